This design comes from an exercise in tuning for small area on the open sky130 flow, not from production work.
At most, simulation tests tie the RTL to the original design; equivalence was not proved.
Order is by start time. A run may have started before the one above it ended, and the first run may already hold edits.
The series may have gaps, and a smaller design here may also do less where the tests do not look.
No functional check of the RTL was part of runs 1, 2, 4 to 7, 12 and 13.
The clock cells of runs 14 and 16 to 20 come from the design's own scripts or RTL, not from TritonCTS.
The flow treats the clock pin as an ideal source. Dropping or thinning the clock tree relies on that and would not hold on a real chip.
Power and IR drop assume default switching activity.

===== config.mk =====
export PLATFORM = sky130hd
export DESIGN_NAME = overall_top
export DESIGN_NICKNAME = overall_top
export VERILOG_FILES = /design/flow/design.v
export SDC_FILE = /design/flow/constraint.sdc
export NUM_CORES = 4
export LEC_CHECK = 0
export CAP_MARGIN = 20
export CORE_MARGIN = 2
export CORE_UTILIZATION = 40
export SLEW_MARGIN = 20
export SYNTH_MEMORY_MAX_BITS = 16384

===== constraint.sdc =====
create_clock -name core_clock -period 10.0 [get_ports {clk_100MHz}]
set_input_delay 2.0000 -clock core_clock [delete_from_list [all_inputs] [get_ports {clk_100MHz}]]
set_output_delay 2.0000 -clock core_clock [all_outputs]
set_load 0.01 [all_outputs]

===== design.v =====
`timescale 1ns / 1ps
module dff(
    input D,
    input clk,
    input rst,
    output reg Q,
    output notQ
    );
    assign notQ = ~Q;
    always @(posedge clk or posedge rst) begin
        if(rst)
            Q <= 1'b0;
        else
            Q <= D;
    end
endmodule
`timescale 1ns / 1ps
module jkff(
    input J,
    input K,
    input clk,
    input rst,
    output Q,
    output notQ
    );
    wire D;
    assign D = (J & ~Q)|(~K & Q);
    dff dff_inst(.clk(clk), .rst(rst), .D(D), .Q(Q), .notQ(notQ));
endmodule
`timescale 1ns / 1ps
module vga_controller(
    input clk_100MHz,
    input reset,
    output display_true,
    output h_sync,
    output v_sync,
    output pixel_clk, 
    output [9:0] x, y
    );
    parameter h_display = 640;
    parameter h_front = 16;
    parameter h_pulse = 96;
    parameter h_back = 48;
    parameter h_max = 799;
    parameter v_display = 480;
    parameter v_front = 10;
    parameter v_pulse = 2;
    parameter v_back = 33;
    parameter v_max = 524;
	reg  [1:0] counter;
	wire result;
	always @(posedge clk_100MHz or posedge reset)begin
		if(reset)
		  counter <= 0;
		else
		  counter <= counter + 1;
	end
	assign result = (counter == 0) ? 1 : 0;
    reg [9:0] h_position, h_position_next, v_position, v_position_next;
    reg v_sync_reg, h_sync_reg;
    wire v_sync_next, h_sync_next;
    always @(posedge clk_100MHz or posedge reset)
        if(reset) begin
            h_position <= 0;
            v_position <= 0;
            v_sync_reg  <= 1'b0;
            h_sync_reg  <= 1'b0;
        end
        else begin
            h_position <= h_position_next;
            v_position <= v_position_next;
            h_sync_reg  <= h_sync_next;
            v_sync_reg  <= v_sync_next;
        end
    wire pixel_rise = (counter == 2'd3);
    always @(posedge clk_100MHz or posedge reset)
        if(reset)
            h_position_next <= 0;
        else if(pixel_rise)
            if(h_position_next == h_max)
                h_position_next <= 0;
            else
                h_position_next <= h_position_next + 1;         
    always @(posedge clk_100MHz or posedge reset)
        if(reset)
            v_position_next <= 0;
        else if(pixel_rise)
            if(h_position_next == h_max)
                if((v_position_next == v_max))
                    v_position_next <= 0;
                else
                    v_position_next <= v_position_next + 1;
    assign h_sync_next = (h_position >= (h_display + h_front) && h_position <= (h_display + h_front + h_pulse - 1));
    assign v_sync_next = (v_position >= (v_display + v_front) && v_position <= (v_display + v_front + v_pulse - 1));
    assign display_true = (h_position < h_display) && (v_position < v_display); 
    assign h_sync = h_sync_reg;
    assign v_sync = v_sync_reg;
    assign x = h_position;
    assign y = v_position;
    assign pixel_clk = result;
endmodule
`timescale 1ns /1ps
module clock_digit_rom(
	input clk, 
	input wire [10:0] addr,
	output reg [7:0] data
	);
	reg [10:0] addr_reg;
	always @(posedge clk)
		addr_reg <= addr;
	always @*
		case(addr_reg)
			11'h300: data = 8'b00000000;	
			11'h301: data = 8'b00000000;	
			11'h302: data = 8'b11111110;	 
			11'h303: data = 8'b11111110;	 
			11'h304: data = 8'b11000110;	 
			11'h305: data = 8'b11000110;	 
			11'h306: data = 8'b11000110;	 
			11'h307: data = 8'b11000110;	 
			11'h308: data = 8'b11000110;	 
			11'h309: data = 8'b11000110;	 
			11'h30a: data = 8'b11111110;	 
			11'h30b: data = 8'b11111110;	 
			11'h30c: data = 8'b00000000;	
			11'h30d: data = 8'b00000000;	
			11'h30e: data = 8'b00000000;	
			11'h30f: data = 8'b00000000;	
			11'h310: data = 8'b00000000;	
			11'h311: data = 8'b00000000;	
			11'h312: data = 8'b00000110;	 
			11'h313: data = 8'b00000110;	 
			11'h314: data = 8'b00000110;	 
			11'h315: data = 8'b00000110;	 
			11'h316: data = 8'b00000110;	 
			11'h317: data = 8'b00000110;	 
			11'h318: data = 8'b00000110;	 
			11'h319: data = 8'b00000110;	 
			11'h31a: data = 8'b00000110;	 
			11'h31b: data = 8'b00000110;	 
			11'h31c: data = 8'b00000000;	
			11'h31d: data = 8'b00000000;	
			11'h31e: data = 8'b00000000;	
			11'h31f: data = 8'b00000000;	
			11'h320: data = 8'b00000000;	
			11'h321: data = 8'b00000000;	
			11'h322: data = 8'b11111110;	 
			11'h323: data = 8'b11111110;	 
			11'h324: data = 8'b00000110;	 
			11'h325: data = 8'b00000110;	 
			11'h326: data = 8'b11111110;	 
			11'h327: data = 8'b11111110;	 
			11'h328: data = 8'b11000000;	 
			11'h329: data = 8'b11000000;	 
			11'h32a: data = 8'b11111110;	 
			11'h32b: data = 8'b11111110;	 
			11'h32c: data = 8'b00000000;	
			11'h32d: data = 8'b00000000;	
			11'h32e: data = 8'b00000000;	
			11'h32f: data = 8'b00000000;	
			11'h330: data = 8'b00000000;	
			11'h331: data = 8'b00000000;	
			11'h332: data = 8'b11111110;	 
			11'h333: data = 8'b11111110;	 
			11'h334: data = 8'b00000110;	 
			11'h335: data = 8'b00000110;	 
			11'h336: data = 8'b11111110;	 
			11'h337: data = 8'b11111110;	 
			11'h338: data = 8'b00000110;	 
			11'h339: data = 8'b00000110;	 
			11'h33a: data = 8'b11111110;	 
			11'h33b: data = 8'b11111110;	 
			11'h33c: data = 8'b00000000;	
			11'h33d: data = 8'b00000000;	
			11'h33e: data = 8'b00000000;	
			11'h33f: data = 8'b00000000;	
			11'h340: data = 8'b00000000;	
			11'h341: data = 8'b00000000;	
			11'h342: data = 8'b11000110;	 
			11'h343: data = 8'b11000110;	 
			11'h344: data = 8'b11000110;	 
			11'h345: data = 8'b11000110;	 
			11'h346: data = 8'b11111110;	 
			11'h347: data = 8'b11111110;	 
			11'h348: data = 8'b00000110;	 
			11'h349: data = 8'b00000110;	 
			11'h34a: data = 8'b00000110;	 
			11'h34b: data = 8'b00000110;	 
			11'h34c: data = 8'b00000000;	
			11'h34d: data = 8'b00000000;	
			11'h34e: data = 8'b00000000;	
			11'h34f: data = 8'b00000000;	
			11'h350: data = 8'b00000000;	
			11'h351: data = 8'b00000000;	
			11'h352: data = 8'b11111110;	 
			11'h353: data = 8'b11111110;	 
			11'h354: data = 8'b11000000;	 
			11'h355: data = 8'b11000000;	 
			11'h356: data = 8'b11111110;	 
			11'h357: data = 8'b11111110;	 
			11'h358: data = 8'b00000110;	 
			11'h359: data = 8'b00000110;	 
			11'h35a: data = 8'b11111110;	 
			11'h35b: data = 8'b11111110;	 
			11'h35c: data = 8'b00000000;	
			11'h35d: data = 8'b00000000;	
			11'h35e: data = 8'b00000000;	
			11'h35f: data = 8'b00000000;	
			11'h360: data = 8'b00000000;	
			11'h361: data = 8'b00000000;	
			11'h362: data = 8'b11111110;	 
			11'h363: data = 8'b11111110;	 
			11'h364: data = 8'b11000000;	 
			11'h365: data = 8'b11000000;	 
			11'h366: data = 8'b11111110;	 
			11'h367: data = 8'b11111110;	 
			11'h368: data = 8'b11000110;	 
			11'h369: data = 8'b11000110;	 
			11'h36a: data = 8'b11111110;	 
			11'h36b: data = 8'b11111110;	 
			11'h36c: data = 8'b00000000;	
			11'h36d: data = 8'b00000000;	
			11'h36e: data = 8'b00000000;	
			11'h36f: data = 8'b00000000;	
			11'h370: data = 8'b00000000;	
			11'h371: data = 8'b00000000;	
			11'h372: data = 8'b11111110;	 
			11'h373: data = 8'b11111110;	 
			11'h374: data = 8'b00000110;	 
			11'h375: data = 8'b00000110;	 
			11'h376: data = 8'b00000110;	 
			11'h377: data = 8'b00000110;	 
			11'h378: data = 8'b00000110;	 
			11'h379: data = 8'b00000110;	 
			11'h37a: data = 8'b00000110;	 
			11'h37b: data = 8'b00000110;	 
			11'h37c: data = 8'b00000000;	
			11'h37d: data = 8'b00000000;	
			11'h37e: data = 8'b00000000;	
			11'h37f: data = 8'b00000000;	
			11'h380: data = 8'b00000000;	
			11'h381: data = 8'b00000000;	
			11'h382: data = 8'b11111110;	 
			11'h383: data = 8'b11111110;	 
			11'h384: data = 8'b11000110;	 
			11'h385: data = 8'b11000110;	 
			11'h386: data = 8'b11111110;	 
			11'h387: data = 8'b11111110;	 
			11'h388: data = 8'b11000110;	 
			11'h389: data = 8'b11000110;	 
			11'h38a: data = 8'b11111110;	 
			11'h38b: data = 8'b11111110;	 
			11'h38c: data = 8'b00000000;	
			11'h38d: data = 8'b00000000;	
			11'h38e: data = 8'b00000000;	
			11'h38f: data = 8'b00000000;	
			11'h390: data = 8'b00000000;	
			11'h391: data = 8'b00000000;	
			11'h392: data = 8'b11111110;	 
			11'h393: data = 8'b11111110;	 
			11'h394: data = 8'b11000110;	 
			11'h395: data = 8'b11000110;	 
			11'h396: data = 8'b11111110;	 
			11'h397: data = 8'b11111110;	 
			11'h398: data = 8'b00000110;	 
			11'h399: data = 8'b00000110;	 
			11'h39a: data = 8'b11111110;	 
			11'h39b: data = 8'b11111110;	 
			11'h39c: data = 8'b00000000;	
			11'h39d: data = 8'b00000000;	
			11'h39e: data = 8'b00000000;	
			11'h39f: data = 8'b00000000;	
			11'h3a0: data = 8'b00000000;	
			11'h3a1: data = 8'b00000000;	
			11'h3a2: data = 8'b00000000;	
			11'h3a3: data = 8'b00000000;	
			11'h3a4: data = 8'b00011000;	 
			11'h3a5: data = 8'b00011000;	 
			11'h3a6: data = 8'b00000000;	
			11'h3a7: data = 8'b00000000;	
			11'h3a8: data = 8'b00011000;	 
			11'h3a9: data = 8'b00011000;	 
			11'h3aa: data = 8'b00000000;	
			11'h3ab: data = 8'b00000000;	
			11'h3ac: data = 8'b00000000;	
			11'h3ad: data = 8'b00000000;	
			11'h3ae: data = 8'b00000000;	
			11'h3af: data = 8'b00000000;	
			11'h3b0: data = 8'b00000000;	
			11'h3b1: data = 8'b00000000;	
			11'h3b2: data = 8'b00000000;	
			11'h3b3: data = 8'b00000000;	
			11'h3b4: data = 8'b00000000;	
			11'h3b5: data = 8'b00000000;	
			11'h3b6: data = 8'b00000000;	
			11'h3b7: data = 8'b01110000;	 
			11'h3b8: data = 8'b10001000;	 
			11'h3b9: data = 8'b11111000;	 
			11'h3ba: data = 8'b10001000;	 
			11'h3bb: data = 8'b10001000;	 
			11'h3bc: data = 8'b00000000;	
			11'h3bd: data = 8'b00000000;	
			11'h3be: data = 8'b00000000;	
			11'h3bf: data = 8'b00000000;	
			11'h3c0: data = 8'b00000000;	
			11'h3c1: data = 8'b00000000;	
			11'h3c2: data = 8'b00000000;	
			11'h3c3: data = 8'b00000000;	
			11'h3c4: data = 8'b00000000;	
			11'h3c5: data = 8'b00000000;	
			11'h3c6: data = 8'b00000000;	
			11'h3c7: data = 8'b11111000;	 
			11'h3c8: data = 8'b00100000;	 
			11'h3c9: data = 8'b00100000;	 
			11'h3ca: data = 8'b00100000;	 
			11'h3cb: data = 8'b00100000;	 
			11'h3cc: data = 8'b00000000;	
			11'h3cd: data = 8'b00000000;	
			11'h3ce: data = 8'b00000000;	
			11'h3cf: data = 8'b00000000;	
			default: data = 8'b00000000;
		endcase
endmodule
`timescale 1ns / 1ps
module pixel_clk_gen(
    input clk,
    input display_true,
    input [9:0] x, y,
    input [3:0] sec_first, sec_second, min_first, min_second, hour_first, hour_second, mode_at,
    output reg [11:0] rgb
    );
    reg [6:0] number_addr;
    wire [6:0] number_addr_sec_first, number_addr_sec_second, number_addr_colon_first, number_addr_min_first, number_addr_min_second, number_addr_colon_second, number_addr_hour_first, number_addr_hour_second, number_addr_at;
    assign number_addr_hour_first = {3'b011, hour_first};
    assign number_addr_hour_second = {3'b011, hour_second};
    assign number_addr_colon_first = 7'h3a;
    assign number_addr_min_first = {3'b011, min_first};
    assign number_addr_min_second = {3'b011, min_second};
    assign number_addr_colon_second = 7'h3a;
    assign number_addr_sec_first = {3'b011, sec_first};
    assign number_addr_sec_second = {3'b011, sec_second};
    assign number_addr_at = {3'b011, mode_at};
    reg [3:0] x_addr;
    wire [3:0] x_addr_sec_first, x_addr_sec_second, x_addr_colon_first, x_addr_min_first, x_addr_min_second, x_addr_colon_second, x_addr_hour_first, x_addr_hour_second, x_addr_at;
    reg [2:0] y_addr;
    wire [2:0] y_addr_sec_first, y_addr_sec_second, y_addr_colon_first, y_addr_min_first, y_addr_min_second, y_addr_colon_second, y_addr_hour_first, y_addr_hour_second, y_addr_at;
    assign x_addr_hour_first = y[5:2];
    assign y_addr_hour_first = x[4:2];
    assign x_addr_hour_second = y[5:2];
    assign y_addr_hour_second = x[4:2];
    assign x_addr_colon_first = y[5:2];
    assign y_addr_colon_first = x[4:2];
    assign x_addr_min_first = y[5:2];
    assign y_addr_min_first = x[4:2];
    assign x_addr_min_second = y[5:2];
    assign y_addr_min_second = x[4:2];
    assign x_addr_colon_second = y[5:2];
    assign y_addr_colon_second = x[4:2];
    assign x_addr_sec_first = y[5:2];
    assign y_addr_sec_first = x[4:2];
    assign x_addr_sec_second = y[5:2];
    assign y_addr_sec_second = x[4:2];
    assign x_addr_at = y[5:2];
    assign y_addr_at = x[4:2];
    wire sec_first_on, sec_second_on, colon_first_on, min_first_on, min_second_on, colon_second_on, hour_first_on, hour_second_on, at_on;
    localparam hour_first_x_l = 192;
    localparam hour_first_x_r = 223;
    localparam hour_first_y_t = 192;
    localparam hour_first_y_b = 256;
    localparam hour_second_x_l = 224;
    localparam hour_second_x_r = 255;
    localparam hour_second_y_t = 192;
    localparam hour_second_y_b = 256;
    localparam colon_first_x_l = 256;
    localparam colon_first_x_r = 287;
    localparam colon_first_y_t = 192;
    localparam colon_first_y_b = 256;
    localparam min_first_x_l = 288;
    localparam min_first_x_r = 319;
    localparam min_first_y_t = 192;
    localparam min_first_y_b = 256;
    localparam min_second_x_l = 320;
    localparam min_second_x_r = 351;
    localparam min_second_y_t = 192;
    localparam min_second_y_b = 256;
    localparam colon_second_x_l = 352;
    localparam colon_second_x_r = 383;
    localparam colon_second_y_t = 192;
    localparam colon_second_y_b = 256;
    localparam sec_first_x_l = 384;
    localparam sec_first_x_r = 415;
    localparam sec_first_y_t = 192;
    localparam sec_first_y_b = 256;  
    localparam sec_second_x_l = 416;
    localparam sec_second_x_r = 447;
    localparam sec_second_y_t = 192;
    localparam sec_second_y_b = 256;
    localparam at_x_l = 448;
    localparam at_x_r = 479;
    localparam at_y_t = 192;
    localparam at_y_b = 256;
    assign hour_first_on = (hour_first_x_l <= x) && (x <= hour_first_x_r) &&
                    (hour_first_y_t <= y) && (y <= hour_first_y_b) && (hour_first != 0);  
    assign hour_second_on =  (hour_second_x_l <= x) && (x <= hour_second_x_r) &&
                    (hour_second_y_t <= y) && (y <= hour_second_y_b);
    assign colon_first_on = (colon_first_x_l <= x) && (x <= colon_first_x_r) &&
                   (colon_first_y_t <= y) && (y <= colon_first_y_b);
    assign min_first_on = (min_first_x_l <= x) && (x <= min_first_x_r) &&
                    (min_first_y_t <= y) && (y <= min_first_y_b);
    assign min_second_on =  (min_second_x_l <= x) && (x <= min_second_x_r) &&
                    (min_second_y_t <= y) && (y <= min_second_y_b);                             
    assign colon_second_on = (colon_second_x_l <= x) && (x <= colon_second_x_r) &&
                   (colon_second_y_t <= y) && (y <= colon_second_y_b);
    assign sec_first_on = (sec_first_x_l <= x) && (x <= sec_first_x_r) &&
                    (sec_first_y_t <= y) && (y <= sec_first_y_b);
    assign sec_second_on =  (sec_second_x_l <= x) && (x <= sec_second_x_r) &&
                    (sec_second_y_t <= y) && (y <= sec_second_y_b);
    assign at_on = (at_x_l <= x) && (x <= at_x_r) &&
                   (at_y_t <= y) && (y <= at_y_b);
    wire [10:0] rom_addr;
    wire [7:0] digit_word; 
    wire digit_bit;
    clock_digit_rom cdr(.clk(clk), .addr(rom_addr), .data(digit_word));
    always @* begin
        rgb = 12'h000;
        number_addr = number_addr_at;
        x_addr = x_addr_at;
        y_addr = y_addr_at;
        if(hour_first_on) begin
            number_addr = number_addr_hour_first;
            x_addr = x_addr_hour_first;
            y_addr = y_addr_hour_first;
            if(digit_bit)
                rgb = 12'hFFF;
        end
        else if(hour_second_on) begin
            number_addr = number_addr_hour_second;
            x_addr = x_addr_hour_second;
            y_addr = y_addr_hour_second;
            if(digit_bit)
                rgb = 12'hFFF;
        end
        else if(colon_first_on) begin
            number_addr = number_addr_colon_first;
            x_addr = x_addr_colon_first;
            y_addr = y_addr_colon_first;
            if(digit_bit)
                rgb = 12'hFFF;
        end
        else if(min_first_on) begin
            number_addr = number_addr_min_first;
            x_addr = x_addr_min_first;
            y_addr = y_addr_min_first;
            if(digit_bit)
                rgb = 12'hFFF;
        end
        else if(min_second_on) begin
            number_addr = number_addr_min_second;
            x_addr = x_addr_min_second;
            y_addr = y_addr_min_second;
            if(digit_bit)
                rgb = 12'hFFF;
        end
        else if(colon_second_on) begin
            number_addr = number_addr_colon_second;
            x_addr = x_addr_colon_second;
            y_addr = y_addr_colon_second;
            if(digit_bit)
                rgb = 12'hFFF;
        end
        else if(sec_first_on) begin
            number_addr = number_addr_sec_first;
            x_addr = x_addr_sec_first;
            y_addr = y_addr_sec_first;
            if(digit_bit)
                rgb = 12'hFFF;
        end
        else if(sec_second_on) begin
            number_addr = number_addr_sec_second;
            x_addr = x_addr_sec_second;
            y_addr = y_addr_sec_second;
            if(digit_bit)
                rgb = 12'hFFF;
        end  
        else if(at_on) begin
            number_addr = number_addr_at;
            x_addr = x_addr_at;
            y_addr = y_addr_at;
            if(digit_bit)
                rgb = 12'hFFF;
        end 
    end    
    assign rom_addr = {number_addr, x_addr};
    assign digit_bit = digit_word[~y_addr];    
endmodule
`timescale 1ns / 1ps
module timer(
    input start,
    input pause,
    input mode,
    input clk_100MHz,
    input reset,
    output one_sec,
    output [3:0] sec_first, sec_second, min_first, min_second, hour_first, hour_second,
    output reg [3:0] mode_at
    );
    parameter HALF_SEC = 50;
    wire Q;
    wire clk_1;
    wire reset_2;
    assign reset_2 = mode & reset;
    jkff jkff_inst(.J(start), .K(pause), .clk(clk_100MHz), .rst(reset_2), .Q(Q), .notQ());
    assign clk_1 = Q & mode;
    reg [31:0] counter;
    reg result;
    wire sec_tick = clk_1 && (counter == HALF_SEC - 1) && !result;
    always @(posedge clk_100MHz or posedge reset_2)
        if(reset_2) begin
            counter <= 32'h0;
            result <= 1'b0;
        end
        else if(clk_1)
            if(counter == HALF_SEC - 1) begin
                counter <= 32'h0;
                result <= ~result;
            end
            else
                counter <= counter + 1;
    reg [5:0] sec_counter;
    reg [5:0] min_counter;
    reg [3:0] hour_counter;
    always @(posedge clk_100MHz or posedge reset_2)
        if(reset_2)
            sec_counter <= 6'b0;
        else if(sec_tick)
            if(sec_counter == 59)
                sec_counter <= 6'b0;
            else
                sec_counter <= sec_counter + 1;
    always @(posedge clk_100MHz or posedge reset_2)
        if(reset_2)
            min_counter <= 6'b0;
        else if(sec_tick)
            if(sec_counter == 59)
                if(min_counter == 59)
                    min_counter <= 6'b0;
                else
                    min_counter <= min_counter + 1;
    always @(posedge clk_100MHz or posedge reset_2)
        if(reset_2)
            hour_counter <= 5'h0;
        else if(sec_tick)
            if(min_counter == 59 && sec_counter == 59)
                if(hour_counter == 23)
                    hour_counter <= 5'h0;
                else
                    hour_counter <= hour_counter + 1;
    assign sec_first = sec_counter / 10;
    assign sec_second = sec_counter % 10;
    assign min_first = min_counter / 10;
    assign min_second = min_counter % 10;
    assign hour_first = hour_counter / 10;
    assign hour_second = hour_counter % 10;
    always @(*) begin
        mode_at = (mode == 1'b0) ? 4'hb : 4'hc;
    end
    assign one_sec = result; 
endmodule
`timescale 1ns / 1ps
module binary_clock(
    input clk_100MHz,
    input reset,
    input mode,
    input sec_button,
    input min_button,
    input hour_button,
    output one_sec,
    output [3:0] sec_first, sec_second, min_first, min_second, hour_first, hour_second,
    output reg [3:0] mode_at
    );
    wire reset_1;
    assign reset_1 = ~mode & reset;
	reg sec_1, sec_2, sec_3, min_1, min_2, min_3, hour_1, hour_2, hour_3;
	wire sec_button_debounce, min_button_debounce, hour_button_debounce;
	always @(posedge clk_100MHz) begin
		sec_1 <= sec_button;
		sec_2 <= sec_1;
		sec_3 <= sec_2;
	end
	assign sec_button_debounce = sec_3;
	always @(posedge clk_100MHz) begin
		min_1 <= min_button;
		min_2 <= min_1;
		min_3 <= min_2;
	end
	assign min_button_debounce = min_3;
	always @(posedge clk_100MHz) begin
		hour_1 <= hour_button;
		hour_2 <= hour_1;
		hour_3 <= hour_2;
	end
	assign hour_button_debounce = hour_3;
    parameter HALF_SEC = 50;
    reg [31:0] counter;
    reg result;
    wire sec_tick = (counter == HALF_SEC - 1) && !result;
    always @(posedge clk_100MHz or posedge reset_1)
        if(reset_1) begin
            counter <= 32'h0;
            result <= 1'b0;
        end
        else
            if(counter == HALF_SEC - 1) begin
                counter <= 32'h0;
                result <= ~result;
            end
            else
                counter <= counter + 1;
    reg [5:0] sec_counter;
    reg [5:0] min_counter;
    reg [4:0] hour_counter;
    always @(posedge clk_100MHz or posedge reset_1)
        if(reset_1)
            sec_counter <= 6'b0;
        else if(sec_tick)
            if(sec_button_debounce)
                if(sec_counter == 59)
                    sec_counter <= 6'b1;
                else if (sec_counter == 58)
                    sec_counter <= 6'b0;
                else
                    sec_counter <= sec_counter + 2;
            else
                if(sec_counter == 59)
                    sec_counter <= 6'b0;
                else
                    sec_counter <= sec_counter + 1;
    always @(posedge clk_100MHz or posedge reset_1)
        if(reset_1)
            min_counter <= 6'b0;
        else if(sec_tick)
            if(min_button_debounce | (sec_counter == 59))
                if(min_counter == 59)
                    min_counter <= 6'b0;
                else
                    min_counter <= min_counter + 1;
    always @(posedge clk_100MHz or posedge reset_1)
        if(reset_1)
            hour_counter <= 5'h0;
        else if(sec_tick)
            if(hour_button_debounce | (min_counter == 59 && sec_counter == 59))
                if(hour_counter == 23)
                    hour_counter <= 5'h0;
                else
                    hour_counter <= hour_counter + 1;
    assign sec_first = sec_counter / 10;
    assign sec_second = sec_counter % 10;
    assign min_first = min_counter / 10;
    assign min_second = min_counter % 10;
    assign hour_first = hour_counter / 10;
    assign hour_second = hour_counter % 10;
    always @(*) begin
        mode_at = (mode == 1'b0) ? 4'hb : 4'hc;
    end
    assign one_sec = result; 
endmodule
`timescale 1ns / 1ps
module timer_top(
    input start,
    input pause,
    input mode,
    input clk_100MHz,
    input reset,
    output h_sync,
    output v_sync, 
    output [11:0] rgb
    );
    wire [9:0] x, y;
    wire display_true, pixel_clk;
    wire [3:0] hour_first, hour_second, min_first, min_second, sec_first, sec_second, mode_at;
    reg [11:0] rgb_reg;
    wire [11:0] rgb_next;
    vga_controller vga(
        .clk_100MHz(clk_100MHz),
        .reset(reset),
        .display_true(display_true),
        .h_sync(h_sync),
        .v_sync(v_sync),
        .pixel_clk(pixel_clk),
        .x(x),
        .y(y)
        );
    timer timer(
        .clk_100MHz(clk_100MHz),
        .reset(reset),
        .mode(mode),
        .start(start),
        .pause(pause),
        .one_sec(),
        .sec_first(sec_first),
        .sec_second(sec_second),
        .min_first(min_first),
        .min_second(min_second),
        .hour_first(hour_first),
        .hour_second(hour_second),
        .mode_at(mode_at)
        );
    pixel_clk_gen pclk(
        .clk(clk_100MHz),
        .display_true(display_true),
        .x(x),
        .y(y),
        .sec_first(sec_first),
        .sec_second(sec_second),
        .min_first(min_first),
        .min_second(min_second),
        .hour_first(hour_first),
        .hour_second(hour_second),
        .mode_at(mode_at),
        .rgb(rgb_next)
        );
    always @(posedge clk_100MHz)
        if(pixel_clk)
            rgb_reg <= rgb_next;
    assign rgb = rgb_reg; 
endmodule
`timescale 1ns / 1ps
module alarm_top(
    input clk_100MHz, 
    input reset,
    input sec_button,
    input mode,
    input min_button,
    input hour_button,
    output h_sync,
    output v_sync, 
    output [11:0] rgb
    );
    wire [9:0] x, y;
    wire display_true, pixel_clk;
    wire [3:0] hour_first, hour_second, min_first, min_second, sec_first, sec_second, mode_at;
    reg [11:0] rgb_reg;
    wire [11:0] rgb_next;
    vga_controller vga(
        .clk_100MHz(clk_100MHz),
        .reset(reset),
        .display_true(display_true),
        .h_sync(h_sync),
        .v_sync(v_sync),
        .pixel_clk(pixel_clk),
        .x(x),
        .y(y)
        );
    binary_clock digital_clock(
        .clk_100MHz(clk_100MHz),
        .reset(reset),
        .mode(mode),
        .sec_button(sec_button),
        .min_button(min_button),
        .hour_button(hour_button),
        .one_sec(),
        .sec_first(sec_first),
        .sec_second(sec_second),
        .min_first(min_first),
        .min_second(min_second),
        .hour_first(hour_first),
        .hour_second(hour_second),
        .mode_at(mode_at)
        );
    pixel_clk_gen pclk(
        .clk(clk_100MHz),
        .display_true(display_true),
        .x(x),
        .y(y),
        .sec_first(sec_first),
        .sec_second(sec_second),
        .min_first(min_first),
        .min_second(min_second),
        .hour_first(hour_first),
        .hour_second(hour_second),
        .mode_at(mode_at),
        .rgb(rgb_next)
        );
    always @(posedge clk_100MHz)
        if(pixel_clk)
            rgb_reg <= rgb_next;
    assign rgb = rgb_reg; 
endmodule
`timescale 1ns / 1ps
module overall_top(
    input clk_100MHz, 
    input reset,
    input sec_button,
    input min_button,
    input hour_button,
    input start,
    input pause,
    input mode,
    output reg h_sync,
    output reg v_sync, 
    output reg [11:0] rgb
    );
    wire [11:0] rgb_a, rgb_t;
    wire h_sync_t, v_sync_t, h_sync_a, v_sync_a;
    timer_top inst1(
        .clk_100MHz(clk_100MHz),
        .reset(reset),
        .start(start),
        .pause(pause),
        .mode(mode),
        .h_sync(h_sync_t),
        .v_sync(v_sync_t),
        .rgb(rgb_t)
        );
    alarm_top inst2(
        .clk_100MHz(clk_100MHz),
        .reset(reset),
        .sec_button(sec_button),
        .min_button(min_button),
        .hour_button(hour_button),
        .mode(mode),
        .h_sync(h_sync_a),
        .v_sync(v_sync_a),
        .rgb(rgb_a)
        );
    always @* begin
        if(mode) begin
            h_sync <= h_sync_t;
            v_sync <= v_sync_t;
            rgb <= rgb_t;
        end
        else begin
            h_sync <= h_sync_a;
            v_sync <= v_sync_a;
            rgb <= rgb_a;
        end
    end    
endmodule

===== run.sh =====
#!/bin/bash
# synth_recipe.tcl (not shown) runs the flow's synth.tcl, then flattens the netlist and writes it again
# the make line also repeats each setting of config.mk as NAME=value (left out here)
make -C /OpenROAD-flow-scripts/flow DESIGN_CONFIG=/design/flow/config.mk WORK_HOME=/design/flow/orfs CLKGATE_MAP_FILE= SYNTH_SCRIPT=/design/flow/synth_recipe.tcl finish

==> summary.md, run 1 <==
| Metric | Value |
|---|---|
| Setup repair after global routing missed its margin | `no` |
| Detailed placer's ending HPWL | `17400 um` |
| Post-synthesis share of cell area spent on xor and xnor gates | `7.71%` |
| Fraction of the yosys area taken by sequential cells | `41.1%` |
| Post-cts resize count | `0` |
| Peak ir drop on the vdd network | `0.000106 V` |
| Adder-cell share of the synthesized area | `5.49%` |
| Largest regs | `inst1.timer.counter: 32 flops, inst2.digital_clock.counter: 32 flops` |
| Initial Util | `40.6%` |
| Syn_area_per_cell | `9.32 um^2` |
| Final worst path period share | `56.7%` |
| Static power due to leakage | `5.64 nW` |
| Met1 Track Usage GR | `22.3%` |
| Post-detailed-routing wire length | `25000 um` |
| TritonCTS Sinks | `207` |
| Final global-route overflow total | `0` |
| Arrival @ worst endpoint | `3.67 ns` |
| Synth unique cells | `105` |
| Register bit count reported by yosys | `207` |
| Number of inserted diodes | `0` |
| 1st-pass router iterations | `5` |
| Die span in y | `180 um` |
| Total negative setup slack | `0 ns` |
| Compound-gate portion of the synthesized area | `16.5%` |
| Post-CTS Repair Setup Buffers | `0` |
| Number of nets at the end of the flow | `1382` |
| Rel. slew slack | `41.6%` |
| Actual transition at the worst max-transition pin | `0.867 ns` |
| Crit path time final | `5.67 ns` |
| Basic-gate share of the synthesized area counting and, or, nand and nor cells | `22.9%` |
| Portion of netlist area occupied by mux cells | `1.90%` |
| IO buf count | `21` |
| Synth top area cells | `sky130_fd_sc_hd__dfrtp_1 37%, sky130_fd_sc_hd__xnor2_1 5.6%, sky130_fd_sc_hd__ha_1 5.3%` |
| Row count | `64` |
| Worst setup SP type | `primary input` |
| Combined area of all synthesized cells | `0.0124 mm^2` |
| Number of buffers between clock root and the deepest sink | `3` |
| Core area | `0.0305 mm^2` |
| Number of standard cells in the layout, taps in and fillers out | `1736` |
| Gr busiest metal | `met2` |
| Power density over the cells | `130 mW/mm^2` |
| Layout Skew | `0.0196 ns` |
| Instance count after placement with tap cells included | `1692` |
| Required time worst endpoint | `8.00 ns` |
| Global-route total usage across every layer | `15.3%` |
| Status | `complete, no violations` |
| Reg2reg setup slack | `5.34 ns` |
| Synth-to-Final Area Change | `9.73%` |
| Die outline area | `0.0324 mm^2` |
| Flip-flop and latch area | `0.00508 mm^2` |
| CTS Hold Bufs | `0` |
| Post-synthesis cell type with the largest combined area | `sky130_fd_sc_hd__dfrtp_1` |
| Critical-path maximum fanout | `15` |
| Layout cell share with drive strength beyond 1 | `8.43%` |
| Async set-reset flop share out of synthesis | `88.9%` |
| Total setup violations reported at the end of the flow | `0` |
| Multi-input combinational cell area | `0.00677 mm^2` |
| Number of global-route vias before repair | `8875` |
| Main combinational cell family by area after synthesis | `simple AND/OR/NAND/NOR gates` |
| Source-to-sink clock delay at the later pin of the worst-skew pair | `0.52 ns` |
| WL/cell | `14.4 um` |
| Final number of hold-violating endpoints | `0` |
| DRC violation count after routing | `0` |
| Clock transition at path regs | `0.05 ns` |
| Antenna violations before repair | `0` |
| EDFF count, synth | `2` |
| Wire length of the first global-routing pass | `43100 um` |
| Post-synth top flop | `sky130_fd_sc_hd__dfrtp_1` |
| Worst Setup End Kind | `output port` |
| Worst setup path category | `primary input to output port` |
| Hold Path Class | `register to register` |
| Syn Inst Count | `1329` |
| Number of max-slew violations in the final report | `0` |
| Fmax | `176 MHz` |
| Number of levels the H-tree was split into | `1` |
| Maximum Capacitance Violations | `0` |
| Met3 usage in global routing | `2.23%` |
| Final estimated routing congestion in global placement | `0.815` |
| Total I/O pin count | `22` |
| Syn Nets | `1389` |
| Die width | `180 um` |
| Met2 usage in global routing | `24.1%` |
| Number of DRC violations after detailed-routing iteration 0 | `544` |
| Post-synth top area share | `37.2%` |
| CTS buffer count | `24` |
| Root buf cell | `sky130_fd_sc_hd__clkbuf_16` |
| Count of antenna-violating nets left after detailed routing | `0` |
| Clock tree from TritonCTS | `yes` |
| Pin count of the biggest net entering global routing | `85` |
| Number of fillers in the final layout | `2908` |
| Mean number of vias per cell | `5.46` |
| Total via count in the routed design | `9482` |
| Synth warn | `9` |
[report_power, final]
group	switching, mW	leakage, nW	total [mW]	internal, mW
clock network	0.343	0.383	0.843	0.499
registers	0.0125	2.66	0.862	0.849
logic	0.0401	2.59	0.0626	0.0225
[critical path, stage by stage]
cell                              delay [ns]
sky130_fd_sc_hd__clkdlybuf4s50_1        0.45
sky130_fd_sc_hd__buf_4                  0.24
sky130_fd_sc_hd__mux2_2                 0.45
sky130_fd_sc_hd__clkdlybuf4s50_1        0.52
[synth_stat cells (14+ instances only)]
cell type,n
sky130_fd_sc_hd__nor4_1,16
sky130_fd_sc_hd__nor3_1,34
sky130_fd_sc_hd__inv_1,59
sky130_fd_sc_hd__dfxtp_1,21
sky130_fd_sc_hd__nor2_1,107
sky130_fd_sc_hd__nand4_1,42
sky130_fd_sc_hd__nand2_1,122
sky130_fd_sc_hd__clkbuf_1,31
sky130_fd_sc_hd__ha_1,52
sky130_fd_sc_hd__xnor2_1,79
sky130_fd_sc_hd__dfrtp_1,184
sky130_fd_sc_hd__a21oi_1,54
sky130_fd_sc_hd__o21ai_0,71
sky130_fd_sc_hd__xor2_1,30
sky130_fd_sc_hd__and3_1,19
sky130_fd_sc_hd__nand3_1,59
sky130_fd_sc_hd__buf_4,14
sky130_fd_sc_hd__o211ai_1,16
sky130_fd_sc_hd__nand2b_1,21
sky130_fd_sc_hd__a21o_1,16
[logic make-up after synthesis]
family,count (synthesis)
buffers and inverters,119
AOI/OAI and AO/OA,289
xor gates and xnor gates,109
muxes,20
and+or+nand+nor,530
adders and majority gates,55
DFF,207
[placed cells by master, fill, tap and decap left out, drive strengths merged, types with 30 or more instances in the layout]
| master | Yosys | routed |
|---|---|---|
| nor3 | 36 | 36 |
| ha | 52 | 52 |
| inv | 61 | 61 |
| xor2 | 30 | 30 |
| nand2 | 123 | 123 |
| a21oi | 57 | 57 |
| clkbuf | 32 | 33 |
| nor2 | 110 | 110 |
| xnor2 | 79 | 79 |
| dfrtp | 184 | 184 |
| o21ai | 80 | 80 |
| nand4 | 42 | 42 |
| nand3 | 59 | 59 |
[final timing paths]
path,startpoint,to,cells past startpoint
setup reg to reg,inst2.digital_clock.sec_counter[2],inst2.pclk.digit_word[6],17
hold reg to reg,inst2.digital_clock.hour_2,inst2.digital_clock.hour_3,0
min in group asynchronous,reset,inst2.digital_clock.hour_counter[1],3
max in group asynchronous,mode,inst2.digital_clock.counter[9],4
hold / removal,inst2.digital_clock.hour_2,inst2.digital_clock.hour_3,0
setup / recovery,mode,rgb[7],4
[final cells by class]
| cell class | instances | share of cell area (%) |
|---|---|---|
| inverters | 61 | 1.69 |
| well taps | 396 | 3.65 |
| repair buffers | 25 | 1.80 |
| clock inverters | 11 | 0.718 |
| multi-input cells | 1003 | 49.8 |
| flip-flops and latches | 207 | 37.4 |
| clock buffers | 33 | 4.96 |
[per-stage QoR]
stage	power, mW	cell area, um^2	setup slack, ns	utilization [%]	hold slack [ns]
3_3_place_gp	0.940	12800	4.35	42.0	0.311
6_report	1.77	13600	4.33	44.5	0.327
2_1_floorplan	0.920	12400	5.11	-	0.310
5_1_grt	1.84	13600	4.29	44.5	0.338
3_5_place_dp	0.941	12800	4.32	42.0	0.314
4_1_cts	1.80	13600	4.32	44.5	0.328
[per-layer routing]
metal	vias up	wire length, um
met5	-	0
met3	28	862
met1	4556	12600
li1	4777	-
met2	121	11100
met4	0	367
==> run 2: changes to the inputs <==
==> design.v (replaced) <==
`timescale 1ns / 1ps
module overall_top(
    input clk_100MHz,
    input reset,
    input sec_button,
    input min_button,
    input hour_button,
    input start,
    input pause,
    input mode,
    output h_sync,
    output v_sync,
    output [11:0] rgb
    );
    reg [1:0] phase;
    reg [9:0] h_pos, v_pos;
    reg h_sync_reg, v_sync_reg;
    wire pix_en = (phase == 2'd3);
    wire h_end = (h_pos == 10'd799);
    always @(posedge clk_100MHz or posedge reset)
        if (reset) begin
            phase <= 2'd3;
            h_pos <= 10'd799;
            v_pos <= 10'd524;
            h_sync_reg <= 1'b0;
            v_sync_reg <= 1'b0;
        end
        else begin
            phase <= phase + 2'd1;
            if (pix_en) begin
                h_pos <= h_end ? 10'd0 : h_pos + 10'd1;
                if (h_end)
                    v_pos <= (v_pos == 10'd524) ? 10'd0 : v_pos + 10'd1;
            end
            h_sync_reg <= (h_pos >= 10'd656) && (h_pos <= 10'd751);
            v_sync_reg <= (v_pos >= 10'd490) && (v_pos <= 10'd491);
        end
    assign h_sync = h_sync_reg;
    assign v_sync = v_sync_reg;
    wire reset_a = reset & ~mode;
    reg [6:0] base_a;           
    wire tick_a = (base_a == 7'd49);
    always @(posedge clk_100MHz or posedge reset_a)
        if (reset_a)
            base_a <= 7'd0;
        else
            base_a <= (base_a == 7'd99) ? 7'd0 : base_a + 7'd1;
    reg sb, mb, hb;
    always @(posedge clk_100MHz)
        if (base_a == 7'd46) begin
            sb <= sec_button;
            mb <= min_button;
            hb <= hour_button;
        end
    reg [3:0] as1, am1, ah1;
    reg [2:0] as10, am10;
    reg [1:0] ah10;
    wire as59 = (as10 == 3'd5) && (as1 == 4'd9);
    wire am59 = (am10 == 3'd5) && (am1 == 4'd9);
    wire as_carry = sb ? as1[3] : (as1 == 4'd9);
    wire am_inc = mb | as59;
    wire ah_inc = hb | (am59 & as59);
    always @(posedge clk_100MHz or posedge reset_a)
        if (reset_a) begin
            as1 <= 4'd0; as10 <= 3'd0;
            am1 <= 4'd0; am10 <= 3'd0;
            ah1 <= 4'd0; ah10 <= 2'd0;
        end
        else if (tick_a) begin
            if (sb)
                as1 <= as1[3] ? {3'b000, as1[0]} : as1 + 4'd2;
            else
                as1 <= (as1 == 4'd9) ? 4'd0 : as1 + 4'd1;
            if (as_carry)
                as10 <= (as10 == 3'd5) ? 3'd0 : as10 + 3'd1;
            if (am_inc) begin
                am1 <= (am1 == 4'd9) ? 4'd0 : am1 + 4'd1;
                if (am1 == 4'd9)
                    am10 <= (am10 == 3'd5) ? 3'd0 : am10 + 3'd1;
            end
            if (ah_inc) begin
                if (ah10 == 2'd2 && ah1 == 4'd3) begin
                    ah1 <= 4'd0; ah10 <= 2'd0;
                end
                else if (ah1 == 4'd9) begin
                    ah1 <= 4'd0; ah10 <= ah10 + 2'd1;
                end
                else
                    ah1 <= ah1 + 4'd1;
            end
        end
    wire reset_t = reset & mode;
    reg run;                    
    always @(posedge clk_100MHz or posedge reset_t)
        if (reset_t)
            run <= 1'b0;
        else
            run <= (start & ~run) | (~pause & run);
    wire en_t = run & mode;
    reg [6:0] base_t;
    wire tick_t = en_t && (base_t == 7'd49);
    always @(posedge clk_100MHz or posedge reset_t)
        if (reset_t)
            base_t <= 7'd0;
        else if (en_t)
            base_t <= (base_t == 7'd99) ? 7'd0 : base_t + 7'd1;
    reg [3:0] ts1, tm1, th1;
    reg [2:0] ts10, tm10;
    reg th10;
    wire ts59 = (ts10 == 3'd5) && (ts1 == 4'd9);
    wire tm59 = (tm10 == 3'd5) && (tm1 == 4'd9);
    always @(posedge clk_100MHz or posedge reset_t)
        if (reset_t) begin
            ts1 <= 4'd0; ts10 <= 3'd0;
            tm1 <= 4'd0; tm10 <= 3'd0;
            th1 <= 4'd0; th10 <= 1'b0;
        end
        else if (tick_t) begin
            ts1 <= (ts1 == 4'd9) ? 4'd0 : ts1 + 4'd1;
            if (ts1 == 4'd9)
                ts10 <= (ts10 == 3'd5) ? 3'd0 : ts10 + 3'd1;
            if (ts59) begin
                tm1 <= (tm1 == 4'd9) ? 4'd0 : tm1 + 4'd1;
                if (tm1 == 4'd9)
                    tm10 <= (tm10 == 3'd5) ? 3'd0 : tm10 + 3'd1;
                if (tm59) begin
                    if (th10 && th1 == 4'd5) begin
                        th1 <= 4'd0; th10 <= 1'b0;
                    end
                    else if (th1 == 4'd9) begin
                        th1 <= 4'd0; th10 <= 1'b1;
                    end
                    else
                        th1 <= th1 + 4'd1;
                end
            end
        end
    wire [4:0] slot = h_pos[9:5];
    wire [3:0] row = v_pos[5:2];
    wire [2:0] col = h_pos[4:2];
    wire in_area = (v_pos[9:6] == 4'd3) && (slot >= 5'd6) && (slot <= 5'd14);
    function glyph_pixel;
        input [3:0] g;
        input [3:0] r;
        input [2:0] c;
        reg [7:0] bits;
        begin
            bits = 8'h00;
            case (g)
                4'd0: case (r)
                    4'd2, 4'd3, 4'd10, 4'd11: bits = 8'b11111110;
                    4'd4, 4'd5, 4'd6, 4'd7, 4'd8, 4'd9: bits = 8'b11000110;
                    default: bits = 8'h00;
                endcase
                4'd1: case (r)
                    4'd2, 4'd3, 4'd4, 4'd5, 4'd6, 4'd7, 4'd8, 4'd9, 4'd10, 4'd11: bits = 8'b00000110;
                    default: bits = 8'h00;
                endcase
                4'd2: case (r)
                    4'd2, 4'd3, 4'd6, 4'd7, 4'd10, 4'd11: bits = 8'b11111110;
                    4'd4, 4'd5: bits = 8'b00000110;
                    4'd8, 4'd9: bits = 8'b11000000;
                    default: bits = 8'h00;
                endcase
                4'd3: case (r)
                    4'd2, 4'd3, 4'd6, 4'd7, 4'd10, 4'd11: bits = 8'b11111110;
                    4'd4, 4'd5, 4'd8, 4'd9: bits = 8'b00000110;
                    default: bits = 8'h00;
                endcase
                4'd4: case (r)
                    4'd2, 4'd3, 4'd4, 4'd5: bits = 8'b11000110;
                    4'd6, 4'd7: bits = 8'b11111110;
                    4'd8, 4'd9, 4'd10, 4'd11: bits = 8'b00000110;
                    default: bits = 8'h00;
                endcase
                4'd5: case (r)
                    4'd2, 4'd3, 4'd6, 4'd7, 4'd10, 4'd11: bits = 8'b11111110;
                    4'd4, 4'd5: bits = 8'b11000000;
                    4'd8, 4'd9: bits = 8'b00000110;
                    default: bits = 8'h00;
                endcase
                4'd6: case (r)
                    4'd2, 4'd3, 4'd6, 4'd7, 4'd10, 4'd11: bits = 8'b11111110;
                    4'd4, 4'd5: bits = 8'b11000000;
                    4'd8, 4'd9: bits = 8'b11000110;
                    default: bits = 8'h00;
                endcase
                4'd7: case (r)
                    4'd2, 4'd3: bits = 8'b11111110;
                    4'd4, 4'd5, 4'd6, 4'd7, 4'd8, 4'd9, 4'd10, 4'd11: bits = 8'b00000110;
                    default: bits = 8'h00;
                endcase
                4'd8: case (r)
                    4'd2, 4'd3, 4'd6, 4'd7, 4'd10, 4'd11: bits = 8'b11111110;
                    4'd4, 4'd5, 4'd8, 4'd9: bits = 8'b11000110;
                    default: bits = 8'h00;
                endcase
                4'd9: case (r)
                    4'd2, 4'd3, 4'd6, 4'd7, 4'd10, 4'd11: bits = 8'b11111110;
                    4'd4, 4'd5: bits = 8'b11000110;
                    4'd8, 4'd9: bits = 8'b00000110;
                    default: bits = 8'h00;
                endcase
                4'd10: case (r)
                    4'd4, 4'd5, 4'd8, 4'd9: bits = 8'b00011000;
                    default: bits = 8'h00;
                endcase
                4'd11: case (r)
                    4'd7: bits = 8'b01110000;
                    4'd8, 4'd10, 4'd11: bits = 8'b10001000;
                    4'd9: bits = 8'b11111000;
                    default: bits = 8'h00;
                endcase
                4'd12: case (r)
                    4'd7: bits = 8'b11111000;
                    4'd8, 4'd9, 4'd10, 4'd11: bits = 8'b00100000;
                    default: bits = 8'h00;
                endcase
                default: bits = 8'h00;
            endcase
            glyph_pixel = bits[~c];
        end
    endfunction
    wire [3:0] letter = mode ? 4'd12 : 4'd11;
    reg [3:0] ga, gt;
    always @* begin
        case (slot)
            5'd6:  ga = (ah10 != 2'd0) ? {2'b00, ah10} : letter;
            5'd7:  ga = ah1;
            5'd9:  ga = {1'b0, am10};
            5'd10: ga = am1;
            5'd12: ga = {1'b0, as10};
            5'd13: ga = as1;
            5'd8, 5'd11: ga = 4'd10;
            default: ga = letter;
        endcase
        case (slot)
            5'd6:  gt = th10 ? 4'd1 : letter;
            5'd7:  gt = th1;
            5'd9:  gt = {1'b0, tm10};
            5'd10: gt = tm1;
            5'd12: gt = {1'b0, ts10};
            5'd13: gt = ts1;
            5'd8, 5'd11: gt = 4'd10;
            default: gt = letter;
        endcase
    end
    reg bit_a, bit_t;
    always @(posedge clk_100MHz) begin
        bit_a <= in_area & glyph_pixel(ga, row, col);
        bit_t <= in_area & glyph_pixel(gt, row, col);
    end
    wire blank_a = (slot == 5'd6) && (ah10 == 2'd0);
    wire blank_t = (slot == 5'd6) && !th10;
    reg pix_a, pix_t;
    always @(posedge clk_100MHz)
        if (pix_en) begin
            pix_a <= bit_a & in_area & ~blank_a;
            pix_t <= bit_t & in_area & ~blank_t;
        end
    assign rgb = {12{mode ? pix_t : pix_a}};
endmodule
==> summary.md, run 2 <==
| Metric | Value |
|---|---|
| Highest routed layer | `met4 (unchanged)` |
| Combined area of all synthesized cells | `0.00577 mm^2 (was 0.0124 mm^2)` |
| Crit path time final | `5.75 ns (was 5.67 ns)` |
| Cell family contributing the most delay on the critical path | `buffers and inverters (unchanged)` |
| Post-CTS Repair Setup Buffers | `0 (unchanged)` |
| Synth top area cells | `sky130_fd_sc_hd__dfrtp_1 29%, sky130_fd_sc_hd__dfstp_2 5.5%, sky130_fd_sc_hd__nand2_1 4.1% (was sky130_fd_sc_hd__dfrtp_1 37%, sky130_fd_sc_hd__xnor2_1 5.6%, sky130_fd_sc_hd__ha_1 5.3%)` |
| Antenna violations before repair | `0 (unchanged)` |
| Synth-to-Final Area Change | `9.65% (was 9.73%)` |
| Setup repair after global routing missed its margin | `no (unchanged)` |
| Total via count in the routed design | `4932 (was 9482)` |
| Die span in y | `124 um (was 180 um)` |
| Power density over the cells | `122 mW/mm^2 (was 130 mW/mm^2)` |
| Met2 routed WL | `6110 um (was 11100 um)` |
| EDFF count, synth | `5 (was 2)` |
| Worst setup path category | `primary input to output port (unchanged)` |
| Detailed placer's ending HPWL | `9820 um (was 17400 um)` |
| Final estimated routing congestion in global placement | `0.920 (was 0.815)` |
| Critical-path maximum fanout | `12 (was 15)` |
| Routed length on met1 | `7030 um (was 12600 um)` |
| Initial Util | `41.2% (was 40.6%)` |
| WL/cell | `16.4 um (was 14.4 um)` |
| Arrival @ worst endpoint | `3.75 ns (was 3.67 ns)` |
| Wire length of the first global-routing pass | `23200 um (was 43100 um)` |
| Mean number of vias per cell | `5.80 (was 5.46)` |
| Status | `complete, no violations (unchanged)` |
| Minimum hold slack | `0.442 ns (was 0.327 ns)` |
| Required time worst endpoint | `8.00 ns (about the same)` |
| Core area | `0.0140 mm^2 (was 0.0305 mm^2)` |
| Number of global-route vias before repair | `4575 (was 8875)` |
| Synth warn | `1 (was 9)` |
| Worst setup SP type | `primary input (unchanged)` |
| Most frequent cells in the layout | `66 x sky130_fd_sc_hd__dfrtp_1, 62 x sky130_fd_sc_hd__nand2_1, 58 x sky130_fd_sc_hd__nor2_1, 39 x sky130_fd_sc_hd__o21ai_0, 33 x sky130_fd_sc_hd__inv_1 (was 184 x sky130_fd_sc_hd__dfrtp_1, 121 x sky130_fd_sc_hd__nand2_1, 107 x sky130_fd_sc_hd__nor2_1, 79 x sky130_fd_sc_hd__xnor2_1, 71 x sky130_fd_sc_hd__o21ai_0)` |
| Async set-reset flop share out of synthesis | `91.8% (was 88.9%)` |
| Layout Skew | `0.00841 ns (was 0.0196 ns)` |
| Row count | `43 (was 64)` |
| Global-route total usage across every layer | `19.4% (was 15.3%)` |
| Post-layout util | `45.2% (was 44.5%)` |
| Most used cell along the critical path | `sky130_fd_sc_hd__clkdlybuf4s50_1 (unchanged)` |
| Largest regs | `h_pos: 10 flops, v_pos: 10 flops (was inst1.timer.counter: 32 flops, inst2.digital_clock.counter: 32 flops)` |
| Fmax | `174 MHz (was 176 MHz)` |
| Cell Chain, Critical Path | `clkdlybuf4s50_1 -> mux2_2 -> clkdlybuf4s50_1 (was clkdlybuf4s50_1 -> buf_4 -> mux2_2 -> clkdlybuf4s50_1)` |
| Register bit count reported by yosys | `85 (was 207)` |
| Source-to-sink clock delay at the later pin of the worst-skew pair | `0.36 ns (was 0.52 ns)` |
| Layout cell share with drive strength beyond 1 | `7.15% (was 8.43%)` |
| 1st-pass router iterations | `4 (was 5)` |
| Number of inserted diodes | `0 (unchanged)` |
| Peak per-stage delay on the critical path | `0.76 ns (was 0.52 ns)` |
| Synth unique cells | `78 (was 105)` |
| Most numerous cell in the Yosys netlist | `sky130_fd_sc_hd__dfrtp_1 (unchanged)` |
| IO buf count | `21 (unchanged)` |
| Final worst path period share | `57.5% (was 56.7%)` |
| Hold Path Class | `register to register (unchanged)` |
| Number of nets at the end of the flow | `690 (was 1382)` |
| Syn Nets | `701 (was 1389)` |
| Critical-path cell with the highest stage delay | `sky130_fd_sc_hd__clkdlybuf4s50_1 (unchanged)` |
| TritonCTS Sinks | `85 (was 207)` |
| Final number of hold-violating endpoints | `0 (unchanged)` |
| Leading cell types by count after synthesis | `66 x sky130_fd_sc_hd__dfrtp_1, 63 x sky130_fd_sc_hd__nand2_1, 58 x sky130_fd_sc_hd__nor2_1 (was 184 x sky130_fd_sc_hd__dfrtp_1, 122 x sky130_fd_sc_hd__nand2_1, 107 x sky130_fd_sc_hd__nor2_1)` |
| Number of buffers between clock root and the deepest sink | `2 (was 3)` |
| Fraction of the yosys area taken by sequential cells | `37.4% (was 41.1%)` |
| Worst Path Buf+Inv | `2 (was 3)` |
| Actual transition at the worst max-transition pin | `0.926 ns (was 0.867 ns)` |
| Total setup violations reported at the end of the flow | `0 (unchanged)` |
| Post-synth top area share | `28.6% (was 37.2%)` |
| CTS buffer count | `9 (was 24)` |
| Total negative setup slack | `0 ns (unchanged)` |
| Post-detailed-routing wire length | `13900 um (was 25000 um)` |
| Maximum Capacitance Violations | `0 (unchanged)` |
| Pin count of the biggest net entering global routing | `31 (was 85)` |
| Leading cell type in the layout, fill and taps excluded | `sky130_fd_sc_hd__dfrtp_1 (unchanged)` |
| Syn Inst Count | `677 (was 1329)` |
| Die width | `124 um (was 180 um)` |
| Post-cts resize count | `0 (unchanged)` |
| Number of DRC violations after detailed-routing iteration 0 | `353 (was 544)` |
| Clock tree from TritonCTS | `yes (unchanged)` |
| Total I/O pin count | `22 (unchanged)` |
| Peak ir drop on the vdd network | `0.0000774 V (was 0.000106 V)` |
| Worst Setup End Kind | `output port (unchanged)` |
| Final global-route overflow total | `0 (unchanged)` |
| Number of levels the H-tree was split into | `3 (was 1)` |
| Clock transition at path regs | `0.06 ns (was 0.05 ns)` |
| Count of antenna-violating nets left after detailed routing | `0 (unchanged)` |
| Met3 wire length | `558 um (was 862 um)` |
| Static power due to leakage | `2.68 nW (was 5.64 nW)` |
| CTS Hold Bufs | `0 (unchanged)` |
| Number of max-slew violations in the final report | `0 (unchanged)` |
| Syn_area_per_cell | `8.52 um^2 (was 9.32 um^2)` |
| Post-synth top flop | `sky130_fd_sc_hd__dfrtp_1 (unchanged)` |
| Post-synthesis cell type with the largest combined area | `sky130_fd_sc_hd__dfrtp_1 (unchanged)` |
| Rel. slew slack | `38.2% (was 41.6%)` |
| Root buf cell | `sky130_fd_sc_hd__clkbuf_16 (unchanged)` |
| DRC violation count after routing | `0 (unchanged)` |
| Die outline area | `0.0154 mm^2 (was 0.0324 mm^2)` |
-- run 2: path summary, 6_finish.rpt --
check	from	end	slack [ns]	cells past startpoint
worst max register to register	h_pos[5]	bit_t	6.13	9
worst max-delay path	mode	rgb[5]	4.25	3
worst min-delay path	phase[0]	phase[0]	0.44	1
worst min register to register	phase[0]	phase[0]	0.44	1
min in group asynchronous	reset	ah10[1]	2.18	3
max in group asynchronous	reset	v_pos[4]	7.11	2
-- run 2: cell type report --
class	instances	area [um^2]
Timing Repair Buffer	24	233
Sequential cell	85	2160
Tap cell	180	225
Clock inverter	6	68.8
Fill cell	1338	7660
Multi-Input combinational cell	512	3270
Clock buffer	10	239
Inverter	34	128
-- run 2: through the flow --
stage / power (mW) / cells / area [um^2] / setup slack, ns
final: 0.772 / 851 / 6320 / 4.25
after global routing: 0.804 / 851 / 6320 / 4.16
after CTS: 0.782 / 851 / 6320 / 4.23
after detailed placement: 0.422 / 835 / 6010 / 4.24
after global placement: 0.420 / 835 / 6010 / 4.26
after floorplan: 0.409 / 677 / 5770 / 5.11
-- run 2: worst register-to-register path: stages (launching register included) --
cell	delay, ns
sky130_fd_sc_hd__dfrtp_1	0.94
sky130_fd_sc_hd__clkinv_1	0.59
sky130_fd_sc_hd__nand3_1	0.32
sky130_fd_sc_hd__o21ai_1	0.14
sky130_fd_sc_hd__or3_1	0.46
sky130_fd_sc_hd__nor3_1	0.47
sky130_fd_sc_hd__nand3_1	0.14
sky130_fd_sc_hd__a21oi_1	0.17
sky130_fd_sc_hd__o21ai_1	0.08
sky130_fd_sc_hd__a2111oi_0	0.42
-- run 2: logic make-up (layout without fill, tap and decap cells) --
logic type / after synthesis / after routing / share of synthesized area [%]
xor gates and xnor gates: 34 / 34 / 5.16
and+or+nand+nor: 289 / 289 / 27.2
DFF: 85 / 85 / 37.4
muxes: 12 / 12 / 2.17
AOI/OAI and AO/OA: 160 / 160 / 18.3
buffers and inverters: 80 / 74 / 6.10
adders and majority gates: 17 / 17 / 3.64
-- run 2: per-layer routing --
metal / GRT usage (%) / vias up
met5: 0 / -
met4: 8.08 / 0
met3: 3.66 / 20
met2: 28.7 / 106
met1: 27.6 / 2392
li1: - / 2414
-- run 2: power breakdown --
group | switching, mW | internal (mW)
registers | 0.0169 | 0.357
clock network | 0.155 | 0.203
logic | 0.0235 | 0.0170
total | 0.195 | 0.577
==> run 3: changes to the inputs <==
==> design.v (replaced) <==
`timescale 1ns / 1ps
module vga_timing(
    input clk,
    input reset,
    output pix_en,
    output reg [9:0] h_pos,
    output reg [9:0] v_pos,
    output reg h_sync,
    output reg v_sync
    );
    reg [1:0] phase;
    assign pix_en = phase[1] & phase[0];
    wire [11:0] hc_inc = {h_pos, phase} + 12'd1;
    wire h_wrap = pix_en & h_pos[9] & h_pos[8] & (&h_pos[4:0]);
    wire [9:0] h_next = hc_inc[11:2] & ~{h_wrap, h_wrap, 2'b00, h_wrap, 5'b00000};
    wire v_last = v_pos[9] & v_pos[3] & v_pos[2];
    wire [9:0] v_inc = v_pos + {9'd0, h_wrap};
    wire vc = h_wrap & v_last;
    wire [9:0] v_next = v_inc & ~{vc, 5'b00000, vc, vc, 1'b0, vc};
    always @(posedge clk or posedge reset)
        if (reset) begin
            phase <= 2'd3;
            h_pos <= 10'd799;
            v_pos <= 10'd524;
            h_sync <= 1'b0;
            v_sync <= 1'b0;
        end
        else begin
            phase <= hc_inc[1:0];
            h_pos <= h_next;
            v_pos <= v_next;
            h_sync <= h_pos[9] & ~h_pos[8] & h_pos[7] & (|h_pos[6:4]) & ~(&h_pos[6:4]);
            v_sync <= (v_pos[8:1] == 8'b11110101);
        end
endmodule
`timescale 1ns / 1ps
module digit_pixel(
    input [3:0] d,
    input rt, ru, rm, rl, rb,
    input cl, cc, cr,
    output p
    );
    wire is1 = d[0] & ~d[1] & ~d[2] & ~d[3];
    wire is4 = d[2] & ~d[1] & ~d[0];
    wire is7 = d[2] & d[1] & d[0];
    wire s_f = d[3] | (d[2] & ~(d[1] & d[0])) | ~(d[2] | d[1] | d[0]);
    wire s_b = ~(d[2] & (d[1] ^ d[0]));
    wire s_e = ~d[0] & (~d[2] | d[1]);
    wire s_c = ~(d[1] & ~d[0] & ~d[2]);
    wire s_g = ~((~d[3] & ~d[2] & ~d[1]) | is7);
    wire s_d = ~(is1 | is4 | is7);
    wire s_a = ~(is1 | is4);
    wire ml = ~(is1 | is7);
    assign p = (cr & (rt | rm | rb | (ru & s_b) | (rl & s_c)))
             | (cl & ((rt & ~is1) | (ru & s_f) | (rm & ml) | (rl & s_e) | (rb & s_d)))
             | (cc & ((rt & s_a) | (rm & s_g) | (rb & s_d)));
endmodule
module glyph_bit(
    input sel_h10, sel_h1, sel_m10, sel_m1, sel_s10, sel_s1, sel_colon, sel_letter,
    input rt, ru, rm, rl, rb,
    input cl, cc, cr,
    input colon_px, letter_px,
    input [3:0] h10, h1, m1, s1,
    input [2:0] m10, s10,
    output bit_o
    );
    wire h10_nz = |h10;
    wire [3:0] d = ({4{sel_h10}} & h10) | ({4{sel_h1}} & h1)
                 | ({4{sel_m10}} & {1'b0, m10}) | ({4{sel_m1}} & m1)
                 | ({4{sel_s10}} & {1'b0, s10}) | ({4{sel_s1}} & s1);
    wire is_digit = (sel_h10 & h10_nz) | sel_h1 | sel_m10 | sel_m1 | sel_s10 | sel_s1;
    wire is_letter = sel_letter | (sel_h10 & ~h10_nz);
    wire dp;
    digit_pixel dpx(.d(d), .rt(rt), .ru(ru), .rm(rm), .rl(rl), .rb(rb),
        .cl(cl), .cc(cc), .cr(cr), .p(dp));
    assign bit_o = (is_digit & dp) | (sel_colon & colon_px) | (is_letter & letter_px);
endmodule
`timescale 1ns / 1ps
module timer_keeper(
    input clk,
    input rst,
    input mode,
    input start,
    input pause,
    output reg [3:0] s1,
    output reg [2:0] s10,
    output reg [3:0] m1,
    output reg [2:0] m10,
    output reg [3:0] h1,
    output reg h10
    );
    reg run;                    
    always @(posedge clk or posedge rst)
        if (rst)
            run <= 1'b0;
        else
            run <= (start & ~run) | (~pause & run);
    wire en = run & mode;
    reg [6:0] base;
    wire tick = en && (base == 7'd49);
    always @(posedge clk or posedge rst)
        if (rst)
            base <= 7'd0;
        else if (en)
            base <= (base == 7'd99) ? 7'd0 : base + 7'd1;
    wire s59 = (s10 == 3'd5) && (s1 == 4'd9);
    wire m59 = (m10 == 3'd5) && (m1 == 4'd9);
    always @(posedge clk or posedge rst)
        if (rst) begin
            s1 <= 4'd0; s10 <= 3'd0;
            m1 <= 4'd0; m10 <= 3'd0;
            h1 <= 4'd0; h10 <= 1'b0;
        end
        else if (tick) begin
            s1 <= (s1 == 4'd9) ? 4'd0 : s1 + 4'd1;
            if (s1 == 4'd9)
                s10 <= (s10 == 3'd5) ? 3'd0 : s10 + 3'd1;
            if (s59) begin
                m1 <= (m1 == 4'd9) ? 4'd0 : m1 + 4'd1;
                if (m1 == 4'd9)
                    m10 <= (m10 == 3'd5) ? 3'd0 : m10 + 3'd1;
                if (m59) begin
                    if (h10 && h1 == 4'd5) begin
                        h1 <= 4'd0; h10 <= 1'b0;
                    end
                    else if (h1 == 4'd9) begin
                        h1 <= 4'd0; h10 <= 1'b1;
                    end
                    else
                        h1 <= h1 + 4'd1;
                end
            end
        end
endmodule
`timescale 1ns / 1ps
module clock_keeper(
    input clk,
    input rst,
    input sec_button,
    input min_button,
    input hour_button,
    output reg [3:0] s1,
    output reg [2:0] s10,
    output reg [3:0] m1,
    output reg [2:0] m10,
    output reg [3:0] h1,
    output reg [1:0] h10
    );
    reg [6:0] base;             
    wire tick = (base == 7'd49);
    always @(posedge clk or posedge rst)
        if (rst)
            base <= 7'd0;
        else
            base <= (base == 7'd99) ? 7'd0 : base + 7'd1;
    reg sb, mb, hb;
    always @(posedge clk)
        if (base == 7'd46) begin
            sb <= sec_button;
            mb <= min_button;
            hb <= hour_button;
        end
    wire s59 = (s10 == 3'd5) && (s1 == 4'd9);
    wire m59 = (m10 == 3'd5) && (m1 == 4'd9);
    wire s_carry = sb ? s1[3] : (s1 == 4'd9);
    wire m_inc = mb | s59;
    wire h_inc = hb | (m59 & s59);
    always @(posedge clk or posedge rst)
        if (rst) begin
            s1 <= 4'd0; s10 <= 3'd0;
            m1 <= 4'd0; m10 <= 3'd0;
            h1 <= 4'd0; h10 <= 2'd0;
        end
        else if (tick) begin
            if (sb)
                s1 <= s1[3] ? {3'b000, s1[0]} : s1 + 4'd2;
            else
                s1 <= (s1 == 4'd9) ? 4'd0 : s1 + 4'd1;
            if (s_carry)
                s10 <= (s10 == 3'd5) ? 3'd0 : s10 + 3'd1;
            if (m_inc) begin
                m1 <= (m1 == 4'd9) ? 4'd0 : m1 + 4'd1;
                if (m1 == 4'd9)
                    m10 <= (m10 == 3'd5) ? 3'd0 : m10 + 3'd1;
            end
            if (h_inc) begin
                if (h10 == 2'd2 && h1 == 4'd3) begin
                    h1 <= 4'd0; h10 <= 2'd0;
                end
                else if (h1 == 4'd9) begin
                    h1 <= 4'd0; h10 <= h10 + 2'd1;
                end
                else
                    h1 <= h1 + 4'd1;
            end
        end
endmodule
`timescale 1ns / 1ps
module overall_top(
    input clk_100MHz,
    input reset,
    input sec_button,
    input min_button,
    input hour_button,
    input start,
    input pause,
    input mode,
    output h_sync,
    output v_sync,
    output [11:0] rgb
    );
    wire pix_en;
    wire [9:0] h_pos, v_pos;
    vga_timing vga(.clk(clk_100MHz), .reset(reset), .pix_en(pix_en),
        .h_pos(h_pos), .v_pos(v_pos), .h_sync(h_sync), .v_sync(v_sync));
    wire [3:0] as1, am1, ah1;
    wire [2:0] as10, am10;
    wire [1:0] ah10;
    clock_keeper ck(.clk(clk_100MHz), .rst(reset & ~mode),
        .sec_button(sec_button), .min_button(min_button), .hour_button(hour_button),
        .s1(as1), .s10(as10), .m1(am1), .m10(am10), .h1(ah1), .h10(ah10));
    wire [3:0] ts1, tm1, th1;
    wire [2:0] ts10, tm10;
    wire th10;
    timer_keeper tk(.clk(clk_100MHz), .rst(reset & mode), .mode(mode),
        .start(start), .pause(pause),
        .s1(ts1), .s10(ts10), .m1(tm1), .m10(tm10), .h1(th1), .h10(th10));
    wire [4:0] slot = h_pos[9:5];
    wire [3:0] row = v_pos[5:2];
    wire [2:0] col = h_pos[4:2];
    wire vband = (v_pos[9:6] == 4'd3);
    wire sel_h10 = (slot == 5'd6), sel_h1 = (slot == 5'd7);
    wire sel_m10 = (slot == 5'd9), sel_m1 = (slot == 5'd10);
    wire sel_s10 = (slot == 5'd12), sel_s1 = (slot == 5'd13);
    wire sel_colon = (slot == 5'd8) | (slot == 5'd11);
    wire sel_letter = (slot == 5'd14);
    wire rt = (row[3:1] == 3'd1), ru = (row[3:1] == 3'd2), rm = (row[3:1] == 3'd3);
    wire rl = (row[3:1] == 3'd4), rb = (row[3:1] == 3'd5);
    wire cl = (col[2:1] == 2'd0), cc = (col >= 3'd2) & (col <= 3'd4), cr = (col == 3'd5) | (col == 3'd6);
    wire colon_px = (ru | rl) & ((col == 3'd3) | (col == 3'd4));
    wire c04 = (col == 3'd0) | (col == 3'd4);
    wire c0to4 = (col <= 3'd4);
    wire a_px = ((row == 4'd7) & (col >= 3'd1) & (col <= 3'd3))
              | (((row == 4'd8) | (row == 4'd10) | (row == 4'd11)) & c04)
              | ((row == 4'd9) & c0to4);
    wire t_px = ((row == 4'd7) & c0to4)
              | ((row >= 4'd8) & (row <= 4'd11) & (col == 3'd2));
    wire letter_px = mode ? t_px : a_px;
    wire nbit_a, nbit_t;
    glyph_bit ga(.sel_h10(sel_h10), .sel_h1(sel_h1), .sel_m10(sel_m10), .sel_m1(sel_m1),
        .sel_s10(sel_s10), .sel_s1(sel_s1), .sel_colon(sel_colon), .sel_letter(sel_letter),
        .rt(rt), .ru(ru), .rm(rm), .rl(rl), .rb(rb), .cl(cl), .cc(cc), .cr(cr),
        .colon_px(colon_px), .letter_px(letter_px),
        .h10({2'b00, ah10}), .h1(ah1), .m10(am10), .m1(am1), .s10(as10), .s1(as1), .bit_o(nbit_a));
    glyph_bit gt(.sel_h10(sel_h10), .sel_h1(sel_h1), .sel_m10(sel_m10), .sel_m1(sel_m1),
        .sel_s10(sel_s10), .sel_s1(sel_s1), .sel_colon(sel_colon), .sel_letter(sel_letter),
        .rt(rt), .ru(ru), .rm(rm), .rl(rl), .rb(rb), .cl(cl), .cc(cc), .cr(cr),
        .colon_px(colon_px), .letter_px(letter_px),
        .h10({3'b000, th10}), .h1(th1), .m10(tm10), .m1(tm1), .s10(ts10), .s1(ts1), .bit_o(nbit_t));
    reg bit_a, bit_t;
    always @(posedge clk_100MHz) begin
        bit_a <= vband & nbit_a;
        bit_t <= vband & nbit_t;
    end
    wire blank_a = sel_h10 && (ah10 == 2'd0);
    wire blank_t = sel_h10 && !th10;
    reg pix_a, pix_t;
    always @(posedge clk_100MHz)
        if (pix_en) begin
            pix_a <= bit_a & vband & ~blank_a;
            pix_t <= bit_t & vband & ~blank_t;
        end
    assign rgb = {12{mode ? pix_t : pix_a}};
endmodule
==> summary.md, run 3 <==
| Metric | Value |
|---|---|
| Status | `complete, no violations (unchanged)` |
| IO buf count | `21 (unchanged)` |
| Actual transition at the worst max-transition pin | `0.915 ns (was 0.926 ns)` |
| Register bit count reported by yosys | `85 (unchanged)` |
| Layout Skew | `0.00961 ns (was 0.00841 ns)` |
| Minimum hold slack | `0.461 ns (was 0.442 ns)` |
| Cell family contributing the most delay on the critical path | `buffers and inverters (unchanged)` |
| Number of nets at the end of the flow | `605 (was 690)` |
| Number of DRC violations after detailed-routing iteration 0 | `205 (was 353)` |
| Fmax | `176 MHz (was 174 MHz)` |
| Leading cell types by count after synthesis | `67 x sky130_fd_sc_hd__nand2_1, 66 x sky130_fd_sc_hd__dfrtp_1, 51 x sky130_fd_sc_hd__nor2_1 (was 66 x sky130_fd_sc_hd__dfrtp_1, 63 x sky130_fd_sc_hd__nand2_1, 58 x sky130_fd_sc_hd__nor2_1)` |
| Post-cts resize count | `0 (unchanged)` |
| TritonCTS Sinks | `85 (unchanged)` |
| Syn_area_per_cell | `9.10 um^2 (was 8.52 um^2)` |
| Critical-path maximum fanout | `12 (unchanged)` |
| Syn Nets | `608 (was 701)` |
| Detailed placer's ending HPWL | `7840 um (was 9820 um)` |
| Clock tree from TritonCTS | `yes (unchanged)` |
| Layout cell share with drive strength beyond 1 | `7.72% (was 7.15%)` |
| Post-layout util | `45.5% (was 45.2%)` |
| Total I/O pin count | `22 (unchanged)` |
| Number of max-slew violations in the final report | `0 (unchanged)` |
| Peak ir drop on the vdd network | `0.0000807 V (was 0.0000774 V)` |
| Mean number of vias per cell | `5.39 (was 5.80)` |
| Synth unique cells | `76 (was 78)` |
| Static power due to leakage | `2.44 nW (was 2.68 nW)` |
| CTS Hold Bufs | `0 (unchanged)` |
| Antenna violations before repair | `0 (unchanged)` |
| Rel. slew slack | `39.0% (was 38.2%)` |
| Post-layout total power | `0.729 mW (was 0.772 mW)` |
| Number of levels the H-tree was split into | `3 (unchanged)` |
| Number of global-route vias before repair | `3939 (was 4575)` |
| Most used cell along the critical path | `sky130_fd_sc_hd__clkdlybuf4s50_1 (unchanged)` |
| Die width | `119 um (was 124 um)` |
| Worst setup SP type | `primary input (unchanged)` |
| Most frequent cells in the layout | `67 x sky130_fd_sc_hd__nand2_1, 66 x sky130_fd_sc_hd__dfrtp_1, 51 x sky130_fd_sc_hd__nor2_1, 35 x sky130_fd_sc_hd__o21ai_0, 29 x sky130_fd_sc_hd__inv_1 (was 66 x sky130_fd_sc_hd__dfrtp_1, 62 x sky130_fd_sc_hd__nand2_1, 58 x sky130_fd_sc_hd__nor2_1, 39 x sky130_fd_sc_hd__o21ai_0, 33 x sky130_fd_sc_hd__inv_1)` |
| Worst setup path category | `primary input to output port (unchanged)` |
| Number of standard cells in the layout, taps in and fillers out | `755 (was 851)` |
| Number of fillers in the final layout | `1231 (was 1338)` |
| Post-detailed-routing wire length | `11000 um (was 13900 um)` |
| Leading cell type in the layout, fill and taps excluded | `sky130_fd_sc_hd__nand2_1 (was sky130_fd_sc_hd__dfrtp_1)` |
| Synth-to-Final Area Change | `9.87% (was 9.65%)` |
| Pin count of the biggest net entering global routing | `28 (was 31)` |
| Required time worst endpoint | `8.00 ns (about the same)` |
| Post-synth top flop | `sky130_fd_sc_hd__dfrtp_1 (unchanged)` |
| Combined area of all synthesized cells | `0.00529 mm^2 (was 0.00577 mm^2)` |
| Row count | `41 (was 43)` |
| Final worst path period share | `56.7% (was 57.5%)` |
| Synth top area cells | `sky130_fd_sc_hd__dfrtp_1 31%, sky130_fd_sc_hd__dfstp_2 6.0%, sky130_fd_sc_hd__nand2_1 4.8% (was sky130_fd_sc_hd__dfrtp_1 29%, sky130_fd_sc_hd__dfstp_2 5.5%, sky130_fd_sc_hd__nand2_1 4.1%)` |
| Number of buffers between clock root and the deepest sink | `2 (unchanged)` |
| Initial Util | `41.4% (was 41.2%)` |
| Global-route total usage across every layer | `16.5% (was 19.4%)` |
| Root buf cell | `sky130_fd_sc_hd__clkbuf_16 (unchanged)` |
| Peak per-stage delay on the critical path | `0.69 ns (was 0.76 ns)` |
| Worst Path Buf+Inv | `2 (unchanged)` |
| WL/cell | `14.6 um (was 16.4 um)` |
| Final estimated routing congestion in global placement | `0.857 (was 0.920)` |
| Power density over the cells | `126 mW/mm^2 (was 122 mW/mm^2)` |
| Post-CTS Repair Setup Buffers | `0 (unchanged)` |
| Fraction of the yosys area taken by sequential cells | `40.8% (was 37.4%)` |
| Cell Chain, Critical Path | `clkdlybuf4s50_1 -> mux2_2 -> clkdlybuf4s50_1 (unchanged)` |
| Most numerous cell in the Yosys netlist | `sky130_fd_sc_hd__nand2_1 (was sky130_fd_sc_hd__dfrtp_1)` |
| Post-synthesis cell type with the largest combined area | `sky130_fd_sc_hd__dfrtp_1 (unchanged)` |
| Worst Setup End Kind | `output port (unchanged)` |
| Count of antenna-violating nets left after detailed routing | `0 (unchanged)` |
| Die span in y | `119 um (was 124 um)` |
| Maximum Capacitance Violations | `0 (unchanged)` |
| Wire length of the first global-routing pass | `19100 um (was 23200 um)` |
| Total via count in the routed design | `4071 (was 4932)` |
| Arrival @ worst endpoint | `3.67 ns (was 3.75 ns)` |
| 1st-pass router iterations | `4 (unchanged)` |
| Core area | `0.0128 mm^2 (was 0.0140 mm^2)` |
| Crit path time final | `5.67 ns (was 5.75 ns)` |
| Post-synth top area share | `31.3% (was 28.6%)` |
| Final number of hold-violating endpoints | `0 (unchanged)` |
| CTS buffer count | `9 (unchanged)` |
| Number of inserted diodes | `0 (unchanged)` |
| Setup repair after global routing missed its margin | `no (unchanged)` |
| EDFF count, synth | `5 (unchanged)` |
| Async set-reset flop share out of synthesis | `91.8% (unchanged)` |
| Critical-path cell with the highest stage delay | `sky130_fd_sc_hd__clkdlybuf4s50_1 (unchanged)` |
| Source-to-sink clock delay at the later pin of the worst-skew pair | `0.35 ns (was 0.36 ns)` |
| Instance count after placement with tap cells included | `739 (was 835)` |
| Total negative setup slack | `0 ns (unchanged)` |
| Largest regs | `vga.h_pos: 10 flops, vga.v_pos: 10 flops (was h_pos: 10 flops, v_pos: 10 flops)` |
| Clock transition at path regs | `0.06 ns (about the same)` |
| Die outline area | `0.0141 mm^2 (was 0.0154 mm^2)` |
| Final global-route overflow total | `0 (unchanged)` |
| Total setup violations reported at the end of the flow | `0 (unchanged)` |
| Hold Path Class | `register to register (unchanged)` |
| DRC violation count after routing | `0 (unchanged)` |
| Synth warn | `4 (was 1)` |
| Syn Inst Count | `581 (was 677)` |
[run 3: cell count changes after synthesis, sizes merged, moves of 7 or more]
| cell | change |
|---|---|
| a21oi | -14 |
| nor3 | -10 |
| nand3 | -9 |
| o22ai | -9 |
| mux2i | +7 |
| nor2 | -7 |
| o21ai | -7 |
[run 3: cell type report]
class / count / area (um^2) / area share (%)
inverter: 30 / 113 / 1.94
sequential: 85 / 2160 / 37.1
clock buffer: 14 / 254 / 4.37
clock inverter: 2 / 35.0 / 0.603
tap: 172 / 215 / 3.71
timing repair buffer: 23 / 225 / 3.88
multi-input combinational: 429 / 2810 / 48.4
[run 3: final timing paths]
path | start | endpoint | slack, ns | cells past startpoint
min | vga.phase[0] | vga.phase[0] | 0.46 | 1
max reg2reg | vga.h_pos[7] | bit_a | 6.48 | 10
min in group asynchronous | reset | tk.base[1] | 2.10 | 3
max in group asynchronous | reset | vga.h_pos[5] | 7.22 | 2
max | mode | rgb[7] | 4.33 | 3
min reg2reg | vga.phase[0] | vga.phase[0] | 0.46 | 1
[run 3: cell families (layout without fill, tap and decap cells)]
logic type,count (synthesis),count (layout),share of synthesized area (%)
xor gates and xnor gates,36,36,5.97
AOI/OAI and AO/OA,111,111,14.3
buffers and inverters,67,69,6.16
DFF,85,85,40.8
and+or+nand+nor,244,244,24.6
adders and majority gates,19,19,4.50
muxes,19,19,3.69
[run 3: worst reg2reg max path: cells and delay by family, from the launching register on]
kind / cells / cell delay (ns)
AO/OA/AOI/OAI: 6 / 1.45
adder cells (fa/ha/maj): 1 / 0.30
buffers and inverters: 1 / 0.14
flip-flops: 1 / 0.89
AND/OR/NAND/NOR: 2 / 0.62
[run 3: stage by stage]
step                setup slack (ns)  cell area (um^2)
floorplan                       5.23              5290
global placement                4.36              5510
detailed placement              4.33              5510
CTS                             4.32              5800
global route                    4.28              5810
finish                          4.33              5810
[run 3: where the power goes]
group | total [mW] | internal (mW) | switching (mW)
clock | 0.332 | 0.200 | 0.132
sequential | 0.368 | 0.356 | 0.0124
combinational | 0.0289 | 0.0135 | 0.0153
total | 0.729 | 0.570 | 0.160
[run 3: layer usage]
| metal | GRT usage (%) | share of wire [%] |
|---|---|---|
| met2 | 25.8 | 46 |
| met4 | 7.29 | 2.5 |
| met3 | 3.59 | 3.4 |
| met5 | 0 | 0 |
| met1 | 22.0 | 48 |
==> run 4: changes to the inputs <==
--- a/design.v
+++ b/design.v
@@ -98,11 +98,31 @@
     wire en = run & mode;
-    reg [6:0] base;
-    wire tick = en && (base == 7'd49);
-    always @(posedge clk or posedge rst)
-        if (rst)
-            base <= 7'd0;
-        else if (en)
-            base <= (base == 7'd99) ? 7'd0 : base + 7'd1;
-    wire s59 = (s10 == 3'd5) && (s1 == 4'd9);
-    wire m59 = (m10 == 3'd5) && (m1 == 4'd9);
+    reg [5:0] cnt;
+    reg half;
+    wire cnt_end = en & (&cnt);
+    wire tick = cnt_end & ~half;
+    wire [5:0] cnt_inc = cnt + {5'd0, en};
+    always @(posedge clk or posedge rst)
+        if (rst) begin
+            cnt <= 6'd14;
+            half <= 1'b0;
+        end
+        else begin
+            cnt <= cnt_inc | {2'b00, {3{cnt_end}}, 1'b0};
+            half <= half ^ cnt_end;
+        end
+    wire s59 = s10[2] & s10[0] & s1[3] & s1[0];
+    wire m59 = m10[2] & m10[0] & m1[3] & m1[0];
+    wire ks = tick;
+    wire s1_carry = ks & s1[3] & s1[0];
+    wire [3:0] s1_t = {ks & s1[0] & (s1[3] | (s1[2] & s1[1])), ks & s1[0] & s1[1], ks & s1[0] & ~s1[3], ks};
+    wire [2:0] s10_t = {s1_carry & s10[0] & (s10[1] | s10[2]), s1_carry & s10[0] & ~s10[2], s1_carry};
+    wire km = tick & s59;
+    wire m1_carry = km & m1[3] & m1[0];
+    wire [3:0] m1_t = {km & m1[0] & (m1[3] | (m1[2] & m1[1])), km & m1[0] & m1[1], km & m1[0] & ~m1[3], km};
+    wire [2:0] m10_t = {m1_carry & m10[0] & (m10[1] | m10[2]), m1_carry & m10[0] & ~m10[2], m1_carry};
+    wire kh = km & m59;
+    wire h15 = h10 & h1[2];
+    wire [3:0] h1_t = {kh & h1[0] & (h1[3] | (h1[2] & h1[1])), kh & h1[0] & (h1[1] | h15),
+                       kh & h1[0] & ~h1[3] & ~h15, kh};
+    wire h10_t = kh & h1[0] & (h1[3] | h15);
     always @(posedge clk or posedge rst)
@@ -113,21 +133,6 @@
         end
-        else if (tick) begin
-            s1 <= (s1 == 4'd9) ? 4'd0 : s1 + 4'd1;
-            if (s1 == 4'd9)
-                s10 <= (s10 == 3'd5) ? 3'd0 : s10 + 3'd1;
-            if (s59) begin
-                m1 <= (m1 == 4'd9) ? 4'd0 : m1 + 4'd1;
-                if (m1 == 4'd9)
-                    m10 <= (m10 == 3'd5) ? 3'd0 : m10 + 3'd1;
-                if (m59) begin
-                    if (h10 && h1 == 4'd5) begin
-                        h1 <= 4'd0; h10 <= 1'b0;
-                    end
-                    else if (h1 == 4'd9) begin
-                        h1 <= 4'd0; h10 <= 1'b1;
-                    end
-                    else
-                        h1 <= h1 + 4'd1;
-                end
-            end
+        else begin
+            s1 <= s1 ^ s1_t; s10 <= s10 ^ s10_t;
+            m1 <= m1 ^ m1_t; m10 <= m10 ^ m10_t;
+            h1 <= h1 ^ h1_t; h10 <= h10 ^ h10_t;
         end
@@ -148,12 +153,19 @@
     );
-    reg [6:0] base;             
-    wire tick = (base == 7'd49);
-    always @(posedge clk or posedge rst)
-        if (rst)
-            base <= 7'd0;
-        else
-            base <= (base == 7'd99) ? 7'd0 : base + 7'd1;
+    reg [5:0] cnt;
+    reg half;
+    wire cnt_end = &cnt;
+    wire tick = cnt_end & ~half;
+    wire [5:0] cnt_inc = cnt + 6'd1;
+    always @(posedge clk or posedge rst)
+        if (rst) begin
+            cnt <= 6'd14;
+            half <= 1'b0;
+        end
+        else begin
+            cnt <= cnt_inc | {2'b00, {3{cnt_end}}, 1'b0};
+            half <= half ^ cnt_end;
+        end
     reg sb, mb, hb;
     always @(posedge clk)
-        if (base == 7'd46) begin
+        if (cnt[5] & cnt[4] & cnt[3] & cnt[2] & ~cnt[1] & ~cnt[0]) begin
             sb <= sec_button;
@@ -162,7 +174,18 @@
         end
-    wire s59 = (s10 == 3'd5) && (s1 == 4'd9);
-    wire m59 = (m10 == 3'd5) && (m1 == 4'd9);
-    wire s_carry = sb ? s1[3] : (s1 == 4'd9);
-    wire m_inc = mb | s59;
-    wire h_inc = hb | (m59 & s59);
+    wire ks = tick & (sb | s1[0]);
+    wire s1_carry = ks & s1[3];
+    wire [3:0] s1_t = {ks & (s1[3] | (s1[2] & s1[1])), ks & s1[1], ks & ~s1[3], tick & ~sb};
+    wire [2:0] s10_t = {s1_carry & s10[0] & (s10[1] | s10[2]), s1_carry & s10[0] & ~s10[2], s1_carry};
+    wire s59 = s10[2] & s10[0] & s1[3] & s1[0];
+    wire m59 = m10[2] & m10[0] & m1[3] & m1[0];
+    wire km = tick & (mb | s59);
+    wire m1_carry = km & m1[3] & m1[0];
+    wire [3:0] m1_t = {km & m1[0] & (m1[3] | (m1[2] & m1[1])), km & m1[0] & m1[1], km & m1[0] & ~m1[3], km};
+    wire [2:0] m10_t = {m1_carry & m10[0] & (m10[1] | m10[2]), m1_carry & m10[0] & ~m10[2], m1_carry};
+    wire kh = tick & (hb | (m59 & s59));
+    wire h23 = h10[1] & h1[1] & h1[0];
+    wire h1_9 = h1[3] & h1[0];
+    wire [3:0] h1_t = {kh & h1[0] & (h1[3] | (h1[2] & h1[1])), kh & h1[0] & h1[1] & ~h10[1],
+                       kh & h1[0] & ~h1[3], kh};
+    wire [1:0] h10_t = {kh & ((h1_9 & h10[0]) | h23), kh & h1_9};
     always @(posedge clk or posedge rst)
@@ -173,24 +196,6 @@
         end
-        else if (tick) begin
-            if (sb)
-                s1 <= s1[3] ? {3'b000, s1[0]} : s1 + 4'd2;
-            else
-                s1 <= (s1 == 4'd9) ? 4'd0 : s1 + 4'd1;
-            if (s_carry)
-                s10 <= (s10 == 3'd5) ? 3'd0 : s10 + 3'd1;
-            if (m_inc) begin
-                m1 <= (m1 == 4'd9) ? 4'd0 : m1 + 4'd1;
-                if (m1 == 4'd9)
-                    m10 <= (m10 == 3'd5) ? 3'd0 : m10 + 3'd1;
-            end
-            if (h_inc) begin
-                if (h10 == 2'd2 && h1 == 4'd3) begin
-                    h1 <= 4'd0; h10 <= 2'd0;
-                end
-                else if (h1 == 4'd9) begin
-                    h1 <= 4'd0; h10 <= h10 + 2'd1;
-                end
-                else
-                    h1 <= h1 + 4'd1;
-            end
+        else begin
+            s1 <= s1 ^ s1_t; s10 <= s10 ^ s10_t;
+            m1 <= m1 ^ m1_t; m10 <= m10 ^ m10_t;
+            h1 <= h1 ^ h1_t; h10 <= h10 ^ h10_t;
         end
==> summary.md, run 4 <==
| Metric | Value |
|---|---|
| Status | `complete, no violations (unchanged)` |
| Clock transition at path regs | `0.06 ns (about the same)` |
| Critical-path cell with the highest stage delay | `sky130_fd_sc_hd__clkdlybuf4s50_1 (unchanged)` |
| Wire length of the first global-routing pass | `16600 um (was 19100 um)` |
| Post-synth top area share | `31.0% (was 31.3%)` |
| Mean number of vias per cell | `5.46 (was 5.39)` |
| Worst setup path category | `primary input to output port (unchanged)` |
| Syn Nets | `522 (was 608)` |
| Worst Setup End Kind | `output port (unchanged)` |
| Detailed placer's ending HPWL | `7100 um (was 7840 um)` |
| Net switching fraction of the power | `21.8% (was 21.9%)` |
| Cell Chain, Critical Path | `clkdlybuf4s50_1 -> mux2_2 -> clkdlybuf4s50_1 (unchanged)` |
| Synth-to-Final Area Change | `12.2% (was 9.87%)` |
| Arrival @ worst endpoint | `3.47 ns (was 3.67 ns)` |
| Required time worst endpoint | `8.00 ns (about the same)` |
| Die span in y | `114 um (was 119 um)` |
| Static power due to leakage | `2.34 nW (was 2.44 nW)` |
| Area of all placed cells without fillers | `0.00543 mm^2 (was 0.00581 mm^2)` |
| Root buf cell | `sky130_fd_sc_hd__clkbuf_16 (unchanged)` |
| Combined area of all synthesized cells | `0.00484 mm^2 (was 0.00529 mm^2)` |
| Flip-flop and latch area | `0.00216 mm^2 (about the same)` |
| Total placed instance area | `0.00511 mm^2 (was 0.00551 mm^2)` |
| 1st-pass router iterations | `4 (unchanged)` |
| Total via count in the routed design | `3546 (was 4071)` |
| Post-layout util | `45.5% (about the same)` |
| Layout Skew | `0.00887 ns (was 0.00961 ns)` |
| Most frequent cells in the layout | `60 x sky130_fd_sc_hd__dfrtp_1, 46 x sky130_fd_sc_hd__nand2_1, 31 x sky130_fd_sc_hd__xnor2_1, 30 x sky130_fd_sc_hd__nor2_1, 29 x sky130_fd_sc_hd__nand3_1 (was 67 x sky130_fd_sc_hd__nand2_1, 66 x sky130_fd_sc_hd__dfrtp_1, 51 x sky130_fd_sc_hd__nor2_1, 35 x sky130_fd_sc_hd__o21ai_0, 29 x sky130_fd_sc_hd__inv_1)` |
| Relative contribution of the clock network to total power | `46.5% (was 45.6%)` |
| Post-cts resize count | `0 (unchanged)` |
| Part of the total power dissipated in sequential elements | `49.7% (was 50.5%)` |
| Most used cell along the critical path | `sky130_fd_sc_hd__clkdlybuf4s50_1 (unchanged)` |
| Final worst path period share | `54.7% (was 56.7%)` |
| Number of max-slew violations in the final report | `0 (unchanged)` |
| Final number of hold-violating endpoints | `0 (unchanged)` |
| Initial Util | `40.6% (was 41.4%)` |
| Worst reg2reg startpoint | `vga.h_pos[5] (was vga.h_pos[7])` |
| Pin count of the biggest net entering global routing | `28 (unchanged)` |
| Cell-internal power | `0.587 mW (was 0.570 mW)` |
| Post-detailed-routing wire length | `9660 um (was 11000 um)` |
| Number of buffers between clock root and the deepest sink | `2 (unchanged)` |
| Peak per-stage delay on the critical path | `0.53 ns (was 0.69 ns)` |
| Number of levels the H-tree was split into | `3 (unchanged)` |
| Leading cell types by count after synthesis | `60 x sky130_fd_sc_hd__dfrtp_1, 46 x sky130_fd_sc_hd__nand2_1, 31 x sky130_fd_sc_hd__xnor2_1 (was 67 x sky130_fd_sc_hd__nand2_1, 66 x sky130_fd_sc_hd__dfrtp_1, 51 x sky130_fd_sc_hd__nor2_1)` |
| Final global-route overflow total | `0 (unchanged)` |
| Multi-input combinational cell area | `0.00243 mm^2 (was 0.00281 mm^2)` |
| Antenna violations before repair | `0 (unchanged)` |
| Synth top area cells | `sky130_fd_sc_hd__dfrtp_1 31%, sky130_fd_sc_hd__dfstp_2 9.8%, sky130_fd_sc_hd__ha_1 6.0% (was sky130_fd_sc_hd__dfrtp_1 31%, sky130_fd_sc_hd__dfstp_2 6.0%, sky130_fd_sc_hd__nand2_1 4.8%)` |
| TritonCTS Sinks | `85 (unchanged)` |
| Switching power total | `0.163 mW (was 0.160 mW)` |
| Layout cell share with drive strength beyond 1 | `9.56% (was 7.72%)` |
| Most numerous cell in the Yosys netlist | `sky130_fd_sc_hd__dfrtp_1 (was sky130_fd_sc_hd__nand2_1)` |
| Die outline area | `0.0130 mm^2 (was 0.0141 mm^2)` |
| Number of global-route vias before repair | `3427 (was 3939)` |
| Critical-path maximum fanout | `12 (unchanged)` |
| Die width | `114 um (was 119 um)` |
| Maximum Capacitance Violations | `0 (unchanged)` |
| Critical path startpoint | `mode (unchanged)` |
| Row count | `40 (was 41)` |
| Worst slack at placement | `4.52 ns (was 4.33 ns)` |
| WL/cell | `14.9 um (was 14.6 um)` |
| Post-synthesis cell type with the largest combined area | `sky130_fd_sc_hd__dfrtp_1 (unchanged)` |
| Total I/O pin count | `22 (unchanged)` |
| Total negative setup slack | `0 ns (unchanged)` |
| Number of DRC violations after detailed-routing iteration 0 | `224 (was 205)` |
| Syn_area_per_cell | `9.85 um^2 (was 9.10 um^2)` |
| Register bit count reported by yosys | `85 (unchanged)` |
| Global-route total usage across every layer | `16.2% (was 16.5%)` |
| Actual transition at the worst max-transition pin | `0.879 ns (was 0.915 ns)` |
| Clock tree from TritonCTS | `yes (unchanged)` |
| Power density over the cells | `138 mW/mm^2 (was 126 mW/mm^2)` |
| Worst setup SP type | `primary input (unchanged)` |
| Syn Inst Count | `491 (was 581)` |
| Minimum hold slack | `0.459 ns (was 0.461 ns)` |
| Post-synth top flop | `sky130_fd_sc_hd__dfrtp_1 (unchanged)` |
| DRC violation count after routing | `0 (unchanged)` |
| Total setup violations reported at the end of the flow | `0 (unchanged)` |
| Async set-reset flop share out of synthesis | `91.8% (unchanged)` |
| Synth unique cells | `69 (was 76)` |
| Worst min-delay path startpoint | `vga.phase[0] (unchanged)` |
| Final estimated routing congestion in global placement | `0.838 (was 0.857)` |
| Fraction of the yosys area taken by sequential cells | `44.8% (was 40.8%)` |
| Crit path time final | `5.47 ns (was 5.67 ns)` |
| IO buf count | `21 (unchanged)` |
| Number of inserted diodes | `0 (unchanged)` |
| Logic gate share of total power | `3.8% (was 4.0%)` |
| Count of antenna-violating nets left after detailed routing | `0 (unchanged)` |
| Largest regs | `vga.h_pos: 10 flops, vga.v_pos: 10 flops (unchanged)` |
| Number of nets at the end of the flow | `528 (was 605)` |
| Leading cell type in the layout, fill and taps excluded | `sky130_fd_sc_hd__dfrtp_1 (was sky130_fd_sc_hd__nand2_1)` |
| Setup slack after layout | `4.53 ns (was 4.33 ns)` |
| Post-CTS Repair Setup Buffers | `0 (unchanged)` |
| Setup repair after global routing missed its margin | `no (unchanged)` |
| CTS buffer count | `9 (unchanged)` |
| CTS Hold Bufs | `0 (unchanged)` |
| Hold Path Class | `register to register (unchanged)` |
| Fmax | `183 MHz (was 176 MHz)` |
| Peak ir drop on the vdd network | `0.0000750 V (was 0.0000807 V)` |
| Source-to-sink clock delay at the later pin of the worst-skew pair | `0.35 ns (about the same)` |
| EDFF count, synth | `5 (unchanged)` |
| Number of fillers in the final layout | `1137 (was 1231)` |
| Core area | `0.0119 mm^2 (was 0.0128 mm^2)` |
| Rel. slew slack | `41.4% (was 39.0%)` |
| Synth warn | `4 (unchanged)` |
-- run 4: cell types whose count changed after synthesis, sizes merged, moves of 6 or more --
cell    previous run  this run
nand2             67        46
nor2              51        30
nand2b            10        23
clkbuf            17         6
o21ai             40        29
xnor2             22        31
a21oi             17         9
nor3              17        10
dfrtp             66        60
dfstp             12        18
inv               29        23
or3                7         1
-- run 4: worst max-delay path, delay by kind of cell --
| family | cells | cell delay, ns |
|---|---|---|
| buffers and inverters | 2 | 1.04 |
| multiplexers | 1 | 0.43 |
-- run 4: final timing paths --
check | to | slack (ns) | cells after the start
min | vga.phase[0] | 0.46 | 1
max reg2reg | bit_a | 6.69 | 10
min in group asynchronous | tk.half | 2.08 | 2
min reg2reg | vga.phase[0] | 0.46 | 1
max in group asynchronous | vga.v_pos[7] | 7.25 | 2
max | rgb[9] | 4.53 | 3
-- run 4: final cells by class --
class                      count  share of cell area, %
clock buffer                  10                   4.61
clock inverter                 6                   1.27
inverter                      23                   1.59
multi-input combinational    355                   44.7
sequential                    85                   39.9
tap                          147                   3.39
timing repair buffer          23                   4.52
-- run 4: metrics by stage --
step                instances  power [mW]
finish                    649       0.750
global route              649       0.781
CTS                       649       0.762
detailed placement        633       0.409
global placement          632       0.405
floorplan                 491       0.396
-- run 4: kinds of logic after synthesis --
| kind of cell | count (synthesis) | synth area share [%] |
|---|---|---|
| AOI/OAI and AO/OA | 76 | 11.2 |
| buffers and inverters | 51 | 5.07 |
| muxes | 14 | 3.00 |
| and+or+nand+nor | 198 | 22.1 |
| adders and majority gates | 23 | 5.95 |
| DFF | 85 | 44.8 |
| xor gates and xnor gates | 44 | 7.97 |
-- run 4: routing by layer --
metal	vias to the layer above	track usage, %	wire length [um]	share of wire, %
li1	1737	-	-	-
met3	20	3.29	347	3.6
met5	-	0	0	0
met4	0	7.72	253	2.6
met1	1719	21.7	4630	48
met2	70	25.3	4430	46
-- run 4: power groups by stage --
stage	logic [mW]	clock network (mW)	registers (mW)
floorplan	0.0195	0	0.377
global placement	0.0266	0	0.378
detailed placement	0.0295	0	0.379
CTS	0.0298	0.359	0.373
global route	0.0328	0.374	0.374
finish	0.0287	0.349	0.373
==> run 5: changes to the inputs <==
--- a/config.mk
+++ b/config.mk
@@ -10,2 +10,4 @@
 export CORE_UTILIZATION = 40
+export CTS_CLUSTER_DIAMETER = 500
+export CTS_CLUSTER_SIZE = 100
 export SLEW_MARGIN = 20
==> summary.md, run 5 <==
| Metric | Value |
|---|---|
| Status | `complete, no violations (unchanged)` |
| Syn Nets | `522 (unchanged)` |
| Required time worst endpoint | `8.00 ns (about the same)` |
| Synth-to-Final Area Change | `12.2% (unchanged)` |
| Layout cell share with drive strength beyond 1 | `9.56% (unchanged)` |
| Fraction of the yosys area taken by sequential cells | `44.8% (unchanged)` |
| Detailed placer's ending HPWL | `7100 um (unchanged)` |
| Number of levels the H-tree was split into | `3 (unchanged)` |
| WL/cell | `14.9 um (unchanged)` |
| Part of the total power dissipated in sequential elements | `49.7% (about the same)` |
| Die outline area | `0.0130 mm^2 (unchanged)` |
| Rel. slew slack | `41.4% (unchanged)` |
| Combined area of all synthesized cells | `0.00484 mm^2 (unchanged)` |
| Arrival @ worst endpoint | `3.47 ns (about the same)` |
| Layout Skew | `0.00887 ns (unchanged)` |
| Source-to-sink clock delay at the later pin of the worst-skew pair | `0.35 ns (about the same)` |
| CTS buffer count | `9 (unchanged)` |
| Post-layout total power | `0.750 mW (unchanged)` |
| Post-CTS Repair Setup Buffers | `0 (unchanged)` |
| Worst setup SP type | `primary input (unchanged)` |
| Synth unique cells | `69 (unchanged)` |
| Hold Path Class | `register to register (unchanged)` |
| TritonCTS Sinks | `85 (unchanged)` |
| Post-cts resize count | `0 (unchanged)` |
| Die width | `114 um (unchanged)` |
| Crit path time final | `5.47 ns (unchanged)` |
| Number of buffers between clock root and the deepest sink | `2 (unchanged)` |
| Async set-reset flop share out of synthesis | `91.8% (unchanged)` |
| Instance count after placement with tap cells included | `633 (unchanged)` |
| Total via count in the routed design | `3546 (unchanged)` |
| Peak ir drop on the vdd network | `0.0000750 V (unchanged)` |
| Count of antenna-violating nets left after detailed routing | `0 (unchanged)` |
| Switching power total | `0.163 mW (unchanged)` |
| Die span in y | `114 um (unchanged)` |
| Fmax | `183 MHz (unchanged)` |
| Most frequent cells in the layout | `60 x sky130_fd_sc_hd__dfrtp_1, 46 x sky130_fd_sc_hd__nand2_1, 31 x sky130_fd_sc_hd__xnor2_1, 30 x sky130_fd_sc_hd__nor2_1, 29 x sky130_fd_sc_hd__nand3_1 (unchanged)` |
| Final global-route overflow total | `0 (unchanged)` |
| Post-detailed-routing wire length | `9660 um (unchanged)` |
| Number of nets at the end of the flow | `528 (unchanged)` |
| Mean number of vias per cell | `5.46 (unchanged)` |
| Leading cell type in the layout, fill and taps excluded | `sky130_fd_sc_hd__dfrtp_1 (unchanged)` |
| Number of global-route vias before repair | `3427 (unchanged)` |
| Register bit count reported by yosys | `85 (unchanged)` |
| Syn Inst Count | `491 (unchanged)` |
| Post-synth top flop | `sky130_fd_sc_hd__dfrtp_1 (unchanged)` |
| Core area | `0.0119 mm^2 (unchanged)` |
| Root buf cell | `sky130_fd_sc_hd__clkbuf_16 (unchanged)` |
| Final estimated routing congestion in global placement | `0.838 (unchanged)` |
| CTS Hold Bufs | `0 (unchanged)` |
| Number of DRC violations after detailed-routing iteration 0 | `224 (unchanged)` |
| Setup repair after global routing missed its margin | `no (unchanged)` |
| Final worst path period share | `54.7% (unchanged)` |
| Final number of hold-violating endpoints | `0 (unchanged)` |
| Most numerous cell in the Yosys netlist | `sky130_fd_sc_hd__dfrtp_1 (unchanged)` |
| Maximum Capacitance Violations | `0 (unchanged)` |
| Synth warn | `4 (unchanged)` |
| Pin count of the biggest net entering global routing | `28 (unchanged)` |
| Clock tree from TritonCTS | `yes (unchanged)` |
| Leading cell types by count after synthesis | `60 x sky130_fd_sc_hd__dfrtp_1, 46 x sky130_fd_sc_hd__nand2_1, 31 x sky130_fd_sc_hd__xnor2_1 (unchanged)` |
| Number of max-slew violations in the final report | `0 (unchanged)` |
| Relative contribution of the clock network to total power | `46.5% (about the same)` |
| Row count | `40 (unchanged)` |
| Critical-path maximum fanout | `12 (unchanged)` |
| Cell-internal power | `0.587 mW (unchanged)` |
| Post-synthesis cell type with the largest combined area | `sky130_fd_sc_hd__dfrtp_1 (unchanged)` |
| DRC violation count after routing | `0 (unchanged)` |
| Total negative setup slack | `0 ns (unchanged)` |
| Actual transition at the worst max-transition pin | `0.879 ns (unchanged)` |
| Number of standard cells in the layout, taps in and fillers out | `649 (unchanged)` |
| Total setup violations reported at the end of the flow | `0 (unchanged)` |
| Wire length of the first global-routing pass | `16600 um (unchanged)` |
| Power density over the cells | `138 mW/mm^2 (unchanged)` |
| Static power due to leakage | `2.34 nW (unchanged)` |
| Largest regs | `vga.h_pos: 10 flops, vga.v_pos: 10 flops (unchanged)` |
| EDFF count, synth | `5 (unchanged)` |
| Clock transition at path regs | `0.06 ns (about the same)` |
| Number of inserted diodes | `0 (unchanged)` |
| Initial Util | `40.6% (unchanged)` |
| Worst setup path category | `primary input to output port (unchanged)` |
| Total I/O pin count | `22 (unchanged)` |
| Worst Setup End Kind | `output port (unchanged)` |
| Net switching fraction of the power | `21.8% (unchanged)` |
| IO buf count | `21 (unchanged)` |
| 1st-pass router iterations | `4 (unchanged)` |
| Syn_area_per_cell | `9.85 um^2 (unchanged)` |
| Global-route total usage across every layer | `16.2% (unchanged)` |
| Logic gate share of total power | `3.8% (about the same)` |
| Synth top area cells | `sky130_fd_sc_hd__dfrtp_1 31%, sky130_fd_sc_hd__dfstp_2 9.8%, sky130_fd_sc_hd__ha_1 6.0% (unchanged)` |
| Antenna violations before repair | `0 (unchanged)` |
| Post-synth top area share | `31.0% (unchanged)` |
run 5: metal layers:
| metal | share of wire, % | global-route usage [%] |
|---|---|---|
| met5 | 0 | 0 |
| met4 | 2.6 | 7.72 |
| met3 | 3.6 | 3.29 |
| met2 | 46 | 25.3 |
| met1 | 48 | 21.7 |
run 5: path summary, 6_finish.rpt:
| path | from | end | slack (ns) | cells past startpoint |
|---|---|---|---|---|
| worst max-delay path | mode | rgb[9] | 4.53 | 3 |
| max in group asynchronous | reset | vga.v_pos[7] | 7.25 | 2 |
| worst max register to register | vga.h_pos[5] | bit_a | 6.69 | 10 |
| worst min register to register | vga.phase[0] | vga.phase[0] | 0.46 | 1 |
| min in group asynchronous | reset | tk.half | 2.08 | 2 |
| worst min-delay path | vga.phase[0] | vga.phase[0] | 0.46 | 1 |
run 5: stage by stage:
stage	hold slack (ns)	util (%)	setup slack (ns)	instance area, um^2
2_1_floorplan	0.433	-	5.42	4840
3_3_place_gp	0.443	42.6	4.55	5080
3_5_place_dp	0.446	42.9	4.52	5110
4_1_cts	0.463	45.5	4.51	5430
5_1_grt	0.468	45.5	4.46	5430
6_report	0.459	45.5	4.53	5430
run 5: worst max-delay path, cell delays in order:
cell and delay (ns):
sky130_fd_sc_hd__clkdlybuf4s50_1 0.53, sky130_fd_sc_hd__mux2_2 0.43, sky130_fd_sc_hd__clkdlybuf4s50_1 0.51
run 5: logic make-up after synthesis:
group	count (synthesis)	synth area share, %
simple gates	198	22.1
fa+ha+maj	23	5.95
xor+xnor	44	7.97
flops	85	44.8
buf+inv	51	5.07
mux	14	3.00
compound gates	76	11.2
run 5: layout make-up:
class,count,area [um^2]
well taps,147,184
fillers,1137,6490
clock inverters,6,68.8
multi-input cells,355,2430
flip-flops and latches,85,2160
repair buffers,23,245
clock buffers,10,250
inverters,23,86.3
run 5: power by group through the flow:
stage / Clock, mW / Combinational (mW) / Sequential, mW
final: 0.349 / 0.0287 / 0.373
after global placement: 0 / 0.0266 / 0.378
after detailed placement: 0 / 0.0295 / 0.379
after global routing: 0.374 / 0.0328 / 0.374
after CTS: 0.359 / 0.0298 / 0.373
after floorplan: 0 / 0.0195 / 0.377
==> run 6: changes to the inputs <==
--- a/config.mk
+++ b/config.mk
@@ -10,2 +10,3 @@
 export CORE_UTILIZATION = 40
+export CTS_BUF_LIST = sky130_fd_sc_hd__clkbuf_8
 export CTS_CLUSTER_DIAMETER = 500
==> summary.md, run 6 <==
| Metric | Value |
|---|---|
| Core area | `0.0119 mm^2 (unchanged)` |
| Total I/O pin count | `22 (unchanged)` |
| Number of nets at the end of the flow | `528 (unchanged)` |
| Pin count of the biggest net entering global routing | `28 (unchanged)` |
| Syn Nets | `522 (unchanged)` |
| Leading cell types by count after synthesis | `60 x sky130_fd_sc_hd__dfrtp_1, 46 x sky130_fd_sc_hd__nand2_1, 31 x sky130_fd_sc_hd__xnor2_1 (unchanged)` |
| Post-layout util | `44.7% (was 45.5%)` |
| Maximum Capacitance Violations | `0 (unchanged)` |
| Required time worst endpoint | `8.00 ns (about the same)` |
| CTS Hold Bufs | `0 (unchanged)` |
| Antenna violations before repair | `0 (unchanged)` |
| Worst reg2reg startpoint | `vga.h_pos[5] (unchanged)` |
| Async set-reset flop share out of synthesis | `91.8% (unchanged)` |
| Setup repair after global routing missed its margin | `no (unchanged)` |
| Number of max-slew violations in the final report | `0 (unchanged)` |
| Status | `complete, no violations (unchanged)` |
| EDFF count, synth | `5 (unchanged)` |
| Synth top area cells | `sky130_fd_sc_hd__dfrtp_1 31%, sky130_fd_sc_hd__dfstp_2 9.8%, sky130_fd_sc_hd__ha_1 6.0% (unchanged)` |
| Die width | `114 um (unchanged)` |
| IO buf count | `21 (unchanged)` |
| Mean number of vias per cell | `5.42 (was 5.46)` |
| Total negative setup slack | `0 ns (unchanged)` |
| Final worst path period share | `54.7% (about the same)` |
| Leading cell type in the layout, fill and taps excluded | `sky130_fd_sc_hd__dfrtp_1 (unchanged)` |
| Clock transition at path regs | `0.09 ns (was 0.06 ns)` |
| Global-route total usage across every layer | `16.2% (about the same)` |
| Power density over the cells | `126 mW/mm^2 (was 138 mW/mm^2)` |
| Clock tree from TritonCTS | `yes (unchanged)` |
| Most frequent cells in the layout | `60 x sky130_fd_sc_hd__dfrtp_1, 46 x sky130_fd_sc_hd__nand2_1, 31 x sky130_fd_sc_hd__xnor2_1, 30 x sky130_fd_sc_hd__nor2_1, 29 x sky130_fd_sc_hd__nand3_1 (unchanged)` |
| Arrival @ worst endpoint | `3.47 ns (about the same)` |
| Syn Inst Count | `491 (unchanged)` |
| TritonCTS Sinks | `85 (unchanged)` |
| Die span in y | `114 um (unchanged)` |
| Number of global-route vias before repair | `3428 (was 3427)` |
| Total via count in the routed design | `3517 (was 3546)` |
| Post-detailed-routing wire length | `9680 um (was 9660 um)` |
| Die outline area | `0.0130 mm^2 (unchanged)` |
| Number of cells on the worst reg-to-reg path | `10 (unchanged)` |
| Peak ir drop on the vdd network | `0.0000730 V (was 0.0000750 V)` |
| Worst setup path category | `primary input to output port (unchanged)` |
| Post-synthesis cell type with the largest combined area | `sky130_fd_sc_hd__dfrtp_1 (unchanged)` |
| Post-synth top flop | `sky130_fd_sc_hd__dfrtp_1 (unchanged)` |
| Post-synth top area share | `31.0% (unchanged)` |
| Source-to-sink clock delay at the later pin of the worst-skew pair | `0.38 ns (was 0.35 ns)` |
| Wire length of the first global-routing pass | `16600 um (about the same)` |
| Syn_area_per_cell | `9.85 um^2 (unchanged)` |
| 1st-pass router iterations | `5 (was 4)` |
| Number of buffers between clock root and the deepest sink | `2 (unchanged)` |
| DRC violation count after routing | `0 (unchanged)` |
| Total setup violations reported at the end of the flow | `0 (unchanged)` |
| Register bit count reported by yosys | `85 (unchanged)` |
| Layout Skew | `0.0128 ns (was 0.00887 ns)` |
| Initial Util | `40.6% (unchanged)` |
| Number of levels the H-tree was split into | `3 (unchanged)` |
| Static power due to leakage | `2.29 nW (was 2.34 nW)` |
| Combined area of all synthesized cells | `0.00484 mm^2 (unchanged)` |
| Final estimated routing congestion in global placement | `0.838 (unchanged)` |
| Final global-route overflow total | `0 (unchanged)` |
| Detailed placer's ending HPWL | `7100 um (unchanged)` |
| Fraction of the yosys area taken by sequential cells | `44.8% (unchanged)` |
| Worst min-delay path startpoint | `vga.phase[0] (unchanged)` |
| WL/cell | `14.9 um (about the same)` |
| Actual transition at the worst max-transition pin | `0.882 ns (was 0.879 ns)` |
| End of the worst register-to-register path | `bit_a (unchanged)` |
| Hold Path Class | `register to register (unchanged)` |
| Rel. slew slack | `41.1% (was 41.4%)` |
| Crit path time final | `5.47 ns (about the same)` |
| Post-cts resize count | `0 (unchanged)` |
| Row count | `40 (unchanged)` |
| Fmax | `183 MHz (about the same)` |
| Final number of hold-violating endpoints | `0 (unchanged)` |
| Number of inserted diodes | `0 (unchanged)` |
| Number of DRC violations after detailed-routing iteration 0 | `219 (was 224)` |
| Root buf cell | `sky130_fd_sc_hd__clkbuf_8 (was sky130_fd_sc_hd__clkbuf_16)` |
| Min-Delay Path Depth | `1 (unchanged)` |
| Synth unique cells | `69 (unchanged)` |
| Critical-path maximum fanout | `12 (unchanged)` |
| Reg2reg setup slack | `6.70 ns (was 6.69 ns)` |
| CTS buffer count | `9 (unchanged)` |
| Worst Setup End Kind | `output port (unchanged)` |
| Count of antenna-violating nets left after detailed routing | `0 (unchanged)` |
| Synth warn | `4 (unchanged)` |
| Layout cell share with drive strength beyond 1 | `9.56% (unchanged)` |
| Synth-to-Final Area Change | `10.2% (was 12.2%)` |
| Most numerous cell in the Yosys netlist | `sky130_fd_sc_hd__dfrtp_1 (unchanged)` |
| Hold Path End | `vga.phase[0] (unchanged)` |
| Worst setup SP type | `primary input (unchanged)` |
| Post-CTS Repair Setup Buffers | `0 (unchanged)` |
| Largest regs | `vga.h_pos: 10 flops, vga.v_pos: 10 flops (unchanged)` |
[run 6: cell counts after synthesis]
No cell type changed its count.
[run 6: critical path: stages]
cell                              delay, ns
sky130_fd_sc_hd__clkdlybuf4s50_1       0.53
sky130_fd_sc_hd__mux2_2                0.43
sky130_fd_sc_hd__clkdlybuf4s50_1       0.51
[run 6: logic make-up after synthesis]
family                     count (synthesis)  synth area share, %
AOI/OAI and AO/OA                         76                 11.2
xor gates and xnor gates                  44                 7.97
adders and majority gates                 23                 5.95
buffers and inverters                     51                 5.07
DFF                                       85                 44.8
muxes                                     14                 3.00
and+or+nand+nor                          198                 22.1
[run 6: per-stage QoR]
step	instances	area [um^2]	hold slack, ns	total power [mW]	worst slack, ns
2_1_floorplan	491	4840	0.433	0.396	5.42
3_3_place_gp	632	5080	0.443	0.405	4.55
3_5_place_dp	633	5110	0.446	0.409	4.52
4_1_cts	649	5330	0.470	0.683	4.51
5_1_grt	649	5330	0.475	0.701	4.46
6_report	649	5330	0.466	0.672	4.53
[run 6: layout make-up]
class                      count  area [um^2]
clock buffer                   9          124
clock inverter                 7         98.8
fill                        1150         6580
inverter                      23         86.3
multi-input combinational    355         2430
sequential                    85         2160
tap                          147          184
timing repair buffer          23          245
[run 6: worst max path at each step]
| stage | from | end | slack, ns |
|---|---|---|---|
| 2_1_floorplan | mode | rgb[10] | 5.42 |
| 3_3_place_gp | mode | rgb[2] | 4.55 |
| 3_5_place_dp | mode | rgb[9] | 4.52 |
| 4_1_cts | mode | rgb[9] | 4.51 |
| 5_1_grt | mode | rgb[8] | 4.46 |
| 6_report | mode | rgb[9] | 4.53 |
[run 6: metal layers]
metal	routed length, um	global-route usage, %	up-vias
met5	0	0	-
met4	225	7.40	0
met3	351	3.45	16
met2	4470	25.4	62
met1	4630	21.6	1700
li1	-	-	1739
[run 6: where the power goes]
group | internal, mW | switching [mW]
Clock | 0.142 | 0.129
Sequential | 0.362 | 0.00994
Combinational | 0.0139 | 0.0149
==> run 7: changes to the inputs <==
--- a/config.mk
+++ b/config.mk
@@ -11,4 +11,4 @@
 export CTS_BUF_LIST = sky130_fd_sc_hd__clkbuf_8
-export CTS_CLUSTER_DIAMETER = 500
-export CTS_CLUSTER_SIZE = 100
+export CTS_CLUSTER_DIAMETER = 200
+export CTS_CLUSTER_SIZE = 30
 export SLEW_MARGIN = 20
==> summary.md, run 7 <==
| Metric | Value |
|---|---|
| Number of global-route vias before repair | `3428 (unchanged)` |
| Total I/O pin count | `22 (unchanged)` |
| Met3 wire length | `351 um (unchanged)` |
| Most frequent cells in the layout | `60 x sky130_fd_sc_hd__dfrtp_1, 46 x sky130_fd_sc_hd__nand2_1, 31 x sky130_fd_sc_hd__xnor2_1, 30 x sky130_fd_sc_hd__nor2_1, 29 x sky130_fd_sc_hd__nand3_1 (unchanged)` |
| Arrival @ worst endpoint | `3.47 ns (about the same)` |
| Number of levels the H-tree was split into | `3 (unchanged)` |
| Static power due to leakage | `2.29 nW (unchanged)` |
| Number of max-slew violations in the final report | `0 (unchanged)` |
| Wire length of the first global-routing pass | `16600 um (unchanged)` |
| Worst Path Buf+Inv | `2 (unchanged)` |
| Global-route total usage across every layer | `16.2% (unchanged)` |
| Status | `complete, no violations (unchanged)` |
| Worst Setup End Kind | `output port (unchanged)` |
| Number of buffers between clock root and the deepest sink | `2 (unchanged)` |
| Clock tree from TritonCTS | `yes (unchanged)` |
| Row count | `40 (unchanged)` |
| Largest regs | `vga.h_pos: 10 flops, vga.v_pos: 10 flops (unchanged)` |
| Met2 routed WL | `4470 um (unchanged)` |
| Leading cell types by count after synthesis | `60 x sky130_fd_sc_hd__dfrtp_1, 46 x sky130_fd_sc_hd__nand2_1, 31 x sky130_fd_sc_hd__xnor2_1 (unchanged)` |
| TritonCTS Sinks | `85 (unchanged)` |
| Total negative setup slack | `0 ns (unchanged)` |
| Hold Path Class | `register to register (unchanged)` |
| CTS buffer count | `9 (unchanged)` |
| Most used cell along the critical path | `sky130_fd_sc_hd__clkdlybuf4s50_1 (unchanged)` |
| Routed length on met1 | `4630 um (unchanged)` |
| Syn Nets | `522 (unchanged)` |
| Post-synth top flop | `sky130_fd_sc_hd__dfrtp_1 (unchanged)` |
| Number of inserted diodes | `0 (unchanged)` |
| Layout Skew | `0.0128 ns (unchanged)` |
| Root buf cell | `sky130_fd_sc_hd__clkbuf_8 (unchanged)` |
| EDFF count, synth | `5 (unchanged)` |
| Synth top area cells | `sky130_fd_sc_hd__dfrtp_1 31%, sky130_fd_sc_hd__dfstp_2 9.8%, sky130_fd_sc_hd__ha_1 6.0% (unchanged)` |
| Post-synthesis cell type with the largest combined area | `sky130_fd_sc_hd__dfrtp_1 (unchanged)` |
| Required time worst endpoint | `8.00 ns (about the same)` |
| Critical-path maximum fanout | `12 (unchanged)` |
| Fraction of the yosys area taken by sequential cells | `44.8% (unchanged)` |
| Final estimated routing congestion in global placement | `0.838 (unchanged)` |
| Leading cell type in the layout, fill and taps excluded | `sky130_fd_sc_hd__dfrtp_1 (unchanged)` |
| Total via count in the routed design | `3517 (unchanged)` |
| Post-CTS Repair Setup Buffers | `0 (unchanged)` |
| Async set-reset flop share out of synthesis | `91.8% (unchanged)` |
| Peak per-stage delay on the critical path | `0.53 ns (about the same)` |
| Die width | `114 um (unchanged)` |
| Most numerous cell in the Yosys netlist | `sky130_fd_sc_hd__dfrtp_1 (unchanged)` |
| Source-to-sink clock delay at the later pin of the worst-skew pair | `0.38 ns (about the same)` |
| Minimum hold slack | `0.466 ns (unchanged)` |
| Fmax | `183 MHz (unchanged)` |
| Worst setup path category | `primary input to output port (unchanged)` |
| Cell family contributing the most delay on the critical path | `buffers and inverters (unchanged)` |
| WL/cell | `14.9 um (unchanged)` |
| Antenna violations before repair | `0 (unchanged)` |
| Number of nets at the end of the flow | `528 (unchanged)` |
| Detailed placer's ending HPWL | `7100 um (unchanged)` |
| Post-detailed-routing wire length | `9680 um (unchanged)` |
| IO buf count | `21 (unchanged)` |
| Total setup violations reported at the end of the flow | `0 (unchanged)` |
| Maximum Capacitance Violations | `0 (unchanged)` |
| Pin count of the biggest net entering global routing | `28 (unchanged)` |
| Register bit count reported by yosys | `85 (unchanged)` |
| Cell Chain, Critical Path | `clkdlybuf4s50_1 -> mux2_2 -> clkdlybuf4s50_1 (unchanged)` |
| Synth unique cells | `69 (unchanged)` |
| Mean number of vias per cell | `5.42 (unchanged)` |
| Layout cell share with drive strength beyond 1 | `9.56% (unchanged)` |
| Count of antenna-violating nets left after detailed routing | `0 (unchanged)` |
| Rel. slew slack | `41.1% (unchanged)` |
| Final global-route overflow total | `0 (unchanged)` |
| Post-synth top area share | `31.0% (unchanged)` |
| Synth-to-Final Area Change | `10.2% (unchanged)` |
| Worst setup SP type | `primary input (unchanged)` |
| Initial Util | `40.6% (unchanged)` |
| Critical-path cell with the highest stage delay | `sky130_fd_sc_hd__clkdlybuf4s50_1 (unchanged)` |
| Core area | `0.0119 mm^2 (unchanged)` |
| Post-cts resize count | `0 (unchanged)` |
| Combined area of all synthesized cells | `0.00484 mm^2 (unchanged)` |
| Final worst path period share | `54.7% (unchanged)` |
| Power density over the cells | `126 mW/mm^2 (unchanged)` |
| Syn Inst Count | `491 (unchanged)` |
| 1st-pass router iterations | `5 (unchanged)` |
| Synth warn | `4 (unchanged)` |
| Highest routed layer | `met4 (unchanged)` |
| CTS Hold Bufs | `0 (unchanged)` |
| Actual transition at the worst max-transition pin | `0.882 ns (unchanged)` |
| Peak ir drop on the vdd network | `0.0000730 V (unchanged)` |
| Final number of hold-violating endpoints | `0 (unchanged)` |
| Syn_area_per_cell | `9.85 um^2 (unchanged)` |
| Die outline area | `0.0130 mm^2 (unchanged)` |
| Crit path time final | `5.47 ns (unchanged)` |
| Setup repair after global routing missed its margin | `no (unchanged)` |
| DRC violation count after routing | `0 (unchanged)` |
| Number of DRC violations after detailed-routing iteration 0 | `219 (unchanged)` |
| Clock transition at path regs | `0.09 ns (about the same)` |
| Number of fillers in the final layout | `1150 (unchanged)` |
| Die span in y | `114 um (unchanged)` |
==> run 7: cell counts after synthesis <==
No cell type changed its count.
==> run 7: stage by stage <==
| step | instances | power [mW] | instance area (um^2) | util (%) | setup WS, ns |
|---|---|---|---|---|---|
| final | 649 | 0.672 | 5330 | 44.7 | 4.53 |
| after detailed placement | 633 | 0.409 | 5110 | 42.9 | 4.52 |
| after global placement | 632 | 0.405 | 5080 | 42.6 | 4.55 |
| after CTS | 649 | 0.683 | 5330 | 44.7 | 4.51 |
| after floorplan | 491 | 0.396 | 4840 | - | 5.42 |
| after global routing | 649 | 0.701 | 5330 | 44.7 | 4.46 |
==> run 7: report_power, final <==
part	switching (mW)	internal, mW	leakage [nW]
clock network	0.129	0.142	0.115
logic	0.0149	0.0139	1.12
registers	0.00994	0.362	1.06
==> run 7: final cells by class <==
type                       count  area, um^2  area share (%)
inverter                      23        86.3            1.62
clock buffer                   9         124            2.32
clock inverter                 7        98.8            1.85
sequential                    85        2160            40.6
multi-input combinational    355        2430            45.5
timing repair buffer          23         245            4.60
tap                          147         184            3.45
==> run 7: path summary, 6_finish.rpt <==
path	from	to	slack, ns	cells past startpoint
min in group asynchronous	reset	tk.cnt[5]	2.05	2
max in group asynchronous	reset	vga.v_pos[7]	7.28	2
max	mode	rgb[9]	4.53	3
max reg2reg	vga.h_pos[5]	bit_a	6.70	10
min reg2reg	vga.phase[0]	vga.phase[0]	0.47	1
min	vga.phase[0]	vga.phase[0]	0.47	1
==> run 7: metal layers <==
metal | track usage, % | up-vias
li1 | - | 1739
met1 | 21.6 | 1700
met2 | 25.4 | 62
met3 | 3.45 | 16
met4 | 7.40 | 0
met5 | 0 | -
==> run 7: kinds of logic (layout without fill, tap and decap cells) <==
| kind of cell | Yosys count | after routing | share of synthesized area, % |
|---|---|---|---|
| simple gates | 198 | 198 | 22.1 |
| flops | 85 | 85 | 44.8 |
| compound gates | 76 | 76 | 11.2 |
| buf+inv | 51 | 62 | 5.07 |
| xor+xnor | 44 | 44 | 7.97 |
| fa+ha+maj | 23 | 23 | 5.95 |
| mux | 14 | 14 | 3.00 |
==> run 8: changes to the inputs <==
--- a/design.v
+++ b/design.v
@@ -10,14 +10,22 @@
     );
-    reg [1:0] phase;
-    assign pix_en = phase[1] & phase[0];
-    wire [11:0] hc_inc = {h_pos, phase} + 12'd1;
-    wire h_wrap = pix_en & h_pos[9] & h_pos[8] & (&h_pos[4:0]);
-    wire [9:0] h_next = hc_inc[11:2] & ~{h_wrap, h_wrap, 2'b00, h_wrap, 5'b00000};
-    wire v_last = v_pos[9] & v_pos[3] & v_pos[2];
-    wire [9:0] v_inc = v_pos + {9'd0, h_wrap};
-    wire vc = h_wrap & v_last;
-    wire [9:0] v_next = v_inc & ~{vc, 5'b00000, vc, vc, 1'b0, vc};
+    reg [1:0] phase;            
+    assign pix_en = phase[1] & ~phase[0];
+    wire [10:0] hc;
+    assign hc[0] = pix_en;
+    genvar i;
+    generate for (i = 0; i < 10; i = i + 1) begin : hcarry
+        assign hc[i + 1] = hc[i] & h_pos[i];
+    end endgenerate
+    wire h_wrap = hc[5] & h_pos[9] & h_pos[8];
+    wire [9:0] h_next = (h_pos ^ hc[9:0]) & ~{h_wrap, h_wrap, 2'b00, h_wrap, 5'b00000};
+    wire [10:0] vcy;
+    assign vcy[0] = h_wrap;
+    generate for (i = 0; i < 10; i = i + 1) begin : vcarry
+        assign vcy[i + 1] = vcy[i] & v_pos[i];
+    end endgenerate
+    wire vc = h_wrap & v_pos[9] & v_pos[3] & v_pos[2];
+    wire [9:0] v_next = (v_pos ^ vcy[9:0]) & ~{vc, 5'b00000, vc, vc, 1'b0, vc};
     always @(posedge clk or posedge reset)
         if (reset) begin
-            phase <= 2'd3;
+            phase <= 2'b10;
             h_pos <= 10'd799;
@@ -28,3 +36,3 @@
         else begin
-            phase <= hc_inc[1:0];
+            phase <= {phase[0], ~phase[1]};
             h_pos <= h_next;
@@ -102,3 +110,4 @@
     wire tick = cnt_end & ~half;
-    wire [5:0] cnt_inc = cnt + {5'd0, en};
+    wire [5:0] cc = {5'b11111 & {&cnt[4:0], &cnt[3:0], &cnt[2:0], &cnt[1:0], cnt[0]}, 1'b1} & {6{en}};
+    wire [5:0] cnt_inc = cnt ^ cc;
     always @(posedge clk or posedge rst)
@@ -157,3 +166,4 @@
     wire tick = cnt_end & ~half;
-    wire [5:0] cnt_inc = cnt + 6'd1;
+    wire [5:0] cc = {&cnt[4:0], &cnt[3:0], &cnt[2:0], &cnt[1:0], cnt[0], 1'b1};
+    wire [5:0] cnt_inc = cnt ^ cc;
     always @(posedge clk or posedge rst)
--- a/config.mk
+++ b/config.mk
@@ -11,4 +11,2 @@
 export CTS_BUF_LIST = sky130_fd_sc_hd__clkbuf_8
-export CTS_CLUSTER_DIAMETER = 200
-export CTS_CLUSTER_SIZE = 30
 export SLEW_MARGIN = 20
==> summary.md, run 8 <==
| Metric | Value |
|---|---|
| Combined area of all synthesized cells | `0.00473 mm^2 (was 0.00484 mm^2)` |
| IO buf count | `21 (unchanged)` |
| Clock transition at path regs | `0.07 ns (was 0.09 ns)` |
| Fraction of the yosys area taken by sequential cells | `45.7% (was 44.8%)` |
| DRC violation count after routing | `0 (unchanged)` |
| Most frequent cells in the layout | `61 x sky130_fd_sc_hd__dfrtp_1, 39 x sky130_fd_sc_hd__ha_1, 38 x sky130_fd_sc_hd__nand2_1, 29 x sky130_fd_sc_hd__inv_1, 25 x sky130_fd_sc_hd__xnor2_1 (was 60 x sky130_fd_sc_hd__dfrtp_1, 46 x sky130_fd_sc_hd__nand2_1, 31 x sky130_fd_sc_hd__xnor2_1, 30 x sky130_fd_sc_hd__nor2_1, 29 x sky130_fd_sc_hd__nand3_1)` |
| Most numerous cell in the Yosys netlist | `sky130_fd_sc_hd__dfrtp_1 (unchanged)` |
| Actual transition at the worst max-transition pin | `0.896 ns (was 0.882 ns)` |
| 1st-pass router iterations | `4 (was 5)` |
| Post-detailed-routing wire length | `9630 um (was 9680 um)` |
| Arrival @ worst endpoint | `3.62 ns (was 3.47 ns)` |
| Met2 usage in global routing | `25.3% (was 25.4%)` |
| Required time worst endpoint | `8.00 ns (about the same)` |
| Clock tree from TritonCTS | `yes (unchanged)` |
| Total placed instance area | `0.00499 mm^2 (was 0.00511 mm^2)` |
| Final global-route overflow total | `0 (unchanged)` |
| Pin count of the biggest net entering global routing | `28 (unchanged)` |
| Setup slack after layout | `4.38 ns (was 4.53 ns)` |
| EDFF count, synth | `5 (unchanged)` |
| Leading cell types by count after synthesis | `61 x sky130_fd_sc_hd__dfrtp_1, 39 x sky130_fd_sc_hd__ha_1, 38 x sky130_fd_sc_hd__nand2_1 (was 60 x sky130_fd_sc_hd__dfrtp_1, 46 x sky130_fd_sc_hd__nand2_1, 31 x sky130_fd_sc_hd__xnor2_1)` |
| Layout Skew | `0.0100 ns (was 0.0128 ns)` |
| Fmax | `178 MHz (was 183 MHz)` |
| Crit path time final | `5.62 ns (was 5.47 ns)` |
| Area of all placed cells without fillers | `0.00521 mm^2 (was 0.00533 mm^2)` |
| Post-cts resize count | `0 (unchanged)` |
| Total via count in the routed design | `3301 (was 3517)` |
| Rel. slew slack | `40.2% (was 41.1%)` |
| Layout cell share with drive strength beyond 1 | `9.57% (was 9.56%)` |
| Initial Util | `41.3% (was 40.6%)` |
| CTS buffer count | `9 (unchanged)` |
| Syn Inst Count | `456 (was 491)` |
| Core area | `0.0115 mm^2 (was 0.0119 mm^2)` |
| Synth unique cells | `66 (was 69)` |
| Number of max-slew violations in the final report | `0 (unchanged)` |
| Met1 Track Usage GR | `23.1% (was 21.6%)` |
| Mean number of vias per cell | `5.38 (was 5.42)` |
| Worst setup SP type | `primary input (unchanged)` |
| Die span in y | `113 um (was 114 um)` |
| Post-synth top flop | `sky130_fd_sc_hd__dfrtp_1 (unchanged)` |
| Global-route total usage across every layer | `16.4% (was 16.2%)` |
| Die outline area | `0.0127 mm^2 (was 0.0130 mm^2)` |
| Final estimated routing congestion in global placement | `0.853 (was 0.838)` |
| Critical-path maximum fanout | `12 (unchanged)` |
| Leading cell type in the layout, fill and taps excluded | `sky130_fd_sc_hd__dfrtp_1 (unchanged)` |
| Multi-input combinational cell area | `0.00231 mm^2 (was 0.00243 mm^2)` |
| CTS Hold Bufs | `0 (unchanged)` |
| Synth warn | `4 (unchanged)` |
| Detailed placer's ending HPWL | `7060 um (was 7100 um)` |
| Die width | `113 um (was 114 um)` |
| Number of inserted diodes | `0 (unchanged)` |
| Worst Setup End Kind | `output port (unchanged)` |
| Flip-flop and latch area | `0.00216 mm^2 (about the same)` |
| Number of global-route vias before repair | `3308 (was 3428)` |
| Setup repair after global routing missed its margin | `no (unchanged)` |
| Number of buffers between clock root and the deepest sink | `2 (unchanged)` |
| Number of fillers in the final layout | `1095 (was 1150)` |
| Maximum Capacitance Violations | `0 (unchanged)` |
| Root buf cell | `sky130_fd_sc_hd__clkbuf_8 (unchanged)` |
| Power density over the cells | `126 mW/mm^2 (about the same)` |
| Static power due to leakage | `2.31 nW (was 2.29 nW)` |
| Number of DRC violations after detailed-routing iteration 0 | `223 (was 219)` |
| WL/cell | `15.7 um (was 14.9 um)` |
| Number of nets at the end of the flow | `512 (was 528)` |
| Largest regs | `vga.h_pos: 10 flops, vga.v_pos: 10 flops (unchanged)` |
| Count of antenna-violating nets left after detailed routing | `0 (unchanged)` |
| Syn_area_per_cell | `10.4 um^2 (was 9.85 um^2)` |
| Gr busiest metal | `met2 (unchanged)` |
| Final worst path period share | `56.2% (was 54.7%)` |
| Syn Nets | `503 (was 522)` |
| Row count | `39 (was 40)` |
| Register bit count reported by yosys | `85 (unchanged)` |
| Met3 usage in global routing | `3.59% (was 3.45%)` |
| Source-to-sink clock delay at the later pin of the worst-skew pair | `0.37 ns (was 0.38 ns)` |
| Total negative setup slack | `0 ns (unchanged)` |
| Total I/O pin count | `22 (unchanged)` |
| Worst setup path category | `primary input to output port (unchanged)` |
| Wire length of the first global-routing pass | `16600 um (about the same)` |
| Status | `complete, no violations (unchanged)` |
| Async set-reset flop share out of synthesis | `91.8% (unchanged)` |
| Synth-to-Final Area Change | `9.96% (was 10.2%)` |
| Post-synth top area share | `32.2% (was 31.0%)` |
| Number of levels the H-tree was split into | `3 (unchanged)` |
| Antenna violations before repair | `0 (unchanged)` |
| Post-synthesis cell type with the largest combined area | `sky130_fd_sc_hd__dfrtp_1 (unchanged)` |
| Worst slack at placement | `4.35 ns (was 4.52 ns)` |
| Hold Path Class | `register to register (unchanged)` |
| TritonCTS Sinks | `85 (unchanged)` |
| Final number of hold-violating endpoints | `0 (unchanged)` |
| Total setup violations reported at the end of the flow | `0 (unchanged)` |
| Post-layout util | `45.4% (was 44.7%)` |
| Peak ir drop on the vdd network | `0.000114 V (was 0.0000730 V)` |
| Synth top area cells | `sky130_fd_sc_hd__dfrtp_1 32%, sky130_fd_sc_hd__ha_1 10%, sky130_fd_sc_hd__dfstp_2 9.4% (was sky130_fd_sc_hd__dfrtp_1 31%, sky130_fd_sc_hd__dfstp_2 9.8%, sky130_fd_sc_hd__ha_1 6.0%)` |
| Post-CTS Repair Setup Buffers | `0 (unchanged)` |
## run 8: cell count changes in the layout (fill, tap and decap cells not counted), sizes merged, moves of 6 or more
cell,change
nand2b,-6
xor2,-10
nor2,-11
o21ai,-8
inv,+7
nand3,-11
nand2,-8
ha,+16
xnor2,-6
## run 8: area by class of cell
class,count,share of cell area [%]
Clock inverter,4,0.889
Tap cell,143,3.44
Multi-Input combinational cell,318,44.5
Sequential cell,85,41.6
Inverter,28,2.02
Clock buffer,12,3.17
Timing Repair Buffer,23,4.47
## run 8: logic make-up after synthesis
family / after synthesis / synth area share [%]
AND/OR/NAND/NOR: 162 / 18.9
multiplexers: 11 / 2.38
flip-flops: 85 / 45.7
XOR/XNOR: 28 / 5.18
buffers and inverters: 53 / 5.42
AO/OA/AOI/OAI: 78 / 12.1
adder cells (fa/ha/maj): 39 / 10.3
## run 8: per-stage QoR
stage | total power [mW] | std cells | hold WS [ns]
final | 0.658 | 613 | 0.392
after global routing | 0.686 | 613 | 0.405
after CTS | 0.670 | 613 | 0.391
after detailed placement | 0.409 | 597 | 0.366
after global placement | 0.406 | 596 | 0.366
after floorplan | 0.397 | 456 | 0.355
## run 8: final timing paths
check                              from            to  slack, ns  cells after the start
min in group asynchronous         reset        tk.run       2.04                      2
min reg2reg                vga.phase[0]  vga.phase[1]       0.39                      0
max                                mode        rgb[6]       4.38                      3
min                        vga.phase[0]  vga.phase[1]       0.39                      0
max in group asynchronous         reset  vga.h_pos[7]       7.21                      2
max reg2reg                vga.phase[1]  vga.v_pos[9]       6.35                     20
## run 8: worst max-delay path: stages
cell	delay, ns
sky130_fd_sc_hd__clkdlybuf4s50_1	0.65
sky130_fd_sc_hd__mux2_2	0.46
sky130_fd_sc_hd__clkdlybuf4s50_1	0.51
## run 8: routing by layer
layer  part of all wire (%)  routed length, um
met4                    1.4                132
met1                     48               4670
met2                     47               4490
met3                    3.6                345
met5                      0                  0
## run 8: where the power goes
part / switching [mW] / internal [mW]
Combinational: 0.0161 / 0.0141
Sequential: 0.00864 / 0.363
Clock: 0.121 / 0.135
Total: 0.146 / 0.512
==> run 9: changes to the inputs <==
==> flow/run.sh (new file) <==
#!/bin/bash
# Own layout flow: the standard flow (standard.sh) with two changes:
#  - the port buffers are sky130_fd_sc_hd__buf_1 (every port still gets one);
#  - the clock tree is built from clkbuf_8 without dummy balancing loads.
# The make output goes to standard.log in the work folder; ORFS's own step
# logs stay under orfs/logs.
set -euo pipefail
export BUFFER_PORTS_ARGS="-buffer_cell sky130_fd_sc_hd__buf_1"
export CTS_ARGS="-sink_clustering_enable -repair_clock_nets -dont_use_dummy_load -buf_list sky130_fd_sc_hd__clkbuf_8"
bash standard.sh > standard.log 2>&1
==> standard.sh (new file) <==
#!/bin/bash
# synth_recipe.tcl (not shown) runs the flow's synth.tcl, then flattens the netlist and writes it again
# the make line also repeats each setting of config.mk as NAME=value (left out here)
make -C /OpenROAD-flow-scripts/flow DESIGN_CONFIG=/design/flow/config.mk WORK_HOME=/design/flow/orfs CLKGATE_MAP_FILE= SYNTH_SCRIPT=/design/flow/synth_recipe.tcl "${@:-finish}"
--- a/config.mk
+++ b/config.mk
@@ -10,3 +10,2 @@
 export CORE_UTILIZATION = 40
-export CTS_BUF_LIST = sky130_fd_sc_hd__clkbuf_8
 export SLEW_MARGIN = 20
removed: run.sh
==> summary.md, run 9 <==
| Metric | Value |
|---|---|
| Most frequent cells in the layout | `61 x sky130_fd_sc_hd__dfrtp_1, 39 x sky130_fd_sc_hd__ha_1, 38 x sky130_fd_sc_hd__nand2_1, 27 x sky130_fd_sc_hd__inv_1, 25 x sky130_fd_sc_hd__xnor2_1 (was 61 x sky130_fd_sc_hd__dfrtp_1, 39 x sky130_fd_sc_hd__ha_1, 38 x sky130_fd_sc_hd__nand2_1, 29 x sky130_fd_sc_hd__inv_1, 25 x sky130_fd_sc_hd__xnor2_1)` |
| Power density over the cells | `117 mW/mm^2 (was 126 mW/mm^2)` |
| Arrival @ worst endpoint | `2.94 ns (was 3.62 ns)` |
| Syn Nets | `503 (unchanged)` |
| Post-CTS Repair Setup Buffers | `0 (unchanged)` |
| Syn Inst Count | `456 (unchanged)` |
| Maximum Capacitance Violations | `0 (unchanged)` |
| Post-synth top area share | `32.2% (unchanged)` |
| Crit path time final | `4.94 ns (was 5.62 ns)` |
| Layout Skew | `0.0166 ns (was 0.0100 ns)` |
| Number of nets at the end of the flow | `513 (was 512)` |
| Detailed placer's ending HPWL | `7020 um (was 7060 um)` |
| Number of max-slew violations in the final report | `0 (unchanged)` |
| Final worst path period share | `49.4% (was 56.2%)` |
| Register bit count reported by yosys | `85 (unchanged)` |
| CTS Hold Bufs | `0 (unchanged)` |
| Async set-reset flop share out of synthesis | `91.8% (unchanged)` |
| Setup repair after global routing missed its margin | `no (unchanged)` |
| Synth-to-Final Area Change | `5.76% (was 9.96%)` |
| Worst Setup End Kind | `output port (unchanged)` |
| Final global-route overflow total | `0 (unchanged)` |
| Total via count in the routed design | `3306 (was 3301)` |
| Pin count of the biggest net entering global routing | `28 (unchanged)` |
| Hold Path Class | `register to register (unchanged)` |
| Synth top area cells | `sky130_fd_sc_hd__dfrtp_1 32%, sky130_fd_sc_hd__ha_1 10%, sky130_fd_sc_hd__dfstp_2 9.4% (unchanged)` |
| Mean number of vias per cell | `5.45 (was 5.38)` |
| Leading cell type in the layout, fill and taps excluded | `sky130_fd_sc_hd__dfrtp_1 (unchanged)` |
| Global-route total usage across every layer | `16.2% (was 16.4%)` |
| Synth warn | `4 (unchanged)` |
| Most numerous cell in the Yosys netlist | `sky130_fd_sc_hd__dfrtp_1 (unchanged)` |
| DRC violation count after routing | `0 (unchanged)` |
| Die width | `113 um (unchanged)` |
| Antenna violations before repair | `0 (unchanged)` |
| Synth unique cells | `66 (unchanged)` |
| Leading cell types by count after synthesis | `61 x sky130_fd_sc_hd__dfrtp_1, 39 x sky130_fd_sc_hd__ha_1, 38 x sky130_fd_sc_hd__nand2_1 (unchanged)` |
| Combined area of all synthesized cells | `0.00473 mm^2 (unchanged)` |
| Number of standard cells in the layout, taps in and fillers out | `607 (was 613)` |
| WL/cell | `15.5 um (was 15.7 um)` |
| Layout cell share with drive strength beyond 1 | `8.84% (was 9.57%)` |
| Clock transition at path regs | `0.07 ns (about the same)` |
| Number of inserted diodes | `0 (unchanged)` |
| Die span in y | `113 um (unchanged)` |
| TritonCTS Sinks | `85 (unchanged)` |
| Instance count after placement with tap cells included | `598 (was 597)` |
| CTS buffer count | `9 (unchanged)` |
| Syn_area_per_cell | `10.4 um^2 (unchanged)` |
| Root buf cell | `sky130_fd_sc_hd__clkbuf_8 (unchanged)` |
| Actual transition at the worst max-transition pin | `0.903 ns (was 0.896 ns)` |
| Peak ir drop on the vdd network | `0.000101 V (was 0.000114 V)` |
| Post-layout total power | `0.586 mW (was 0.658 mW)` |
| Required time worst endpoint | `8.00 ns (about the same)` |
| Clock tree from TritonCTS | `yes (unchanged)` |
| Source-to-sink clock delay at the later pin of the worst-skew pair | `0.35 ns (was 0.37 ns)` |
| Total negative setup slack | `0 ns (unchanged)` |
| IO buf count | `21 (unchanged)` |
| Post-synthesis cell type with the largest combined area | `sky130_fd_sc_hd__dfrtp_1 (unchanged)` |
| Total setup violations reported at the end of the flow | `0 (unchanged)` |
| Row count | `39 (unchanged)` |
| Critical-path maximum fanout | `12 (unchanged)` |
| Total I/O pin count | `22 (unchanged)` |
| Number of buffers between clock root and the deepest sink | `2 (unchanged)` |
| Post-synth top flop | `sky130_fd_sc_hd__dfrtp_1 (unchanged)` |
| Post-detailed-routing wire length | `9400 um (was 9630 um)` |
| Wire length of the first global-routing pass | `16400 um (was 16600 um)` |
| Initial Util | `41.3% (unchanged)` |
| Worst setup path category | `primary input to output port (unchanged)` |
| 1st-pass router iterations | `5 (was 4)` |
| Core area | `0.0115 mm^2 (unchanged)` |
| Final number of hold-violating endpoints | `0 (unchanged)` |
| Worst setup SP type | `primary input (unchanged)` |
| Fraction of the yosys area taken by sequential cells | `45.7% (unchanged)` |
| Post-cts resize count | `0 (unchanged)` |
| Number of levels the H-tree was split into | `3 (unchanged)` |
| Static power due to leakage | `2.21 nW (was 2.31 nW)` |
| EDFF count, synth | `5 (unchanged)` |
| Number of DRC violations after detailed-routing iteration 0 | `237 (was 223)` |
| Largest regs | `vga.h_pos: 10 flops, vga.v_pos: 10 flops (unchanged)` |
| Number of global-route vias before repair | `3317 (was 3308)` |
| Count of antenna-violating nets left after detailed routing | `0 (unchanged)` |
| Final estimated routing congestion in global placement | `0.879 (was 0.853)` |
| Status | `complete, no violations (unchanged)` |
| Die outline area | `0.0127 mm^2 (unchanged)` |
| Rel. slew slack | `39.8% (was 40.2%)` |
| Fmax | `203 MHz (was 178 MHz)` |
## run 9: changes by cell type in the layout (fill, tap and decap cells not counted)
cell and change:
sky130_fd_sc_hd__clkdlybuf4s50_1 -21, sky130_fd_sc_hd__inv_1 -2, sky130_fd_sc_hd__inv_6 -1, sky130_fd_sc_hd__buf_8 -1
sky130_fd_sc_hd__buf_1 +21, sky130_fd_sc_hd__buf_16 +1, sky130_fd_sc_hd__clkbuf_8 -3, sky130_fd_sc_hd__bufinv_16 -1
sky130_fd_sc_hd__buf_4 +1
## run 9: layout make-up
class | instances | area [um^2]
inverters | 28 | 105
flip-flops and latches | 85 | 2160
clock buffers | 9 | 124
multi-input cells | 318 | 2310
repair buffers | 24 | 121
fillers | 1081 | 6460
well taps | 143 | 179
## run 9: per-layer routing
layer | global-route usage [%] | up-vias | wire, um
met2 | 26.1 | 69 | 4490
met3 | 3.27 | 18 | 384
li1 | - | 1618 | -
met4 | 6.02 | 0 | 187
met5 | 0 | - | 0
met1 | 21.6 | 1601 | 4350
## run 9: worst paths after layout
check	startpoint	endpoint	slack (ns)	depth (start not counted)
max	mode	rgb[5]	5.06	3
min	vga.phase[0]	vga.phase[1]	0.39	0
max reg2reg	vga.phase[1]	vga.v_pos[9]	6.29	20
min reg2reg	vga.phase[0]	vga.phase[1]	0.39	0
max in group asynchronous	reset	vga.v_pos[1]	7.53	2
min in group asynchronous	reset	tk.h1[0]	1.76	2
## run 9: worst max-delay path: stages
cell and delay [ns]:
sky130_fd_sc_hd__buf_1 0.31, sky130_fd_sc_hd__mux2_2 0.47, sky130_fd_sc_hd__buf_1 0.16
## run 9: power by group
group / internal [mW] / leakage [nW] / total (mW) / switching [mW]
clock network: 0.0805 / 0.0647 / 0.186 / 0.105
registers: 0.363 / 1.05 / 0.371 / 0.00826
logic: 0.0130 / 1.09 / 0.0291 / 0.0161
total: 0.456 / 2.21 / 0.586 / 0.130
## run 9: metrics by stage
stage | hold WS, ns | setup slack (ns) | utilization, % | cell area, um^2
5_1_grt | 0.403 | 5.02 | 43.7 | 5010
3_3_place_gp | 0.362 | 5.09 | 42.3 | 4860
2_1_floorplan | 0.355 | 5.42 | - | 4730
3_5_place_dp | 0.372 | 5.05 | 42.6 | 4880
6_report | 0.388 | 5.06 | 43.7 | 5010
4_1_cts | 0.389 | 5.05 | 43.7 | 5010
## run 9: cell families after synthesis
logic type / count (synthesis) / synth area share (%)
buffers and inverters: 53 / 5.42
DFF: 85 / 45.7
AOI/OAI and AO/OA: 78 / 12.1
muxes: 11 / 2.38
adders and majority gates: 39 / 10.3
xor gates and xnor gates: 28 / 5.18
and+or+nand+nor: 162 / 18.9
==> run 10: changes to the inputs <==
==> flow/run.sh (replaced) <==
#!/bin/bash
# Own layout flow: the standard flow (standard.sh) with three changes.
#  1. After the standard synthesis, the combinational logic between the
#     (untouched) registers is re-mapped by ABC for area (remap.abc); a
#     Yosys equivalence check against the standard netlist guards it, and the
#     standard netlist is kept if the check does not pass.
#  2. The port buffers are sky130_fd_sc_hd__buf_1 (every port still gets one).
#  3. The clock tree is built from clkbuf_8 without dummy balancing loads.
# Each tool's output goes to a log file of its own in the work folder.
set -euo pipefail
WORK=$(pwd)
FLOWDIR=$WORK/flow
RES=$WORK/orfs/results/$FLOW_PLATFORM/overall_top/base
PLAT=$FLOW_HOME/platforms/$FLOW_PLATFORM
LIB=$PLAT/lib/sky130_fd_sc_hd__tt_025C_1v80.lib
YOSYS=${YOSYS_EXE:-$(command -v yosys || echo $FLOW_HOME/../tools/install/yosys/bin/yosys)}

export BUFFER_PORTS_ARGS="-buffer_cell sky130_fd_sc_hd__buf_1"
export CTS_ARGS="-sink_clustering_enable -repair_clock_nets -dont_use_dummy_load -buf_list sky130_fd_sc_hd__clkbuf_8"

bash standard.sh synth > standard_synth.log 2>&1
cp "$RES/1_2_yosys.v" "$WORK/netlist_standard.v"

DONT_USE=$(sed -n '/DONT_USE_CELLS +=/,/^$/p' "$PLAT/config.mk" | grep -o 'sky130_fd_sc_hd__[A-Za-z0-9_]*' | sed 's/^/-dont_use /' | tr '\n' ' ')
SEQ="sky130_fd_sc_hd__df* sky130_fd_sc_hd__edf* sky130_fd_sc_hd__sdf* sky130_fd_sc_hd__dl*"

cat > "$WORK/remap.ys" <<EOS
read_liberty -ignore_miss_func -ignore_miss_dir -ignore_miss_data_latch $LIB
read_verilog $WORK/netlist_standard.v
hierarchy -top $FLOW_TOP
setattr -mod -set keep_hierarchy 1 $SEQ
flatten
opt_clean
setattr -mod -set blackbox 1 $SEQ
techmap
opt -fast
abc -liberty $LIB $DONT_USE -script $FLOWDIR/remap.abc
setundef -zero
splitnets
opt_clean -purge
hilomap -singleton -hicell sky130_fd_sc_hd__conb_1 HI -locell sky130_fd_sc_hd__conb_1 LO
insbuf -buf sky130_fd_sc_hd__buf_4 A X
check -assert -mapped
tee -o $WORK/remap_stat.txt stat -liberty $LIB
write_verilog -noattr -nohex -nodec -selected $WORK/netlist_remap.v
EOS

cat > "$WORK/equiv.ys" <<EOS
read_liberty -ignore_miss_func -ignore_miss_dir -ignore_miss_data_latch $LIB
read_verilog $WORK/netlist_standard.v
rename $FLOW_TOP gold
read_verilog $WORK/netlist_remap.v
rename $FLOW_TOP gate
hierarchy -check
flatten gold gate
opt_clean
async2sync
equiv_make gold gate eq
hierarchy -top eq
equiv_simple -seq 1
equiv_induct -seq 1
equiv_status -assert
EOS

use_remap=0
if "$YOSYS" -s "$WORK/remap.ys" > "$WORK/remap.log" 2>&1 \
   && "$YOSYS" -s "$WORK/equiv.ys" > "$WORK/equiv.log" 2>&1; then
  # the same registers, by name and cell type
  if diff <(grep -o 'sky130_fd_sc_hd__[de]*df[a-z0-9_]* [^ ]*' "$WORK/netlist_standard.v" | sort) \
          <(grep -o 'sky130_fd_sc_hd__[de]*df[a-z0-9_]* [^ ]*' "$WORK/netlist_remap.v" | sort) > "$WORK/regs_diff.log"; then
    use_remap=1
  fi
fi
echo "use_remap=$use_remap" > "$WORK/remap_used.txt"
if [[ $use_remap == 1 ]]; then
  cp "$WORK/netlist_remap.v" "$RES/1_2_yosys.v"
  rm -f "$RES/1_synth.odb" "$RES/1_synth.sdc"
fi

bash standard.sh > standard.log 2>&1
==> flow/remap.abc (new file) <==
strash
balance; rewrite; refactor; balance; rewrite; rewrite -z; balance; refactor -z; rewrite -z; balance
&get -n
&deepsyn -T 60
&put
dch
amap
topo
==> summary.md, run 10 <==
| Metric | Value |
|---|---|
| Source-to-sink clock delay at the later pin of the worst-skew pair | `0.35 ns (about the same)` |
| Post-CTS Repair Setup Buffers | `0 (unchanged)` |
| EDFF count, synth | `5 (unchanged)` |
| Die width | `113 um (unchanged)` |
| Cell Chain, Critical Path | `buf_1 -> mux2_2 -> buf_1 (unchanged)` |
| Worst setup SP type | `primary input (unchanged)` |
| Count of antenna-violating nets left after detailed routing | `0 (unchanged)` |
| Final global-route overflow total | `0 (unchanged)` |
| Register bit count reported by yosys | `85 (unchanged)` |
| Layout Skew | `0.0166 ns (unchanged)` |
| Antenna violations before repair | `0 (unchanged)` |
| Total negative setup slack | `0 ns (unchanged)` |
| Global-route total usage across every layer | `16.2% (unchanged)` |
| Number of buffers between clock root and the deepest sink | `2 (unchanged)` |
| Static power due to leakage | `2.21 nW (unchanged)` |
| DRC violation count after routing | `0 (unchanged)` |
| Clock transition at path regs | `0.07 ns (about the same)` |
| WL/cell | `15.5 um (unchanged)` |
| Detailed placer's ending HPWL | `7020 um (unchanged)` |
| Largest regs | `vga.h_pos: 10 flops, vga.v_pos: 10 flops (unchanged)` |
| Crit path time final | `4.94 ns (unchanged)` |
| Row count | `39 (unchanged)` |
| Peak ir drop on the vdd network | `0.000101 V (unchanged)` |
| Most frequent cells in the layout | `61 x sky130_fd_sc_hd__dfrtp_1, 39 x sky130_fd_sc_hd__ha_1, 38 x sky130_fd_sc_hd__nand2_1, 27 x sky130_fd_sc_hd__inv_1, 25 x sky130_fd_sc_hd__xnor2_1 (unchanged)` |
| Leading cell types by count after synthesis | `61 x sky130_fd_sc_hd__dfrtp_1, 39 x sky130_fd_sc_hd__ha_1, 38 x sky130_fd_sc_hd__nand2_1 (unchanged)` |
| Power density over the cells | `117 mW/mm^2 (unchanged)` |
| Post-synthesis cell type with the largest combined area | `sky130_fd_sc_hd__dfrtp_1 (unchanged)` |
| Die span in y | `113 um (unchanged)` |
| Final number of hold-violating endpoints | `0 (unchanged)` |
| Syn Inst Count | `456 (unchanged)` |
| 1st-pass router iterations | `5 (unchanged)` |
| Hold Path Class | `register to register (unchanged)` |
| Worst Setup End Kind | `output port (unchanged)` |
| Total setup violations reported at the end of the flow | `0 (unchanged)` |
| Critical-path cell with the highest stage delay | `sky130_fd_sc_hd__mux2_2 (unchanged)` |
| Post-layout total power | `0.586 mW (unchanged)` |
| Core area | `0.0115 mm^2 (unchanged)` |
| Post-detailed-routing wire length | `9400 um (unchanged)` |
| Setup repair after global routing missed its margin | `no (unchanged)` |
| Async set-reset flop share out of synthesis | `91.8% (unchanged)` |
| Synth-to-Final Area Change | `5.76% (unchanged)` |
| Synth top area cells | `sky130_fd_sc_hd__dfrtp_1 32%, sky130_fd_sc_hd__ha_1 10%, sky130_fd_sc_hd__dfstp_2 9.4% (unchanged)` |
| Rel. slew slack | `39.8% (unchanged)` |
| Total placed instance area | `0.00488 mm^2 (unchanged)` |
| Post-synth top flop | `sky130_fd_sc_hd__dfrtp_1 (unchanged)` |
| Leading cell type in the layout, fill and taps excluded | `sky130_fd_sc_hd__dfrtp_1 (unchanged)` |
| Critical-path maximum fanout | `12 (unchanged)` |
| Pin count of the biggest net entering global routing | `28 (unchanged)` |
| IO buf count | `21 (unchanged)` |
| Maximum Capacitance Violations | `0 (unchanged)` |
| Initial Util | `41.3% (unchanged)` |
| Number of levels the H-tree was split into | `3 (unchanged)` |
| Number of global-route vias before repair | `3317 (unchanged)` |
| Layout cell share with drive strength beyond 1 | `8.84% (unchanged)` |
| Post-cts resize count | `0 (unchanged)` |
| Mean number of vias per cell | `5.45 (unchanged)` |
| Wire length of the first global-routing pass | `16400 um (unchanged)` |
| Total I/O pin count | `22 (unchanged)` |
| CTS buffer count | `9 (unchanged)` |
| Synth unique cells | `66 (unchanged)` |
| Syn_area_per_cell | `10.4 um^2 (unchanged)` |
| Actual transition at the worst max-transition pin | `0.903 ns (unchanged)` |
| Worst setup path category | `primary input to output port (unchanged)` |
| Syn Nets | `503 (unchanged)` |
| Number of DRC violations after detailed-routing iteration 0 | `237 (unchanged)` |
| Final worst path period share | `49.4% (unchanged)` |
| Most numerous cell in the Yosys netlist | `sky130_fd_sc_hd__dfrtp_1 (unchanged)` |
| Number of inserted diodes | `0 (unchanged)` |
| Required time worst endpoint | `8.00 ns (about the same)` |
| Most used cell along the critical path | `sky130_fd_sc_hd__buf_1 (unchanged)` |
| Arrival @ worst endpoint | `2.94 ns (about the same)` |
| Root buf cell | `sky130_fd_sc_hd__clkbuf_8 (unchanged)` |
| Area of all placed cells without fillers | `0.00501 mm^2 (unchanged)` |
| Combined area of all synthesized cells | `0.00473 mm^2 (unchanged)` |
| Final estimated routing congestion in global placement | `0.879 (unchanged)` |
| Clock tree from TritonCTS | `yes (unchanged)` |
| Number of fillers in the final layout | `1081 (unchanged)` |
| CTS Hold Bufs | `0 (unchanged)` |
| Number of max-slew violations in the final report | `0 (unchanged)` |
| Number of nets at the end of the flow | `513 (unchanged)` |
| Die outline area | `0.0127 mm^2 (unchanged)` |
| Status | `complete, no violations (unchanged)` |
| Fmax | `203 MHz (unchanged)` |
| Total via count in the routed design | `3306 (unchanged)` |
| TritonCTS Sinks | `85 (unchanged)` |
| Post-synth top area share | `32.2% (unchanged)` |
| Fraction of the yosys area taken by sequential cells | `45.7% (unchanged)` |
| Peak per-stage delay on the critical path | `0.47 ns (about the same)` |
| Synth warn | `4 (unchanged)` |
[run 10: cells by family (layout without fill, tap and decap cells)]
| logic type | Yosys count | in the layout | synth area share (%) |
|---|---|---|---|
| and+or+nand+nor | 162 | 162 | 18.9 |
| buffers and inverters | 53 | 61 | 5.42 |
| xor gates and xnor gates | 28 | 28 | 5.18 |
| adders and majority gates | 39 | 39 | 10.3 |
| DFF | 85 | 85 | 45.7 |
| AOI/OAI and AO/OA | 78 | 78 | 12.1 |
| muxes | 11 | 11 | 2.38 |
[run 10: critical path: cells and delay by family]
family / cells / cell delay [ns]
buffers and inverters: 2 / 0.47
muxes: 1 / 0.47
[run 10: layout make-up]
| type | instances | area [um^2] | area share (%) |
|---|---|---|---|
| multi-input cells | 318 | 2310 | 46.2 |
| repair buffers | 24 | 121 | 2.42 |
| well taps | 143 | 179 | 3.57 |
| clock buffers | 9 | 124 | 2.47 |
| inverters | 28 | 105 | 2.10 |
| flip-flops and latches | 85 | 2160 | 43.2 |
[run 10: worst paths after layout]
check | startpoint | endpoint | slack [ns] | cells past startpoint
setup / recovery | mode | rgb[5] | 5.06 | 3
hold / removal | vga.phase[0] | vga.phase[1] | 0.39 | 0
setup reg to reg | vga.phase[1] | vga.v_pos[9] | 6.29 | 20
hold reg to reg | vga.phase[0] | vga.phase[1] | 0.39 | 0
max in group asynchronous | reset | vga.v_pos[1] | 7.53 | 2
min in group asynchronous | reset | tk.h1[0] | 1.76 | 2
[run 10: metal layers]
layer | GRT usage, % | wire [um] | vias to the layer above
met5 | 0 | 0 | -
li1 | - | - | 1618
met1 | 21.6 | 4350 | 1601
met4 | 6.02 | 187 | 0
met2 | 26.1 | 4490 | 69
met3 | 3.27 | 384 | 18
[run 10: through the flow]
stage / worst slack [ns] / std cells / utilization (%) / hold WS [ns]
after floorplan: 5.42 / 456 / - / 0.355
after global placement: 5.09 / 597 / 42.3 / 0.362
after detailed placement: 5.05 / 598 / 42.6 / 0.372
after CTS: 5.05 / 607 / 43.7 / 0.389
after global routing: 5.02 / 607 / 43.7 / 0.403
final: 5.06 / 607 / 43.7 / 0.388
[run 10: power by group]
group	internal [mW]	switching, mW
logic	0.0130	0.0161
clock network	0.0805	0.105
registers	0.363	0.00826
==> run 11: changes to the inputs <==
--- a/flow/run.sh
+++ b/flow/run.sh
@@ -42,3 +42,2 @@
 insbuf -buf sky130_fd_sc_hd__buf_4 A X
-check -assert -mapped
 tee -o $WORK/remap_stat.txt stat -liberty $LIB
==> summary.md, run 11 <==
| Metric | Value |
|---|---|
| Post-cts resize count | `0 (unchanged)` |
| Status | `complete, no violations (unchanged)` |
| CTS buffer count | `9 (unchanged)` |
| Wire length of the first global-routing pass | `14600 um (was 16400 um)` |
| CTS Hold Bufs | `0 (unchanged)` |
| Worst setup path category | `primary input to output port (unchanged)` |
| Fmax | `206 MHz (was 203 MHz)` |
| Setup repair after global routing missed its margin | `no (unchanged)` |
| Number of max-slew violations in the final report | `0 (unchanged)` |
| Die span in y | `105 um (was 113 um)` |
| Count of antenna-violating nets left after detailed routing | `0 (unchanged)` |
| TritonCTS Sinks | `85 (unchanged)` |
| Arrival @ worst endpoint | `2.86 ns (was 2.94 ns)` |
| Final worst path period share | `48.6% (was 49.4%)` |
| Pin count of the biggest net entering global routing | `28 (unchanged)` |
| WL/cell | `12.9 um (was 15.5 um)` |
| Die outline area | `0.0110 mm^2 (was 0.0127 mm^2)` |
| 1st-pass router iterations | `5 (unchanged)` |
| Clock tree from TritonCTS | `yes (unchanged)` |
| Core area | `0.00982 mm^2 (was 0.0115 mm^2)` |
| Number of global-route vias before repair | `3162 (was 3317)` |
| Total negative setup slack | `0 ns (unchanged)` |
| Global-route total usage across every layer | `16.5% (was 16.2%)` |
| Number of nets at the end of the flow | `510 (was 513)` |
| Combined area of all synthesized cells | `0.00407 mm^2 (was 0.00473 mm^2)` |
| Initial Util | `41.5% (was 41.3%)` |
| Die width | `105 um (was 113 um)` |
| Total via count in the routed design | `3219 (was 3306)` |
| Source-to-sink clock delay at the later pin of the worst-skew pair | `0.36 ns (was 0.35 ns)` |
| Post-CTS Repair Setup Buffers | `0 (unchanged)` |
| Layout cell share with drive strength beyond 1 | `5.80% (was 8.84%)` |
| Final estimated routing congestion in global placement | `0.896 (was 0.879)` |
| Number of DRC violations after detailed-routing iteration 0 | `196 (was 237)` |
| Worst reg2reg startpoint | `vga.phase[1] (unchanged)` |
| Root buf cell | `sky130_fd_sc_hd__clkbuf_8 (unchanged)` |
| Most frequent cells in the layout | `119 x sky130_fd_sc_hd__nor2_1, 74 x sky130_fd_sc_hd__clkinv_1, 61 x sky130_fd_sc_hd__dfrtp_1, 38 x sky130_fd_sc_hd__nand2_1, 33 x sky130_fd_sc_hd__a21oi_1 (was 61 x sky130_fd_sc_hd__dfrtp_1, 39 x sky130_fd_sc_hd__ha_1, 38 x sky130_fd_sc_hd__nand2_1, 27 x sky130_fd_sc_hd__inv_1, 25 x sky130_fd_sc_hd__xnor2_1)` |
| Reg2reg setup slack | `6.44 ns (was 6.29 ns)` |
| Worst Setup End Kind | `output port (unchanged)` |
| Critical-path maximum fanout | `12 (unchanged)` |
| Actual transition at the worst max-transition pin | `0.828 ns (was 0.903 ns)` |
| Antenna violations before repair | `0 (unchanged)` |
| Layout Skew | `0.0175 ns (was 0.0166 ns)` |
| End of the worst register-to-register path | `vga.v_pos[9] (unchanged)` |
| Row count | `36 (was 39)` |
| Number of cells on the worst reg-to-reg path | `18 (was 20)` |
| Final global-route overflow total | `0 (unchanged)` |
| Total I/O pin count | `22 (unchanged)` |
| Static power due to leakage | `1.68 nW (was 2.21 nW)` |
| Synth-to-Final Area Change | `7.47% (was 5.76%)` |
| Total setup violations reported at the end of the flow | `0 (unchanged)` |
| Leading cell type in the layout, fill and taps excluded | `sky130_fd_sc_hd__nor2_1 (was sky130_fd_sc_hd__dfrtp_1)` |
| Syn_area_per_cell | `8.50 um^2 (was 10.4 um^2)` |
| Worst setup SP type | `primary input (unchanged)` |
| DRC violation count after routing | `0 (unchanged)` |
| Power density over the cells | `135 mW/mm^2 (was 117 mW/mm^2)` |
| Post-detailed-routing wire length | `8140 um (was 9400 um)` |
| Synth warn | `4 (unchanged)` |
| Post-layout total power | `0.591 mW (was 0.586 mW)` |
| Clock transition at path regs | `0.07 ns (about the same)` |
| Rel. slew slack | `44.4% (was 39.8%)` |
| Peak ir drop on the vdd network | `0.0000961 V (was 0.000101 V)` |
| Required time worst endpoint | `8.00 ns (about the same)` |
| Syn Nets | `487 (was 503)` |
| Number of inserted diodes | `0 (unchanged)` |
| Final number of hold-violating endpoints | `0 (unchanged)` |
| Number of levels the H-tree was split into | `3 (unchanged)` |
| Number of fillers in the final layout | `1003 (was 1081)` |
| Maximum Capacitance Violations | `0 (unchanged)` |
| Hold Path Class | `register to register (unchanged)` |
| Capturing instance or port of the critical path | `rgb[3] (was rgb[5])` |
| Number of buffers between clock root and the deepest sink | `2 (unchanged)` |
| Syn Inst Count | `479 (was 456)` |
| Mean number of vias per cell | `5.09 (was 5.45)` |
| IO buf count | `21 (unchanged)` |
| Detailed placer's ending HPWL | `6150 um (was 7020 um)` |
| Critical path startpoint | `mode (unchanged)` |
| Largest regs | `vga.h_pos: 10 flops, vga.v_pos: 10 flops (unchanged)` |
| Crit path time final | `4.86 ns (was 4.94 ns)` |
==> run 11: worst max-delay path, cell delays in order <==
cell	delay, ns
sky130_fd_sc_hd__buf_1	0.24
sky130_fd_sc_hd__clkinv_1	0.14
sky130_fd_sc_hd__o22a_1	0.31
sky130_fd_sc_hd__buf_1	0.17
==> run 11: power breakdown <==
group	leakage [nW]	switching, mW	total, mW	internal, mW
sequential	0.989	0.00883	0.374	0.366
combinational	0.629	0.0158	0.0267	0.0109
clock	0.0647	0.110	0.190	0.0806
total	1.68	0.134	0.591	0.457
==> run 11: worst min path at each step <==
stage,from,to,slack (ns),cells past startpoint
floorplan,vga.phase[0],vga.phase[1],0.36,0
global placement,vga.phase[0],vga.phase[1],0.37,0
detailed placement,vga.phase[0],vga.phase[1],0.36,0
CTS,vga.phase[0],vga.phase[1],0.39,0
global route,vga.phase[0],vga.phase[1],0.40,0
finish,vga.phase[0],vga.phase[1],0.39,0
==> run 11: stage by stage <==
step	utilization (%)	setup slack [ns]	hold WS, ns	instance area (um^2)	cells
global placement	43.3	5.12	0.366	4250	624
detailed placement	43.3	4.98	0.365	4250	624
global route	44.6	4.90	0.403	4380	633
CTS	44.5	5.14	0.391	4370	633
floorplan	-	5.43	0.355	4070	479
finish	44.6	5.14	0.390	4380	633
==> run 11: cell type report <==
class	instances	area [um^2]	area share [%]
repair buffers	23	93.8	2.14
well taps	133	166	3.80
multi-input cells	309	1550	35.4
inverters	74	278	6.35
clock buffers	9	124	2.83
flip-flops and latches	85	2160	49.4
==> run 11: layer usage <==
metal / vias to the layer above / GRT usage (%) / routed length [um]
met3: 11 / 4.05 / 318
met5: - / 0 / 0
met4: 0 / 6.48 / 117
li1: 1659 / - / -
met1: 1497 / 21.9 / 4000
met2: 52 / 25.9 / 3710
==> run 12: changes to the inputs <==
--- a/design.v
+++ b/design.v
@@ -5,2 +5,3 @@
     output pix_en,
+    output pre_en,
     output reg [9:0] h_pos,
@@ -12,2 +13,3 @@
     assign pix_en = phase[1] & ~phase[0];
+    assign pre_en = ~phase[1] & phase[0];      
     wire [10:0] hc;
@@ -69,6 +71,7 @@
     input cl, cc, cr,
-    input colon_px, letter_px,
+    input colon_px,
     input [3:0] h10, h1, m1, s1,
     input [2:0] m10, s10,
-    output bit_o
+    output part,
+    output is_letter
     );
@@ -79,3 +82,3 @@
     wire is_digit = (sel_h10 & h10_nz) | sel_h1 | sel_m10 | sel_m1 | sel_s10 | sel_s1;
-    wire is_letter = sel_letter | (sel_h10 & ~h10_nz);
+    assign is_letter = sel_letter | (sel_h10 & ~h10_nz);
     wire dp;
@@ -83,3 +86,3 @@
         .cl(cl), .cc(cc), .cr(cr), .p(dp));
-    assign bit_o = (is_digit & dp) | (sel_colon & colon_px) | (is_letter & letter_px);
+    assign part = (is_digit & dp) | (sel_colon & colon_px);
 endmodule
@@ -160,3 +163,9 @@
     output reg [3:0] h1,
-    output reg [1:0] h10
+    output reg [1:0] h10,
+    output [3:0] n_s1,
+    output [2:0] n_s10,
+    output [3:0] n_m1,
+    output [2:0] n_m10,
+    output [3:0] n_h1,
+    output [1:0] n_h10
     );
@@ -200,2 +209,8 @@
     wire [1:0] h10_t = {kh & ((h1_9 & h10[0]) | h23), kh & h1_9};
+    assign n_s1 = s1 ^ s1_t;
+    assign n_s10 = s10 ^ s10_t;
+    assign n_m1 = m1 ^ m1_t;
+    assign n_m10 = m10 ^ m10_t;
+    assign n_h1 = h1 ^ h1_t;
+    assign n_h10 = h10 ^ h10_t;
     always @(posedge clk or posedge rst)
@@ -207,5 +222,5 @@
         else begin
-            s1 <= s1 ^ s1_t; s10 <= s10 ^ s10_t;
-            m1 <= m1 ^ m1_t; m10 <= m10 ^ m10_t;
-            h1 <= h1 ^ h1_t; h10 <= h10 ^ h10_t;
+            s1 <= n_s1; s10 <= n_s10;
+            m1 <= n_m1; m10 <= n_m10;
+            h1 <= n_h1; h10 <= n_h10;
         end
@@ -226,5 +241,5 @@
     );
-    wire pix_en;
+    wire pix_en, pre_en;
     wire [9:0] h_pos, v_pos;
-    vga_timing vga(.clk(clk_100MHz), .reset(reset), .pix_en(pix_en),
+    vga_timing vga(.clk(clk_100MHz), .reset(reset), .pix_en(pix_en), .pre_en(pre_en),
         .h_pos(h_pos), .v_pos(v_pos), .h_sync(h_sync), .v_sync(v_sync));
@@ -233,5 +248,9 @@
     wire [1:0] ah10;
+    wire [3:0] ns1, nm1, nh1;
+    wire [2:0] ns10, nm10;
+    wire [1:0] nh10;
     clock_keeper ck(.clk(clk_100MHz), .rst(reset & ~mode),
         .sec_button(sec_button), .min_button(min_button), .hour_button(hour_button),
-        .s1(as1), .s10(as10), .m1(am1), .m10(am10), .h1(ah1), .h10(ah10));
+        .s1(as1), .s10(as10), .m1(am1), .m10(am10), .h1(ah1), .h10(ah10),
+        .n_s1(ns1), .n_s10(ns10), .n_m1(nm1), .n_m10(nm10), .n_h1(nh1), .n_h10(nh10));
     wire [3:0] ts1, tm1, th1;
@@ -263,17 +282,21 @@
     wire letter_px = mode ? t_px : a_px;
-    wire nbit_a, nbit_t;
-    glyph_bit ga(.sel_h10(sel_h10), .sel_h1(sel_h1), .sel_m10(sel_m10), .sel_m1(sel_m1),
-        .sel_s10(sel_s10), .sel_s1(sel_s1), .sel_colon(sel_colon), .sel_letter(sel_letter),
-        .rt(rt), .ru(ru), .rm(rm), .rl(rl), .rb(rb), .cl(cl), .cc(cc), .cr(cr),
-        .colon_px(colon_px), .letter_px(letter_px),
-        .h10({2'b00, ah10}), .h1(ah1), .m10(am10), .m1(am1), .s10(as10), .s1(as1), .bit_o(nbit_a));
-    glyph_bit gt(.sel_h10(sel_h10), .sel_h1(sel_h1), .sel_m10(sel_m10), .sel_m1(sel_m1),
+    wire [1:0] u_h10 = pre_en ? nh10 : {1'b0, th10};
+    wire [3:0] u_h1 = pre_en ? nh1 : th1;
+    wire [2:0] u_m10 = pre_en ? nm10 : tm10;
+    wire [3:0] u_m1 = pre_en ? nm1 : tm1;
+    wire [2:0] u_s10 = pre_en ? ns10 : ts10;
+    wire [3:0] u_s1 = pre_en ? ns1 : ts1;
+    wire part, is_letter;
+    glyph_bit gu(.sel_h10(sel_h10), .sel_h1(sel_h1), .sel_m10(sel_m10), .sel_m1(sel_m1),
         .sel_s10(sel_s10), .sel_s1(sel_s1), .sel_colon(sel_colon), .sel_letter(sel_letter),
         .rt(rt), .ru(ru), .rm(rm), .rl(rl), .rb(rb), .cl(cl), .cc(cc), .cr(cr),
-        .colon_px(colon_px), .letter_px(letter_px),
-        .h10({3'b000, th10}), .h1(th1), .m10(tm10), .m1(tm1), .s10(ts10), .s1(ts1), .bit_o(nbit_t));
-    reg bit_a, bit_t;
+        .colon_px(colon_px),
+        .h10({2'b00, u_h10}), .h1(u_h1), .m10(u_m10), .m1(u_m1), .s10(u_s10), .s1(u_s1),
+        .part(part), .is_letter(is_letter));
+    reg part_a, letter_a, bit_a, bit_t;
     always @(posedge clk_100MHz) begin
-        bit_a <= vband & nbit_a;
-        bit_t <= vband & nbit_t;
+        part_a <= part;                                 
+        letter_a <= is_letter;                          
+        bit_a <= part_a | (letter_a & letter_px);       
+        bit_t <= part | (is_letter & letter_px);        
     end
==> summary.md, run 12 <==
| Metric | Value |
|---|---|
| Status | `complete, no violations (unchanged)` |
| Worst setup SP type | `primary input (unchanged)` |
| IO buf count | `21 (unchanged)` |
| Pin count of the biggest net entering global routing | `28 (unchanged)` |
| Clock transition at path regs | `0.06 ns (was 0.07 ns)` |
| Number of buffers between clock root and the deepest sink | `2 (unchanged)` |
| Post-synthesis cell type with the largest combined area | `sky130_fd_sc_hd__dfrtp_1` |
| Synth top area cells | `sky130_fd_sc_hd__dfrtp_1 33%, sky130_fd_sc_hd__ha_1 9.7%, sky130_fd_sc_hd__dfstp_2 9.6%` |
| Number of DRC violations after detailed-routing iteration 0 | `207 (was 196)` |
| Worst Path Buf+Inv | `2 (was 3)` |
| Final estimated routing congestion in global placement | `0.858 (was 0.896)` |
| Async set-reset flop share out of synthesis | `89.7%` |
| Static power due to leakage | `2.24 nW (was 1.68 nW)` |
| Post-detailed-routing wire length | `8980 um (was 8140 um)` |
| Combined area of all synthesized cells | `0.00467 mm^2 (was 0.00407 mm^2)` |
| Post-cts resize count | `0 (unchanged)` |
| Setup repair after global routing missed its margin | `no (unchanged)` |
| Min-Delay Path Depth | `1 (was 0)` |
| Initial Util | `40.9% (was 41.5%)` |
| Post-synth top area share | `32.7%` |
| Number of nets at the end of the flow | `494 (was 510)` |
| Row count | `39 (was 36)` |
| Number of inserted diodes | `0 (unchanged)` |
| Power density over the cells | `121 mW/mm^2 (was 135 mW/mm^2)` |
| Final worst path period share | `48.8% (was 48.6%)` |
| Crit path time final | `4.88 ns (was 4.86 ns)` |
| Clock tree from TritonCTS | `yes (unchanged)` |
| Syn Inst Count | `438 (was 479)` |
| TritonCTS Sinks | `87 (was 85)` |
| Die span in y | `112 um (was 105 um)` |
| Fmax | `205 MHz (was 206 MHz)` |
| Wire length of the first global-routing pass | `15500 um (was 14600 um)` |
| Total negative setup slack | `0 ns (unchanged)` |
| Final global-route overflow total | `0 (unchanged)` |
| Layout Skew | `0.0270 ns (was 0.0175 ns)` |
| Die outline area | `0.0125 mm^2 (was 0.0110 mm^2)` |
| Leading cell type in the layout, fill and taps excluded | `sky130_fd_sc_hd__dfrtp_1 (was sky130_fd_sc_hd__nor2_1)` |
| Maximum Capacitance Violations | `0 (unchanged)` |
| Total setup violations reported at the end of the flow | `0 (unchanged)` |
| Number of max-slew violations in the final report | `0 (unchanged)` |
| Setup slack after layout | `5.12 ns (was 5.14 ns)` |
| Synth warn | `4 (unchanged)` |
| CTS Hold Bufs | `0 (unchanged)` |
| Largest regs | `vga.h_pos: 10 flops, vga.v_pos: 10 flops (unchanged)` |
| Synth-to-Final Area Change | `4.83% (was 7.47%)` |
| Leading cell types by count after synthesis | `61 x sky130_fd_sc_hd__dfrtp_1, 40 x sky130_fd_sc_hd__nand2_1, 36 x sky130_fd_sc_hd__ha_1` |
| Final number of hold-violating endpoints | `0 (unchanged)` |
| Count of antenna-violating nets left after detailed routing | `0 (unchanged)` |
| Number of fillers in the final layout | `1110 (was 1003)` |
| Stages on worst setup path | `3 (was 4)` |
| Cell family contributing the most delay on the critical path | `multiplexers (was buffers and inverters)` |
| Number of levels the H-tree was split into | `3 (unchanged)` |
| Worst Setup End Kind | `output port (unchanged)` |
| Register bit count reported by yosys | `87` |
| Critical-path cell with the highest stage delay | `sky130_fd_sc_hd__mux2_2 (was sky130_fd_sc_hd__o22a_1)` |
| Post-CTS Repair Setup Buffers | `0 (unchanged)` |
| Worst slack at placement | `5.10 ns (was 4.98 ns)` |
| WL/cell | `15.2 um (was 12.9 um)` |
| Antenna violations before repair | `0 (unchanged)` |
| Detailed placer's ending HPWL | `6740 um (was 6150 um)` |
| Arrival @ worst endpoint | `2.88 ns (was 2.86 ns)` |
| Total via count in the routed design | `3143 (was 3219)` |
| Total placed instance area | `0.00477 mm^2 (was 0.00425 mm^2)` |
| 1st-pass router iterations | `4 (was 5)` |
| Fraction of the yosys area taken by sequential cells | `47.2%` |
| Required time worst endpoint | `8.00 ns (about the same)` |
| CTS buffer count | `9 (unchanged)` |
| Peak per-stage delay on the critical path | `0.46 ns (was 0.31 ns)` |
| Hold Path Class | `register to register (unchanged)` |
| Worst setup path category | `primary input to output port (unchanged)` |
| Global-route total usage across every layer | `15.4% (was 16.5%)` |
| Number of cells on the worst reg-to-reg path | `18 (unchanged)` |
| Peak ir drop on the vdd network | `0.0000638 V (was 0.0000961 V)` |
| Most frequent cells in the layout | `61 x sky130_fd_sc_hd__dfrtp_1, 40 x sky130_fd_sc_hd__nand2_1, 36 x sky130_fd_sc_hd__ha_1, 22 x sky130_fd_sc_hd__xnor2_1, 22 x sky130_fd_sc_hd__inv_1 (was 119 x sky130_fd_sc_hd__nor2_1, 74 x sky130_fd_sc_hd__clkinv_1, 61 x sky130_fd_sc_hd__dfrtp_1, 38 x sky130_fd_sc_hd__nand2_1, 33 x sky130_fd_sc_hd__a21oi_1)` |
| Post-synth top flop | `sky130_fd_sc_hd__dfrtp_1` |
| Area of all placed cells without fillers | `0.00489 mm^2 (was 0.00438 mm^2)` |
| Source-to-sink clock delay at the later pin of the worst-skew pair | `0.35 ns (was 0.36 ns)` |
| Layout cell share with drive strength beyond 1 | `11.2% (was 5.80%)` |
| Most used cell along the critical path | `sky130_fd_sc_hd__buf_1 (unchanged)` |
| Total I/O pin count | `22 (unchanged)` |
| Syn_area_per_cell | `10.7 um^2 (was 8.50 um^2)` |
| Number of global-route vias before repair | `3161 (was 3162)` |
| DRC violation count after routing | `0 (unchanged)` |
| Root buf cell | `sky130_fd_sc_hd__clkbuf_8 (unchanged)` |
| Mean number of vias per cell | `5.32 (was 5.09)` |
| Rel. slew slack | `37.4% (was 44.4%)` |
| Syn Nets | `482 (was 487)` |
| Die width | `112 um (was 105 um)` |
| Post-layout total power | `0.592 mW (was 0.591 mW)` |
| Cell Chain, Critical Path | `buf_1 -> mux2_2 -> buf_1 (was buf_1 -> clkinv_1 -> o22a_1 -> buf_1)` |
| Synth unique cells | `75` |
| Critical-path maximum fanout | `12 (unchanged)` |
| EDFF count, synth | `5` |
| Core area | `0.0114 mm^2 (was 0.00982 mm^2)` |
| Actual transition at the worst max-transition pin | `0.938 ns (was 0.828 ns)` |
| Most numerous cell in the Yosys netlist | `sky130_fd_sc_hd__dfrtp_1` |
[run 12: worst reg2reg max path: stages, from the launching register on]
cell,delay [ns]
sky130_fd_sc_hd__dfstp_2,0.54
sky130_fd_sc_hd__ha_1,0.17
sky130_fd_sc_hd__and3_1,0.18
sky130_fd_sc_hd__and3_1,0.22
sky130_fd_sc_hd__ha_1,0.34
sky130_fd_sc_hd__o21a_1,0.20
sky130_fd_sc_hd__and3_1,0.16
sky130_fd_sc_hd__ha_1,0.18
sky130_fd_sc_hd__nand2b_1,0.08
sky130_fd_sc_hd__xnor2_1,0.14
sky130_fd_sc_hd__nor2_1,0.17
sky130_fd_sc_hd__nand4bb_1,0.15
sky130_fd_sc_hd__nand4b_1,0.23
sky130_fd_sc_hd__nor2_1,0.27
sky130_fd_sc_hd__ha_1,0.24
sky130_fd_sc_hd__a31oi_1,0.10
sky130_fd_sc_hd__a32o_1,0.23
sky130_fd_sc_hd__o311ai_1,0.32
sky130_fd_sc_hd__nand3_1,0.12
[run 12: cell families (layout without fill, tap and decap cells)]
| logic type | after synthesis | count (layout) | share of synthesized area [%] |
|---|---|---|---|
| and+or+nand+nor | 157 | 157 | 19.0 |
| DFF | 87 | 87 | 47.2 |
| AOI/OAI and AO/OA | 78 | 78 | 11.8 |
| buffers and inverters | 46 | 56 | 5.60 |
| adders and majority gates | 36 | 36 | 9.65 |
| xor gates and xnor gates | 25 | 25 | 4.69 |
| muxes | 9 | 9 | 2.01 |
[run 12: metal layers]
layer / vias to the layer above / track usage [%] / wire length [um]
met3: 10 / 2.54 / 348
met5: - / 0 / 0
met4: 0 / 6.02 / 148
met2: 62 / 23.6 / 3930
met1: 1524 / 21.9 / 4550
li1: 1547 / - / -
[run 12: worst paths after layout]
check / slack [ns] / from / endpoint
hold / removal: 0.41 / part_a / bit_a
max in group asynchronous: 7.55 / reset / vga.phase[0]
min in group asynchronous: 1.55 / reset / ck.h10[1]
setup / recovery: 5.12 / mode / rgb[3]
hold reg to reg: 0.41 / part_a / bit_a
setup reg to reg: 5.82 / ck.cnt[1] / bit_t
[run 12: layout make-up]
class                      instances  area (um^2)  area share, %
sequential                        87         2200           45.0
multi-input combinational        305         2200           45.0
tap                              143          179           3.66
clock buffer                       9          124           2.53
timing repair buffer              23         93.8           1.92
inverter                          24         90.1           1.84
[run 12: per-stage QoR]
| step | std cells | hold slack [ns] | util [%] |
|---|---|---|---|
| after floorplan | 438 | 0.382 | - |
| after global placement | 582 | 0.393 | 41.8 |
| after detailed placement | 582 | 0.391 | 41.8 |
| after CTS | 591 | 0.406 | 42.8 |
| after global routing | 591 | 0.431 | 42.8 |
| final | 591 | 0.407 | 42.8 |
[run 12: report_power, final]
part	switching [mW]	leakage, nW	internal [mW]
clock	0.105	0.0647	0.0806
combinational	0.0159	1.11	0.0120
sequential	0.00804	1.06	0.371
==> run 13: changes to the inputs <==
--- a/flow/run.sh
+++ b/flow/run.sh
@@ -41,3 +41,3 @@
 hilomap -singleton -hicell sky130_fd_sc_hd__conb_1 HI -locell sky130_fd_sc_hd__conb_1 LO
-insbuf -buf sky130_fd_sc_hd__buf_4 A X
+insbuf -buf sky130_fd_sc_hd__buf_1 A X
 tee -o $WORK/remap_stat.txt stat -liberty $LIB
@@ -46,17 +46,16 @@
 
+# Equivalence: both netlists with their (identical) registers cut into
+# inputs and outputs must compute the same functions (SAT proof).
+python3 "$FLOWDIR/cut_ffs.py" "$WORK/netlist_standard.v" "$WORK/cut_standard.v" > "$WORK/cut.log" 2>&1 || true
 cat > "$WORK/equiv.ys" <<EOS
 read_liberty -ignore_miss_func -ignore_miss_dir -ignore_miss_data_latch $LIB
-read_verilog $WORK/netlist_standard.v
+read_verilog $WORK/cut_standard.v
 rename $FLOW_TOP gold
-read_verilog $WORK/netlist_remap.v
+read_verilog $WORK/cut_remap.v
 rename $FLOW_TOP gate
-hierarchy -check
 flatten gold gate
 opt_clean
-async2sync
-equiv_make gold gate eq
-hierarchy -top eq
-equiv_simple -seq 1
-equiv_induct -seq 1
-equiv_status -assert
+miter -equiv -flatten -make_outputs gold gate miter
+hierarchy -top miter
+sat -verify -prove trigger 0 miter
 EOS
@@ -65,2 +64,3 @@
 if "$YOSYS" -s "$WORK/remap.ys" > "$WORK/remap.log" 2>&1 \
+   && python3 "$FLOWDIR/cut_ffs.py" "$WORK/netlist_remap.v" "$WORK/cut_remap.v" >> "$WORK/cut.log" 2>&1 \
    && "$YOSYS" -s "$WORK/equiv.ys" > "$WORK/equiv.log" 2>&1; then
==> flow/cut_ffs.py (new file) <==
# Cut the flip-flops of a mapped netlist: each register's Q becomes a new
# input and its D, reset, set and enable pins new outputs, so that two
# netlists with the same registers can be compared combinationally.
import re, sys
# Replace flip-flop instances by cut points: Q from a new input, D/reset/set/enable to new outputs.
src, dst = sys.argv[1], sys.argv[2]
t = open(src).read()
inst_re = re.compile(r'\n\s*(sky130_fd_sc_hd__(?:e?df\w+))\s+(\\\S+|\w+)\s*\((.*?)\);', re.S)
flops = []
for m in inst_re.finditer(t):
    pins = dict(re.findall(r'\.(\w+)\(([^()]*?)\)', m.group(3)))
    flops.append((m.group(2), m.group(1), pins, m.span()))
flops.sort(key=lambda f: f[0])
names = {f[0]: i for i, f in enumerate(flops)}
newports, decls, assigns = [], [], []
for name, typ, pins, span in flops:
    i = names[name]
    for p, net in pins.items():
        net = net.strip()
        if net.startswith("\\"): net = net + " "
        if p == 'CLK': continue
        if p in ('Q',):
            newports.append(f'cutq{i}'); decls.append(f'  input cutq{i};'); assigns.append(f'  assign {net} = cutq{i};')
        elif p == 'Q_N':
            newports.append(f'cutqn{i}'); decls.append(f'  input cutqn{i};'); assigns.append(f'  assign {net} = cutqn{i};')
        else:
            newports.append(f'cut{p}{i}'); decls.append(f'  output cut{p}{i};'); assigns.append(f'  assign cut{p}{i} = {net};')
# remove instances (from the end)
for name, typ, pins, span in sorted(flops, key=lambda f: -f[3][0]):
    t = t[:span[0]] + '\n' + t[span[1]:]
# add ports to module header
t = re.sub(r'(module\s+' + re.escape(sys.argv[3] if len(sys.argv) > 3 else 'overall_top') + r'\s*\()', r'\1' + ', '.join(newports) + ', ', t, count=1)
t = t.replace('endmodule', '\n'.join(decls + assigns) + '\nendmodule', 1)
open(dst, 'w').write(t)
print(len(flops), 'flops cut')
==> summary.md, run 13 <==
| Metric | Value |
|---|---|
| Critical-path maximum fanout | `7 (was 12)` |
| Post-CTS Repair Setup Buffers | `0 (unchanged)` |
| Detailed placer's ending HPWL | `6370 um (was 6740 um)` |
| Synth warn | `4 (unchanged)` |
| Post-detailed-routing wire length | `8300 um (was 8980 um)` |
| Fmax | `199 MHz (was 205 MHz)` |
| Final worst path period share | `50.4% (was 48.8%)` |
| Worst setup path category | `primary input to register (was primary input to output port)` |
| Wire length of the first global-routing pass | `14200 um (was 15500 um)` |
| Antenna violations before repair | `0 (unchanged)` |
| Total via count in the routed design | `3209 (was 3143)` |
| Crit path time final | `5.04 ns (was 4.88 ns)` |
| Status | `complete, no violations (unchanged)` |
| Setup repair after global routing missed its margin | `no (unchanged)` |
| Total setup violations reported at the end of the flow | `0 (unchanged)` |
| Switching power total | `0.134 mW (was 0.128 mW)` |
| Most used cell along the critical path | `sky130_fd_sc_hd__nor2_1 (was sky130_fd_sc_hd__buf_1)` |
| Total negative setup slack | `0 ns (unchanged)` |
| Rel. slew slack | `43.8% (was 37.4%)` |
| Worst Path Buf+Inv | `2 (unchanged)` |
| Number of fillers in the final layout | `950 (was 1110)` |
| Worst slack at placement | `4.66 ns (was 5.10 ns)` |
| Final estimated routing congestion in global placement | `0.898 (was 0.858)` |
| Count of antenna-violating nets left after detailed routing | `0 (unchanged)` |
| Total placed instance area | `0.00425 mm^2 (was 0.00477 mm^2)` |
| Synth-to-Final Area Change | `8.37% (was 4.83%)` |
| Number of levels the H-tree was split into | `3 (unchanged)` |
| Die span in y | `104 um (was 112 um)` |
| Layout Skew | `0.0306 ns (was 0.0270 ns)` |
| Number of buffers between clock root and the deepest sink | `2 (unchanged)` |
| Relative contribution of the clock network to total power | `31.6% (was 31.3%)` |
| Post-cts resize count | `0 (unchanged)` |
| Number of nets at the end of the flow | `494 (unchanged)` |
| Peak per-stage delay on the critical path | `0.33 ns (was 0.46 ns)` |
| Pin count of the biggest net entering global routing | `28 (unchanged)` |
| Row count | `36 (was 39)` |
| Die outline area | `0.0109 mm^2 (was 0.0125 mm^2)` |
| Clock tree from TritonCTS | `yes (unchanged)` |
| Mean number of vias per cell | `5.20 (was 5.32)` |
| Number of max-slew violations in the final report | `0 (unchanged)` |
| Layout cell share with drive strength beyond 1 | `5.79% (was 11.2%)` |
| TritonCTS Sinks | `87 (unchanged)` |
| Total I/O pin count | `22 (unchanged)` |
| Largest regs | `vga.h_pos: 10 flops, vga.v_pos: 10 flops (unchanged)` |
| Stages on worst setup path | `17 (was 3)` |
| DRC violation count after routing | `0 (unchanged)` |
| Global-route total usage across every layer | `16.4% (was 15.4%)` |
| Static power due to leakage | `1.69 nW (was 2.24 nW)` |
| Syn Inst Count | `464 (was 438)` |
| Combined area of all synthesized cells | `0.00404 mm^2 (was 0.00467 mm^2)` |
| Final number of hold-violating endpoints | `0 (unchanged)` |
| Logic gate share of total power | `4.5% (was 4.7%)` |
| Cell-internal power | `0.465 mW (was 0.463 mW)` |
| Syn Nets | `472 (was 482)` |
| Root buf cell | `sky130_fd_sc_hd__clkbuf_8 (unchanged)` |
| IO buf count | `21 (unchanged)` |
| Maximum Capacitance Violations | `0 (unchanged)` |
| 1st-pass router iterations | `4 (unchanged)` |
| Source-to-sink clock delay at the later pin of the worst-skew pair | `0.36 ns (was 0.35 ns)` |
| Hold Path Class | `register to register (unchanged)` |
| Clock transition at path regs | `0.06 ns (about the same)` |
| CTS Hold Bufs | `0 (unchanged)` |
| Peak ir drop on the vdd network | `0.0000670 V (was 0.0000638 V)` |
| Number of inserted diodes | `0 (unchanged)` |
| Syn_area_per_cell | `8.70 um^2 (was 10.7 um^2)` |
| Number of cells on the worst reg-to-reg path | `25 (was 18)` |
| Part of the total power dissipated in sequential elements | `63.9% (was 64.0%)` |
| Initial Util | `41.3% (was 40.9%)` |
| Number of global-route vias before repair | `2975 (was 3161)` |
| Worst setup SP type | `primary input (unchanged)` |
| Min-Delay Path Depth | `0 (was 1)` |
| WL/cell | `13.4 um (was 15.2 um)` |
| Leading cell type in the layout, fill and taps excluded | `sky130_fd_sc_hd__nor2_1 (was sky130_fd_sc_hd__dfrtp_1)` |
| Power density over the cells | `137 mW/mm^2 (was 121 mW/mm^2)` |
| Critical-path cell with the highest stage delay | `sky130_fd_sc_hd__buf_1 (was sky130_fd_sc_hd__mux2_2)` |
| CTS buffer count | `9 (unchanged)` |
| Setup slack after layout | `4.96 ns (was 5.12 ns)` |
| Number of DRC violations after detailed-routing iteration 0 | `211 (was 207)` |
| Area of all placed cells without fillers | `0.00437 mm^2 (was 0.00489 mm^2)` |
| Final global-route overflow total | `0 (unchanged)` |
| Most frequent cells in the layout | `96 x sky130_fd_sc_hd__nor2_1, 70 x sky130_fd_sc_hd__clkinv_1, 61 x sky130_fd_sc_hd__dfrtp_1, 33 x sky130_fd_sc_hd__nand2_1, 30 x sky130_fd_sc_hd__a21oi_1 (was 61 x sky130_fd_sc_hd__dfrtp_1, 40 x sky130_fd_sc_hd__nand2_1, 36 x sky130_fd_sc_hd__ha_1, 22 x sky130_fd_sc_hd__xnor2_1, 22 x sky130_fd_sc_hd__inv_1)` |
| Worst Setup End Kind | `register (was output port)` |
| Cell Chain, Critical Path | `buf_1 -> and3_1 -> and3_1 -> and3_1 -> nand2_1 -> nor2_1 -> nand2_1 -> nor2_1 -> nand2_1 -> nor2_1 -> nand3_1 -> nor2_1 -> clkinv_1 -> nor2_1 -> nand2_1 -> nor3_1 -> a311oi_1 (was buf_1 -> mux2_2 -> buf_1)` |
| Required time worst endpoint | `10.21 ns (was 8.00 ns)` |
| Cell family contributing the most delay on the critical path | `simple AND/OR/NAND/NOR gates (was multiplexers)` |
| Net switching fraction of the power | `22.4% (was 21.7%)` |
| Die width | `104 um (was 112 um)` |
| Core area | `0.00977 mm^2 (was 0.0114 mm^2)` |
| Arrival @ worst endpoint | `5.24 ns (was 2.88 ns)` |
| Actual transition at the worst max-transition pin | `0.838 ns (was 0.938 ns)` |
-- run 13: changes by cell type in the layout (fill, tap and decap cells not counted), moves of 19 or more --
cell / change
sky130_fd_sc_hd__a21oi_1: +19
sky130_fd_sc_hd__xnor2_1: -22
sky130_fd_sc_hd__inv_1: -22
sky130_fd_sc_hd__ha_1: -36
sky130_fd_sc_hd__nor2_1: +76
sky130_fd_sc_hd__clkinv_1: +69
-- run 13: final timing paths --
| check | start | slack (ns) | endpoint |
|---|---|---|---|
| min in group asynchronous | reset | 1.76 | vga.v_sync |
| max in group asynchronous | mode | 7.58 | ck.cnt[3] |
| worst max-delay path | mode | 4.96 | tk.h1[2] |
| worst min-delay path | vga.phase[0] | 0.40 | vga.phase[1] |
| worst max register to register | ck.cnt[2] | 5.18 | bit_t |
| worst min register to register | vga.phase[0] | 0.40 | vga.phase[1] |
-- run 13: cell type report --
class                   instances  area (um^2)  share of cell area [%]
repair buffers                 22         86.3                    1.97
clock buffers                   9          124                    2.83
flip-flops and latches         87         2200                    50.4
inverters                      70          263                    6.01
well taps                     133          166                    3.80
multi-input cells             296         1530                    35.0
-- run 13: stage by stage --
stage	instances	util (%)	hold WS [ns]	total power, mW
after detailed placement	608	43.5	0.386	0.417
after global routing	617	44.8	0.423	0.628
after floorplan	464	-	0.375	0.407
after CTS	617	44.8	0.404	0.606
final	617	44.8	0.403	0.599
after global placement	608	43.5	0.387	0.416
-- run 13: worst register-to-register path, cell delays in order, from the launching register on --
cell and delay, ns:
sky130_fd_sc_hd__dfstp_2 0.56, sky130_fd_sc_hd__nand4_1 0.16, sky130_fd_sc_hd__nor2_1 0.21, sky130_fd_sc_hd__clkinv_1 0.12
sky130_fd_sc_hd__nor2_1 0.18, sky130_fd_sc_hd__clkinv_1 0.14, sky130_fd_sc_hd__nor2_1 0.15, sky130_fd_sc_hd__clkinv_1 0.09
sky130_fd_sc_hd__o21ai_0 0.38, sky130_fd_sc_hd__nor2b_1 0.16, sky130_fd_sc_hd__o21ai_0 0.25, sky130_fd_sc_hd__o221ai_1 0.14
sky130_fd_sc_hd__a221oi_1 0.31, sky130_fd_sc_hd__a31oi_1 0.10, sky130_fd_sc_hd__nor2_1 0.22, sky130_fd_sc_hd__clkinv_1 0.15
sky130_fd_sc_hd__nor3_1 0.27, sky130_fd_sc_hd__clkinv_1 0.10, sky130_fd_sc_hd__o211ai_1 0.18, sky130_fd_sc_hd__o21a_1 0.14
sky130_fd_sc_hd__a31oi_1 0.04, sky130_fd_sc_hd__a31oi_1 0.16, sky130_fd_sc_hd__a21oi_1 0.06, sky130_fd_sc_hd__nand2b_1 0.15
sky130_fd_sc_hd__o21ai_0 0.10, sky130_fd_sc_hd__o21ai_0 0.14
-- run 13: power by group through the flow --
stage	combinational (mW)	sequential, mW	clock, mW
floorplan	0.0203	0.386	0
detailed placement	0.0275	0.389	0
global route	0.0313	0.385	0.212
global placement	0.0270	0.389	0
CTS	0.0277	0.383	0.196
finish	0.0270	0.383	0.189
-- run 13: layer usage --
layer | global-route usage, % | up-vias | part of all wire [%]
li1 | - | 1624 | -
met1 | 23.5 | 1495 | 50
met2 | 23.8 | 68 | 42
met3 | 3.45 | 22 | 4.4
met4 | 7.72 | 0 | 3.0
met5 | 0 | - | 0
==> run 14: changes to the inputs <==
==> design.v: back to that of run 8 <==
==> flow/run.sh (replaced) <==
#!/bin/bash
# Own layout flow: the standard flow (standard.sh) with these changes.
#  1. After the standard synthesis, the combinational logic between the
#     (untouched) registers is re-mapped by ABC for area: four runs with
#     different seeds (remap.abc), the smallest netlist that a SAT proof
#     shows equal to the standard one (registers cut into inputs and
#     outputs) is used; the standard netlist is kept if none passes.
#  2. The port buffers are sky130_fd_sc_hd__buf_1 (every port still gets one).
#  3. CTS builds its tree from clkbuf_8 without dummy loads; clock_tree.tcl
#     then replaces it by a smaller tree if that meets its checks.
# Each tool's output goes to a log file of its own in the work folder.
set -euo pipefail
WORK=$(pwd)
export FLOWDIR=$WORK/flow
export RES=$WORK/orfs/results/$FLOW_PLATFORM/overall_top/base
PLAT=$FLOW_HOME/platforms/$FLOW_PLATFORM
LIB=$PLAT/lib/sky130_fd_sc_hd__tt_025C_1v80.lib
YOSYS=${YOSYS_EXE:-$(command -v yosys || echo $FLOW_HOME/../tools/install/yosys/bin/yosys)}
OPENROAD=${OPENROAD_EXE:-$(command -v openroad || echo $FLOW_HOME/../tools/install/OpenROAD/bin/openroad)}

export BUFFER_PORTS_ARGS="-buffer_cell sky130_fd_sc_hd__buf_1"
export CTS_ARGS="-sink_clustering_enable -repair_clock_nets -dont_use_dummy_load -buf_list sky130_fd_sc_hd__clkbuf_8"

bash standard.sh synth > standard_synth.log 2>&1
cp "$RES/1_2_yosys.v" "$WORK/netlist_standard.v"
python3 "$FLOWDIR/cut_ffs.py" "$WORK/netlist_standard.v" "$WORK/cut_standard.v" > "$WORK/cut_standard.log" 2>&1 || true

DONT_USE=$(sed -n '/DONT_USE_CELLS +=/,/^$/p' "$PLAT/config.mk" | grep -o 'sky130_fd_sc_hd__[A-Za-z0-9_]*' | sed 's/^/-dont_use /' | tr '\n' ' ')
SEQ="sky130_fd_sc_hd__df* sky130_fd_sc_hd__edf* sky130_fd_sc_hd__sdf* sky130_fd_sc_hd__dl*"

for S in 1 2 3 4; do
  sed "s/@SEED@/$S/" "$FLOWDIR/remap.abc" > "$WORK/remap_$S.abc"
  cat > "$WORK/remap_$S.ys" <<EOS
read_liberty -ignore_miss_func -ignore_miss_dir -ignore_miss_data_latch $LIB
read_verilog $WORK/netlist_standard.v
hierarchy -top $FLOW_TOP
setattr -mod -set keep_hierarchy 1 $SEQ
flatten
opt_clean
setattr -mod -set blackbox 1 $SEQ
techmap
opt -fast
abc -liberty $LIB $DONT_USE -script $WORK/remap_$S.abc
setundef -zero
splitnets
opt_clean -purge
hilomap -singleton -hicell sky130_fd_sc_hd__conb_1 HI -locell sky130_fd_sc_hd__conb_1 LO
insbuf -buf sky130_fd_sc_hd__buf_4 A X
tee -o $WORK/remap_stat_$S.txt stat -liberty $LIB
write_verilog -noattr -nohex -nodec -selected $WORK/netlist_remap_$S.v
EOS
  "$YOSYS" -s "$WORK/remap_$S.ys" > "$WORK/remap_$S.log" 2>&1 &
done
wait || true

# candidates, smallest first
: > "$WORK/remap_areas.txt"
for S in 1 2 3 4; do
  if [[ -s "$WORK/netlist_remap_$S.v" && -s "$WORK/remap_stat_$S.txt" ]]; then
    a=$(grep -m1 "Chip area" "$WORK/remap_stat_$S.txt" | awk '{print $NF}')
    echo "$a $S" >> "$WORK/remap_areas.txt"
  fi
done
use_remap=0
for S in $(sort -g "$WORK/remap_areas.txt" | awk '{print $2}'); do
  python3 "$FLOWDIR/cut_ffs.py" "$WORK/netlist_remap_$S.v" "$WORK/cut_remap_$S.v" > "$WORK/cut_remap_$S.log" 2>&1 || continue
  cat > "$WORK/equiv_$S.ys" <<EOS
read_liberty -ignore_miss_func -ignore_miss_dir -ignore_miss_data_latch $LIB
read_verilog $WORK/cut_standard.v
rename $FLOW_TOP gold
read_verilog $WORK/cut_remap_$S.v
rename $FLOW_TOP gate
flatten gold gate
opt_clean
miter -equiv -flatten -make_outputs gold gate miter
hierarchy -top miter
sat -verify -prove trigger 0 miter
EOS
  "$YOSYS" -s "$WORK/equiv_$S.ys" > "$WORK/equiv_$S.log" 2>&1 || continue
  # the same registers, by name and cell type
  diff <(grep -o 'sky130_fd_sc_hd__[de]*df[a-z0-9_]* [^ ]*' "$WORK/netlist_standard.v" | sort) \
       <(grep -o 'sky130_fd_sc_hd__[de]*df[a-z0-9_]* [^ ]*' "$WORK/netlist_remap_$S.v" | sort) > "$WORK/regs_diff_$S.log" || continue
  use_remap=$S
  break
done
echo "use_remap=$use_remap" > "$WORK/remap_used.txt"
if [[ $use_remap != 0 ]]; then
  cp "$WORK/netlist_remap_$use_remap.v" "$RES/1_2_yosys.v"
  rm -f "$RES/1_synth.odb" "$RES/1_synth.sdc"
fi

bash standard.sh cts > standard_cts.log 2>&1
if "$OPENROAD" -no_init -exit "$FLOWDIR/clock_tree.tcl" > "$WORK/clock_tree.log" 2>&1 \
   && [[ -s "$RES/4_cts_tree.odb" ]]; then
  cp "$RES/4_cts.odb" "$WORK/4_cts_cts.odb"
  mv "$RES/4_cts_tree.odb" "$RES/4_cts.odb"
  echo "clock tree replaced" > "$WORK/clock_tree_used.txt"
else
  echo "clock tree kept" > "$WORK/clock_tree_used.txt"
fi

bash standard.sh > standard.log 2>&1
==> flow/clock_tree.tcl (new file) <==
# Replace the clock tree that CTS built in 4_cts.odb by a smaller one: a
# clkbuf_4 root driving K leaf buffers, each leaf driving one k-means cluster
# of the registers, each leaf sized to the smallest clkbuf whose registers see
# at most the target clock slew (placement estimate).  Writes 4_cts_tree.odb
# only if the result is placed legally and meets the slew and timing checks.
set res $::env(RES)
set plat $::env(FLOW_HOME)/platforms/$::env(FLOW_PLATFORM)
read_lef $plat/lef/sky130_fd_sc_hd.tlef
read_lef $plat/lef/sky130_fd_sc_hd_merged.lef
read_liberty $plat/lib/sky130_fd_sc_hd__tt_025C_1v80.lib
read_db $res/4_cts.odb
read_sdc $res/4_cts.sdc
source $plat/setRC.tcl
set_propagated_clock [all_clocks]
source $::env(FLOWDIR)/clock_tree_lib.tcl

set clkport [get_property [lindex [get_property [lindex [all_clocks] 0] sources] 0] name]
puts "clock port $clkport"
set best [best_clock_tree $clkport 0.105]
if {$best eq {}} { puts "no tree found"; exit 1 }
puts "best tree: $best"
apply_clock_tree $clkport $best
detailed_placement
check_placement
estimate_parasitics -placement
set worst 0
foreach p [get_pins -hierarchical */CLK] { set s [get_property $p slew_max]; if {$s > $worst} { set worst $s } }
puts "worst clock-pin slew (estimate) $worst"
report_clock_skew
set wsmin [sta::worst_slack_cmd min]
set wsmax [sta::worst_slack_cmd max]
puts "worst slack min $wsmin max $wsmax"
if {$worst > 0.118 || $wsmin < 0.05e-9 || $wsmax < 0.5e-9} { puts "tree rejected"; exit 1 }
write_db $res/4_cts_tree.odb
puts "tree written"
==> flow/clock_tree_lib.tcl (new file) <==
# Replace the clock tree in the loaded design by a root buffer driving K
# leaf buffers, each driving a k-means cluster of the clock sinks.
proc rebuild_clock_tree {clkport K rootcell leafcell} {
  set db [ord::get_db]
  set block [ord::get_db_block]
  set pnet [[$block findBTerm $clkport] getNet]
  # collect sinks (register clock pins) through existing clock buffers
  set sinks {}
  set bufs {}
  set todo [list $pnet]
  while {[llength $todo]} {
    set net [lindex $todo 0]; set todo [lrange $todo 1 end]
    foreach it [$net getITerms] {
      if {[$it isOutputSignal]} continue
      set inst [$it getInst]
      set m [[$inst getMaster] getName]
      if {[string match "*clkbuf*" $m] || [string match "*clkinv*" $m] || [string match "clkload*" [$inst getName]]} {
        if {[string match "*clkinv*" $m] && ![string match "clkload*" [$inst getName]]} { error "inverter in clock tree" }
        lappend bufs $inst
        foreach o [$inst getITerms] { if {[$o isOutputSignal] && [$o getNet] ne "NULL"} { lappend todo [$o getNet] } }
      } else {
        lappend sinks $it
      }
    }
  }
  # disconnect and delete the old tree
  set oldnets {}
  foreach b $bufs {
    foreach o [$b getITerms] { if {[$o isOutputSignal] && [$o getNet] ne "NULL"} { lappend oldnets [$o getNet] } }
  }
  foreach it $sinks { $it disconnect }
  foreach b $bufs { odb::dbInst_destroy $b }
  foreach n $oldnets { if {[$n getName] ne [$pnet getName]} { odb::dbNet_destroy $n } }
  # sink locations
  set pts {}
  foreach it $sinks {
    set bb [[$it getInst] getBBox]
    lappend pts [list [expr ([$bb xMin]+[$bb xMax])/2.0] [expr ([$bb yMin]+[$bb yMax])/2.0]]
  }
  set n [llength $pts]
  # k-means, seeded along the sorted x order
  set order [lsort -real -index 0 $pts]
  set cents {}
  for {set k 0} {$k < $K} {incr k} { lappend cents [lindex $order [expr int(($k + 0.5) * $n / $K)]] }
  for {set iter 0} {$iter < 50} {incr iter} {
    set asg {}
    foreach p $pts {
      set best 0; set bd 1e30
      for {set k 0} {$k < $K} {incr k} {
        set c [lindex $cents $k]
        set d [expr abs([lindex $p 0]-[lindex $c 0]) + abs([lindex $p 1]-[lindex $c 1])]
        if {$d < $bd} { set bd $d; set best $k }
      }
      lappend asg $best
    }
    set new {}
    for {set k 0} {$k < $K} {incr k} {
      set sx 0; set sy 0; set c 0
      foreach p $pts a $asg { if {$a == $k} { set sx [expr $sx + [lindex $p 0]]; set sy [expr $sy + [lindex $p 1]]; incr c } }
      if {$c} { lappend new [list [expr $sx / $c] [expr $sy / $c]] } else { lappend new [lindex $cents $k] }
    }
    set cents $new
  }
  set rootm [$db findMaster $rootcell]
  set leafm [$db findMaster $leafcell]
  set root [odb::dbInst_create $block $rootm clkbuf_root]
  set rnet [odb::dbNet_create $block clknet_root]
  $rnet setSigType CLOCK
  [$root findITerm A] connect $pnet
  [$root findITerm X] connect $rnet
  set rx 0; set ry 0
  for {set k 0} {$k < $K} {incr k} {
    set leaf [odb::dbInst_create $block $leafm clkbuf_leaf_$k]
    set lnet [odb::dbNet_create $block clknet_leaf_$k]
    $lnet setSigType CLOCK
    [$leaf findITerm A] connect $rnet
    [$leaf findITerm X] connect $lnet
    foreach it $sinks a $asg { if {$a == $k} { $it connect $lnet } }
    set c [lindex $cents $k]
    $leaf setLocation [expr int([lindex $c 0])] [expr int([lindex $c 1])]
    $leaf setPlacementStatus PLACED
    set rx [expr $rx + [lindex $c 0]]; set ry [expr $ry + [lindex $c 1]]
  }
  $root setLocation [expr int($rx / $K)] [expr int($ry / $K)]
  $root setPlacementStatus PLACED
  puts "clock tree: [llength $bufs] old cells removed; $n sinks in $K clusters"
}

# worst clock-pin slew of the sinks driven by net
proc net_sink_slew {net} {
  set worst 0
  foreach it [$net getITerms] {
    if {[$it isOutputSignal]} continue
    set pin [get_pins -of_objects [get_cells [[$it getInst] getName]] -filter "name==[[$it getMTerm] getName]"]
    set s [get_property $pin slew_max]
    if {$s > $worst} { set worst $s }
  }
  return $worst
}

# Build trees with 3..8 leaves, size each leaf to the smallest buffer whose
# sinks see at most target slew (estimated), and keep the smallest tree.
proc best_clock_tree {clkport target} {
  set sizes {sky130_fd_sc_hd__clkbuf_4 sky130_fd_sc_hd__clkbuf_8 sky130_fd_sc_hd__clkbuf_16}
  set best_area 1e30; set best {}
  for {set K 3} {$K <= 8} {incr K} {
    rebuild_clock_tree $clkport $K sky130_fd_sc_hd__clkbuf_4 sky130_fd_sc_hd__clkbuf_16
    set area 0; set cfg {}; set ok 1
    for {set k 0} {$k < $K} {incr k} {
      set inst [get_cells clkbuf_leaf_$k]
      set net [[ord::get_db_block] findNet clknet_leaf_$k]
      set chosen ""
      foreach s $sizes {
        replace_cell $inst $s
        estimate_parasitics -placement
        if {[net_sink_slew $net] <= $target} { set chosen $s; break }
      }
      if {$chosen eq ""} { set ok 0; break }
      lappend cfg $chosen
      set m [[ord::get_db] findMaster $chosen]
      set area [expr $area + [$m getWidth] * [$m getHeight] / 1e6]
    }
    puts "K=$K ok=$ok area=$area $cfg"
    if {$ok && $area < $best_area} { set best_area $area; set best [list $K $cfg] }
  }
  return $best
}

proc apply_clock_tree {clkport best} {
  lassign $best K cfg
  rebuild_clock_tree $clkport $K sky130_fd_sc_hd__clkbuf_4 sky130_fd_sc_hd__clkbuf_16
  for {set k 0} {$k < $K} {incr k} { replace_cell [get_cells clkbuf_leaf_$k] [lindex $cfg $k] }
}
--- a/flow/remap.abc
+++ b/flow/remap.abc
@@ -3,3 +3,3 @@
 &get -n
-&deepsyn -T 60
+&deepsyn -T 200 -S @SEED@
 &put
==> summary.md, run 14 <==
| Metric | Value |
|---|---|
| Layout Skew | `0.0264 ns (was 0.0306 ns)` |
| Most used cell along the critical path | `sky130_fd_sc_hd__nand2_1 (was sky130_fd_sc_hd__nor2_1)` |
| Critical path startpoint | `mode (unchanged)` |
| Row count | `36 (unchanged)` |
| Setup repair after global routing missed its margin | `no (unchanged)` |
| Flip-flop and latch area | `0.00216 mm^2 (was 0.00220 mm^2)` |
| Post-CTS Repair Setup Buffers | `0 (unchanged)` |
| Power density over the cells | `129 mW/mm^2 (was 137 mW/mm^2)` |
| Core area | `0.00977 mm^2 (unchanged)` |
| Initial Util | `41.2% (was 41.3%)` |
| Global-route total usage across every layer | `15.2% (was 16.4%)` |
| Wire length of the first global-routing pass | `13900 um (was 14200 um)` |
| Cell family contributing the most delay on the critical path | `simple AND/OR/NAND/NOR gates (unchanged)` |
| DRC violation count after routing | `0 (unchanged)` |
| Source-to-sink clock delay at the later pin of the worst-skew pair | `0.45 ns (was 0.36 ns)` |
| Syn_area_per_cell | `8.72 um^2 (was 8.70 um^2)` |
| 1st-pass router iterations | `4 (unchanged)` |
| Rel. slew slack | `42.5% (was 43.8%)` |
| Fmax | `205 MHz (was 199 MHz)` |
| Number of max-slew violations in the final report | `0 (unchanged)` |
| Synth-to-Final Area Change | `6.93% (was 8.37%)` |
| Setup slack after layout | `5.12 ns (was 4.96 ns)` |
| Number of fillers in the final layout | `992 (was 950)` |
| Syn Nets | `470 (was 472)` |
| CTS Hold Bufs | `0 (unchanged)` |
| Peak ir drop on the vdd network | `0.0000720 V (was 0.0000670 V)` |
| Stages on worst setup path | `19 (was 17)` |
| Clock transition at path regs | `0.09 ns (was 0.06 ns)` |
| Synth warn | `4 (unchanged)` |
| TritonCTS Sinks | `85 (was 87)` |
| Most frequent cells in the layout | `99 x sky130_fd_sc_hd__nor2_1, 70 x sky130_fd_sc_hd__clkinv_1, 61 x sky130_fd_sc_hd__dfrtp_1, 40 x sky130_fd_sc_hd__nand2_1, 29 x sky130_fd_sc_hd__a21oi_1 (was 96 x sky130_fd_sc_hd__nor2_1, 70 x sky130_fd_sc_hd__clkinv_1, 61 x sky130_fd_sc_hd__dfrtp_1, 33 x sky130_fd_sc_hd__nand2_1, 30 x sky130_fd_sc_hd__a21oi_1)` |
| Min-Delay Path Depth | `0 (unchanged)` |
| Multi-input combinational cell area | `0.00152 mm^2 (was 0.00153 mm^2)` |
| Worst slack at placement | `4.68 ns (was 4.66 ns)` |
| Total I/O pin count | `22 (unchanged)` |
| Hold Path Class | `register to register (unchanged)` |
| Largest regs | `vga.h_pos: 10 flops, vga.v_pos: 10 flops (unchanged)` |
| Actual transition at the worst max-transition pin | `0.857 ns (was 0.838 ns)` |
| Worst reg2reg startpoint | `tk.run (was ck.cnt[2])` |
| Die outline area | `0.0109 mm^2 (about the same)` |
| Mean number of vias per cell | `5.12 (was 5.20)` |
| Number of DRC violations after detailed-routing iteration 0 | `156 (was 211)` |
| Crit path time final | `4.88 ns (was 5.04 ns)` |
| Count of antenna-violating nets left after detailed routing | `0 (unchanged)` |
| Worst setup path category | `primary input to register (unchanged)` |
| Number of global-route vias before repair | `3019 (was 2975)` |
| Critical-path cell with the highest stage delay | `sky130_fd_sc_hd__nor2_1 (was sky130_fd_sc_hd__buf_1)` |
| Maximum Capacitance Violations | `0 (unchanged)` |
| Total negative setup slack | `0 ns (unchanged)` |
| Arrival @ worst endpoint | `5.22 ns (was 5.24 ns)` |
| Worst Path Buf+Inv | `1 (was 2)` |
| Die span in y | `104 um (about the same)` |
| Total setup violations reported at the end of the flow | `0 (unchanged)` |
| Detailed placer's ending HPWL | `6080 um (was 6370 um)` |
| Number of inserted diodes | `0 (unchanged)` |
| Syn Inst Count | `462 (was 464)` |
| Final worst path period share | `48.8% (was 50.4%)` |
| Static power due to leakage | `1.72 nW (was 1.69 nW)` |
| Leading cell type in the layout, fill and taps excluded | `sky130_fd_sc_hd__nor2_1 (unchanged)` |
| Status | `complete, no violations (unchanged)` |
| Final number of hold-violating endpoints | `0 (unchanged)` |
| Worst min-delay path startpoint | `vga.phase[0] (unchanged)` |
| Antenna violations before repair | `0 (unchanged)` |
| Worst setup SP type | `primary input (unchanged)` |
| Number of cells on the worst reg-to-reg path | `18 (was 25)` |
| Total via count in the routed design | `3158 (was 3209)` |
| Layout cell share with drive strength beyond 1 | `5.99% (was 5.79%)` |
| Number of nets at the end of the flow | `494 (unchanged)` |
| Post-layout total power | `0.557 mW (was 0.599 mW)` |
| Combined area of all synthesized cells | `0.00403 mm^2 (was 0.00404 mm^2)` |
| Die width | `104 um (about the same)` |
| Final global-route overflow total | `0 (unchanged)` |
| Critical-path maximum fanout | `7 (unchanged)` |
| Pin count of the biggest net entering global routing | `28 (unchanged)` |
| WL/cell | `12.9 um (was 13.4 um)` |
| Required time worst endpoint | `10.34 ns (was 10.21 ns)` |
| Worst Setup End Kind | `register (unchanged)` |
| Peak per-stage delay on the critical path | `0.28 ns (was 0.33 ns)` |
| IO buf count | `21 (unchanged)` |
| Cell Chain, Critical Path | `buf_1 -> and3_1 -> and3_1 -> and3_1 -> nand2_1 -> nor2_1 -> and3_1 -> nand2_1 -> nor2_1 -> nand2_1 -> nor2_1 -> nand2_1 -> nor2_1 -> nand2_1 -> nor3_1 -> nor2_1 -> nand3_1 -> nand2_1 -> o21ai_0 (was buf_1 -> and3_1 -> and3_1 -> and3_1 -> nand2_1 -> nor2_1 -> nand2_1 -> nor2_1 -> nand2_1 -> nor2_1 -> nand3_1 -> nor2_1 -> clkinv_1 -> nor2_1 -> nand2_1 -> nor3_1 -> a311oi_1)` |
| Final estimated routing congestion in global placement | `0.858 (was 0.898)` |
| Post-cts resize count | `0 (unchanged)` |
| Post-detailed-routing wire length | `7940 um (was 8300 um)` |
## run 14: cell types whose count changed in the layout (fill, tap and decap cells not counted), sizes merged, moves of 3 or more
cell   previous run  this run
nand4             4         1
nand2            34        40
o22ai             7        13
o21ai            21        12
nor2b             4         1
nor2             96        99
## run 14: path summary, 6_finish.rpt
path | endpoint | slack (ns)
worst max register to register | tk.h1[1] | 6.54
worst min register to register | vga.phase[1] | 0.40
worst min-delay path | vga.phase[1] | 0.40
worst max-delay path | tk.h1[1] | 5.12
max in group asynchronous | tk.h1[2] | 7.72
min in group asynchronous | vga.h_pos[7] | 1.63
## run 14: report_power, final
group | leakage [nW] | internal (mW) | switching (mW)
clock | 0.0492 | 0.0545 | 0.102
combinational | 0.661 | 0.0114 | 0.0154
sequential | 1.01 | 0.365 | 0.00893
## run 14: stage by stage
| step | hold slack [ns] | util, % | instance area (um^2) | cells |
|---|---|---|---|---|
| 2_1_floorplan | 0.355 | - | 4030 | 462 |
| 4_1_cts | 0.394 | 44.4 | 4340 | 617 |
| 3_5_place_dp | 0.365 | 43.2 | 4220 | 608 |
| 5_1_grt | 0.410 | 44.0 | 4310 | 617 |
| 3_3_place_gp | 0.363 | 43.0 | 4200 | 607 |
| 6_report | 0.398 | 44.0 | 4310 | 617 |
## run 14: per-layer routing
layer	global-route usage (%)	routed length [um]
met1	21.2	3940
met2	24.5	3460
met3	2.57	358
met4	4.25	176
met5	0	0
## run 14: final cells by class
type / instances / share of cell area [%]
repair buffers: 24 / 2.53
multi-input cells: 296 / 35.3
flip-flops and latches: 85 / 50.2
inverters: 70 / 6.10
plain buffers: 9 / 2.01
well taps: 133 / 3.87
==> run 15: changes to the inputs <==
--- a/flow/run.sh
+++ b/flow/run.sh
@@ -3,3 +3,3 @@
 #  1. After the standard synthesis, the combinational logic between the
-#     (untouched) registers is re-mapped by ABC for area: four runs with
+#     (untouched) registers is re-mapped by ABC for area: runs with
 #     different seeds (remap.abc), the smallest netlist that a SAT proof
@@ -7,2 +7,3 @@
 #     outputs) is used; the standard netlist is kept if none passes.
+#     Eight seeds, four at a time; each run is deterministic.
 #  2. The port buffers are sky130_fd_sc_hd__buf_1 (every port still gets one).
@@ -30,3 +31,4 @@
 
-for S in 1 2 3 4; do
+SEEDS="1 2 3 4 5 6 7 8"
+for S in $SEEDS; do
   sed "s/@SEED@/$S/" "$FLOWDIR/remap.abc" > "$WORK/remap_$S.abc"
@@ -52,2 +54,3 @@
   "$YOSYS" -s "$WORK/remap_$S.ys" > "$WORK/remap_$S.log" 2>&1 &
+  while (( $(jobs -rp | wc -l) >= 4 )); do sleep 2; done
 done
@@ -57,3 +60,3 @@
 : > "$WORK/remap_areas.txt"
-for S in 1 2 3 4; do
+for S in $SEEDS; do
   if [[ -s "$WORK/netlist_remap_$S.v" && -s "$WORK/remap_stat_$S.txt" ]]; then
--- a/flow/remap.abc
+++ b/flow/remap.abc
@@ -3,3 +3,3 @@
 &get -n
-&deepsyn -T 200 -S @SEED@
+&deepsyn -J 1000 -S @SEED@
 &put
--- a/config.mk
+++ b/config.mk
@@ -7,6 +7,6 @@
 export LEC_CHECK = 0
-export CAP_MARGIN = 20
+export CAP_MARGIN = 0
 export CORE_MARGIN = 2
 export CORE_UTILIZATION = 40
-export SLEW_MARGIN = 20
+export SLEW_MARGIN = 0
 export SYNTH_MEMORY_MAX_BITS = 16384
==> summary.md, run 15 <==
| Metric | Value |
|---|---|
| Worst reg2reg startpoint | `vga.phase[1] (was tk.run)` |
| Die width | `104 um (about the same)` |
| Leading cell type in the layout, fill and taps excluded | `sky130_fd_sc_hd__nor2_1 (unchanged)` |
| Synth-to-Final Area Change | `7.52% (was 6.93%)` |
| Reg2reg setup slack | `6.16 ns (was 6.54 ns)` |
| Number of inserted diodes | `0 (unchanged)` |
| Worst setup path category | `primary input to output port (was primary input to register)` |
| Total setup violations reported at the end of the flow | `0 (unchanged)` |
| Number of nets at the end of the flow | `495 (was 494)` |
| Minimum hold slack | `0.380 ns (was 0.398 ns)` |
| Static power due to leakage | `1.64 nW (was 1.72 nW)` |
| 1st-pass router iterations | `4 (unchanged)` |
| Global-route total usage across every layer | `15.8% (was 15.2%)` |
| Die outline area | `0.0108 mm^2 (was 0.0109 mm^2)` |
| Clock transition at path regs | `0.07 ns (was 0.09 ns)` |
| Clock tree from TritonCTS | `yes` |
| Syn_area_per_cell | `8.65 um^2 (was 8.72 um^2)` |
| Layout cell share with drive strength beyond 1 | `5.77% (was 5.99%)` |
| Number of DRC violations after detailed-routing iteration 0 | `230 (was 156)` |
| Number of global-route vias before repair | `3006 (was 3019)` |
| Crit path time final | `4.87 ns (was 4.88 ns)` |
| Mean number of vias per cell | `5.04 (was 5.12)` |
| Actual transition at the worst max-transition pin | `1.09 ns (was 0.857 ns)` |
| Initial Util | `41.0% (was 41.2%)` |
| WL/cell | `12.6 um (was 12.9 um)` |
| Post-detailed-routing wire length | `7760 um (was 7940 um)` |
| Combined area of all synthesized cells | `0.00401 mm^2 (was 0.00403 mm^2)` |
| Cell family contributing the most delay on the critical path | `buffers and inverters (was simple AND/OR/NAND/NOR gates)` |
| Wire length of the first global-routing pass | `13700 um (was 13900 um)` |
| Worst Setup End Kind | `output port (was register)` |
| Peak ir drop on the vdd network | `0.0000696 V (was 0.0000720 V)` |
| Hold Path Class | `register to register (unchanged)` |
| Post-cts resize count | `0 (unchanged)` |
| Final worst path period share | `48.7% (was 48.8%)` |
| Layout Skew | `0.0233 ns (was 0.0264 ns)` |
| Fmax | `206 MHz (was 205 MHz)` |
| CTS buffer count | `9` |
| Number of buffers between clock root and the deepest sink | `2` |
| Number of cells on the worst reg-to-reg path | `20 (was 18)` |
| Count of antenna-violating nets left after detailed routing | `0 (unchanged)` |
| TritonCTS Sinks | `85 (unchanged)` |
| IO buf count | `21 (unchanged)` |
| Setup slack after layout | `5.13 ns (was 5.12 ns)` |
| Synth warn | `4 (unchanged)` |
| Syn Inst Count | `464 (was 462)` |
| Cell Chain, Critical Path | `buf_1 -> clkinv_1 -> o22a_1 -> buf_1 (was buf_1 -> and3_1 -> and3_1 -> and3_1 -> nand2_1 -> nor2_1 -> and3_1 -> nand2_1 -> nor2_1 -> nand2_1 -> nor2_1 -> nand2_1 -> nor2_1 -> nand2_1 -> nor3_1 -> nor2_1 -> nand3_1 -> nand2_1 -> o21ai_0)` |
| Stages on worst setup path | `4 (was 19)` |
| Critical path startpoint | `mode (unchanged)` |
| Required time worst endpoint | `8.00 ns (was 10.34 ns)` |
| Total negative setup slack | `0 ns (unchanged)` |
| Setup repair after global routing missed its margin | `no (unchanged)` |
| Largest regs | `vga.h_pos: 10 flops, vga.v_pos: 10 flops (unchanged)` |
| Final global-route overflow total | `0 (unchanged)` |
| Worst Path Buf+Inv | `3 (was 1)` |
| Final number of hold-violating endpoints | `0 (unchanged)` |
| Power density over the cells | `140 mW/mm^2 (was 129 mW/mm^2)` |
| Rel. slew slack | `27.4% (was 42.5%)` |
| Min-Delay Path Depth | `0 (unchanged)` |
| Most used cell along the critical path | `sky130_fd_sc_hd__buf_1 (was sky130_fd_sc_hd__nand2_1)` |
| Worst setup SP type | `primary input (unchanged)` |
| Total I/O pin count | `22 (unchanged)` |
| Final estimated routing congestion in global placement | `0.866 (was 0.858)` |
| Worst slack at placement | `5.01 ns (was 4.68 ns)` |
| Critical-path maximum fanout | `12 (was 7)` |
| Syn Nets | `472 (was 470)` |
| Detailed placer's ending HPWL | `5980 um (was 6080 um)` |
| Maximum Capacitance Violations | `0 (unchanged)` |
| DRC violation count after routing | `0 (unchanged)` |
| Number of levels the H-tree was split into | `3` |
| Total via count in the routed design | `3113 (was 3158)` |
| Worst min-delay path startpoint | `vga.phase[0] (unchanged)` |
| Post-CTS Repair Setup Buffers | `0 (unchanged)` |
| Most frequent cells in the layout | `97 x sky130_fd_sc_hd__nor2_1, 74 x sky130_fd_sc_hd__clkinv_1, 61 x sky130_fd_sc_hd__dfrtp_1, 41 x sky130_fd_sc_hd__a21oi_1, 37 x sky130_fd_sc_hd__nand2_1 (was 99 x sky130_fd_sc_hd__nor2_1, 70 x sky130_fd_sc_hd__clkinv_1, 61 x sky130_fd_sc_hd__dfrtp_1, 40 x sky130_fd_sc_hd__nand2_1, 29 x sky130_fd_sc_hd__a21oi_1)` |
| Arrival @ worst endpoint | `2.87 ns (was 5.22 ns)` |
| Critical-path cell with the highest stage delay | `sky130_fd_sc_hd__o22a_1 (was sky130_fd_sc_hd__nor2_1)` |
| CTS Hold Bufs | `0 (unchanged)` |
| Row count | `36 (unchanged)` |
| Root buf cell | `sky130_fd_sc_hd__clkbuf_8` |
| Hold Path End | `vga.phase[1] (unchanged)` |
| End of the worst register-to-register path | `vga.v_pos[9] (was tk.h1[1])` |
| Source-to-sink clock delay at the later pin of the worst-skew pair | `0.35 ns (was 0.45 ns)` |
| Core area | `0.00977 mm^2 (unchanged)` |
| Status | `complete, no violations (unchanged)` |
| Number of max-slew violations in the final report | `0 (unchanged)` |
| Die span in y | `104 um (about the same)` |
| Antenna violations before repair | `0 (unchanged)` |
| Peak per-stage delay on the critical path | `0.31 ns (was 0.28 ns)` |
| Pin count of the biggest net entering global routing | `28 (unchanged)` |
run 15: worst reg2reg max path, stage by stage, from the launching register on:
cell and delay, ns:
sky130_fd_sc_hd__dfstp_2 0.52, sky130_fd_sc_hd__clkinv_1 0.07, sky130_fd_sc_hd__nor2_1 0.22, sky130_fd_sc_hd__and2_0 0.23, sky130_fd_sc_hd__nand2_1 0.10, sky130_fd_sc_hd__nor2_1 0.15
sky130_fd_sc_hd__clkinv_1 0.10, sky130_fd_sc_hd__nor2_1 0.23, sky130_fd_sc_hd__clkinv_1 0.13, sky130_fd_sc_hd__nor2_1 0.15, sky130_fd_sc_hd__clkinv_1 0.12, sky130_fd_sc_hd__nor3_1 0.26
sky130_fd_sc_hd__buf_4 0.20, sky130_fd_sc_hd__nand2_1 0.08, sky130_fd_sc_hd__nor2_1 0.20, sky130_fd_sc_hd__nand3_1 0.16, sky130_fd_sc_hd__nor3_1 0.29, sky130_fd_sc_hd__and2_0 0.24
sky130_fd_sc_hd__nand2_1 0.11, sky130_fd_sc_hd__nor2_1 0.13, sky130_fd_sc_hd__o21a_1 0.13
run 15: area by class of cell:
cell class | instances | area (um^2)
fillers | 980 | 5460
flip-flops and latches | 85 | 2160
multi-input cells | 294 | 1490
inverters | 74 | 278
well taps | 133 | 166
clock buffers | 9 | 124
repair buffers | 23 | 93.8
run 15: per-stage QoR:
stage	area, um^2	utilization (%)	power [mW]	instances
after global placement	4190	42.9	0.425	609
after global routing	4310	44.1	0.638	618
final	4310	44.1	0.603	618
after detailed placement	4190	42.9	0.426	609
after floorplan	4010	-	0.415	464
after CTS	4310	44.1	0.615	618
run 15: report_power, final:
group	total (mW)	internal, mW	switching [mW]
sequential	0.382	0.369	0.0127
combinational	0.0364	0.0144	0.0221
clock	0.185	0.0805	0.105
run 15: worst max-delay path by stage:
stage | end
after global placement | tk.h1[2]
after global routing | tk.h1[3]
final | rgb[11]
after CTS | rgb[11]
after floorplan | rgb[10]
after detailed placement | tk.h1[3]
run 15: per-layer routing:
metal  GRT usage (%)  wire length [um]  vias up
met5               0                 0        -
met4            5.50                57        0
met3            4.32               338        5
met2            24.6              3640       46
met1            21.4              3730     1446
li1                -                 -     1616
==> run 16: changes to the inputs <==
--- a/design.v
+++ b/design.v
@@ -245,8 +245,8 @@
     wire [2:0] col = h_pos[4:2];
-    wire vband = (v_pos[9:6] == 4'd3);
+    wire vband = ~v_pos[8] & v_pos[7] & v_pos[6];           
     wire sel_h10 = (slot == 5'd6), sel_h1 = (slot == 5'd7);
-    wire sel_m10 = (slot == 5'd9), sel_m1 = (slot == 5'd10);
-    wire sel_s10 = (slot == 5'd12), sel_s1 = (slot == 5'd13);
-    wire sel_colon = (slot == 5'd8) | (slot == 5'd11);
-    wire sel_letter = (slot == 5'd14);
+    wire sel_m10 = (slot[3:0] == 4'd9), sel_m1 = (slot[3:0] == 4'd10);
+    wire sel_s10 = (slot[3:0] == 4'd12), sel_s1 = (slot[3:0] == 4'd13);
+    wire sel_colon = (slot == 5'd8) | (slot[3:0] == 4'd11);
+    wire sel_letter = (slot[3:0] == 4'd14);
     wire rt = (row[3:1] == 3'd1), ru = (row[3:1] == 3'd2), rm = (row[3:1] == 3'd3);
@@ -276,4 +276,4 @@
     always @(posedge clk_100MHz) begin
-        bit_a <= vband & nbit_a;
-        bit_t <= vband & nbit_t;
+        bit_a <= nbit_a;
+        bit_t <= nbit_t;
     end
--- a/flow/run.sh
+++ b/flow/run.sh
@@ -95,3 +95,5 @@
 bash standard.sh cts > standard_cts.log 2>&1
-if "$OPENROAD" -no_init -exit "$FLOWDIR/clock_tree.tcl" > "$WORK/clock_tree.log" 2>&1 \
+K=$(TREE_K=0 "$OPENROAD" -no_init -exit "$FLOWDIR/clock_tree.tcl" 2>&1 | tee "$WORK/clock_tree_search.log" | awk '/^BEST_K/ {print $2}' || true)
+K=${K:-0}
+if [[ $K != 0 ]] && TREE_K=$K "$OPENROAD" -no_init -exit "$FLOWDIR/clock_tree.tcl" > "$WORK/clock_tree.log" 2>&1 \
    && [[ -s "$RES/4_cts_tree.odb" ]]; then
--- a/flow/clock_tree.tcl
+++ b/flow/clock_tree.tcl
@@ -3,4 +3,6 @@
 # of the registers, each leaf sized to the smallest clkbuf whose registers see
-# at most the target clock slew (placement estimate).  Writes 4_cts_tree.odb
-# only if the result is placed legally and meets the slew and timing checks.
+# at most the target clock slew (placement estimate, after legalizing).
+# With TREE_K=0 it only searches for the best number of leaves; otherwise it
+# builds that tree and writes 4_cts_tree.odb if the result is placed legally
+# and meets the slew and timing checks.
 set res $::env(RES)
@@ -18,7 +20,15 @@
 puts "clock port $clkport"
-set best [best_clock_tree $clkport 0.105]
-if {$best eq {}} { puts "no tree found"; exit 1 }
-puts "best tree: $best"
-apply_clock_tree $clkport $best
-detailed_placement
+set limit 0.105
+if {$::env(TREE_K) == 0} {
+  # search: print the number of leaves with the smallest tree
+  set best_k 0; set best_a 1e30
+  for {set K 3} {$K <= 8} {incr K} {
+    set a [build_and_size $clkport $K $limit]
+    if {$a >= 0 && $a < $best_a} { set best_a $a; set best_k $K }
+  }
+  puts "BEST_K $best_k"
+  exit 0
+}
+set a [build_and_size $clkport $::env(TREE_K) $limit]
+if {$a < 0} { puts "tree failed"; exit 1 }
 check_placement
@@ -32,3 +42,3 @@
 puts "worst slack min $wsmin max $wsmax"
-if {$worst > 0.118 || $wsmin < 0.05e-9 || $wsmax < 0.5e-9} { puts "tree rejected"; exit 1 }
+if {$worst > 0.108 || $wsmin < 0.05e-9 || $wsmax < 0.5e-9} { puts "tree rejected"; exit 1 }
 write_db $res/4_cts_tree.odb
--- a/flow/clock_tree_lib.tcl
+++ b/flow/clock_tree_lib.tcl
@@ -100,34 +100,42 @@
 
-# Build trees with 3..8 leaves, size each leaf to the smallest buffer whose
-# sinks see at most target slew (estimated), and keep the smallest tree.
-proc best_clock_tree {clkport target} {
-  set sizes {sky130_fd_sc_hd__clkbuf_4 sky130_fd_sc_hd__clkbuf_8 sky130_fd_sc_hd__clkbuf_16}
-  set best_area 1e30; set best {}
-  for {set K 3} {$K <= 8} {incr K} {
-    rebuild_clock_tree $clkport $K sky130_fd_sc_hd__clkbuf_4 sky130_fd_sc_hd__clkbuf_16
-    set area 0; set cfg {}; set ok 1
-    for {set k 0} {$k < $K} {incr k} {
-      set inst [get_cells clkbuf_leaf_$k]
-      set net [[ord::get_db_block] findNet clknet_leaf_$k]
-      set chosen ""
-      foreach s $sizes {
-        replace_cell $inst $s
-        estimate_parasitics -placement
-        if {[net_sink_slew $net] <= $target} { set chosen $s; break }
-      }
-      if {$chosen eq ""} { set ok 0; break }
-      lappend cfg $chosen
-      set m [[ord::get_db] findMaster $chosen]
-      set area [expr $area + [$m getWidth] * [$m getHeight] / 1e6]
-    }
-    puts "K=$K ok=$ok area=$area $cfg"
-    if {$ok && $area < $best_area} { set best_area $area; set best [list $K $cfg] }
+# worst clock-pin slew over all registers, and the leaf that drives it
+proc worst_leaf {K} {
+  set worst 0; set wk -1
+  for {set k 0} {$k < $K} {incr k} {
+    set s [net_sink_slew [[ord::get_db_block] findNet clknet_leaf_$k]]
+    if {$s > $worst} { set worst $s; set wk $k }
   }
-  return $best
+  return [list $worst $wk]
 }
 
-proc apply_clock_tree {clkport best} {
-  lassign $best K cfg
-  rebuild_clock_tree $clkport $K sky130_fd_sc_hd__clkbuf_4 sky130_fd_sc_hd__clkbuf_16
-  for {set k 0} {$k < $K} {incr k} { replace_cell [get_cells clkbuf_leaf_$k] [lindex $cfg $k] }
+# Build a tree with K leaves (all clkbuf_4 at first), legalize it, then
+# upsize the leaf with the worst register slew until every register sees at
+# most limit.  Returns the leaf area, or -1 if the limit cannot be met.
+proc build_and_size {clkport K limit} {
+  set sizes {sky130_fd_sc_hd__clkbuf_4 sky130_fd_sc_hd__clkbuf_8 sky130_fd_sc_hd__clkbuf_16}
+  rebuild_clock_tree $clkport $K sky130_fd_sc_hd__clkbuf_4 sky130_fd_sc_hd__clkbuf_4
+  set lvl {}
+  for {set k 0} {$k < $K} {incr k} { lappend lvl 0 }
+  detailed_placement
+  estimate_parasitics -placement
+  for {set it 0} {$it < 3 * $K} {incr it} {
+    lassign [worst_leaf $K] worst wk
+    if {$worst <= $limit} break
+    set l [lindex $lvl $wk]
+    if {$l >= 2} { return -1 }
+    incr l
+    lset lvl $wk $l
+    replace_cell [get_cells clkbuf_leaf_$wk] [lindex $sizes $l]
+    detailed_placement
+    estimate_parasitics -placement
+  }
+  lassign [worst_leaf $K] worst wk
+  if {$worst > $limit} { return -1 }
+  set area 0
+  for {set k 0} {$k < $K} {incr k} {
+    set m [[ord::get_db] findMaster [lindex $sizes [lindex $lvl $k]]]
+    set area [expr $area + [$m getWidth] * [$m getHeight] / 1e6]
+  }
+  puts "K=$K leaf area $area worst slew $worst sizes $lvl"
+  return $area
 }
==> summary.md, run 16 <==
| Metric | Value |
|---|---|
| Die span in y | `104 um (about the same)` |
| Wire length of the first global-routing pass | `13900 um (was 13700 um)` |
| Status | `complete, no violations (unchanged)` |
| Total I/O pin count | `22 (unchanged)` |
| DRC violation count after routing | `0 (unchanged)` |
| Worst slack at placement | `4.77 ns (was 5.01 ns)` |
| WL/cell | `12.8 um (was 12.6 um)` |
| Number of fillers in the final layout | `985 (was 980)` |
| Global-route total usage across every layer | `15.3% (was 15.8%)` |
| Net switching fraction of the power | `22.8% (was 23.1%)` |
| Clock transition at path regs | `0.08 ns (was 0.07 ns)` |
| Layout Skew | `0.0158 ns (was 0.0233 ns)` |
| Area of all placed cells without fillers | `0.00427 mm^2 (was 0.00431 mm^2)` |
| Post-CTS Repair Setup Buffers | `0 (unchanged)` |
| Final worst path period share | `48.2% (was 48.7%)` |
| Core area | `0.00973 mm^2 (was 0.00977 mm^2)` |
| Cell family contributing the most delay on the critical path | `buffers and inverters (unchanged)` |
| IO buf count | `21 (unchanged)` |
| Layout cell share with drive strength beyond 1 | `5.70% (was 5.77%)` |
| TritonCTS Sinks | `85 (unchanged)` |
| Worst Path Buf+Inv | `3 (unchanged)` |
| Actual transition at the worst max-transition pin | `1.08 ns (was 1.09 ns)` |
| Most used cell along the critical path | `sky130_fd_sc_hd__buf_1 (unchanged)` |
| Number of DRC violations after detailed-routing iteration 0 | `255 (was 230)` |
| Number of nets at the end of the flow | `484 (was 495)` |
| Fmax | `207 MHz (was 206 MHz)` |
| Source-to-sink clock delay at the later pin of the worst-skew pair | `0.46 ns (was 0.35 ns)` |
| Number of global-route vias before repair | `2913 (was 3006)` |
| Syn Nets | `462 (was 472)` |
| Detailed placer's ending HPWL | `5940 um (was 5980 um)` |
| Final number of hold-violating endpoints | `0 (unchanged)` |
| Number of inserted diodes | `0 (unchanged)` |
| Instance count after placement with tap cells included | `598 (was 609)` |
| Static power due to leakage | `1.64 nW (about the same)` |
| Synth-to-Final Area Change | `6.89% (was 7.52%)` |
| Peak ir drop on the vdd network | `0.0000720 V (was 0.0000696 V)` |
| Multi-input combinational cell area | `0.00149 mm^2 (about the same)` |
| Critical-path cell with the highest stage delay | `sky130_fd_sc_hd__a22o_1 (was sky130_fd_sc_hd__o22a_1)` |
| Worst setup path category | `primary input to output port (unchanged)` |
| Most frequent cells in the layout | `98 x sky130_fd_sc_hd__nor2_1, 70 x sky130_fd_sc_hd__clkinv_1, 61 x sky130_fd_sc_hd__dfrtp_1, 39 x sky130_fd_sc_hd__nand2_1, 34 x sky130_fd_sc_hd__a21oi_1 (was 97 x sky130_fd_sc_hd__nor2_1, 74 x sky130_fd_sc_hd__clkinv_1, 61 x sky130_fd_sc_hd__dfrtp_1, 41 x sky130_fd_sc_hd__a21oi_1, 37 x sky130_fd_sc_hd__nand2_1)` |
| Post-layout util | `43.9% (was 44.1%)` |
| Crit path time final | `4.82 ns (was 4.87 ns)` |
| Cell-internal power | `0.445 mW (was 0.464 mW)` |
| Die width | `104 um (about the same)` |
| Flip-flop and latch area | `0.00216 mm^2 (unchanged)` |
| Number of standard cells in the layout, taps in and fillers out | `607 (was 618)` |
| Count of antenna-violating nets left after detailed routing | `0 (unchanged)` |
| Final estimated routing congestion in global placement | `0.837 (was 0.866)` |
| 1st-pass router iterations | `4 (unchanged)` |
| Power density over the cells | `135 mW/mm^2 (was 140 mW/mm^2)` |
| Syn_area_per_cell | `8.80 um^2 (was 8.65 um^2)` |
| CTS Hold Bufs | `0 (unchanged)` |
| Combined area of all synthesized cells | `0.00400 mm^2 (was 0.00401 mm^2)` |
| Hold Path Class | `register to register (unchanged)` |
| Total setup violations reported at the end of the flow | `0 (unchanged)` |
| Total via count in the routed design | `3065 (was 3113)` |
| Leading cell type in the layout, fill and taps excluded | `sky130_fd_sc_hd__nor2_1 (unchanged)` |
| Post-cts resize count | `0 (unchanged)` |
| Setup repair after global routing missed its margin | `no (unchanged)` |
| Total negative setup slack | `0 ns (unchanged)` |
| Setup slack after layout | `5.18 ns (was 5.13 ns)` |
| Worst setup SP type | `primary input (unchanged)` |
| Relative contribution of the clock network to total power | `29.7% (was 30.7%)` |
| Initial Util | `41.1% (was 41.0%)` |
| Rel. slew slack | `27.9% (was 27.4%)` |
| Worst Setup End Kind | `output port (unchanged)` |
| Largest regs | `vga.h_pos: 10 flops, vga.v_pos: 10 flops (unchanged)` |
| Mean number of vias per cell | `5.05 (was 5.04)` |
| Switching power total | `0.131 mW (was 0.139 mW)` |
| Total placed instance area | `0.00417 mm^2 (was 0.00419 mm^2)` |
| Arrival @ worst endpoint | `2.82 ns (was 2.87 ns)` |
| Number of max-slew violations in the final report | `0 (unchanged)` |
| Syn Inst Count | `454 (was 464)` |
| Final global-route overflow total | `0 (unchanged)` |
| Synth warn | `4 (unchanged)` |
| Row count | `36 (unchanged)` |
| Maximum Capacitance Violations | `0 (unchanged)` |
| Die outline area | `0.0108 mm^2 (about the same)` |
| Part of the total power dissipated in sequential elements | `65.0% (was 63.3%)` |
| Post-detailed-routing wire length | `7780 um (was 7760 um)` |
| Antenna violations before repair | `0 (unchanged)` |
| Peak per-stage delay on the critical path | `0.30 ns (was 0.31 ns)` |
| Pin count of the biggest net entering global routing | `28 (unchanged)` |
| Cell Chain, Critical Path | `buf_1 -> clkinv_1 -> a22o_1 -> buf_1 (was buf_1 -> clkinv_1 -> o22a_1 -> buf_1)` |
| Logic gate share of total power | `5.3% (was 6.0%)` |
| Critical-path maximum fanout | `12 (unchanged)` |
| Required time worst endpoint | `8.00 ns (about the same)` |
==> run 16: cell types whose count changed in the layout (fill, tap and decap cells not counted), sizes merged, moves of 3 or more <==
cell	before	now
o22ai	14	10
nand3	8	12
a21oi	41	34
a2111oi	1	4
o21ai	16	13
o32a	0	3
a31oi	9	1
nand4	4	1
clkinv	74	70
==> run 16: worst register-to-register path, stage by stage (launching register included) <==
cell	delay [ns]
sky130_fd_sc_hd__dfrtp_1	0.39
sky130_fd_sc_hd__and3_1	0.23
sky130_fd_sc_hd__and3_1	0.22
sky130_fd_sc_hd__and3_1	0.21
sky130_fd_sc_hd__nand2_1	0.14
sky130_fd_sc_hd__nor2_1	0.23
sky130_fd_sc_hd__nand2_1	0.12
sky130_fd_sc_hd__nor2_1	0.19
sky130_fd_sc_hd__nand2_1	0.12
sky130_fd_sc_hd__nor2_1	0.22
sky130_fd_sc_hd__nand3_1	0.16
sky130_fd_sc_hd__nor2_1	0.20
sky130_fd_sc_hd__clkinv_1	0.11
sky130_fd_sc_hd__nor2_1	0.15
sky130_fd_sc_hd__nand2_1	0.11
sky130_fd_sc_hd__clkinv_1	0.10
sky130_fd_sc_hd__nand2_1	0.07
sky130_fd_sc_hd__a221oi_1	0.26
==> run 16: through the flow <==
stage,power (mW),hold slack [ns]
finish,0.576,0.386
detailed placement,0.413,0.366
global placement,0.413,0.360
floorplan,0.405,0.355
global route,0.608,0.406
CTS,0.599,0.387
==> run 16: per-layer routing <==
metal	GRT usage (%)	wire, um	share of wire [%]
met3	2.51	307	3.9
met4	3.57	141	1.8
met5	0	0	0
met2	23.7	3430	44
met1	22.6	3900	50
==> run 16: power by group through the flow <==
stage / Sequential (mW) / Combinational [mW] / Clock [mW]
final: 0.375 / 0.0304 / 0.171
after global routing: 0.377 / 0.0364 / 0.194
after CTS: 0.375 / 0.0315 / 0.192
after detailed placement: 0.381 / 0.0319 / 0
after global placement: 0.381 / 0.0316 / 0
after floorplan: 0.379 / 0.0268 / 0
==> run 16: path summary, 6_finish.rpt <==
check | start | to | slack, ns | depth (start not counted)
min reg2reg | vga.phase[0] | vga.phase[1] | 0.39 | 0
max | mode | rgb[1] | 5.18 | 4
max reg2reg | tk.run | tk.h1[3] | 6.67 | 17
min | vga.phase[0] | vga.phase[1] | 0.39 | 0
max in group asynchronous | mode | tk.m1[2] | 7.43 | 2
min in group asynchronous | reset | vga.phase[0] | 1.62 | 2
==> run 16: final cells by class <==
class	instances	area share, %
inverters	70	6.15
multi-input cells	288	34.8
flip-flops and latches	85	50.7
plain buffers	9	2.46
well taps	133	3.90
repair buffers	22	2.02
==> run 17: changes to the inputs <==
--- a/flow/run.sh
+++ b/flow/run.sh
@@ -2,8 +2,2 @@
 # Own layout flow: the standard flow (standard.sh) with these changes.
-#  1. After the standard synthesis, the combinational logic between the
-#     (untouched) registers is re-mapped by ABC for area: runs with
-#     different seeds (remap.abc), the smallest netlist that a SAT proof
-#     shows equal to the standard one (registers cut into inputs and
-#     outputs) is used; the standard netlist is kept if none passes.
-#     Eight seeds, four at a time; each run is deterministic.
 #  2. The port buffers are sky130_fd_sc_hd__buf_1 (every port still gets one).
@@ -49,3 +43,2 @@
 hilomap -singleton -hicell sky130_fd_sc_hd__conb_1 HI -locell sky130_fd_sc_hd__conb_1 LO
-insbuf -buf sky130_fd_sc_hd__buf_4 A X
 tee -o $WORK/remap_stat_$S.txt stat -liberty $LIB
--- a/config.mk
+++ b/config.mk
@@ -10,2 +10,3 @@
 export CORE_UTILIZATION = 40
+export GPL_TIMING_DRIVEN = 0
 export SLEW_MARGIN = 0
==> summary.md, run 17 <==
| Metric | Value |
|---|---|
| Status | `complete, no violations (unchanged)` |
| Post-layout util | `44.1% (was 43.9%)` |
| Post-cts resize count | `0 (unchanged)` |
| Peak ir drop on the vdd network | `0.0000861 V (was 0.0000720 V)` |
| 1st-pass router iterations | `5 (was 4)` |
| Initial Util | `40.6% (was 41.1%)` |
| Total negative setup slack | `0 ns (unchanged)` |
| Critical-path maximum fanout | `7 (was 12)` |
| Wire length of the first global-routing pass | `13200 um (was 13900 um)` |
| Worst reg2reg startpoint | `tk.run (unchanged)` |
| Synth warn | `4 (unchanged)` |
| Final estimated routing congestion in global placement | `0.946 (was 0.837)` |
| Actual transition at the worst max-transition pin | `1.14 ns (was 1.08 ns)` |
| Number of nets at the end of the flow | `482 (was 484)` |
| Number of standard cells in the layout, taps in and fillers out | `605 (was 607)` |
| DRC violation count after routing | `0 (unchanged)` |
| Post-layout total power | `0.573 mW (was 0.576 mW)` |
| Syn Nets | `451 (was 462)` |
| Largest regs | `vga.h_pos: 10 flops, vga.v_pos: 10 flops (unchanged)` |
| Count of antenna-violating nets left after detailed routing | `0 (unchanged)` |
| Number of fillers in the final layout | `974 (was 985)` |
| Fmax | `205 MHz (was 207 MHz)` |
| Number of max-slew violations in the final report | `0 (unchanged)` |
| Multi-input combinational cell area | `0.00149 mm^2 (unchanged)` |
| Routed length on met1 | `3730 um (was 3900 um)` |
| Total via count in the routed design | `3071 (was 3065)` |
| Hold Path End | `vga.phase[1] (unchanged)` |
| Final number of hold-violating endpoints | `0 (unchanged)` |
| CTS Hold Bufs | `0 (unchanged)` |
| Number of global-route vias before repair | `2919 (was 2913)` |
| Antenna violations before repair | `0 (unchanged)` |
| Total placed instance area | `0.00416 mm^2 (was 0.00417 mm^2)` |
| Post-CTS Repair Setup Buffers | `0 (unchanged)` |
| Arrival @ worst endpoint | `5.23 ns (was 2.82 ns)` |
| Mean number of vias per cell | `5.08 (was 5.05)` |
| Hold Path Class | `register to register (unchanged)` |
| Setup repair after global routing missed its margin | `no (unchanged)` |
| Final global-route overflow total | `0 (unchanged)` |
| Number of inserted diodes | `0 (unchanged)` |
| TritonCTS Sinks | `85 (unchanged)` |
| Synth-to-Final Area Change | `8.76% (was 6.89%)` |
| Number of DRC violations after detailed-routing iteration 0 | `97 (was 255)` |
| Crit path time final | `4.88 ns (was 4.82 ns)` |
| Layout Skew | `0.0250 ns (was 0.0158 ns)` |
| Row count | `36 (unchanged)` |
| Combined area of all synthesized cells | `0.00391 mm^2 (was 0.00400 mm^2)` |
| Instance count after placement with tap cells included | `597 (was 598)` |
| Clock transition at path regs | `0.10 ns (was 0.08 ns)` |
| End of the worst register-to-register path | `tk.h1[3] (unchanged)` |
| Flip-flop and latch area | `0.00216 mm^2 (unchanged)` |
| Maximum Capacitance Violations | `0 (unchanged)` |
| Pin count of the biggest net entering global routing | `28 (unchanged)` |
| Layout cell share with drive strength beyond 1 | `5.30% (was 5.70%)` |
| Total setup violations reported at the end of the flow | `0 (unchanged)` |
| Met2 routed WL | `3730 um (was 3430 um)` |
| Total I/O pin count | `22 (unchanged)` |
| Syn Inst Count | `443 (was 454)` |
| WL/cell | `13.1 um (was 12.8 um)` |
| Source-to-sink clock delay at the later pin of the worst-skew pair | `0.46 ns (about the same)` |
| Post-detailed-routing wire length | `7950 um (was 7780 um)` |
| Min-Delay Path Depth | `0 (unchanged)` |
| Power density over the cells | `135 mW/mm^2 (about the same)` |
| Static power due to leakage | `1.63 nW (was 1.64 nW)` |
| Detailed placer's ending HPWL | `5970 um (was 5940 um)` |
| Met3 wire length | `313 um (was 307 um)` |
| Reg2reg setup slack | `6.61 ns (was 6.67 ns)` |
| Die span in y | `103 um (was 104 um)` |
| Leading cell type in the layout, fill and taps excluded | `sky130_fd_sc_hd__nor2_1 (unchanged)` |
| Syn_area_per_cell | `8.83 um^2 (was 8.80 um^2)` |
| IO buf count | `21 (unchanged)` |
| Critical path startpoint | `mode (unchanged)` |
| Worst Setup End Kind | `register (was output port)` |
| Worst min-delay path startpoint | `vga.phase[0] (unchanged)` |
| Die outline area | `0.0106 mm^2 (was 0.0108 mm^2)` |
| Worst setup path category | `primary input to register (was primary input to output port)` |
| Rel. slew slack | `24.1% (was 27.9%)` |
| Highest routed layer | `met4 (unchanged)` |
| Most frequent cells in the layout | `98 x sky130_fd_sc_hd__nor2_1, 70 x sky130_fd_sc_hd__clkinv_1, 61 x sky130_fd_sc_hd__dfrtp_1, 39 x sky130_fd_sc_hd__nand2_1, 34 x sky130_fd_sc_hd__a21oi_1 (unchanged)` |
| Die width | `103 um (was 104 um)` |
| Global-route total usage across every layer | `15.6% (was 15.3%)` |
| Required time worst endpoint | `10.34 ns (was 8.00 ns)` |
| Final worst path period share | `48.8% (was 48.2%)` |
| Number of cells on the worst reg-to-reg path | `17 (unchanged)` |
| Core area | `0.00964 mm^2 (was 0.00973 mm^2)` |
| Worst setup SP type | `primary input (unchanged)` |
| Area of all placed cells without fillers | `0.00426 mm^2 (was 0.00427 mm^2)` |
==> run 17: layout make-up <==
type | count | area share [%]
plain buffers | 8 | 2.29
inverters | 70 | 6.17
multi-input cells | 288 | 34.9
flip-flops and latches | 85 | 50.8
well taps | 133 | 3.91
repair buffers | 21 | 1.85
==> run 17: layer usage <==
metal,global-route usage (%),vias up
met5,0,-
met3,2.85,16
met2,25.5,39
li1,-,1581
met1,21.1,1435
met4,4.96,0
==> run 17: through the flow <==
step           setup WS [ns]  hold WS (ns)
2_1_floorplan           5.09         0.355
3_3_place_gp            4.77         0.359
3_5_place_dp            4.62         0.372
4_1_cts                 5.03         0.368
5_1_grt                 4.68         0.412
6_report                5.12         0.388
==> run 17: power by group <==
part           switching [mW]  internal [mW]  total, mW
Clock                   0.105         0.0625      0.167
Sequential            0.00908          0.366      0.375
Combinational          0.0193         0.0118     0.0311
Total                   0.133          0.440      0.573
==> run 17: worst max-delay path by stage <==
stage | to
global route | tk.h1[1]
global placement | tk.h1[3]
floorplan | rgb[0]
detailed placement | tk.h1[3]
CTS | tk.h1[3]
finish | tk.h1[3]
==> run 17: critical path, cell delays in order <==
cell	delay, ns
sky130_fd_sc_hd__buf_1	0.26
sky130_fd_sc_hd__and3_1	0.29
sky130_fd_sc_hd__and3_1	0.24
sky130_fd_sc_hd__and3_1	0.22
sky130_fd_sc_hd__nand2_1	0.16
sky130_fd_sc_hd__nor2_1	0.24
sky130_fd_sc_hd__nand2_1	0.12
sky130_fd_sc_hd__nor2_1	0.18
sky130_fd_sc_hd__nand2_1	0.12
sky130_fd_sc_hd__nor2_1	0.23
sky130_fd_sc_hd__nand3_1	0.16
sky130_fd_sc_hd__nor2_1	0.20
sky130_fd_sc_hd__clkinv_1	0.11
sky130_fd_sc_hd__nor2_1	0.14
sky130_fd_sc_hd__nand2_1	0.11
sky130_fd_sc_hd__clkinv_1	0.10
sky130_fd_sc_hd__nand2_1	0.08
sky130_fd_sc_hd__a221oi_1	0.26
==> run 18: changes to the inputs <==
--- a/flow/run.sh
+++ b/flow/run.sh
@@ -25,3 +25,3 @@
 
-SEEDS="1 2 3 4 5 6 7 8"
+SEEDS="1 2 3 4 5 6 7 8 9 10 11 12 13 14 15 16"
 for S in $SEEDS; do
==> summary.md, run 18 <==
| Metric | Value |
|---|---|
| DRC violation count after routing | `0 (unchanged)` |
| Critical-path maximum fanout | `7 (unchanged)` |
| Highest routed layer | `met4 (unchanged)` |
| Met2 routed WL | `3730 um (unchanged)` |
| Combined area of all synthesized cells | `0.00391 mm^2 (unchanged)` |
| Hold Path Class | `register to register (unchanged)` |
| Syn Inst Count | `443 (unchanged)` |
| Power density over the cells | `135 mW/mm^2 (unchanged)` |
| Total negative setup slack | `0 ns (unchanged)` |
| Post-layout util | `44.1% (unchanged)` |
| Status | `complete, no violations (unchanged)` |
| CTS Hold Bufs | `0 (unchanged)` |
| Peak ir drop on the vdd network | `0.0000861 V (unchanged)` |
| Fmax | `205 MHz (unchanged)` |
| Leading cell type in the layout, fill and taps excluded | `sky130_fd_sc_hd__nor2_1 (unchanged)` |
| Number of max-slew violations in the final report | `0 (unchanged)` |
| Synth-to-Final Area Change | `8.76% (unchanged)` |
| Most frequent cells in the layout | `98 x sky130_fd_sc_hd__nor2_1, 70 x sky130_fd_sc_hd__clkinv_1, 61 x sky130_fd_sc_hd__dfrtp_1, 39 x sky130_fd_sc_hd__nand2_1, 34 x sky130_fd_sc_hd__a21oi_1 (unchanged)` |
| Number of global-route vias before repair | `2919 (unchanged)` |
| Post-CTS Repair Setup Buffers | `0 (unchanged)` |
| Final worst path period share | `48.8% (unchanged)` |
| Worst setup path category | `primary input to register (unchanged)` |
| Total setup violations reported at the end of the flow | `0 (unchanged)` |
| Total I/O pin count | `22 (unchanged)` |
| Static power due to leakage | `1.63 nW (unchanged)` |
| Antenna violations before repair | `0 (unchanged)` |
| IO buf count | `21 (unchanged)` |
| Core area | `0.00964 mm^2 (unchanged)` |
| Met3 wire length | `313 um (unchanged)` |
| Initial Util | `40.6% (unchanged)` |
| Worst slack at placement | `4.62 ns (unchanged)` |
| Source-to-sink clock delay at the later pin of the worst-skew pair | `0.46 ns (about the same)` |
| Cell family contributing the most delay on the critical path | `simple AND/OR/NAND/NOR gates (unchanged)` |
| Count of antenna-violating nets left after detailed routing | `0 (unchanged)` |
| Row count | `36 (unchanged)` |
| Wire length of the first global-routing pass | `13200 um (unchanged)` |
| Syn_area_per_cell | `8.83 um^2 (unchanged)` |
| Final estimated routing congestion in global placement | `0.946 (unchanged)` |
| Crit path time final | `4.88 ns (unchanged)` |
| Maximum Capacitance Violations | `0 (unchanged)` |
| Number of nets at the end of the flow | `482 (unchanged)` |
| Arrival @ worst endpoint | `5.23 ns (about the same)` |
| Final number of hold-violating endpoints | `0 (unchanged)` |
| Worst Path Buf+Inv | `3 (unchanged)` |
| Global-route total usage across every layer | `15.6% (unchanged)` |
| Worst Setup End Kind | `register (unchanged)` |
| Worst setup SP type | `primary input (unchanged)` |
| Die outline area | `0.0106 mm^2 (unchanged)` |
| Routed length on met1 | `3730 um (unchanged)` |
| Rel. slew slack | `24.1% (unchanged)` |
| 1st-pass router iterations | `5 (unchanged)` |
| Number of inserted diodes | `0 (unchanged)` |
| Required time worst endpoint | `10.34 ns (about the same)` |
| TritonCTS Sinks | `85 (unchanged)` |
| Post-cts resize count | `0 (unchanged)` |
| Largest regs | `vga.h_pos: 10 flops, vga.v_pos: 10 flops (unchanged)` |
| Critical-path cell with the highest stage delay | `sky130_fd_sc_hd__and3_1 (unchanged)` |
| WL/cell | `13.1 um (unchanged)` |
| Cell Chain, Critical Path | `buf_1 -> and3_1 -> and3_1 -> and3_1 -> nand2_1 -> nor2_1 -> nand2_1 -> nor2_1 -> nand2_1 -> nor2_1 -> nand3_1 -> nor2_1 -> clkinv_1 -> nor2_1 -> nand2_1 -> clkinv_1 -> nand2_1 -> a221oi_1 (unchanged)` |
| Detailed placer's ending HPWL | `5970 um (unchanged)` |
| Die span in y | `103 um (unchanged)` |
| Post-detailed-routing wire length | `7950 um (unchanged)` |
| Total via count in the routed design | `3071 (unchanged)` |
| Setup repair after global routing missed its margin | `no (unchanged)` |
| Setup slack after layout | `5.12 ns (unchanged)` |
| Peak per-stage delay on the critical path | `0.29 ns (about the same)` |
| Area of all placed cells without fillers | `0.00426 mm^2 (unchanged)` |
| Final global-route overflow total | `0 (unchanged)` |
| Synth warn | `4 (unchanged)` |
| Layout Skew | `0.0250 ns (unchanged)` |
| Minimum hold slack | `0.388 ns (unchanged)` |
| Number of fillers in the final layout | `974 (unchanged)` |
| Actual transition at the worst max-transition pin | `1.14 ns (unchanged)` |
| Mean number of vias per cell | `5.08 (unchanged)` |
| Pin count of the biggest net entering global routing | `28 (unchanged)` |
| Clock transition at path regs | `0.10 ns (about the same)` |
| Total placed instance area | `0.00416 mm^2 (unchanged)` |
| Die width | `103 um (unchanged)` |
| Number of DRC violations after detailed-routing iteration 0 | `97 (unchanged)` |
| Syn Nets | `451 (unchanged)` |
| Layout cell share with drive strength beyond 1 | `5.30% (unchanged)` |
-- run 18: cell counts in the layout (fill, tap and decap cells not counted) --
Identical to the previous run, type by type.
-- run 18: metal layers --
layer	vias to the layer above	GRT usage, %
li1	1581	-
met1	1435	21.1
met2	39	25.5
met3	16	2.85
met4	0	4.96
met5	-	0
-- run 18: where the power goes --
group,internal [mW],switching (mW),total [mW]
registers,0.366,0.00908,0.375
logic,0.0118,0.0193,0.0311
clock network,0.0625,0.105,0.167
-- run 18: worst paths after layout --
path,start,endpoint,slack (ns),cells past startpoint
worst max-delay path,mode,tk.h1[3],5.12,18
worst min-delay path,vga.phase[0],vga.phase[1],0.39,0
worst max register to register,tk.run,tk.h1[3],6.61,17
worst min register to register,vga.phase[0],vga.phase[1],0.39,0
max in group asynchronous,mode,ck.m1[0],7.13,3
min in group asynchronous,reset,vga.phase[0],1.60,2
-- run 18: area by class of cell --
type,count,area [um^2],share of cell area (%)
Inverter,70,263,6.17
Multi-Input combinational cell,288,1490,34.9
Tap cell,133,166,3.91
Sequential cell,85,2160,50.8
Buffer,8,97.6,2.29
Timing Repair Buffer,21,78.8,1.85
-- run 18: metrics by stage --
| stage | power, mW | std cells |
|---|---|---|
| 2_1_floorplan | 0.402 | 443 |
| 3_3_place_gp | 0.410 | 597 |
| 3_5_place_dp | 0.413 | 597 |
| 4_1_cts | 0.602 | 606 |
| 5_1_grt | 0.602 | 605 |
| 6_report | 0.573 | 605 |
==> run 19: changes to the inputs <==
--- a/design.v
+++ b/design.v
@@ -5,4 +5,4 @@
     output pix_en,
-    output reg [9:0] h_pos,
-    output reg [9:0] v_pos,
+    output [9:0] h_pos,
+    output [9:0] v_pos,
     output reg h_sync,
@@ -10,3 +10,7 @@
     );
-    reg [1:0] phase;            
+    reg [1:0] phase_x;
+    reg [9:0] h_x, v_x;
+    wire [1:0] phase = phase_x ^ 2'b10;    
+    assign h_pos = h_x ^ 10'd799;
+    assign v_pos = v_x ^ 10'd524;
     assign pix_en = phase[1] & ~phase[0];
@@ -29,5 +33,5 @@
         if (reset) begin
-            phase <= 2'b10;
-            h_pos <= 10'd799;
-            v_pos <= 10'd524;
+            phase_x <= 2'b00;
+            h_x <= 10'd0;
+            v_x <= 10'd0;
             h_sync <= 1'b0;
@@ -36,5 +40,5 @@
         else begin
-            phase <= {phase[0], ~phase[1]};
-            h_pos <= h_next;
-            v_pos <= v_next;
+            phase_x <= {phase[0], ~phase[1]} ^ 2'b10;
+            h_x <= h_next ^ 10'd799;
+            v_x <= v_next ^ 10'd524;
             h_sync <= h_pos[9] & ~h_pos[8] & h_pos[7] & (|h_pos[6:4]) & ~(&h_pos[6:4]);
@@ -106,3 +110,4 @@
     wire en = run & mode;
-    reg [5:0] cnt;
+    reg [5:0] cnt_x;                        
+    wire [5:0] cnt = cnt_x ^ 6'd14;
     reg half;
@@ -114,3 +119,3 @@
         if (rst) begin
-            cnt <= 6'd14;
+            cnt_x <= 6'd0;
             half <= 1'b0;
@@ -118,3 +123,3 @@
         else begin
-            cnt <= cnt_inc | {2'b00, {3{cnt_end}}, 1'b0};
+            cnt_x <= (cnt_inc | {2'b00, {3{cnt_end}}, 1'b0}) ^ 6'd14;
             half <= half ^ cnt_end;
@@ -162,3 +167,4 @@
     );
-    reg [5:0] cnt;
+    reg [5:0] cnt_x;                        
+    wire [5:0] cnt = cnt_x ^ 6'd14;
     reg half;
@@ -170,3 +176,3 @@
         if (rst) begin
-            cnt <= 6'd14;
+            cnt_x <= 6'd0;
             half <= 1'b0;
@@ -174,3 +180,3 @@
         else begin
-            cnt <= cnt_inc | {2'b00, {3{cnt_end}}, 1'b0};
+            cnt_x <= (cnt_inc | {2'b00, {3{cnt_end}}, 1'b0}) ^ 6'd14;
             half <= half ^ cnt_end;
--- a/flow/run.sh
+++ b/flow/run.sh
@@ -25,3 +25,3 @@
 
-SEEDS="1 2 3 4 5 6 7 8 9 10 11 12 13 14 15 16"
+SEEDS="1 2 3 4 5 6 7 8"
 for S in $SEEDS; do
==> summary.md, run 19 <==
| Metric | Value |
|---|---|
| Status | `complete, no violations (unchanged)` |
| IO buf count | `21 (unchanged)` |
| Die outline area | `0.0105 mm^2 (was 0.0106 mm^2)` |
| Switching power total | `0.128 mW (was 0.133 mW)` |
| 1st-pass router iterations | `4 (was 5)` |
| Setup slack after layout | `4.62 ns (was 5.12 ns)` |
| Initial Util | `41.7% (was 40.6%)` |
| Antenna violations before repair | `0 (unchanged)` |
| Number of max-slew violations in the final report | `0 (unchanged)` |
| Post-CTS Repair Setup Buffers | `0 (unchanged)` |
| Hold Path Class | `register to register (unchanged)` |
| Final worst path period share | `53.8% (was 48.8%)` |
| Logic gate share of total power | `5.0% (was 5.4%)` |
| Worst Setup End Kind | `register (unchanged)` |
| Total I/O pin count | `22 (unchanged)` |
| Number of global-route vias before repair | `2948 (was 2919)` |
| Synth-to-Final Area Change | `9.07% (was 8.76%)` |
| Layout Skew | `0.0261 ns (was 0.0250 ns)` |
| Mean number of vias per cell | `5.17 (was 5.08)` |
| Most frequent cells in the layout | `96 x sky130_fd_sc_hd__nor2_1, 78 x sky130_fd_sc_hd__dfrtp_1, 69 x sky130_fd_sc_hd__clkinv_1, 39 x sky130_fd_sc_hd__nand2_1, 27 x sky130_fd_sc_hd__a21oi_1 (was 98 x sky130_fd_sc_hd__nor2_1, 70 x sky130_fd_sc_hd__clkinv_1, 61 x sky130_fd_sc_hd__dfrtp_1, 39 x sky130_fd_sc_hd__nand2_1, 34 x sky130_fd_sc_hd__a21oi_1)` |
| Critical-path maximum fanout | `5 (was 7)` |
| TritonCTS Sinks | `85 (unchanged)` |
| Syn Nets | `453 (was 451)` |
| Detailed placer's ending HPWL | `5900 um (was 5970 um)` |
| Post-layout util | `45.5% (was 44.1%)` |
| Rel. slew slack | `24.5% (was 24.1%)` |
| WL/cell | `12.9 um (was 13.1 um)` |
| Final global-route overflow total | `0 (unchanged)` |
| Final estimated routing congestion in global placement | `0.921 (was 0.946)` |
| Required time worst endpoint | `10.37 ns (was 10.34 ns)` |
| Synth warn | `4 (unchanged)` |
| Crit path time final | `5.38 ns (was 4.88 ns)` |
| Setup repair after global routing missed its margin | `no (unchanged)` |
| Total setup violations reported at the end of the flow | `0 (unchanged)` |
| Total via count in the routed design | `3122 (was 3071)` |
| Wire length of the first global-routing pass | `13900 um (was 13200 um)` |
| Row count | `35 (was 36)` |
| Part of the total power dissipated in sequential elements | `66.2% (was 65.4%)` |
| Actual transition at the worst max-transition pin | `1.13 ns (was 1.14 ns)` |
| Net switching fraction of the power | `22.6% (was 23.2%)` |
| Final number of hold-violating endpoints | `0 (unchanged)` |
| Area of all placed cells without fillers | `0.00424 mm^2 (was 0.00426 mm^2)` |
| Die width | `103 um (about the same)` |
| Number of nets at the end of the flow | `485 (was 482)` |
| Worst setup path category | `primary input to register (unchanged)` |
| Cell-internal power | `0.437 mW (was 0.440 mW)` |
| Arrival @ worst endpoint | `5.76 ns (was 5.23 ns)` |
| Reg2reg setup slack | `6.25 ns (was 6.61 ns)` |
| Pin count of the biggest net entering global routing | `28 (unchanged)` |
| Source-to-sink clock delay at the later pin of the worst-skew pair | `0.44 ns (was 0.46 ns)` |
| CTS Hold Bufs | `0 (unchanged)` |
| Fmax | `186 MHz (was 205 MHz)` |
| Clock transition at path regs | `0.10 ns (about the same)` |
| Worst setup SP type | `primary input (unchanged)` |
| Core area | `0.00933 mm^2 (was 0.00964 mm^2)` |
| Leading cell type in the layout, fill and taps excluded | `sky130_fd_sc_hd__nor2_1 (unchanged)` |
| Post-detailed-routing wire length | `7820 um (was 7950 um)` |
| Peak ir drop on the vdd network | `0.0000777 V (was 0.0000861 V)` |
| Post-cts resize count | `0 (unchanged)` |
| Largest regs | `vga.h_x: 10 flops, vga.v_x: 10 flops (was vga.h_pos: 10 flops, vga.v_pos: 10 flops)` |
| Number of DRC violations after detailed-routing iteration 0 | `111 (was 97)` |
| Relative contribution of the clock network to total power | `28.8% (was 29.2%)` |
| Maximum Capacitance Violations | `0 (unchanged)` |
| Syn Inst Count | `445 (was 443)` |
| Minimum hold slack | `0.398 ns (was 0.388 ns)` |
| Worst slack at placement | `4.14 ns (was 4.62 ns)` |
| Count of antenna-violating nets left after detailed routing | `0 (unchanged)` |
| DRC violation count after routing | `0 (unchanged)` |
| Static power due to leakage | `1.69 nW (was 1.63 nW)` |
| Total placed instance area | `0.00413 mm^2 (was 0.00416 mm^2)` |
| Number of inserted diodes | `0 (unchanged)` |
| Global-route total usage across every layer | `16.2% (was 15.6%)` |
| Power density over the cells | `133 mW/mm^2 (was 135 mW/mm^2)` |
| Syn_area_per_cell | `8.74 um^2 (was 8.83 um^2)` |
| Die span in y | `103 um (about the same)` |
| Combined area of all synthesized cells | `0.00389 mm^2 (was 0.00391 mm^2)` |
| Layout cell share with drive strength beyond 1 | `1.89% (was 5.30%)` |
| Total negative setup slack | `0 ns (unchanged)` |
-- run 19: cell count changes in the layout (fill, tap and decap cells not counted), moves of 3 or more --
cell                       delta
sky130_fd_sc_hd__a311oi_1     +3
sky130_fd_sc_hd__dfstp_2     -17
sky130_fd_sc_hd__dfrtp_1     +17
sky130_fd_sc_hd__o21ai_0     +11
sky130_fd_sc_hd__a21oi_1      -7
sky130_fd_sc_hd__a31oi_1      +5
-- run 19: power by group through the flow --
| stage | Sequential, mW | Combinational [mW] | Clock [mW] |
|---|---|---|---|
| after floorplan | 0.378 | 0.0226 | 0 |
| after global placement | 0.380 | 0.0277 | 0 |
| after detailed placement | 0.381 | 0.0288 | 0 |
| after CTS | 0.374 | 0.0288 | 0.194 |
| after global routing | 0.376 | 0.0333 | 0.185 |
| final | 0.374 | 0.0285 | 0.163 |
-- run 19: worst max-delay path: stages --
cell and delay [ns]:
sky130_fd_sc_hd__buf_1 0.27, sky130_fd_sc_hd__clkinv_1 0.18, sky130_fd_sc_hd__nor2b_1 0.18, sky130_fd_sc_hd__nand2_1 0.13, sky130_fd_sc_hd__or3_1 0.40, sky130_fd_sc_hd__nor2_1 0.17, sky130_fd_sc_hd__and2_0 0.20, sky130_fd_sc_hd__nand2_1 0.11
sky130_fd_sc_hd__nor2_1 0.21, sky130_fd_sc_hd__nand2_1 0.13, sky130_fd_sc_hd__nor2_1 0.18, sky130_fd_sc_hd__nand2_1 0.11, sky130_fd_sc_hd__nor2_1 0.22, sky130_fd_sc_hd__nand3_1 0.16, sky130_fd_sc_hd__nor2_1 0.20, sky130_fd_sc_hd__clkinv_1 0.11
sky130_fd_sc_hd__nor2_1 0.17, sky130_fd_sc_hd__nand2_1 0.15, sky130_fd_sc_hd__a211oi_1 0.28, sky130_fd_sc_hd__nor2_1 0.07, sky130_fd_sc_hd__a21oi_1 0.12
-- run 19: cell type report --
| class | count | area, um^2 |
|---|---|---|
| buffer | 8 | 97.6 |
| sequential | 85 | 2140 |
| fill | 927 | 5080 |
| inverter | 69 | 259 |
| tap | 129 | 161 |
| multi-input combinational | 291 | 1490 |
| timing repair buffer | 22 | 93.8 |
-- run 19: metal layers --
layer	wire length, um	global-route usage, %
met5	0	0
met4	108	3.18
met3	351	2.64
met2	3460	25.4
met1	3890	24.1
-- run 19: path summary, 6_finish.rpt --
path                                start              to  cells past startpoint
max in group asynchronous            mode        tk.s1[2]                      2
max                                  mode        tk.h1[1]                     21
min                        vga.phase_x[1]  vga.phase_x[0]                      0
min in group asynchronous           reset      vga.v_x[5]                      2
min reg2reg                vga.phase_x[1]  vga.phase_x[0]                      0
max reg2reg                        tk.run        tk.h1[1]                     19
-- run 19: through the flow --
stage / power (mW) / std cells
finish: 0.565 / 604
global route: 0.595 / 604
CTS: 0.597 / 604
detailed placement: 0.410 / 595
global placement: 0.408 / 595
floorplan: 0.400 / 445
==> run 20: changes to the inputs <==
--- a/flow/run.sh
+++ b/flow/run.sh
@@ -3,3 +3,4 @@
 #  2. The port buffers are sky130_fd_sc_hd__buf_1 (every port still gets one).
-#  3. CTS builds its tree from clkbuf_8 without dummy loads; clock_tree.tcl
+#  3. After synthesis, buffers of drive 6 and up are not used (see below).
+#  4. CTS builds its tree from clkbuf_8 without dummy loads; clock_tree.tcl
 #     then replaces it by a smaller tree if that meets its checks.
@@ -87,2 +88,5 @@
 
+# From placement on, large buffers (buf_6 and up) are not used: repairs use
+# smaller buffers or sizing instead.
+export DONT_USE_CELLS="sky130_fd_sc_hd__buf_6 sky130_fd_sc_hd__buf_8 sky130_fd_sc_hd__buf_12 sky130_fd_sc_hd__buf_16"
 bash standard.sh cts > standard_cts.log 2>&1
==> summary.md, run 20 <==
| Metric | Value |
|---|---|
| Multi-input combinational cell area | `0.00149 mm^2 (unchanged)` |
| Count of antenna-violating nets left after detailed routing | `0 (unchanged)` |
| Number of DRC violations after detailed-routing iteration 0 | `111 (unchanged)` |
| Die outline area | `0.0105 mm^2 (unchanged)` |
| CTS Hold Bufs | `0 (unchanged)` |
| Setup slack after layout | `4.62 ns (unchanged)` |
| Worst slack at placement | `4.14 ns (unchanged)` |
| Number of fillers in the final layout | `927 (unchanged)` |
| Instance count after placement with tap cells included | `595 (unchanged)` |
| End of the worst register-to-register path | `tk.h1[1] (unchanged)` |
| Number of cells on the worst reg-to-reg path | `19 (unchanged)` |
| Largest regs | `vga.h_x: 10 flops, vga.v_x: 10 flops (unchanged)` |
| Number of standard cells in the layout, taps in and fillers out | `604 (unchanged)` |
| Synth-to-Final Area Change | `9.07% (unchanged)` |
| Mean number of vias per cell | `5.17 (unchanged)` |
| Core area | `0.00933 mm^2 (unchanged)` |
| Required time worst endpoint | `10.37 ns (about the same)` |
| Power density over the cells | `133 mW/mm^2 (unchanged)` |
| TritonCTS Sinks | `85 (unchanged)` |
| Global-route total usage across every layer | `16.2% (unchanged)` |
| 1st-pass router iterations | `4 (unchanged)` |
| Post-cts resize count | `0 (unchanged)` |
| Critical-path maximum fanout | `5 (unchanged)` |
| Worst min-delay path startpoint | `vga.phase_x[1] (unchanged)` |
| Total setup violations reported at the end of the flow | `0 (unchanged)` |
| Die span in y | `103 um (unchanged)` |
| Combined area of all synthesized cells | `0.00389 mm^2 (unchanged)` |
| Syn Inst Count | `445 (unchanged)` |
| Reg2reg setup slack | `6.25 ns (about the same)` |
| WL/cell | `12.9 um (unchanged)` |
| Worst reg2reg startpoint | `tk.run (unchanged)` |
| Setup repair after global routing missed its margin | `no (unchanged)` |
| Status | `complete, no violations (unchanged)` |
| Syn_area_per_cell | `8.74 um^2 (unchanged)` |
| Flip-flop and latch area | `0.00214 mm^2 (unchanged)` |
| Layout cell share with drive strength beyond 1 | `1.89% (unchanged)` |
| Fmax | `186 MHz (unchanged)` |
| Wire length of the first global-routing pass | `13900 um (unchanged)` |
| Hold Path End | `vga.phase_x[0] (unchanged)` |
| Maximum Capacitance Violations | `0 (unchanged)` |
| Number of global-route vias before repair | `2948 (unchanged)` |
| Source-to-sink clock delay at the later pin of the worst-skew pair | `0.44 ns (about the same)` |
| Worst setup SP type | `primary input (unchanged)` |
| Min-Delay Path Depth | `0 (unchanged)` |
| Static power due to leakage | `1.69 nW (unchanged)` |
| Die width | `103 um (unchanged)` |
| Leading cell type in the layout, fill and taps excluded | `sky130_fd_sc_hd__nor2_1 (unchanged)` |
| Total via count in the routed design | `3122 (unchanged)` |
| Worst Setup End Kind | `register (unchanged)` |
| Final number of hold-violating endpoints | `0 (unchanged)` |
| Post-detailed-routing wire length | `7820 um (unchanged)` |
| Minimum hold slack | `0.398 ns (unchanged)` |
| Initial Util | `41.7% (unchanged)` |
| IO buf count | `21 (unchanged)` |
| Number of nets at the end of the flow | `485 (unchanged)` |
| Pin count of the biggest net entering global routing | `28 (unchanged)` |
| Syn Nets | `453 (unchanged)` |
| Synth warn | `4 (unchanged)` |
| Post-layout util | `45.5% (unchanged)` |
| Final estimated routing congestion in global placement | `0.921 (unchanged)` |
| Hold Path Class | `register to register (unchanged)` |
| Worst setup path category | `primary input to register (unchanged)` |
| Arrival @ worst endpoint | `5.76 ns (about the same)` |
| Crit path time final | `5.38 ns (unchanged)` |
| Antenna violations before repair | `0 (unchanged)` |
| Total negative setup slack | `0 ns (unchanged)` |
| Most frequent cells in the layout | `96 x sky130_fd_sc_hd__nor2_1, 78 x sky130_fd_sc_hd__dfrtp_1, 69 x sky130_fd_sc_hd__clkinv_1, 39 x sky130_fd_sc_hd__nand2_1, 27 x sky130_fd_sc_hd__a21oi_1 (unchanged)` |
| Final worst path period share | `53.8% (unchanged)` |
| Row count | `35 (unchanged)` |
| Number of max-slew violations in the final report | `0 (unchanged)` |
| DRC violation count after routing | `0 (unchanged)` |
| Final global-route overflow total | `0 (unchanged)` |
| Peak ir drop on the vdd network | `0.0000777 V (unchanged)` |
| Rel. slew slack | `24.5% (unchanged)` |
| Number of inserted diodes | `0 (unchanged)` |
| Total I/O pin count | `22 (unchanged)` |
| Actual transition at the worst max-transition pin | `1.13 ns (unchanged)` |
| Detailed placer's ending HPWL | `5900 um (unchanged)` |
| Post-CTS Repair Setup Buffers | `0 (unchanged)` |
| Layout Skew | `0.0261 ns (unchanged)` |
| Clock transition at path regs | `0.10 ns (about the same)` |
-- run 20: worst max path at each step --
stage / start / to / cells after the start
after CTS: mode / tk.h1[1] / 21
final: mode / tk.h1[1] / 21
after global routing: mode / tk.h10 / 21
after floorplan: mode / tk.h10 / 20
after global placement: mode / tk.h10 / 21
after detailed placement: mode / tk.h1[1] / 21
-- run 20: critical path, cell delays in order --
cell                       delay, ns
sky130_fd_sc_hd__buf_1          0.27
sky130_fd_sc_hd__clkinv_1       0.18
sky130_fd_sc_hd__nor2b_1        0.18
sky130_fd_sc_hd__nand2_1        0.13
sky130_fd_sc_hd__or3_1          0.40
sky130_fd_sc_hd__nor2_1         0.17
sky130_fd_sc_hd__and2_0         0.20
sky130_fd_sc_hd__nand2_1        0.11
sky130_fd_sc_hd__nor2_1         0.21
sky130_fd_sc_hd__nand2_1        0.13
sky130_fd_sc_hd__nor2_1         0.18
sky130_fd_sc_hd__nand2_1        0.11
sky130_fd_sc_hd__nor2_1         0.22
sky130_fd_sc_hd__nand3_1        0.16
sky130_fd_sc_hd__nor2_1         0.20
sky130_fd_sc_hd__clkinv_1       0.11
sky130_fd_sc_hd__nor2_1         0.17
sky130_fd_sc_hd__nand2_1        0.15
sky130_fd_sc_hd__a211oi_1       0.28
sky130_fd_sc_hd__nor2_1         0.07
sky130_fd_sc_hd__a21oi_1        0.12
-- run 20: through the flow --
| stage | instance area, um^2 | power, mW |
|---|---|---|
| final | 4240 | 0.565 |
| after global routing | 4240 | 0.595 |
| after CTS | 4250 | 0.597 |
| after detailed placement | 4130 | 0.410 |
| after global placement | 4130 | 0.408 |
| after floorplan | 3890 | 0.400 |
-- run 20: layout make-up --
| class | count | area share, % |
|---|---|---|
| Sequential cell | 85 | 50.5 |
| Multi-Input combinational cell | 291 | 35.1 |
| Inverter | 69 | 6.10 |
| Tap cell | 129 | 3.80 |
| Buffer | 8 | 2.30 |
| Timing Repair Buffer | 22 | 2.21 |
-- run 20: power breakdown --
part           switching (mW)  internal, mW  leakage (nW)
Clock                   0.100        0.0625        0.0523
Sequential             0.0108         0.363          1.03
Combinational          0.0168        0.0117         0.611
-- run 20: metal layers --
metal | wire length (um) | global-route usage, % | up-vias | part of all wire [%]
met2 | 3460 | 25.4 | 56 | 44
li1 | - | - | 1609 | -
met1 | 3890 | 24.1 | 1445 | 50
met5 | 0 | 0 | - | 0
met4 | 108 | 3.18 | 0 | 1.4
met3 | 351 | 2.64 | 12 | 4.5

-- afterwards: timing with drivers on the ports --
How much do the figures lean on ideal ports? The routed layouts below were timed once more, with nothing changed but the port constraints.
Step 1 assumes that a clkbuf_16 drives the clock port and a buf_2 every other input.
Step 2 also shifts input and output timing later by t, the mid clock arrival at the registers, as if the neighbouring blocks saw the same clock.
Slacks: ideal / step 1 / step 2; pairs: ideal / step 1.
run	t (ns)	setup WS [ns]	slew at the worst register clock pin (ns)
run 1	0.560	4.333 / 4.280 / 4.280	0.06 / 0.06
run 2	0.396	4.246 / 4.223 / 4.223	0.07 / 0.07
run 3	0.380	4.330 / 4.303 / 4.303	0.06 / 0.06
run 4	0.379	4.527 / 4.498 / 4.498	0.07 / 0.07
run 5	0.379	4.527 / 4.498 / 4.498	0.07 / 0.07
run 6	0.401	4.526 / 4.497 / 4.497	0.09 / 0.09
run 7	0.401	4.526 / 4.497 / 4.497	0.09 / 0.09
run 8	0.396	4.376 / 4.351 / 4.351	0.09 / 0.09
run 9	0.381	5.065 / 5.038 / 5.038	0.08 / 0.08
run 10	0.381	5.065 / 5.038 / 5.038	0.08 / 0.08
run 11	0.385	5.140 / 5.115 / 4.953	0.08 / 0.08
run 12	0.373	5.121 / 5.096 / 5.096	0.09 / 0.09
run 13	0.380	4.965 / 4.974 / 4.594	0.10 / 0.10
run 14	0.465	5.124 / 5.127 / 4.662	0.11 / 0.11
run 15	0.377	5.135 / 5.112 / 5.030	0.08 / 0.08
run 16	0.479	5.178 / 5.151 / 4.772	0.09 / 0.09
run 17	0.477	5.117 / 5.103 / 4.645	0.10 / 0.10
run 18	0.477	5.117 / 5.103 / 4.645	0.10 / 0.10
run 19	0.455	4.616 / 4.621 / 4.166	0.10 / 0.10
run 20	0.455	4.616 / 4.621 / 4.166	0.10 / 0.10
After both steps every run listed still meets setup and hold.
